From an optimization exercise on the open Yosys and OpenROAD flow, aimed at small area and a short achievable clock period; shortcuts taken in it are not production practice. RTL that was checked went through simulation tests only; none was proved equivalent to the original. Runs are listed by start time; runs that overlapped did not see each other's results, and the first one shown may already differ from the original design. Some runs may be left out. An edit can pass the tests and still lose a function that they never use. For runs 2 to 14, 17, 18 and 20, only the layout was checked, not whether the RTL still works. The clock cells of runs 8 to 35 come from the design's own scripts or RTL, not from TritonCTS. The clock input has no modelled driver; a real chip could not lean on it and would need a root buffer or a full tree. No activity file was given, so power comes from the tool's default toggle rates.

==> flow/design.v <==
module accumulator_sum #(
    parameter int BIT_WIDTH = 32   
) (
    input  logic        clk,
    input  logic        rst,             
    input  logic        start,           
    input  logic        clear,           
    input  logic [3:0]  data_in_a,       
    input  logic [3:0]  data_in_b,       
    output logic [3:0]  data_out,        
    output logic        data_out_valid,   
    output logic        result_complete,  
    output logic        ready,           
    output logic        response         
);
    localparam int NIBBLES_PER_INPUT = BIT_WIDTH / 4;   
    localparam int OUTPUT_WIDTH = BIT_WIDTH + $clog2(BIT_WIDTH) + 1;   
    localparam int OUTPUT_NIBBLES = OUTPUT_WIDTH / 4;   
    localparam int MAX_NIBBLES = (NIBBLES_PER_INPUT > OUTPUT_NIBBLES) ? NIBBLES_PER_INPUT : OUTPUT_NIBBLES;
    localparam int NIBBLE_COUNTER_WIDTH = $clog2(MAX_NIBBLES);  
    typedef enum logic [2:0] {
        IDLE         = 3'b000,
        RECV_DATA    = 3'b001,
        SEND_RESULT  = 3'b010,
        DONE         = 3'b011
    } state_t;
    state_t current_state;
    state_t next_state;
    logic [OUTPUT_WIDTH-1:0] accumulator;                             
    logic [NIBBLE_COUNTER_WIDTH-1:0] nibble_counter;                   
    always_ff @(posedge clk) begin
        if (rst)
            current_state <= IDLE;
        else
            current_state <= next_state;
    end
    always_comb begin
        next_state = current_state;
        case (current_state)
            IDLE: begin
                if (start) begin
                    if (clear) begin
                        next_state = SEND_RESULT;   
                    end else begin
                        next_state = RECV_DATA;     
                    end
                end
            end
            RECV_DATA: begin
                if (nibble_counter == NIBBLES_PER_INPUT - 1) begin
                    next_state = IDLE;   
                end
            end
            SEND_RESULT: begin
                if (nibble_counter == OUTPUT_NIBBLES - 1) begin   
                    next_state = DONE;
                end
            end
            DONE: begin
                next_state = IDLE;   
            end
        endcase
    end
    always_ff @(posedge clk) begin
        if (rst) begin
            nibble_counter <= '0;
            accumulator <= '0;
        end else
        case (current_state)
            IDLE: begin
                nibble_counter <= '0;
                if (start) begin
                    if (clear) begin
                        nibble_counter <= '0;
                    end else begin
                        accumulator <= accumulator + 
                                     {{(OUTPUT_WIDTH-4){1'b0}}, data_in_a} + 
                                     {{(OUTPUT_WIDTH-4){1'b0}}, data_in_b};
                        nibble_counter <= 1'b1;   
                    end
                end
            end
            RECV_DATA: begin
                accumulator <= accumulator + 
                              ({{(OUTPUT_WIDTH-4){1'b0}}, data_in_a} << (nibble_counter * 4)) +
                              ({{(OUTPUT_WIDTH-4){1'b0}}, data_in_b} << (nibble_counter * 4));
                nibble_counter <= nibble_counter + 1'b1;
                if (nibble_counter == NIBBLES_PER_INPUT - 1) begin
                    nibble_counter <= '0;   
                end
            end
            SEND_RESULT: begin
                nibble_counter <= nibble_counter + 1'b1;
                if (nibble_counter == OUTPUT_NIBBLES - 1) begin
                    nibble_counter <= '0;
                end
            end
            DONE: begin
                nibble_counter <= '0;
                accumulator <= '0;
            end
            default: begin
                nibble_counter <= '0;
            end
        endcase
    end
    always_comb begin
        response = 1'b0;   
        case (current_state)
            RECV_DATA: begin
                if (nibble_counter == NIBBLES_PER_INPUT - 1) begin
                    response = 1'b1;
                end
            end
            SEND_RESULT: begin
                if (nibble_counter == OUTPUT_NIBBLES - 1) begin
                    response = 1'b1;
                end
            end
            default: begin
                response = 1'b0;
            end
        endcase
    end
    always_ff @(posedge clk) begin
        if (rst) begin
            ready <= 1'b1;
            data_out_valid <= 1'b0;
            result_complete <= 1'b0;
            data_out <= 4'h0;
        end else
        case (current_state)
            IDLE: begin
                ready <= 1'b1;
                data_out_valid <= 1'b0;
                result_complete <= 1'b0;
                data_out <= 4'h0;
            end
            RECV_DATA: begin
                ready <= 1'b0;
                data_out_valid <= 1'b0;
                result_complete <= 1'b0;
                data_out <= 4'h0;
            end
            SEND_RESULT: begin
                ready <= 1'b0;
                result_complete <= 1'b0;
                data_out_valid <= 1'b1;
                data_out <= accumulator[nibble_counter * 4 +: 4];
            end
            DONE: begin
                ready <= 1'b1;
                result_complete <= 1'b1;
                data_out_valid <= 1'b0;
                data_out <= 4'h0;
            end
        endcase
    end
endmodule
==> flow/run.sh <==
#!/bin/bash
# synth_recipe.tcl (not shown) runs the flow's synth.tcl, then flattens the netlist and writes it again
# the make line also repeats each setting of config.mk as NAME=value (left out here)
make -C /OpenROAD-flow-scripts/flow DESIGN_CONFIG=/design/flow/config.mk WORK_HOME=/design/flow/orfs CLKGATE_MAP_FILE= SYNTH_SCRIPT=/design/flow/synth_recipe.tcl finish
==> flow/config.mk <==
export PLATFORM = sky130hd
export DESIGN_NAME = accumulator_sum
export DESIGN_NICKNAME = accumulator_sum
export VERILOG_FILES = /design/flow/design.v
export SDC_FILE = /design/flow/constraint.sdc
export NUM_CORES = 4
export LEC_CHECK = 0
export CAP_MARGIN = 20
export CORE_MARGIN = 2
export CORE_UTILIZATION = 40
export SLEW_MARGIN = 20
==> flow/constraint.sdc <==
create_clock -name core_clock -period 10.0 [get_ports {clk}]
set_input_delay 2.0000 -clock core_clock [delete_from_list [all_inputs] [get_ports {clk}]]
set_output_delay 2.0000 -clock core_clock [all_outputs]
set_load 0.01 [all_outputs]
==> results.json, run 1 <==
{
  "maxSlewHeadroom_pct": 26.6,
  "setup_slack_ps": 3900,
  "core_area_um2": 17200,
  "pin_count": 20,
  "antenna_left": 0,
  "final_area_um2": 7470,
  "synth_edf_count": 0,
  "port_buffers": 19,
  "tns_ps": 0,
  "cts_buffers": 5,
  "syn_area_per_cell_um2": 7.68,
  "nets": 993,
  "top_layer": "met4",
  "yosysWarningCount": 1,
  "post_cts_buffers": 0,
  "clk_latency_ps": 310,
  "cp_cell_sequence": "clkdlybuf4s50_1 -> inv_1 -> nor4_1 -> fa_1 -> ha_1 -> inv_1 -> fa_1 -> nand2b_1 -> a21oi_1 -> o21a_1 -> o21ai_1 -> o41ai_1 -> xor2_1 -> a222oi_1 -> nor3_1",
  "area_growth_pct": 6.13,
  "wirelength_mm": 23.5,
  "die_w_um": 137,
  "final_cell_mix": "a21oi_1, nor2_1, nand2_1",
  "fin_cells": 1117,
  "cap_violations": 0,
  "outcome": "timing/DRC/antenna clean",
  "start_util_pct": 40.8,
  "max_freq_mhz": 164,
  "timing.final.hold_violations": 0,
  "worstPathArrival_ps": 6250,
  "drv_slew": 0,
  "clk_pin_slew_ps": 70,
  "cellLeakagePower_nw": 3.16,
  "dp_hpwl_mm": 17.6,
  "die_h_um": 137,
  "final_common_cell": "a21oi_1",
  "grt_max_degree": 50,
  "place_congestion": 0.901,
  "critPathMaxFanout": 6,
  "antenna_found_initial": 0,
  "crit_type": "in2reg",
  "diodes": 0,
  "ys_types": 76,
  "postCtsHoldBufs": 0,
  "grt_pass1_vias": 6672,
  "post_dp_cell_area_um2": 7330,
  "slowest_stage": "clkdlybuf4s50_1",
  "met1Wirelength_mm": 10.7,
  "cts_sinks": 51,
  "synth_nets": 1018,
  "wl_per_cell_um": 21.1,
  "fin_crit_sh_pct": 61.0,
  "drt_iter0_drc": 810,
  "critPathCaptureType": "flop",
  "async_flop_share_pct": 0,
  "post_cts_resized": 0,
  "required_ps": 10150,
  "vias": 7068,
  "powerDensity_nw_per_um2": 138,
  "drive_above_1_share_pct": 4.26,
  "startpoint_type": "primary input",
  "vdd_drop_max_uv": 130,
  "place_inst": 1110,
  "crit_family": "compound AO/OA/AOI/OAI gates",
  "grt_usage_pct": 26.1,
  "wl_met3_mm": 2.05,
  "syn_area_um2": 7040,
  "dr_wl_met2_mm": 10.3,
  "ys_ff_latch": 51,
  "max_slew.worst_pin.slew_ps": 1100,
  "drc_errors": 0,
  "dr.pass1.iters": 5,
  "synth_cells": 917,
  "rsz0062_at_grt": "no",
  "die_area_um2": 18700,
  "crit_path_max_incr_delay_ps": 620,
  "grt_pass1_wl_mm": 37.5,
  "setup_viol": 0,
  "cts_tree": "built",
  "cts_max_level": 2,
  "holdCritPathClass": "reg2reg",
  "rows": 48,
  "fin_worst_skew_ps": 7.96,
  "clockRootBuffer": "clkbuf_16",
  "synth_flop_cell": "dfxtp_1",
  "whs_ps": 493,
  "overflow": 0,
  "clockBufferDepth": 2,
  "critPathBufInv": 3,
  "vias_per_cell": 6.33,
  "pre_cts_ws_ps": 3750,
  "yosysSeqAreaShare_pct": 14.5,
  "layout_min_cycle_time_ps": 6100
}
## power by group
group | switching, mW | internal, mW | total [mW] | leakage, nW
Sequential | 0.0253 | 0.222 | 0.248 | 0.413
Clock | 0.0900 | 0.0985 | 0.188 | 0.0727
Combinational | 0.392 | 0.204 | 0.596 | 2.68
Total | 0.507 | 0.525 | 1.03 | 3.16
## path summary, 6_finish.rpt
kind / startpoint / to / slack, ps / depth (start not counted)
hold reg to reg: current_state[0] / current_state[0] / 490 / 2
setup reg to reg: nibble_counter[1] / accumulator[35] / 5130 / 12
setup / recovery: data_in_b[0] / accumulator[25] / 3900 / 15
hold / removal: current_state[0] / current_state[0] / 490 / 2
## cell families after synthesis
group | after synthesis | share of synthesized area, %
compound gates | 276 | 25.8
xor+xnor | 26 | 3.24
fa+ha+maj | 89 | 20.4
buf+inv | 84 | 4.78
flops | 51 | 14.5
mux | 15 | 3.57
simple gates | 376 | 27.7
## through the flow
step                      utilization, %  total power [mW]
after floorplan                        -             0.691
after global placement              42.5             0.837
after detailed placement            42.5             0.836
after CTS                           43.3              1.02
after global routing                43.3              1.10
final                               43.3              1.03
## tightest hold or removal path, cell delays in order (launching register included)
cell and delay (ps):
dfxtp_1 340, nand2_1 60, a21oi_1 50
## sequential cells by signal, indices dropped and copies added (netlist names)
signal / flops
current_state: 2
data_out_valid: 1
result_complete: 1
accumulator: 38
data_out: 4
ready: 1
nibble_counter: 4
## cell type report
| cell class | instances | area [µm²] |
|---|---|---|
| timing repair buffer | 25 | 230 |
| fill | 1738 | 9770 |
| sequential | 51 | 1020 |
| tap | 225 | 282 |
| clock inverter | 1 | 5.00 |
| inverter | 27 | 101 |
| multi-input combinational | 782 | 5690 |
| clock buffer | 6 | 139 |
## layer usage
metal | vias to the layer above | track usage, %
met2 | 357 | 40.0
met3 | 31 | 3.85
met4 | 0 | 6.89
met1 | 3362 | 38.1
met5 | - | 0
li1 | 3318 | -
## synth_stat cells (4+ instances only)
master | instances | area share, %
a211o_1 | 5 | 0.62
a211oi_1 | 11 | 1.2
a21o_1 | 30 | 3.2
a21oi_1 | 81 | 5.8
a221oi_1 | 4 | 0.50
a22oi_1 | 4 | 0.43
a31oi_1 | 12 | 1.1
a41oi_1 | 6 | 0.75
and2_1 | 43 | 3.8
and3_1 | 37 | 3.3
and4_1 | 7 | 0.87
buf_1 | 5 | 0.27
buf_2 | 5 | 0.36
clkbuf_1 | 45 | 2.4
dfxtp_1 | 51 | 15
fa_1 | 43 | 12
ha_1 | 46 | 8.2
inv_1 | 27 | 1.4
mux2i_1 | 6 | 0.85
mux4_2 | 8 | 2.6
nand2_1 | 74 | 3.9
nand2b_1 | 13 | 1.2
nand3_1 | 30 | 2.1
nand4_1 | 15 | 1.3
nor2_1 | 78 | 4.2
nor2b_1 | 8 | 0.71
nor3_1 | 36 | 2.6
nor3b_1 | 8 | 0.85
nor4_1 | 6 | 0.53
o211ai_1 | 4 | 0.43
o21a_1 | 9 | 0.96
o21ai_0 | 44 | 3.1
o21ai_1 | 14 | 1.0
o21bai_1 | 4 | 0.43
o22ai_1 | 4 | 0.36
o31ai_1 | 5 | 0.53
or2_2 | 5 | 0.44
or3_1 | 5 | 0.44
xnor2_1 | 15 | 1.9
xor2_1 | 11 | 1.4
==> run 2: changes to the inputs <==
==> flow/design.v (replaced) <==
module accumulator_sum (
    input  logic        clk,
    input  logic        rst,
    input  logic        start,
    input  logic        clear,
    input  logic [3:0]  data_in_a,
    input  logic [3:0]  data_in_b,
    output logic [3:0]  data_out,
    output logic        data_out_valid,
    output logic        result_complete,
    output logic        ready,
    output logic        response
);
    logic        s_q;          
    logic        r_q;          
    logic [3:0]  c_q;          
    logic        ready_q, valid_q, complete_q, resp_q;
    logic [31:0] acc_q;        
    logic [3:0]  hi_q;         
    logic [1:0]  cy_q;         
    logic        zq;           
    wire idle    = !s_q && !r_q;
    wire sum_go  = idle && start && !clear;
    wire rd_go   = idle && start && clear;
    wire s_last  = s_q && (c_q == 4'd7);
    wire r_last  = r_q && (c_q == 4'd10);
    wire en_s    = sum_go || s_q;
    wire en      = en_s || (r_q && (c_q != 4'd1));
    wire [3:0] lo  = zq ? 4'd0 : acc_q[3:0];
    wire [5:0] nib = {2'b00, lo} + {2'b00, data_in_a} + {2'b00, data_in_b}
                   + {4'b0000, (s_q ? cy_q : 2'b00)};
    always_ff @(posedge clk) begin
        if (rst) begin
            s_q        <= 1'b0;
            r_q        <= 1'b0;
            c_q        <= 4'd0;
            ready_q    <= 1'b1;
            valid_q    <= 1'b0;
            complete_q <= 1'b0;
            resp_q     <= 1'b0;
        end else begin
            ready_q    <= idle || r_last;
            valid_q    <= r_q && (c_q <= 4'd9);
            complete_q <= r_last;
            resp_q     <= (s_q && c_q == 4'd6) || (r_q && c_q == 4'd8);
            if (sum_go) begin
                s_q <= 1'b1;
                c_q <= 4'd1;
            end else if (rd_go) begin
                r_q <= 1'b1;
                c_q <= 4'd1;
            end else if (s_last || r_last) begin
                s_q <= 1'b0;
                r_q <= 1'b0;
                c_q <= 4'd0;
            end else if (!idle) begin
                c_q <= c_q + 4'd1;
            end
        end
    end
    always_ff @(posedge clk) begin
        if (en)
            acc_q <= {nib[3:0], acc_q[31:4]};
    end
    always_ff @(posedge clk) begin
        if (rst) begin
            cy_q <= 2'b00;
            hi_q <= 4'd0;
            zq   <= 1'b1;
        end else begin
            cy_q <= en_s ? nib[5:4] : 2'b00;
            if (r_last)
                hi_q <= 4'd0;
            else
                hi_q <= hi_q + {2'b00, (s_q ? 2'b00 : cy_q)};
            if (r_last)
                zq <= 1'b1;
            else if (s_last)
                zq <= 1'b0;
        end
    end
    assign data_out        = r_last ? hi_q : (zq ? 4'd0 : acc_q[3:0]);
    assign data_out_valid  = valid_q;
    assign result_complete = complete_q;
    assign ready           = ready_q;
    assign response        = resp_q;
endmodule
==> results.json, run 2 <==
{
  "vias": 1263,
  "largest_register_ff_count": 32,
  "wirelength_mm": 3.52,
  "nets": 226,
  "die_h_um": 78.3,
  "final_cell_mix": "edfxtp_1, inv_1, clkdlybuf4s50_1",
  "holdCritPathClass": "reg2reg",
  "drv_slew": 0,
  "die_area_um2": 6140,
  "cp_cell_sequence": "clkdlybuf4s50_1 -> inv_1 -> fa_1 -> fa_1 -> inv_1 -> ha_1 -> inv_1 -> fa_1 -> nor2b_1 -> o21ai_0 -> a211oi_1",
  "dr.pass1.iters": 4,
  "grt-busiest-layer": "met2",
  "overflow": 0,
  "clk_pin_slew_ps": 90,
  "startpoint_type": "primary input",
  "grt_max_degree": 33,
  "yosysWarningCount": 1,
  "synth_flop_cell": "edfxtp_1",
  "synth_top_area_share_pct": 43.5,
  "cts_tree": "built",
  "diodes": 0,
  "power.share.clock_pct": 28.5,
  "area_growth_pct": 14.4,
  "async_flop_share_pct": 0,
  "clockRootBuffer": "clkbuf_8",
  "start_util_pct": 40.9,
  "tns_ps": 0,
  "ys_types": 43,
  "place_congestion": 0.831,
  "pre_cts_ws_ps": 5330,
  "vdd_drop_max_uv": 93.3,
  "whs_ps": 426,
  "p_switching_mw": 0.0957,
  "cts_sinks": 49,
  "syn_area_um2": 2210,
  "rr_worst_depth": 10,
  "final_common_cell": "edfxtp_1",
  "grtUsageMet1_pct": 17.0,
  "required_ps": 10210,
  "core_area_um2": 5410,
  "p_comb_share_pct": 9.5,
  "syn_area_per_cell_um2": 12.8,
  "worstPathArrival_ps": 4570,
  "grt_use_met2_pct": 20.0,
  "switching_share_pct": 23.7,
  "rsz0062_at_grt": "no",
  "outcome": "timing/DRC/antenna clean",
  "cts_max_level": 2,
  "yosysSeqAreaShare_pct": 58.9,
  "synthTopCellsByArea": "edfxtp_1, dfxtp_1, ha_1",
  "post_cts_buffers": 0,
  "clk_latency_ps": 300,
  "synth_nets": 205,
  "post-route-util_pct": 46.8,
  "power_frac_seq_pct": 61.9,
  "setup_slack_ps": 5640,
  "use_met3_pct": 3.45,
  "timing.final.hold_violations": 0,
  "post_cts_resized": 0,
  "drive_above_1_share_pct": 8.72,
  "critPathCaptureType": "flop",
  "port_buffers": 19,
  "n_fill_cell": 509,
  "crit_type": "in2reg",
  "maxSlewHeadroom_pct": 72.5,
  "power_mw": 0.403,
  "antenna_left": 0,
  "grt_usage_pct": 12.7,
  "p_int_mw": 0.307,
  "grt_pass1_vias": 1292,
  "max_slew.worst_pin.slew_ps": 411,
  "reg_top3": "acc_q: 32 flops, c_q: 4 flops, hi_q: 4 flops",
  "grt_pass1_wl_mm": 6.02,
  "max_freq_mhz": 230,
  "die_w_um": 78.3,
  "setup_viol": 0,
  "powerDensity_nw_per_um2": 159,
  "synth_largest_area_cell": "edfxtp_1",
  "fin_crit_sh_pct": 43.6,
  "synth_edf_count": 32,
  "clockBufferDepth": 2,
  "synth_cells": 173,
  "postCtsHoldBufs": 0,
  "crit_path_max_incr_delay_ps": 500,
  "wl_per_cell_um": 13.2,
  "pin_count": 20,
  "fin_worst_skew_ps": 11.4,
  "ys_ff_latch": 49,
  "slowest_stage": "fa_1",
  "yosysMostFrequentCell": "edfxtp_1",
  "rows": 27,
  "antenna_found_initial": 0,
  "cap_violations": 0,
  "drc_errors": 0,
  "cts_buffers": 5,
  "regMostFlops": "acc_q",
  "layout_min_cycle_time_ps": 4360,
  "cellLeakagePower_nw": 0.995,
  "dp_hpwl_mm": 2.56,
  "vias_per_cell": 4.73,
  "drt_iter0_drc": 39,
  "synth_common_cells": "edfxtp_1, inv_1, dfxtp_1, ha_1, nand2_1",
  "critPathMaxFanout": 2,
  "whs_path_depth": 0
}
## run 2: cell count changes after synthesis, sizes merged, moves of 33 or more
cell	before	now
nand2	74	12
clkbuf	45	0
and3	38	2
dfxtp	51	17
o21ai	58	8
a21oi	81	5
ha	46	13
and2	43	1
nor2	78	8
fa	43	7
## run 2: logic make-up after synthesis
family                   share of synthesized area [%]
buffers and inverters                             7.13
flip-flops                                        58.9
multiplexers                                     0.453
XOR/XNOR                                         0.792
adder cells (fa/ha/maj)                           13.7
AO/OA/AOI/OAI                                     6.85
AND/OR/NAND/NOR                                   12.2
## run 2: worst paths after layout
path	start	end	slack (ps)
setup / recovery	data_in_a[1]	cy_q[1]	5640
setup reg to reg	zq	cy_q[1]	7280
hold / removal	acc_q[24]	acc_q[20]	430
hold reg to reg	acc_q[24]	acc_q[20]	430
## run 2: layer usage
metal / up-vias / part of all wire (%)
met1: 612 / 49
li1: 634 / -
met2: 15 / 48
met3: 2 / 2.7
met4: 0 / 0.71
met5: - / 0
## run 2: power by group through the flow
stage          clock network, mW  logic [mW]  registers [mW]
2_1_floorplan                  0      0.0272           0.251
3_3_place_gp                   0      0.0379           0.253
3_5_place_dp                   0      0.0384           0.254
4_1_cts                    0.120      0.0391           0.250
5_1_grt                    0.128      0.0442           0.252
6_report                   0.115      0.0384           0.250
## run 2: area by class of cell
type | count | area (µm²) | area share (%)
multi-input cells | 92 | 752 | 29.7
repair buffers | 20 | 198 | 7.82
clock buffers | 5 | 68.8 | 2.72
inverters | 26 | 97.6 | 3.86
flip-flops and latches | 49 | 1300 | 51.5
well taps | 72 | 90.1 | 3.56
clock inverters | 3 | 21.3 | 0.841
## run 2: stage by stage
| stage | instances | instance area, µm² |
|---|---|---|
| global route | 267 | 2530 |
| floorplan | 173 | 2210 |
| global placement | 259 | 2440 |
| finish | 267 | 2530 |
| detailed placement | 259 | 2440 |
| CTS | 267 | 2530 |
## run 2: worst max-delay path: cells and delay by family
kind | cells | cell delay, ps
fa+ha+maj | 4 | 1520
compound gates | 2 | 300
simple gates | 1 | 120
buf+inv | 4 | 620
==> run 3: changes to the inputs <==
==> flow/flow/run.sh (new file) <==
#!/bin/bash
# Standard ORFS layout with a few settings changed:
#  - no full/half-adder cells (abc maps the adder as plain gates),
#  - small port buffers (buf_1 instead of the slow clkdlybuf4s50_1),
#  - repair_timing aims for extra setup margin (the clock is much slower than the logic),
#  - no CTS dummy loads.
set -euo pipefail
bash standard.sh \
  ADDER_MAP_FILE= \
  "BUFFER_PORTS_ARGS=-buffer_cell sky130_fd_sc_hd__buf_1" \
  SETUP_SLACK_MARGIN=7.2 \
  "CTS_ARGS=-sink_clustering_enable -repair_clock_nets -dont_use_dummy_load" \
  finish > standard_run.log 2>&1
==> flow/standard.sh (new file) <==
#!/bin/bash
# synth_recipe.tcl (not shown) runs the flow's synth.tcl, then flattens the netlist and writes it again
# the make line also repeats each setting of config.mk as NAME=value (left out here)
make -C /OpenROAD-flow-scripts/flow DESIGN_CONFIG=/design/flow/config.mk WORK_HOME=/design/flow/orfs CLKGATE_MAP_FILE= SYNTH_SCRIPT=/design/flow/synth_recipe.tcl "${@:-finish}"
removed: flow/run.sh
==> results.json, run 3 <==
{
  "outcome": "timing/DRC/antenna clean",
  "overflow": 0,
  "drt_iter0_drc": 75,
  "ys_ff_latch": 49,
  "synth_largest_area_cell": "edfxtp_1",
  "ys_types": 42,
  "dp_hpwl_mm": 2.66,
  "cts_buffers": 5,
  "switching_share_pct": 24.0,
  "r2r_slack_ps": 7830,
  "async_flop_share_pct": 0,
  "wl_per_cell_um": 13.8,
  "reg_top3": "acc_q: 32 flops, c_q: 4 flops, hi_q: 4 flops",
  "setup_viol": 0,
  "regMostFlops": "acc_q",
  "drc_errors": 0,
  "grt_max_degree": 33,
  "syn_area_per_cell_um2": 11.3,
  "syn_area_um2": 2170,
  "area_growth_pct": 26.3,
  "fin_worst_skew_ps": 23.7,
  "yosysMostFrequentCell": "edfxtp_1",
  "fin_crit_sh_pct": 34.5,
  "nets": 237,
  "fin_cells": 293,
  "powerDensity_nw_per_um2": 148,
  "holdCritPathClass": "reg2reg",
  "cts_max_level": 2,
  "grt_pass1_vias": 1394,
  "die_w_um": 77.6,
  "place_congestion": 0.792,
  "largest_register_ff_count": 32,
  "antenna_left": 0,
  "maxSlewHeadroom_pct": 40.9,
  "yosysSeqAreaShare_pct": 60.0,
  "final_common_cell": "edfxtp_1",
  "synthTopCellsByArea": "edfxtp_1, dfxtp_1, xnor2_1",
  "p_switching_mw": 0.0973,
  "start_util_pct": 41.9,
  "min_from": "acc_q[30]",
  "pin_count": 20,
  "max_slew.worst_pin.slew_ps": 876,
  "rr_worst_depth": 6,
  "yosysWarningCount": 1,
  "worst-path-stages": 4,
  "required_ps": 8000,
  "worstPathArrival_ps": 1450,
  "crit_family": "flip-flops",
  "synth_nets": 204,
  "post_dp_cell_area_um2": 2400,
  "vias": 1466,
  "critPathCaptureType": "primary output",
  "grt_usage_pct": 14.3,
  "drv_slew": 0,
  "whs_path_depth": 0,
  "startpoint_type": "flop",
  "tns_ps": 0,
  "diodes": 0,
  "dr.pass1.iters": 4,
  "vias_per_cell": 5.00,
  "rows": 26,
  "core_area_um2": 5170,
  "critPathBufInv": 1,
  "place_inst": 276,
  "clk_latency_ps": 290,
  "cellLeakagePower_nw": 1.00,
  "cts_tree": "built",
  "pre_cts_ws_ps": 6090,
  "rsz0062_at_grt": "yes",
  "die_area_um2": 6020,
  "clk_pin_slew_ps": 90,
  "critPathMaxFanout": 6,
  "power_frac_seq_pct": 61.6,
  "clockBufferDepth": 2,
  "synth_edf_count": 32,
  "clockRootBuffer": "clkbuf_8",
  "port_buffers": 19,
  "final_area_um2": 2740,
  "synth_top_area_share_pct": 44.3,
  "cts_sinks": 49,
  "grt_pass1_wl_mm": 6.75,
  "setup_slack_ps": 6550,
  "wirelength_mm": 4.04,
  "cap_violations": 0,
  "synth_common_cells": "edfxtp_1, nor2_1, nand2_1, dfxtp_1",
  "vdd_drop_max_uv": 104,
  "drive_above_1_share_pct": 30.0,
  "crit_path_max_incr_delay_ps": 370,
  "timing.final.hold_violations": 0,
  "antenna_found_initial": 0,
  "slowest_stage": "dfxtp_4",
  "synth_cells": 192,
  "cp_cell_sequence": "nor3_4 -> nand2_4 -> mux2_4 -> buf_6",
  "synth_flop_cell": "edfxtp_1",
  "p_int_mw": 0.308,
  "layout_min_cycle_time_ps": 3450,
  "power.share.clock_pct": 25.6,
  "timing.rr.end": "cy_q[0]",
  "p_comb_share_pct": 12.8,
  "die_h_um": 77.6,
  "max_freq_mhz": 289,
  "crit_type": "reg2out",
  "holdPathEnd": "acc_q[26]",
  "r2r_start": "s_q",
  "final_cell_mix": "edfxtp_1, nor2_1, nand2_1"
}
## run 3: changes by cell type after synthesis, moves of 4 or more
cell	before	now
ha_1	13	0
o21ai_0	8	12
nor2_1	7	22
inv_1	26	6
xor2_1	1	6
xnor2_1	1	12
fa_1	7	0
nand2_1	12	21
clkbuf_1	0	4
## run 3: layout make-up
| type | instances | area, µm² |
|---|---|---|
| Sequential cell | 49 | 1320 |
| Multi-Input combinational cell | 132 | 1040 |
| Tap cell | 70 | 87.6 |
| Fill cell | 456 | 2430 |
| Inverter | 6 | 22.5 |
| Timing Repair Buffer | 31 | 205 |
| Clock buffer | 5 | 68.8 |
## run 3: cell families after synthesis
group,synth area share (%)
AND/OR/NAND/NOR,15.1
flip-flops,60.0
buffers and inverters,2.25
AO/OA/AOI/OAI,11.3
XOR/XNOR,8.03
adder cells (fa/ha/maj),1.39
multiplexers,1.96
## run 3: metrics by stage
stage | hold WS [ps] | utilization [%] | total power [mW]
finish | 398 | 52.9 | 0.405
global route | 402 | 52.9 | 0.424
CTS | 397 | 50.6 | 0.404
detailed placement | 405 | 46.3 | 0.296
global placement | 402 | 46.3 | 0.295
floorplan | 400 | - | 0.283
## run 3: power groups by stage
stage          logic [mW]  clock network (mW)  registers [mW]
2_1_floorplan      0.0326                   0           0.251
3_3_place_gp       0.0396                   0           0.255
3_5_place_dp       0.0398                   0           0.256
4_1_cts            0.0469               0.107           0.250
5_1_grt            0.0569               0.115           0.252
6_report           0.0517               0.104           0.250
## run 3: repair_timing
action                                  4_1_cts  5_1_grt
endpoints found under the setup margin        9       25
pin swaps                                     6        2
hold buffers                                  0        0
resized for setup                            32       21
setup buffers                                 9        3
cloned                                        0        0
## run 3: worst max-delay path by stage
stage,from,endpoint,slack (ps)
global route,c_q[2],data_out[2],6490
detailed placement,data_in_b[1],cy_q[0],6090
floorplan,data_in_b[0],cy_q[0],6460
CTS,c_q[2],data_out[2],6550
global placement,data_in_b[1],cy_q[0],6150
finish,c_q[2],data_out[2],6550
## run 3: layer usage
metal	vias up	GRT usage, %	part of all wire, %
li1	749	-	-
met1	692	20.5	51
met2	21	21.2	44
met3	4	3.95	3.6
met4	0	4.29	0.82
met5	-	0	0
==> run 4: changes to the inputs <==
--- a/flow/design.v
+++ b/flow/design.v
@@ -15,20 +15,25 @@
     logic        r_q;          
     logic [3:0]  c_q;          
     logic        ready_q, valid_q, complete_q, resp_q;
+    logic        hsel_q;       
     logic [31:0] acc_q;        
     logic [3:0]  hi_q;         
     logic [1:0]  cy_q;         
     logic        zq;           
+    logic [4:0]  ab_q;         
     wire idle    = !s_q && !r_q;
     wire sum_go  = idle && start && !clear;
     wire rd_go   = idle && start && clear;
     wire s_last  = s_q && (c_q == 4'd7);
     wire r_last  = r_q && (c_q == 4'd10);
-    wire en_s    = sum_go || s_q;
-    wire en      = en_s || (r_q && (c_q != 4'd1));
+    wire fold_last = idle && !ready_q;
+    wire fold    = s_q || fold_last;
+    wire en      = fold || (r_q && (c_q != 4'd1));
     wire [3:0] lo  = zq ? 4'd0 : acc_q[3:0];
-    wire [5:0] nib = {2'b00, lo} + {2'b00, data_in_a} + {2'b00, data_in_b}
-                   + {4'b0000, (s_q ? cy_q : 2'b00)};
+    wire [5:0] nib = {2'b00, lo} + {1'b0, ab_q} + {4'b0000, cy_q};
+    always_ff @(posedge clk) begin
+        ab_q <= {1'b0, data_in_a} + {1'b0, data_in_b};
+    end
     always_ff @(posedge clk) begin
         if (rst) begin
             s_q        <= 1'b0;
@@ -38,11 +43,13 @@
             valid_q    <= 1'b0;
             complete_q <= 1'b0;
             resp_q     <= 1'b0;
+            hsel_q     <= 1'b0;
         end else begin
             ready_q    <= idle || r_last;
             valid_q    <= r_q && (c_q <= 4'd9);
             complete_q <= r_last;
             resp_q     <= (s_q && c_q == 4'd6) || (r_q && c_q == 4'd8);
+            hsel_q     <= r_q && (c_q == 4'd9);
             if (sum_go) begin
                 s_q <= 1'b1;
                 c_q <= 4'd1;
@@ -68,18 +75,18 @@
             hi_q <= 4'd0;
             zq   <= 1'b1;
         end else begin
-            cy_q <= en_s ? nib[5:4] : 2'b00;
+            cy_q <= s_q ? nib[5:4] : 2'b00;
             if (r_last)
                 hi_q <= 4'd0;
-            else
-                hi_q <= hi_q + {2'b00, (s_q ? 2'b00 : cy_q)};
+            else if (fold_last)
+                hi_q <= hi_q + {2'b00, nib[5:4]};
             if (r_last)
                 zq <= 1'b1;
-            else if (s_last)
+            else if (fold_last)
                 zq <= 1'b0;
         end
     end
-    assign data_out        = r_last ? hi_q : (zq ? 4'd0 : acc_q[3:0]);
+    assign data_out        = hsel_q ? hi_q : (zq ? 4'd0 : acc_q[3:0]);
     assign data_out_valid  = valid_q;
     assign result_complete = complete_q;
     assign ready           = ready_q;
--- a/flow/flow/run.sh
+++ b/flow/flow/run.sh
@@ -8,6 +8,6 @@
 bash standard.sh \
   ADDER_MAP_FILE= \
   "BUFFER_PORTS_ARGS=-buffer_cell sky130_fd_sc_hd__buf_1" \
-  SETUP_SLACK_MARGIN=7.2 \
+  SETUP_SLACK_MARGIN=7.6 \
   "CTS_ARGS=-sink_clustering_enable -repair_clock_nets -dont_use_dummy_load" \
   finish > standard_run.log 2>&1
==> results.json, run 4 <==
{
  "synth_common_cells": "edfxtp_1, dfxtp_1, nand2_1, nor2_1",
  "synth_nets": 232,
  "synth_cells": 220,
  "drt_iter0_drc": 109,
  "cts_max_level": 2,
  "powerDensity_nw_per_um2": 152,
  "grt_usage_pct": 13.7,
  "clk_latency_ps": 300,
  "max_freq_mhz": 325,
  "startpoint_type": "flop",
  "cap_violations": 0,
  "clockBufferDepth": 2,
  "grt_pass1_vias": 1584,
  "synth_largest_area_cell": "edfxtp_1",
  "pin_count": 20,
  "dp_hpwl_mm": 2.93,
  "port_buffers": 19,
  "antenna_found_initial": 0,
  "crit_family": "flip-flops",
  "clk_pin_slew_ps": 90,
  "critPathMaxFanout": 7,
  "post_dp_cell_area_um2": 2720,
  "die_w_um": 82.8,
  "tns_ps": 0,
  "drv_slew": 0,
  "critPathBufInv": 1,
  "syn_area_um2": 2480,
  "required_ps": 8000,
  "cp_cell_sequence": "nand2b_4 -> o21ai_4 -> buf_2",
  "power_frac_seq_pct": 60.9,
  "ys_ff_latch": 55,
  "yosysWarningCount": 1,
  "core_area_um2": 5960,
  "regMostFlops": "acc_q",
  "die_area_um2": 6860,
  "vias": 1765,
  "fin_worst_skew_ps": 10.9,
  "final_cell_mix": "edfxtp_1, buf_4, dfxtp_1",
  "async_flop_share_pct": 0,
  "dr.pass1.iters": 5,
  "yosysMostFrequentCell": "edfxtp_1",
  "power.share.clock_pct": 22.6,
  "maxSlewHeadroom_pct": 63.5,
  "start_util_pct": 41.7,
  "holdCritPathClass": "reg2reg",
  "post-route-util_pct": 53.4,
  "drive_above_1_share_pct": 33.2,
  "largest_register_ff_count": 32,
  "crit_type": "reg2out",
  "grt_max_degree": 33,
  "syn_area_per_cell_um2": 11.3,
  "grt_pass1_wl_mm": 7.62,
  "reg_top3": "acc_q: 32 flops, ab_q: 5 flops",
  "synth_top_family_by_area": "simple AND/OR/NAND/NOR gates",
  "power_mw": 0.482,
  "yosysSeqAreaShare_pct": 57.2,
  "area_growth_pct": 27.9,
  "fin_crit_sh_pct": 30.8,
  "max_slew.worst_pin.slew_ps": 544,
  "cellLeakagePower_nw": 1.20,
  "wl_per_cell_um": 14.1,
  "postCtsHoldBufs": 0,
  "slowest_stage": "dfxtp_4",
  "vdd_drop_max_uv": 82.1,
  "synthTopCellsByArea": "edfxtp_1, dfxtp_1, xnor2_1",
  "synthXorXnorAreaFrac_pct": 7.05,
  "outcome": "timing/DRC/antenna clean",
  "worstPathArrival_ps": 1080,
  "switching_share_pct": 25.4,
  "drc_errors": 0,
  "diodes": 0,
  "crit_path_max_incr_delay_ps": 380,
  "rsz0062_at_grt": "yes",
  "wirelength_mm": 4.70,
  "timing.final.hold_violations": 0,
  "synth-simple-area-share_pct": 18.0,
  "synth_top_area_share_pct": 38.7,
  "nets": 273,
  "clockRootBuffer": "clkbuf_8",
  "antenna_left": 0,
  "p_switching_mw": 0.122,
  "cts_buffers": 5,
  "cts_tree": "built",
  "final_area_um2": 3180,
  "critPathCaptureType": "primary output",
  "p_int_mw": 0.359,
  "synth_fa_ha_area_share_pct": 1.21,
  "setup_viol": 0,
  "rows": 28,
  "overflow": 0,
  "final_common_cell": "edfxtp_1",
  "place_congestion": 0.800,
  "synth_edf_count": 32,
  "synth_flop_cell": "edfxtp_1",
  "synth_compound_area_share_pct": 12.7,
  "layout_min_cycle_time_ps": 3080,
  "ys_types": 55,
  "die_h_um": 82.8,
  "muxShareOfSynthArea_pct": 1.26,
  "p_comb_share_pct": 16.5,
  "cts_sinks": 55,
  "vias_per_cell": 5.28
}
[run 4: final cells by class]
type	instances	area (µm²)
multi-input cells	151	1170
well taps	75	93.8
repair buffers	45	400
clock buffers	5	68.8
inverters	3	11.3
flip-flops and latches	55	1430
fillers	516	2780
[run 4: kinds of logic after synthesis]
logic type / count (synthesis)
AO/OA/AOI/OAI: 41
XOR/XNOR: 20
adder cells (fa/ha/maj): 3
buffers and inverters: 15
flip-flops: 55
multiplexers: 3
AND/OR/NAND/NOR: 83
[run 4: repair_timing]
action,4_1_cts,5_1_grt
endpoints found under the setup margin,22,18
buffers inserted,20,4
gates resized for setup,43,12
pin swaps,14,8
gates cloned,1,1
[run 4: path summary, 6_finish.rpt]
kind,start,endpoint,slack (ps),depth (start not counted)
min reg2reg,acc_q[28],acc_q[24],420,0
max,zq,data_out[2],6920,3
min,acc_q[28],acc_q[24],420,0
max reg2reg,acc_q[3],hi_q[1],7410,10
[run 4: per-layer routing]
layer / GRT usage [%] / up-vias / wire [µm]
met1: 20.0 / 844 / 2340
met5: 0 / - / 0
met2: 19.6 / 30 / 2120
met3: 3.48 / 7 / 150
li1: - / 884 / -
met4: 4.77 / 0 / 94
[run 4: stage by stage]
step	cells	setup WS, ps	hold WS, ps
after floorplan	220	7160	400
after global placement	303	6930	403
after detailed placement	303	6870	406
after CTS	329	6910	425
after global routing	334	6880	419
final	334	6920	423
[run 4: power groups by stage]
stage / Sequential (mW) / Combinational, mW / Clock, mW
CTS: 0.294 / 0.0747 / 0.112
floorplan: 0.288 / 0.0580 / 0
global route: 0.297 / 0.0867 / 0.121
finish: 0.293 / 0.0797 / 0.109
detailed placement: 0.300 / 0.0590 / 0
global placement: 0.300 / 0.0584 / 0
==> run 5: changes to the inputs <==
--- a/flow/flow/run.sh
+++ b/flow/flow/run.sh
@@ -8,6 +8,6 @@
 bash standard.sh \
   ADDER_MAP_FILE= \
   "BUFFER_PORTS_ARGS=-buffer_cell sky130_fd_sc_hd__buf_1" \
-  SETUP_SLACK_MARGIN=7.6 \
+  SETUP_SLACK_MARGIN=7.2 \
   "CTS_ARGS=-sink_clustering_enable -repair_clock_nets -dont_use_dummy_load" \
   finish > standard_run.log 2>&1
==> results.json, run 5 <==
{
  "synthTopCellsByArea": "edfxtp_1, dfxtp_1, xnor2_1",
  "crit_type": "reg2out",
  "critPathCaptureType": "primary output",
  "whs_ps": 398,
  "layout_min_cycle_time_ps": 3090,
  "die_w_um": 82.8,
  "final_cell_mix": "edfxtp_1, nand2_1, dfxtp_1",
  "r2r_slack_ps": 7390,
  "grt_pass1_vias": 1531,
  "rsz0062_at_grt": "yes",
  "timing.final.hold_violations": 0,
  "start_util_pct": 41.7,
  "reg_top3": "acc_q: 32 flops, ab_q: 5 flops",
  "pin_count": 20,
  "synth_flop_cell": "edfxtp_1",
  "max_slew.worst_pin.slew_ps": 505,
  "cts_sinks": 55,
  "multiInputGateArea_um2": 1080,
  "outcome": "timing/DRC/antenna clean",
  "cts_buffers": 5,
  "n_fill_cell": 550,
  "largest_register_ff_count": 32,
  "vias": 1651,
  "cp_cell_sequence": "nand2b_4 -> o21ai_2 -> buf_2",
  "maxSlewHeadroom_pct": 66.1,
  "async_flop_share_pct": 0,
  "syn_area_per_cell_um2": 11.3,
  "drt_iter0_drc": 98,
  "top_layer": "met4",
  "clk_latency_ps": 310,
  "syn_area_um2": 2480,
  "crit_path_max_incr_delay_ps": 480,
  "grt_usage_pct": 13.0,
  "cap_violations": 0,
  "synth_top_area_share_pct": 38.7,
  "cts_tree": "built",
  "port_buffers": 19,
  "tns_ps": 0,
  "startpoint_type": "flop",
  "area_growth_pct": 14.8,
  "cp-startpoint": "acc_q[2]",
  "overflow": 0,
  "max_freq_mhz": 323,
  "die_area_um2": 6860,
  "core_area_um2": 5960,
  "die_h_um": 82.8,
  "ys_types": 55,
  "yosysMostFrequentCell": "edfxtp_1",
  "post_dp_cell_area_um2": 2650,
  "fin_worst_skew_ps": 28.7,
  "antenna_left": 0,
  "yosysSeqAreaShare_pct": 57.2,
  "register_area_um2": 1430,
  "diodes": 0,
  "final_common_cell": "edfxtp_1",
  "dp_hpwl_mm": 2.83,
  "dr.pass1.iters": 4,
  "clockBufferDepth": 2,
  "vias_per_cell": 5.18,
  "required_ps": 8000,
  "wl_per_cell_um": 13.6,
  "r2r_start": "acc_q[1]",
  "place_congestion": 0.726,
  "met1Wirelength_mm": 2.34,
  "rr_worst_depth": 7,
  "final_area_um2": 2850,
  "setup_viol": 0,
  "dr_wl_met2_mm": 1.85,
  "postCtsHoldBufs": 0,
  "cts_max_level": 2,
  "holdCritPathClass": "reg2reg",
  "clockRootBuffer": "clkbuf_8",
  "synth_largest_area_cell": "edfxtp_1",
  "wirelength_mm": 4.34,
  "rows": 28,
  "drive_above_1_share_pct": 21.7,
  "drv_slew": 0,
  "regMostFlops": "acc_q",
  "cellLeakagePower_nw": 1.04,
  "yosysWarningCount": 1,
  "nets": 258,
  "grt_max_degree": 33,
  "wl_met3_um": 107,
  "vdd_drop_max_uv": 68.5,
  "post-route-util_pct": 47.9,
  "drc_errors": 0,
  "synth_edf_count": 32,
  "ys_ff_latch": 55,
  "timing.rr.end": "hi_q[3]",
  "antenna_found_initial": 0,
  "grt_pass1_wl_mm": 7.33,
  "clk_pin_slew_ps": 110,
  "fin_crit_sh_pct": 30.9,
  "synth_cells": 220,
  "critPathMaxFanout": 2,
  "synth_common_cells": "edfxtp_1, dfxtp_1, nand2_1, nor2_1",
  "worstPathArrival_ps": 1090,
  "slowest_stage": "edfxtp_1",
  "crit_path_end": "data_out[2]",
  "powerDensity_nw_per_um2": 164,
  "synth_nets": 232
}
run 5: repair_timing:
| action | 4_1_cts | 5_1_grt |
|---|---|---|
| endpoints found under the setup margin | 6 | 6 |
| setup buffers | 10 | 1 |
| endpoints found under the hold margin | 0 | 0 |
| gates resized for setup | 15 | 2 |
| pin swaps | 1 | 1 |
run 5: how the worst min path moves through the flow:
| stage | depth (start not counted) | from | end |
|---|---|---|---|
| global route | 0 | acc_q[25] | acc_q[21] |
| finish | 0 | acc_q[18] | acc_q[14] |
| global placement | 0 | acc_q[13] | acc_q[9] |
| floorplan | 0 | acc_q[4] | acc_q[0] |
| CTS | 0 | acc_q[18] | acc_q[14] |
| detailed placement | 0 | acc_q[7] | acc_q[3] |
run 5: cell type report:
| class | instances | area share (%) |
|---|---|---|
| Inverter | 3 | 0.395 |
| Timing Repair Buffer | 31 | 5.97 |
| Tap cell | 75 | 3.29 |
| Clock buffer | 5 | 2.41 |
| Sequential cell | 55 | 50.1 |
| Multi-Input combinational cell | 150 | 37.8 |
run 5: power by group:
group          switching [mW]  leakage, nW  internal (mW)
clock                  0.0637       0.0359         0.0454
combinational          0.0361        0.513         0.0300
sequential             0.0189        0.496          0.274
run 5: through the flow:
step	setup WS, ps	cells	power [mW]
floorplan	7160	220	0.341
global placement	6940	303	0.355
detailed placement	6880	303	0.355
CTS	6870	318	0.472
global route	6820	319	0.496
finish	6910	319	0.468
run 5: routing by layer:
| layer | GRT usage [%] | vias to the layer above |
|---|---|---|
| li1 | - | 860 |
| met1 | 19.5 | 774 |
| met3 | 3.48 | 4 |
| met5 | 0 | - |
| met4 | 2.68 | 0 |
| met2 | 18.8 | 13 |
run 5: cells by family after synthesis:
| kind of cell | Yosys count | share of synthesized area (%) |
|---|---|---|
| compound gates | 41 | 12.7 |
| xor+xnor | 20 | 7.05 |
| fa+ha+maj | 3 | 1.21 |
| buf+inv | 15 | 2.52 |
| flops | 55 | 57.2 |
| mux | 3 | 1.26 |
| simple gates | 83 | 18.0 |
run 5: worst max-delay path: cells and delay by family (launching register included):
family / cells / cell delay, ps
flip-flops: 1 / 480
buffers and inverters: 1 / 140
AND/OR/NAND/NOR: 1 / 110
AO/OA/AOI/OAI: 1 / 50
==> run 6: changes to the inputs <==
--- a/flow/design.v
+++ b/flow/design.v
@@ -15,7 +15,7 @@
     logic        r_q;          
     logic [3:0]  c_q;          
     logic        ready_q, valid_q, complete_q, resp_q;
-    logic        hsel_q;       
+    logic [3:0]  dout_q;       
     logic [31:0] acc_q;        
     logic [3:0]  hi_q;         
     logic [1:0]  cy_q;         
@@ -28,7 +28,7 @@
     wire r_last  = r_q && (c_q == 4'd10);
     wire fold_last = idle && !ready_q;
     wire fold    = s_q || fold_last;
-    wire en      = fold || (r_q && (c_q != 4'd1));
+    wire en      = fold || r_q;
     wire [3:0] lo  = zq ? 4'd0 : acc_q[3:0];
     wire [5:0] nib = {2'b00, lo} + {1'b0, ab_q} + {4'b0000, cy_q};
     always_ff @(posedge clk) begin
@@ -43,13 +43,11 @@
             valid_q    <= 1'b0;
             complete_q <= 1'b0;
             resp_q     <= 1'b0;
-            hsel_q     <= 1'b0;
         end else begin
             ready_q    <= idle || r_last;
             valid_q    <= r_q && (c_q <= 4'd9);
             complete_q <= r_last;
             resp_q     <= (s_q && c_q == 4'd6) || (r_q && c_q == 4'd8);
-            hsel_q     <= r_q && (c_q == 4'd9);
             if (sum_go) begin
                 s_q <= 1'b1;
                 c_q <= 4'd1;
@@ -86,7 +84,10 @@
                 zq <= 1'b0;
         end
     end
-    assign data_out        = hsel_q ? hi_q : (zq ? 4'd0 : acc_q[3:0]);
+    always_ff @(posedge clk) begin
+        dout_q <= (r_q && c_q == 4'd9) ? hi_q : lo;
+    end
+    assign data_out        = dout_q;
     assign data_out_valid  = valid_q;
     assign result_complete = complete_q;
     assign ready           = ready_q;
==> flow/flow/run.sh (replaced) <==
#!/bin/bash
# Standard ORFS layout with a few settings changed:
#  - no full/half-adder cells and abc's area script (abc maps the adders as plain gates),
#  - small port buffers (buf_1 instead of the slow clkdlybuf4s50_1),
#  - repair_timing aims for extra setup margin (the clock is much slower than the logic),
#  - no CTS dummy loads.
set -euo pipefail
bash standard.sh \
  ADDER_MAP_FILE= ABC_AREA=1 \
  "BUFFER_PORTS_ARGS=-buffer_cell sky130_fd_sc_hd__buf_1" \
  SETUP_SLACK_MARGIN=7.2 \
  "CTS_ARGS=-sink_clustering_enable -repair_clock_nets -dont_use_dummy_load" \
  finish > standard_run.log 2>&1
==> results.json, run 6 <==
{
  "die_area_um2": 6420,
  "fin_worst_skew_ps": 12.9,
  "clockRootBuffer": "clkbuf_8",
  "rr_worst_depth": 12,
  "setup_slack_ps": 7220,
  "r2r_start": "zq",
  "startpoint_type": "primary input",
  "vdd_drop_max_uv": 103,
  "dp_hpwl_mm": 2.67,
  "yosysWarningCount": 1,
  "critPathCaptureType": "flop",
  "start_util_pct": 41.8,
  "final_common_cell": "nand2_1",
  "grt_use_met2_pct": 18.8,
  "regMostFlops": "acc_q",
  "cts_sinks": 58,
  "cts_max_level": 3,
  "ys_types": 27,
  "vias_per_cell": 4.59,
  "overflow": 0,
  "cap_violations": 0,
  "core_area_um2": 5540,
  "outcome": "timing/DRC/antenna clean",
  "diodes": 0,
  "wirelength_mm": 3.70,
  "powerDensity_nw_per_um2": 195,
  "n_fill_cell": 547,
  "synthTopCellsByArea": "edfxtp_1, dfxtp_1, nand2_1",
  "worstPathArrival_ps": 3000,
  "synth_cells": 222,
  "cts_tree": "built",
  "yosysMostFrequentCell": "nand2_1",
  "drc_errors": 0,
  "max_slew.worst_pin.slew_ps": 408,
  "cts_buffers": 9,
  "holdPathEnd": "acc_q[0]",
  "clk_pin_slew_ps": 60,
  "multiInputGateArea_um2": 747,
  "post_dp_cell_area_um2": 2520,
  "synth_largest_area_cell": "edfxtp_1",
  "syn_area_um2": 2320,
  "synth_common_cells": "nand2_1, edfxtp_1, inv_1, dfxtp_1, nor2_1",
  "rows": 27,
  "holdCritPathClass": "reg2reg",
  "final_cell_mix": "nand2_1, edfxtp_1, inv_1",
  "max_freq_mhz": 360,
  "pin_count": 20,
  "r2r_slack_ps": 8120,
  "grt_max_degree": 33,
  "min_from": "acc_q[4]",
  "slowest_stage": "maj3_2",
  "whs_ps": 413,
  "clockBufferDepth": 2,
  "final_area_um2": 2660,
  "die_w_um": 80.1,
  "layout_min_cycle_time_ps": 2780,
  "grtUsageMet1_pct": 19.4,
  "largest_register_ff_count": 32,
  "register_area_um2": 1480,
  "crit_type": "in2reg",
  "maxSlewHeadroom_pct": 72.8,
  "setup_viol": 0,
  "clk_latency_ps": 330,
  "timing.rr.end": "hi_q[3]",
  "place_congestion": 0.835,
  "crit_path_max_incr_delay_ps": 320,
  "cp_cell_sequence": "buf_2 -> xnor2_4 -> o21ai_2 -> maj3_2 -> maj3_2",
  "use_met3_pct": 6.74,
  "drive_above_1_share_pct": 21.1,
  "crit_family": "adder cells",
  "async_flop_share_pct": 0,
  "critPathMaxFanout": 2,
  "tns_ps": 0,
  "timing.final.hold_violations": 0,
  "required_ps": 10220,
  "critPathBufInv": 1,
  "area_growth_pct": 15.0,
  "grt_pass1_vias": 1379,
  "postCtsHoldBufs": 0,
  "dr.pass1.iters": 4,
  "post_cts_buffers": 0,
  "grt_usage_pct": 14.1,
  "yosysSeqAreaShare_pct": 63.9,
  "antenna_left": 0,
  "syn_area_per_cell_um2": 10.4,
  "die_h_um": 80.1,
  "pre_cts_ws_ps": 6790,
  "drv_slew": 0,
  "grt-busiest-layer": "met1",
  "antenna_found_initial": 0,
  "cpMostUsedCell": "maj3_2",
  "rsz0062_at_grt": "yes",
  "fin_crit_sh_pct": 27.8,
  "grt_pass1_wl_mm": 6.54,
  "drt_iter0_drc": 111,
  "synth_edf_count": 32,
  "nets": 265,
  "synth_top_area_share_pct": 41.5,
  "whs_path_depth": 0,
  "ys_ff_latch": 58,
  "synth_flop_cell": "edfxtp_1",
  "reg_top3": "acc_q: 32 flops, ab_q: 5 flops",
  "port_buffers": 19,
  "cellLeakagePower_nw": 1.09,
  "vias": 1483,
  "synth_nets": 234,
  "wl_per_cell_um": 11.5
}
-- run 6: per-stage QoR --
stage          instances  power (mW)  util (%)
2_1_floorplan        222       0.351         -
3_3_place_gp         314       0.368      45.4
3_5_place_dp         314       0.370      45.4
4_1_cts              323       0.527      47.7
5_1_grt              323       0.550      48.1
6_report             323       0.519      48.1
-- run 6: cell families (layout without fill, tap and decap cells) --
logic type	count (synthesis)	in the layout	share of synthesized area, %
XOR/XNOR	11	11	4.16
AND/OR/NAND/NOR	92	92	18.6
buffers and inverters	33	62	5.35
flip-flops	58	58	63.9
adder cells (fa/ha/maj)	2	2	0.864
AO/OA/AOI/OAI	26	26	7.13
-- run 6: worst max-delay path by stage --
stage | startpoint | to | slack, ps | depth (start not counted)
after global placement | data_in_a[1] | ab_q[4] | 6820 | 5
after floorplan | data_in_a[1] | ab_q[4] | 7030 | 4
final | data_in_b[1] | ab_q[4] | 7220 | 5
after detailed placement | data_in_a[1] | ab_q[4] | 6790 | 5
after CTS | ready_q | ready | 7200 | 1
after global routing | ready_q | ready | 7190 | 1
-- run 6: timing repair --
action	4_1_cts	5_1_grt
gates resized for setup	4	10
hold endpoints to repair	0	0
pin swaps	0	3
setup endpoints to repair	2	10
-- run 6: area by class of cell --
| type | count | area share [%] |
|---|---|---|
| well taps | 72 | 3.38 |
| inverters | 33 | 4.65 |
| repair buffers | 20 | 3.62 |
| multi-input cells | 131 | 28.0 |
| flip-flops and latches | 58 | 55.7 |
| clock buffers | 9 | 4.65 |
-- run 6: report_power, final --
| group | total (mW) | switching, mW | internal (mW) |
|---|---|---|---|
| logic | 0.0598 | 0.0395 | 0.0203 |
| registers | 0.306 | 0.0124 | 0.293 |
| clock network | 0.154 | 0.0743 | 0.0796 |
| total | 0.519 | 0.126 | 0.393 |
-- run 6: per-layer routing --
metal	routed length, µm	vias up
met5	0	-
met4	53	0
met3	200	5
met2	1510	29
met1	1940	663
li1	-	786
-- run 6: worst register-to-register path: stages (launching register included) --
cell and delay [ps]:
dfxtp_1 320, inv_2 110, nand2_1 160, o21ai_2 190, nand3_2 120, o21ai_2 170, nand2_1 100, nand2_1 120
nor2_2 60, o21bai_2 200, nand2_1 90, nand2_1 80, a21oi_2 50
==> run 7: changes to the inputs <==
--- a/flow/flow/run.sh
+++ b/flow/flow/run.sh
@@ -9,5 +9,5 @@
   ADDER_MAP_FILE= ABC_AREA=1 \
   "BUFFER_PORTS_ARGS=-buffer_cell sky130_fd_sc_hd__buf_1" \
   SETUP_SLACK_MARGIN=7.2 \
-  "CTS_ARGS=-sink_clustering_enable -repair_clock_nets -dont_use_dummy_load" \
+  "CTS_ARGS=-sink_clustering_enable -repair_clock_nets -dont_use_dummy_load -sink_clustering_size 64 -sink_clustering_max_diameter 400 -buf_list sky130_fd_sc_hd__clkbuf_16" \
   finish > standard_run.log 2>&1
==> results.json, run 7 <==
{
  "outcome": "timing/DRC/antenna clean",
  "cap_violations": 0,
  "synth_top_area_share_pct": 41.5,
  "rows": 27,
  "postCtsHoldBufs": 0,
  "power_mw": 0.609,
  "reg_top3": "acc_q: 32 flops, ab_q: 5 flops",
  "synth_flop_cell": "edfxtp_1",
  "layout_min_cycle_time_ps": 2770,
  "port_buffers": 19,
  "grt_pass1_vias": 1372,
  "vdd_drop_max_uv": 124,
  "fin_worst_skew_ps": 11.1,
  "pin_count": 20,
  "worstPathArrival_ps": 2970,
  "timing.final.hold_violations": 0,
  "wl_per_cell_um": 11.7,
  "startpoint_type": "primary input",
  "synth_edf_count": 32,
  "syn_area_um2": 2320,
  "syn_area_per_cell_um2": 10.4,
  "dr.pass1.iters": 4,
  "die_area_um2": 6420,
  "drt_iter0_drc": 88,
  "antenna_left": 0,
  "critPathCaptureType": "flop",
  "cts_tree": "built",
  "max_freq_mhz": 361,
  "synth_common_cells": "nand2_1, edfxtp_1, inv_1, dfxtp_1, nor2_1",
  "ys_types": 27,
  "synth_nets": 234,
  "vias": 1486,
  "required_ps": 10210,
  "cts_buffers": 9,
  "ys_ff_latch": 58,
  "maxSlewHeadroom_pct": 73.2,
  "clk_latency_ps": 320,
  "die_h_um": 80.1,
  "fin_crit_sh_pct": 27.7,
  "max_slew.worst_pin.slew_ps": 402,
  "start_util_pct": 41.8,
  "clockRootBuffer": "clkbuf_16",
  "pre_cts_ws_ps": 6790,
  "yosysMostFrequentCell": "nand2_1",
  "yosysSeqAreaShare_pct": 63.9,
  "yosysWarningCount": 1,
  "grt_pass1_wl_mm": 6.53,
  "final_cell_mix": "nand2_1, edfxtp_1, inv_1",
  "synth_largest_area_cell": "edfxtp_1",
  "core_area_um2": 5540,
  "drv_slew": 0,
  "die_w_um": 80.1,
  "cts_sinks": 58,
  "place_congestion": 0.835,
  "crit_type": "in2reg",
  "post_dp_cell_area_um2": 2520,
  "synth_cells": 222,
  "final_common_cell": "nand2_1",
  "cellLeakagePower_nw": 1.12,
  "critPathMaxFanout": 2,
  "clockBufferDepth": 2,
  "nets": 266,
  "dp_hpwl_mm": 2.67,
  "final_area_um2": 2780,
  "diodes": 0,
  "vias_per_cell": 4.59,
  "area_growth_pct": 19.9,
  "post-route-util_pct": 50.1,
  "wirelength_mm": 3.78,
  "powerDensity_nw_per_um2": 219,
  "clk_pin_slew_ps": 50,
  "overflow": 0,
  "setup_slack_ps": 7230,
  "async_flop_share_pct": 0,
  "drc_errors": 0,
  "grt_max_degree": 33,
  "drive_above_1_share_pct": 19.4,
  "holdCritPathClass": "reg2reg",
  "largest_register_ff_count": 32,
  "cts_max_level": 3,
  "tns_ps": 0,
  "grt_usage_pct": 14.1,
  "synthTopCellsByArea": "edfxtp_1, dfxtp_1, nand2_1",
  "rsz0062_at_grt": "yes",
  "regMostFlops": "acc_q",
  "antenna_found_initial": 0,
  "setup_viol": 0
}
-- run 7: cell counts after synthesis --
Identical to the previous run, type by type.
-- run 7: final timing paths --
| check | to | from | depth (start not counted) | slack, ps |
|---|---|---|---|---|
| worst min register to register | acc_q[0] | acc_q[4] | 0 | 410 |
| worst min-delay path | acc_q[0] | acc_q[4] | 0 | 410 |
| worst max register to register | hi_q[3] | acc_q[3] | 15 | 8110 |
| worst max-delay path | ab_q[4] | data_in_a[1] | 5 | 7230 |
-- run 7: worst max-delay path, stage by stage --
cell and delay, ps:
buf_4 130, xnor2_4 150, o21ai_2 80, maj3_2 310
maj3_2 300
-- run 7: kinds of logic after synthesis --
family / after synthesis / share of synthesized area, %
xor+xnor: 11 / 4.16
flops: 58 / 63.9
fa+ha+maj: 2 / 0.864
simple gates: 92 / 18.6
buf+inv: 33 / 5.35
compound gates: 26 / 7.13
-- run 7: power by group --
group          internal, mW  leakage (nW)  switching, mW
Combinational        0.0210         0.490         0.0396
Sequential            0.294         0.521         0.0125
Clock                 0.156         0.111         0.0857
-- run 7: metrics by stage --
| stage | instances | hold WS, ps |
|---|---|---|
| floorplan | 222 | 400 |
| global placement | 314 | 401 |
| detailed placement | 314 | 405 |
| CTS | 323 | 411 |
| global route | 324 | 417 |
| finish | 324 | 411 |
-- run 7: timing repair --
| item | in CTS | in global routing |
|---|---|---|
| hold endpoints to repair | 0 | 0 |
| pin swaps | 0 | 4 |
| gates resized for setup | 4 | 8 |
| setup buffers | 0 | 1 |
| setup endpoints to repair | 2 | 5 |
-- run 7: routing by layer --
layer	global-route usage [%]	part of all wire (%)
met5	0	0
met4	7.12	1.8
met3	5.73	4.9
met2	18.5	40
met1	19.7	53
-- run 7: final cells by class --
class / count / area (µm²)
sequential: 58 / 1480
fill: 534 / 2760
tap: 72 / 90.1
timing repair buffer: 21 / 106
multi-input combinational: 131 / 747
inverter: 33 / 126
clock buffer: 9 / 225
==> run 8: changes to the inputs <==
--- a/flow/design.v
+++ b/flow/design.v
@@ -20,7 +20,7 @@
     logic [3:0]  hi_q;         
     logic [1:0]  cy_q;         
     logic        zq;           
-    logic [4:0]  ab_q;         
+    logic [3:0]  a_q, b_q;     
     wire idle    = !s_q && !r_q;
     wire sum_go  = idle && start && !clear;
     wire rd_go   = idle && start && clear;
@@ -30,9 +30,10 @@
     wire fold    = s_q || fold_last;
     wire en      = fold || r_q;
     wire [3:0] lo  = zq ? 4'd0 : acc_q[3:0];
-    wire [5:0] nib = {2'b00, lo} + {1'b0, ab_q} + {4'b0000, cy_q};
+    wire [5:0] nib = {2'b00, lo} + {2'b00, a_q} + {2'b00, b_q} + {4'b0000, cy_q};
     always_ff @(posedge clk) begin
-        ab_q <= {1'b0, data_in_a} + {1'b0, data_in_b};
+        a_q <= data_in_a;
+        b_q <= data_in_b;
     end
     always_ff @(posedge clk) begin
         if (rst) begin
==> flow/flow/run.sh (replaced) <==
#!/bin/bash
# Standard ORFS layout with a few settings changed:
#  - no full/half-adder cells and abc's area script (abc maps the adders as plain gates),
#  - small port buffers (buf_1 instead of the slow clkdlybuf4s50_1),
#  - repair_timing aims for extra setup margin (the clock is much slower than the logic),
#  - after CTS, one clock buffer drives all flip-flops (flow/cts_post.tcl).
set -euo pipefail
bash standard.sh \
  ADDER_MAP_FILE= ABC_AREA=1 \
  "BUFFER_PORTS_ARGS=-buffer_cell sky130_fd_sc_hd__buf_1" \
  SETUP_SLACK_MARGIN=7.3 \
  "CTS_ARGS=-repair_clock_nets -dont_use_dummy_load" \
  POST_CTS_TCL=$PWD/flow/cts_post.tcl FLOW_CLKBUF=sky130_fd_sc_hd__clkbuf_8 \
  finish > standard_run.log 2>&1
==> flow/flow/cts_post.tcl (new file) <==
# After CTS: replace the clock tree by one level of 4 clock buffers, each driving
# the flip-flops of one quarter of the design, all driven by the clock port.
# The design is small: this meets the clock-pin slew limit with less latency and
# area than the two-level H-tree CTS builds. All flip-flops get the same kind of path.
set block [ord::get_db_block]
set clk_net [[$block findBTerm clk] getNet]

# (sourced inside a proc: keep the lists in the global namespace)
set ::cts_sinks {}
set ::cts_bufs {}
set ::cts_nets {}
proc walk_clock {net} {
  foreach it [$net getITerms] {
    if {![$it isInputSignal]} { continue }
    set inst [$it getInst]
    set m [[$inst getMaster] getName]
    if {[regexp {__(clkbuf|buf|clkinv|inv)_} $m]} {
      lappend ::cts_bufs $inst
      foreach ot [$inst getITerms] {
        if {[$ot isOutputSignal] && [$ot getNet] ne "NULL"} {
          lappend ::cts_nets [$ot getNet]
          walk_clock [$ot getNet]
        }
      }
    } else {
      lappend ::cts_sinks $it
    }
  }
}
walk_clock $clk_net
set sinks $::cts_sinks
set bufs $::cts_bufs
set nets $::cts_nets
puts "cts_post: [llength $bufs] clock buffers, [llength $sinks] sinks"

# split the sinks into 4 groups by position (halves by x, then halves by y);
# each group gets its own buffer at its centre, all driven by the clock port
proc sink_xy {it} {
  set b [[$it getInst] getBBox]
  return [list [expr {([$b xMin] + [$b xMax]) / 2}] [expr {([$b yMin] + [$b yMax]) / 2}]]
}
proc split_by {items k} {
  set keyed {}
  foreach it $items { lappend keyed [list [lindex [sink_xy $it] $k] $it] }
  set sorted {}
  foreach p [lsort -integer -index 0 $keyed] { lappend sorted [lindex $p 1] }
  set h [expr {[llength $sorted] / 2}]
  return [list [lrange $sorted 0 [expr {$h - 1}]] [lrange $sorted $h end]]
}
set groups {}
foreach half [split_by $sinks 0] {
  foreach q [split_by $half 1] { lappend groups $q }
}

foreach it $sinks { $it disconnect }
foreach inst $bufs { odb::dbInst_destroy $inst }
foreach net $nets { odb::dbNet_destroy $net }

set master [[ord::get_db] findMaster $::env(FLOW_CLKBUF)]
set i 0
foreach g $groups {
  set sx 0; set sy 0
  foreach it $g {
    lassign [sink_xy $it] x y
    set sx [expr {$sx + $x}]; set sy [expr {$sy + $y}]
  }
  set n [llength $g]
  set buf [odb::dbInst_create $block $master clkbuf_leaf_$i]
  set net [odb::dbNet_create $block clknet_leaf_$i]
  $net setSigType CLOCK
  [$buf findITerm A] connect $clk_net
  [$buf findITerm X] connect $net
  foreach it $g { $it connect $net }
  $buf setLocation [expr {$sx / $n}] [expr {$sy / $n}]
  $buf setPlacementStatus PLACED
  incr i
}

detailed_placement
estimate_parasitics -placement
report_clock_latency
repair_timing_helper
detailed_placement
check_placement -verbose
==> results.json, run 8 <==
{
  "synth_top_area_share_pct": 37.4,
  "p_comb_share_pct": 13.0,
  "nets": 296,
  "pre_cts_ws_ps": 7170,
  "drv_slew": 0,
  "core_area_um2": 6280,
  "grt_usage_pct": 13.0,
  "final_cell_mix": "nand2_1, inv_1, edfxtp_1",
  "vdd_drop_max_uv": 105,
  "final_area_um2": 2840,
  "synth_fa_ha_area_share_pct": 0,
  "synthTopCellsByArea": "edfxtp_1, dfxtp_1, nand2_1",
  "yosysWarningCount": 1,
  "die_h_um": 84.1,
  "crit_path_max_incr_delay_ps": 410,
  "ys_types": 34,
  "dp_hpwl_mm": 3.09,
  "clk_pin_slew_ps": 90,
  "tns_ps": 0,
  "synth_flop_cell": "edfxtp_1",
  "worstPathArrival_ps": 2750,
  "vias_per_cell": 4.67,
  "place_inst": 354,
  "switching_share_pct": 23.7,
  "clk_latency_ps": 150,
  "post-route-util_pct": 45.2,
  "fin_worst_skew_ps": 8.64,
  "r2r_slack_ps": 7960,
  "required_ps": 10090,
  "drt_iter0_drc": 76,
  "power.share.clock_pct": 20.8,
  "grt_max_degree": 33,
  "antenna_left": 0,
  "async_flop_share_pct": 0,
  "crit_path_end": "c_q[2]",
  "synth_top_family_by_area": "simple AND/OR/NAND/NOR gates",
  "overflow": 0,
  "grt_pass1_vias": 1578,
  "synth_common_cells": "nand2_1, inv_1, edfxtp_1, dfxtp_1, nor2_1",
  "port_buffers": 19,
  "timing.final.hold_violations": 0,
  "wirelength_mm": 4.20,
  "syn_area_um2": 2570,
  "area_growth_pct": 10.5,
  "power_mw": 0.462,
  "powerDensity_nw_per_um2": 163,
  "drc_errors": 0,
  "synth_nets": 270,
  "critPathCaptureType": "flop",
  "synthXorXnorAreaFrac_pct": 2.05,
  "maxSlewHeadroom_pct": 70.7,
  "p_switching_mw": 0.110,
  "pin_count": 20,
  "rr_worst_depth": 15,
  "die_w_um": 84.1,
  "grt_pass1_wl_mm": 7.21,
  "muxShareOfSynthArea_pct": 0,
  "holdCritPathClass": "reg2reg",
  "vias": 1678,
  "rows": 29,
  "wl_per_cell_um": 11.7,
  "outcome": "timing/DRC/antenna clean",
  "regMostFlops": "acc_q",
  "drive_above_1_share_pct": 23.4,
  "whs_ps": 416,
  "antenna_found_initial": 0,
  "rsz0062_at_grt": "no",
  "startpoint_type": "primary input",
  "synth_largest_area_cell": "edfxtp_1",
  "dr.pass1.iters": 4,
  "post_dp_cell_area_um2": 2750,
  "max_freq_mhz": 376,
  "crit_type": "in2reg",
  "max_slew.worst_pin.slew_ps": 435,
  "syn_area_per_cell_um2": 9.95,
  "yosysSeqAreaShare_pct": 60.0,
  "cp_cell_sequence": "buf_1 -> inv_1 -> nor2_1 -> or3_4 -> nor3b_2",
  "start_util_pct": 40.9,
  "largest_register_ff_count": 32,
  "p_int_mw": 0.352,
  "slowest_stage": "or3_4",
  "cap_violations": 0,
  "setup_slack_ps": 7340,
  "die_area_um2": 7080,
  "synth-simple-area-share_pct": 23.9,
  "cts_sinks": 61,
  "final_common_cell": "nand2_1",
  "setup_viol": 0,
  "layout_min_cycle_time_ps": 2660,
  "critPathMaxFanout": 4,
  "n_fill_cell": 606,
  "cp-startpoint": "start",
  "synth_edf_count": 32,
  "synth_compound_area_share_pct": 7.31,
  "fin_crit_sh_pct": 26.6,
  "diodes": 0,
  "timing.rr.end": "hi_q[3]",
  "yosysMostFrequentCell": "nand2_1",
  "synth_cells": 258,
  "fin_cells": 359,
  "power_frac_seq_pct": 66.1,
  "r2r_start": "cy_q[1]",
  "cellLeakagePower_nw": 1.20,
  "ys_ff_latch": 61,
  "place_congestion": 0.831
}
-- run 8: how the worst min path moves through the flow --
| stage | to | start | depth (start not counted) |
|---|---|---|---|
| 2_1_floorplan | acc_q[0] | acc_q[4] | 0 |
| 3_5_place_dp | acc_q[14] | acc_q[18] | 0 |
| 6_report | acc_q[25] | acc_q[29] | 0 |
| 5_1_grt | acc_q[25] | acc_q[29] | 0 |
| 3_3_place_gp | acc_q[22] | acc_q[26] | 0 |
-- run 8: area by class of cell --
class / count / area [µm²] / share of cell area [%]
plain buffers: 4 / 55.1 / 1.94
inverters: 45 / 169 / 5.95
multi-input cells: 151 / 871 / 30.7
flip-flops and latches: 61 / 1540 / 54.4
well taps: 77 / 96.3 / 3.40
repair buffers: 21 / 104 / 3.66
-- run 8: power groups by stage --
stage / sequential [mW] / combinational [mW] / clock (mW)
5_1_grt: 0.308 / 0.0687 / 0.110
3_3_place_gp: 0.311 / 0.0585 / 0
2_1_floorplan: 0.309 / 0.0457 / 0
6_report: 0.305 / 0.0602 / 0.0963
3_5_place_dp: 0.311 / 0.0597 / 0
-- run 8: logic make-up (layout without fill, tap and decap cells) --
group / Yosys count / in the layout
AO/OA/AOI/OAI: 28 / 28
XOR/XNOR: 6 / 6
buffers and inverters: 46 / 70
flip-flops: 61 / 61
AND/OR/NAND/NOR: 117 / 117
-- run 8: metal layers --
metal,track usage [%],up-vias,wire [µm]
li1,-,878,-
met1,17.2,776,2060
met2,20.7,19,1940
met3,2.77,5,123
met4,5.28,0,81
met5,0,-,0
-- run 8: worst max-delay path, delay by kind of cell --
family / cells / cell delay, ps
buffers and inverters: 2 / 130
AND/OR/NAND/NOR: 3 / 620
==> run 9: changes to the inputs <==
==> flow/flow/run.sh (replaced) <==
#!/bin/bash
# Standard ORFS layout with a few settings changed:
#  - abc maps with an area script (flow/abc_area.script; ORFS's scripts are copied so that
#    only this one file differs), and no full/half-adder cells,
#  - small port buffers (buf_1 instead of the slow clkdlybuf4s50_1),
#  - repair_timing aims for extra setup margin (the clock is much slower than the logic),
#  - after CTS, one level of clock buffers drives all flip-flops (flow/cts_post.tcl).
set -euo pipefail
rm -rf orfs_scripts
cp -r "$FLOW_HOME/scripts" orfs_scripts
cp flow/abc_area.script orfs_scripts/abc_area.script
bash standard.sh \
  SCRIPTS_DIR=$PWD/orfs_scripts \
  ADDER_MAP_FILE= ABC_AREA=1 \
  "BUFFER_PORTS_ARGS=-buffer_cell sky130_fd_sc_hd__buf_1" \
  SETUP_SLACK_MARGIN=7.3 \
  "CTS_ARGS=-repair_clock_nets -dont_use_dummy_load" \
  POST_CTS_TCL=$PWD/flow/cts_post.tcl FLOW_CLKBUF=sky130_fd_sc_hd__clkbuf_8 \
  finish > standard_run.log 2>&1
==> flow/flow/abc_area.script (new file) <==
strash; dc2; dch -f; amap; topo
==> results.json, run 9 <==
{
  "final_cell_mix": "edfxtp_1, dfxtp_1, clkinv_1",
  "cellLeakagePower_nw": 0.914,
  "min_from": "acc_q[14]",
  "async_flop_share_pct": 0,
  "diodes": 0,
  "dr.pass1.iters": 6,
  "ys_ff_latch": 61,
  "max_freq_mhz": 370,
  "area_growth_pct": 20.6,
  "port_buffers": 19,
  "startpoint_type": "flop",
  "clk_pin_slew_ps": 90,
  "max_slew.worst_pin.slew_ps": 404,
  "synth_edf_count": 32,
  "rr_worst_depth": 20,
  "maxSlewHeadroom_pct": 72.9,
  "whs_ps": 423,
  "n_fill_cell": 498,
  "final_common_cell": "edfxtp_1",
  "r2r_slack_ps": 7300,
  "largest_register_ff_count": 32,
  "critPathMaxFanout": 3,
  "antenna_left": 0,
  "final_area_um2": 2600,
  "power_mw": 0.460,
  "worstPathArrival_ps": 2750,
  "whs_path_depth": 0,
  "rsz0062_at_grt": "yes",
  "cts_sinks": 61,
  "drc_errors": 0,
  "wl_per_cell_um": 11.7,
  "cap_violations": 0,
  "synth_top_area_share_pct": 44.5,
  "grt_usage_pct": 10.9,
  "holdCritPathClass": "reg2reg",
  "syn_area_um2": 2160,
  "multiInputGateArea_um2": 664,
  "syn_area_per_cell_um2": 11.3,
  "pin_count": 20,
  "antenna_found_initial": 0,
  "vdd_drop_max_uv": 90.1,
  "outcome": "timing/DRC/antenna clean",
  "yosysWarningCount": 1,
  "r2r_start": "cy_q[1]",
  "fin_crit_sh_pct": 27.0,
  "drive_above_1_share_pct": 24.2,
  "synth_cells": 191,
  "start_util_pct": 42.0,
  "synthTopCellsByArea": "edfxtp_1, dfxtp_1, nor2_1",
  "yosysMostFrequentCell": "edfxtp_1",
  "critPathCaptureType": "flop",
  "synth_nets": 203,
  "timing.final.hold_violations": 0,
  "pre_cts_ws_ps": 6920,
  "grt_max_degree": 33,
  "nets": 237,
  "yosysSeqAreaShare_pct": 71.5,
  "layout_min_cycle_time_ps": 2700,
  "rows": 26,
  "grt_pass1_vias": 1083,
  "die_area_um2": 6000,
  "setup_viol": 0,
  "ys_types": 22,
  "die_h_um": 77.4,
  "holdPathEnd": "acc_q[10]",
  "fin_worst_skew_ps": 8.67,
  "place_congestion": 0.807,
  "synth_largest_area_cell": "edfxtp_1",
  "crit_type": "reg2reg",
  "overflow": 0,
  "synth_flop_cell": "edfxtp_1",
  "dp_hpwl_mm": 2.21,
  "drt_iter0_drc": 105,
  "die_w_um": 77.4,
  "vias_per_cell": 4.75,
  "timing.rr.end": "hi_q[3]",
  "register_area_um2": 1550,
  "wirelength_mm": 3.43,
  "synth_common_cells": "edfxtp_1, dfxtp_1, nor2_1, clkinv_1, nand2_1",
  "drv_slew": 0,
  "setup_slack_ps": 7300,
  "clk_latency_ps": 150,
  "post_dp_cell_area_um2": 2320,
  "core_area_um2": 5140,
  "powerDensity_nw_per_um2": 177,
  "required_ps": 10040,
  "grt_pass1_wl_mm": 4.99,
  "vias": 1392,
  "regMostFlops": "acc_q",
  "tns_ps": 0
}
-- run 9: final cells by class --
| type | count | share of cell area [%] |
|---|---|---|
| repair buffers | 28 | 6.01 |
| inverters | 23 | 3.37 |
| plain buffers | 4 | 2.12 |
| flip-flops and latches | 61 | 59.6 |
| multi-input cells | 107 | 25.5 |
| well taps | 70 | 3.37 |
-- run 9: power by group --
part	switching [mW]	internal [mW]	total, mW
clock network	0.0577	0.0369	0.0947
registers	0.00943	0.301	0.310
logic	0.0347	0.0206	0.0553
total	0.102	0.358	0.460
-- run 9: logic make-up after synthesis --
| kind of cell | Yosys count | synth area share, % |
|---|---|---|
| DFF | 61 | 71.5 |
| and+or+nand+nor | 62 | 12.0 |
| buffers and inverters | 23 | 4.00 |
| AOI/OAI and AO/OA | 45 | 12.5 |
-- run 9: stage by stage --
step,utilization (%),cells
floorplan,-,191
global placement,45.2,281
detailed placement,45.2,281
global route,50.6,293
finish,50.6,293
-- run 9: worst max-delay path, stage by stage, from the launching register on --
cell and delay, ps:
dfxtp_4 370, o21ai_4 170, nor2_2 70, a21oi_2 190
nand2_2 110, o21ai_4 90, o21ai_2 100, nand2_1 130
o21ai_2 100, o21ai_2 130, nand2_1 80, nand2_1 70
nand2_1 60, and2_4 160, nor2_4 140, a21oi_4 40
and2_4 170, o21ai_4 170, nor2_4 70, nor2_2 110
a211oi_2 40
-- run 9: routing by layer --
layer	part of all wire, %	GRT usage [%]	up-vias
li1	-	-	724
met1	51	15.5	641
met2	44	15.8	22
met3	3.5	2.79	5
met4	1.3	4.29	0
met5	0	0	-
-- run 9: worst max path at each step --
stage | startpoint | end | cells past startpoint
after global routing | b_q[2] | hi_q[3] | 20
after global placement | zq | hi_q[3] | 20
after detailed placement | a_q[1] | hi_q[3] | 19
after floorplan | a_q[1] | hi_q[3] | 19
final | cy_q[1] | hi_q[3] | 20
==> run 10: changes to the inputs <==
--- a/flow/flow/run.sh
+++ b/flow/flow/run.sh
@@ -13,7 +13,7 @@
   SCRIPTS_DIR=$PWD/orfs_scripts \
   ADDER_MAP_FILE= ABC_AREA=1 \
   "BUFFER_PORTS_ARGS=-buffer_cell sky130_fd_sc_hd__buf_1" \
-  SETUP_SLACK_MARGIN=7.3 \
+  SETUP_SLACK_MARGIN=7.15 \
   "CTS_ARGS=-repair_clock_nets -dont_use_dummy_load" \
   POST_CTS_TCL=$PWD/flow/cts_post.tcl FLOW_CLKBUF=sky130_fd_sc_hd__clkbuf_8 \
   finish > standard_run.log 2>&1
==> results.json, run 10 <==
{
  "critPathBufInv": 0,
  "crit_family": "simple AND/OR/NAND/NOR gates",
  "wl_met3_um": 107,
  "synthTopCellsByArea": "edfxtp_1, dfxtp_1, nor2_1",
  "drt_iter0_drc": 75,
  "yosysSeqAreaShare_pct": 71.5,
  "critPathMaxFanout": 3,
  "timing.final.hold_violations": 0,
  "synth_cells": 191,
  "max_slew.worst_pin.slew_ps": 396,
  "crit_path_max_incr_delay_ps": 370,
  "yosysWarningCount": 1,
  "worstPathArrival_ps": 2820,
  "maxSlewHeadroom_pct": 73.6,
  "grt_max_degree": 33,
  "nets": 236,
  "dp_hpwl_mm": 2.21,
  "die_area_um2": 6000,
  "pre_cts_ws_ps": 6920,
  "fin_cells": 292,
  "final_common_cell": "edfxtp_1",
  "core_area_um2": 5140,
  "synth_edf_count": 32,
  "die_h_um": 77.4,
  "crit_type": "reg2reg",
  "startpoint_type": "flop",
  "r2r_slack_ps": 7250,
  "syn_area_um2": 2160,
  "clk_latency_ps": 150,
  "clk_pin_slew_ps": 90,
  "regMostFlops": "acc_q",
  "drv_slew": 0,
  "top_layer": "met4",
  "place_inst": 281,
  "die_w_um": 77.4,
  "vdd_drop_max_uv": 96.6,
  "rsz0062_at_grt": "no",
  "outcome": "timing/DRC/antenna clean",
  "fin_worst_skew_ps": 8.58,
  "powerDensity_nw_per_um2": 179,
  "tns_ps": 0,
  "slowest_stage": "dfxtp_4",
  "cap_violations": 0,
  "wirelength_mm": 3.27,
  "synth_nets": 203,
  "final_cell_mix": "edfxtp_1, dfxtp_1, nor2_1",
  "yosysMostFrequentCell": "edfxtp_1",
  "cp_cell_sequence": "o21ai_4 -> nor2_2 -> a21oi_2 -> nand2_2 -> o21ai_4 -> nor2_2 -> a21oi_2 -> nand2_2 -> o21ai_2 -> nand2_1 -> nand2_1 -> nand2_1 -> and2_4 -> nor2_4 -> a21oi_4 -> and2_4 -> o21ai_4 -> nor2_2 -> a211oi_2",
  "vias": 1368,
  "synth_top_area_share_pct": 44.5,
  "wl_per_cell_um": 11.2,
  "ys_types": 22,
  "grt_pass1_vias": 1052,
  "synth_common_cells": "edfxtp_1, dfxtp_1, nor2_1, clkinv_1, nand2_1",
  "setup_viol": 0,
  "async_flop_share_pct": 0,
  "cellLeakagePower_nw": 0.869,
  "post_dp_cell_area_um2": 2320,
  "synth_largest_area_cell": "edfxtp_1",
  "required_ps": 10080,
  "holdCritPathClass": "reg2reg",
  "layout_min_cycle_time_ps": 2750,
  "antenna_found_initial": 0,
  "final_area_um2": 2560,
  "syn_area_per_cell_um2": 11.3,
  "overflow": 0,
  "cts_sinks": 61,
  "drc_errors": 0,
  "area_growth_pct": 18.6,
  "start_util_pct": 42.0,
  "post-route-util_pct": 49.8,
  "met1Wirelength_mm": 1.71,
  "dr_wl_met2_mm": 1.43,
  "ys_ff_latch": 61,
  "place_congestion": 0.807,
  "port_buffers": 19,
  "antenna_left": 0,
  "largest_register_ff_count": 32,
  "drive_above_1_share_pct": 18.9,
  "max_freq_mhz": 364,
  "fin_crit_sh_pct": 27.5,
  "synth_flop_cell": "edfxtp_1",
  "vias_per_cell": 4.68,
  "rows": 26,
  "pin_count": 20,
  "setup_slack_ps": 7250,
  "grt_pass1_wl_mm": 4.80,
  "dr.pass1.iters": 4,
  "grt_usage_pct": 10.5,
  "critPathCaptureType": "flop",
  "diodes": 0
}
-- run 10: cell count changes in the layout (fill, tap and decap cells not counted), moves of 2 or more --
cell    delta
buf_1      +8
nor2_1     +2
buf_2      -6
nor2_4     -2
-- run 10: layout make-up --
type	instances	area, µm²
plain buffers	4	55.1
fillers	502	2580
inverters	23	86.3
multi-input cells	107	648
flip-flops and latches	61	1550
well taps	70	87.6
repair buffers	27	133
-- run 10: worst paths after layout --
check	depth (start not counted)	start	to
worst max register to register	19	cy_q[1]	hi_q[3]
worst min register to register	0	acc_q[14]	acc_q[10]
worst max-delay path	19	cy_q[1]	hi_q[3]
worst min-delay path	0	acc_q[14]	acc_q[10]
-- run 10: cells by family (layout without fill, tap and decap cells) --
logic type      after synthesis  count (layout)  synth area share [%]
buf+inv                      23              54                  4.00
compound gates               45              45                  12.5
simple gates                 62              62                  12.0
flops                        61              61                  71.5
-- run 10: per-stage QoR --
stage | hold slack (ps) | total power, mW
6_report | 420 | 0.458
5_1_grt | 434 | 0.480
3_5_place_dp | 406 | 0.359
3_3_place_gp | 402 | 0.357
2_1_floorplan | 400 | 0.344
-- run 10: report_power, final --
group / internal, mW / switching (mW) / total (mW)
Sequential: 0.301 / 0.00931 / 0.310
Combinational: 0.0195 / 0.0342 / 0.0537
Clock: 0.0369 / 0.0572 / 0.0941
-- run 10: metal layers --
layer / vias up / GRT usage (%)
li1: 727 / -
met1: 616 / 15.1
met2: 20 / 15.0
met3: 5 / 2.79
met4: 0 / 4.29
met5: - / 0
==> run 11: changes to the inputs <==
--- a/flow/flow/run.sh
+++ b/flow/flow/run.sh
@@ -13,7 +13,7 @@
   SCRIPTS_DIR=$PWD/orfs_scripts \
   ADDER_MAP_FILE= ABC_AREA=1 \
   "BUFFER_PORTS_ARGS=-buffer_cell sky130_fd_sc_hd__buf_1" \
-  SETUP_SLACK_MARGIN=7.15 \
+  SETUP_SLACK_MARGIN=6.9 \
   "CTS_ARGS=-repair_clock_nets -dont_use_dummy_load" \
   POST_CTS_TCL=$PWD/flow/cts_post.tcl FLOW_CLKBUF=sky130_fd_sc_hd__clkbuf_8 \
   finish > standard_run.log 2>&1
==> results.json, run 11 <==
{
  "p_int_mw": 0.352,
  "crit_path_end": "hi_q[3]",
  "nets": 229,
  "dr.pass1.iters": 4,
  "synth_flop_cell": "edfxtp_1",
  "post_dp_cell_area_um2": 2320,
  "grt-busiest-layer": "met1",
  "yosysMostFrequentCell": "edfxtp_1",
  "crit_type": "reg2reg",
  "layout_min_cycle_time_ps": 2800,
  "place_congestion": 0.807,
  "yosysSeqAreaShare_pct": 71.5,
  "rr_worst_depth": 20,
  "outcome": "timing/DRC/antenna clean",
  "regMostFlops": "acc_q",
  "p_switching_mw": 0.0961,
  "pre_cts_ws_ps": 6920,
  "power.share.clock_pct": 20.9,
  "die_area_um2": 6000,
  "pin_count": 20,
  "maxSlewHeadroom_pct": 73.7,
  "ys_ff_latch": 61,
  "vdd_drop_max_uv": 90.5,
  "rows": 26,
  "wirelength_mm": 3.05,
  "synth_cells": 191,
  "use_met3_pct": 3.14,
  "startpoint_type": "flop",
  "drt_iter0_drc": 85,
  "syn_area_per_cell_um2": 11.3,
  "cts_sinks": 61,
  "p_comb_share_pct": 9.9,
  "die_h_um": 77.4,
  "cp-startpoint": "zq",
  "vias_per_cell": 4.60,
  "antenna_found_initial": 0,
  "place_inst": 281,
  "wl_per_cell_um": 10.7,
  "largest_register_ff_count": 32,
  "crit_family": "simple AND/OR/NAND/NOR gates",
  "dp_hpwl_mm": 2.21,
  "grt_usage_pct": 10.5,
  "timing.rr.end": "hi_q[3]",
  "synthTopCellsByArea": "edfxtp_1, dfxtp_1, nor2_1",
  "switching_share_pct": 21.4,
  "synth_nets": 203,
  "final_cell_mix": "edfxtp_1, dfxtp_1, nor2_1",
  "fin_crit_sh_pct": 28.0,
  "fin_cells": 285,
  "clk_pin_slew_ps": 90,
  "overflow": 0,
  "cap_violations": 0,
  "start_util_pct": 42.0,
  "grt_pass1_vias": 1047,
  "vias": 1312,
  "timing.final.hold_violations": 0,
  "critPathCaptureType": "flop",
  "cp_cell_sequence": "clkinv_1 -> nand2_2 -> clkinv_1 -> nand2_1 -> o21ai_1 -> nor2_1 -> a21oi_1 -> nand2_1 -> o21ai_1 -> o21ai_2 -> nand2_1 -> nand2_1 -> nand2_1 -> and2_0 -> nor2_2 -> a21oi_1 -> and2_1 -> o21ai_2 -> nor2_2 -> a211oi_1",
  "die_w_um": 77.4,
  "grtUsageMet1_pct": 15.0,
  "cellLeakagePower_nw": 0.812,
  "r2r_slack_ps": 7200,
  "synth_top_area_share_pct": 44.5,
  "grt_use_met2_pct": 14.9,
  "fin_worst_skew_ps": 9.58,
  "slowest_stage": "dfxtp_1",
  "r2r_start": "zq",
  "tns_ps": 0,
  "setup_slack_ps": 7200,
  "grt_max_degree": 33,
  "synth_common_cells": "edfxtp_1, dfxtp_1, nor2_1, clkinv_1, nand2_1",
  "diodes": 0,
  "port_buffers": 19,
  "critPathMaxFanout": 5,
  "antenna_left": 0,
  "clk_latency_ps": 150,
  "drv_slew": 0,
  "max_freq_mhz": 357,
  "core_area_um2": 5140,
  "max_slew.worst_pin.slew_ps": 394,
  "critPathBufInv": 2,
  "rsz0062_at_grt": "no",
  "power_frac_seq_pct": 69.1,
  "async_flop_share_pct": 0,
  "worst-path-stages": 20,
  "yosysWarningCount": 1,
  "holdCritPathClass": "reg2reg",
  "crit_path_max_incr_delay_ps": 320,
  "final_common_cell": "edfxtp_1",
  "syn_area_um2": 2160,
  "setup_viol": 0,
  "cpMostUsedCell": "nand2_1",
  "final_area_um2": 2410,
  "area_growth_pct": 11.8,
  "synth_edf_count": 32,
  "worstPathArrival_ps": 2860,
  "ys_types": 22,
  "drive_above_1_share_pct": 6.98,
  "drc_errors": 0,
  "whs_ps": 420,
  "grt_pass1_wl_mm": 4.77,
  "powerDensity_nw_per_um2": 186,
  "synth_largest_area_cell": "edfxtp_1",
  "required_ps": 10060
}
==> run 11: worst min-delay path by stage <==
stage | start | to | slack (ps) | cells past startpoint
after detailed placement | acc_q[6] | acc_q[2] | 410 | 0
after global routing | acc_q[6] | acc_q[2] | 430 | 0
final | acc_q[14] | acc_q[10] | 420 | 0
after floorplan | acc_q[4] | acc_q[0] | 400 | 0
after global placement | acc_q[16] | acc_q[12] | 400 | 0
==> run 11: logic make-up after synthesis <==
group           after synthesis  share of synthesized area [%]
simple gates                 62                           12.0
compound gates               45                           12.5
flops                        61                           71.5
buf+inv                      23                           4.00
==> run 11: worst reg2reg max path: cells and delay by family, from the launching register on <==
kind / cells / cell delay [ps]
AO/OA/AOI/OAI: 7 / 870
AND/OR/NAND/NOR: 11 / 1290
flip-flops: 1 / 320
buffers and inverters: 2 / 240
==> run 11: power groups by stage <==
stage / Sequential (mW) / Clock, mW / Combinational (mW)
detailed placement: 0.316 / 0 / 0.0426
floorplan: 0.314 / 0 / 0.0301
global placement: 0.315 / 0 / 0.0421
global route: 0.313 / 0.106 / 0.0508
finish: 0.310 / 0.0939 / 0.0444
==> run 11: routing by layer <==
layer	share of wire [%]	vias up
met4	1.4	0
met3	3.5	5
met1	54	570
met5	0	-
met2	41	22
li1	-	715
==> run 11: layout make-up <==
| type | count | area (µm²) |
|---|---|---|
| timing repair buffer | 20 | 78.8 |
| fill | 509 | 2730 |
| inverter | 23 | 86.3 |
| tap | 70 | 87.6 |
| buffer | 4 | 55.1 |
| sequential | 61 | 1540 |
| multi-input combinational | 107 | 562 |
==> run 11: per-stage QoR <==
step | total power, mW | util (%)
2_1_floorplan | 0.344 | -
3_3_place_gp | 0.357 | 45.2
3_5_place_dp | 0.359 | 45.2
5_1_grt | 0.470 | 46.9
6_report | 0.448 | 46.9
==> run 12: changes to the inputs <==
--- a/flow/design.v
+++ b/flow/design.v
@@ -20,7 +20,7 @@
     logic [3:0]  hi_q;         
     logic [1:0]  cy_q;         
     logic        zq;           
-    logic [3:0]  a_q, b_q;     
+    logic [3:0]  p_q, g_q;     
     wire idle    = !s_q && !r_q;
     wire sum_go  = idle && start && !clear;
     wire rd_go   = idle && start && clear;
@@ -29,11 +29,14 @@
     wire fold_last = idle && !ready_q;
     wire fold    = s_q || fold_last;
     wire en      = fold || r_q;
+    wire cy_mid  = (s_q && c_q != 4'd1) || fold_last;
     wire [3:0] lo  = zq ? 4'd0 : acc_q[3:0];
-    wire [5:0] nib = {2'b00, lo} + {2'b00, a_q} + {2'b00, b_q} + {4'b0000, cy_q};
+    wire [3:0] fs  = lo ^ p_q;
+    wire [4:0] fc  = {(g_q | (p_q & lo)), 1'b0};
+    wire [5:0] nib = {2'b00, fs} + {1'b0, fc} + {4'b0000, (cy_mid ? cy_q : 2'b00)};
     always_ff @(posedge clk) begin
-        a_q <= data_in_a;
-        b_q <= data_in_b;
+        p_q <= data_in_a ^ data_in_b;
+        g_q <= data_in_a & data_in_b;
     end
     always_ff @(posedge clk) begin
         if (rst) begin
@@ -74,11 +77,11 @@
             hi_q <= 4'd0;
             zq   <= 1'b1;
         end else begin
-            cy_q <= s_q ? nib[5:4] : 2'b00;
+            cy_q <= fold ? nib[5:4] : 2'b00;
             if (r_last)
                 hi_q <= 4'd0;
-            else if (fold_last)
-                hi_q <= hi_q + {2'b00, nib[5:4]};
+            else
+                hi_q <= hi_q + {2'b00, (cy_mid ? 2'b00 : cy_q)};
             if (r_last)
                 zq <= 1'b1;
             else if (fold_last)
--- a/flow/flow/run.sh
+++ b/flow/flow/run.sh
@@ -13,7 +13,7 @@
   SCRIPTS_DIR=$PWD/orfs_scripts \
   ADDER_MAP_FILE= ABC_AREA=1 \
   "BUFFER_PORTS_ARGS=-buffer_cell sky130_fd_sc_hd__buf_1" \
-  SETUP_SLACK_MARGIN=6.9 \
+  SETUP_SLACK_MARGIN=7.3 \
   "CTS_ARGS=-repair_clock_nets -dont_use_dummy_load" \
   POST_CTS_TCL=$PWD/flow/cts_post.tcl FLOW_CLKBUF=sky130_fd_sc_hd__clkbuf_8 \
   finish > standard_run.log 2>&1
==> results.json, run 12 <==
{
  "outcome": "timing/DRC/antenna clean",
  "powerDensity_nw_per_um2": 174,
  "cap_violations": 0,
  "switching_share_pct": 21.1,
  "fin_cells": 308,
  "antenna_left": 0,
  "place_congestion": 0.780,
  "crit_path_max_incr_delay_ps": 180,
  "pre_cts_ws_ps": 6950,
  "synth_top_area_share_pct": 43.7,
  "timing.final.hold_violations": 0,
  "p_int_mw": 0.348,
  "place_inst": 299,
  "antenna_found_initial": 0,
  "synth_edf_count": 32,
  "ys_ff_latch": 61,
  "drv_slew": 0,
  "yosysWarningCount": 1,
  "syn_area_per_cell_um2": 10.5,
  "rsz0062_at_grt": "yes",
  "fin_crit_sh_pct": 26.9,
  "pin_count": 20,
  "async_flop_share_pct": 0,
  "slowest_stage": "a31oi_4",
  "nets": 252,
  "synth_largest_area_cell": "edfxtp_1",
  "vias": 1444,
  "synth_nets": 221,
  "final_common_cell": "nor2_1",
  "min_from": "acc_q[23]",
  "vdd_drop_max_uv": 84.2,
  "power.share.clock_pct": 21.4,
  "die_h_um": 78.1,
  "drc_errors": 0,
  "whs_ps": 421,
  "wl_per_cell_um": 10.9,
  "cellLeakagePower_nw": 0.901,
  "final_area_um2": 2530,
  "syn_area_um2": 2200,
  "max_freq_mhz": 372,
  "power_mw": 0.441,
  "tns_ps": 0,
  "yosysMostFrequentCell": "nor2_1",
  "largest_register_ff_count": 32,
  "grt_usage_pct": 12.1,
  "wl_met3_um": 129,
  "die_area_um2": 6110,
  "required_ps": 10070,
  "start_util_pct": 42.2,
  "cp_cell_sequence": "buf_8 -> nor2_4 -> clkinv_4 -> a31oi_4 -> clkinv_2 -> a311oi_1",
  "clk_pin_slew_ps": 90,
  "top_layer": "met4",
  "critPathBufInv": 3,
  "cp-startpoint": "rst",
  "setup_viol": 0,
  "critPathCaptureType": "flop",
  "synth_cells": 209,
  "final_cell_mix": "nor2_1, edfxtp_1, dfxtp_1",
  "synth_common_cells": "nor2_1, edfxtp_1, dfxtp_1, clkinv_1, nand2_1",
  "grt_max_degree": 33,
  "regMostFlops": "acc_q",
  "overflow": 0,
  "synth_flop_cell": "edfxtp_1",
  "critPathMaxFanout": 5,
  "holdCritPathClass": "reg2reg",
  "diodes": 0,
  "die_w_um": 78.1,
  "worstPathArrival_ps": 2760,
  "grt_pass1_wl_mm": 5.68,
  "dr_wl_met2_mm": 1.52,
  "post_dp_cell_area_um2": 2400,
  "fin_worst_skew_ps": 7.78,
  "layout_min_cycle_time_ps": 2690,
  "port_buffers": 19,
  "p_switching_mw": 0.0930,
  "rows": 26,
  "met1Wirelength_mm": 1.63,
  "wirelength_mm": 3.35,
  "crit_type": "in2reg",
  "drt_iter0_drc": 58,
  "core_area_um2": 5200,
  "setup_slack_ps": 7310,
  "vias_per_cell": 4.69,
  "ys_types": 18,
  "drive_above_1_share_pct": 11.8,
  "post-route-util_pct": 48.7,
  "area_growth_pct": 15.2,
  "dr.pass1.iters": 4,
  "r2r_start": "c_q[0]",
  "dp_hpwl_mm": 2.44,
  "cts_sinks": 61,
  "startpoint_type": "primary input",
  "max_slew.worst_pin.slew_ps": 610,
  "synthTopCellsByArea": "edfxtp_1, dfxtp_1, nor2_1",
  "p_comb_share_pct": 9.9,
  "n_fill_cell": 488,
  "yosysSeqAreaShare_pct": 70.1,
  "power_frac_seq_pct": 68.7,
  "grt_pass1_vias": 1319,
  "clk_latency_ps": 150,
  "maxSlewHeadroom_pct": 59.0,
  "crit_family": "compound AO/OA/AOI/OAI gates"
}
## run 12: kinds of logic after synthesis
| group | after synthesis | share of synthesized area, % |
|---|---|---|
| flip-flops | 61 | 70.1 |
| buffers and inverters | 28 | 4.78 |
| AND/OR/NAND/NOR | 82 | 15.2 |
| AO/OA/AOI/OAI | 38 | 9.90 |
## run 12: worst register-to-register path, cell delays in order (launching register included)
cell      delay (ps)
dfxtp_1          350
clkinv_1         140
nor2_1           240
nand2_1           90
a21oi_1          250
nor2_1           100
nand2_1           90
nand2_1           70
nand2_1           70
o21a_1           150
nand2_1           90
nand2_1          110
nor2_1            50
nor2_1           100
and2_0           160
nor2_1            50
nor3_1           130
## run 12: worst paths after layout
kind | slack, ps | cells after the start | end
setup / recovery | 7310 | 6 | c_q[0]
hold / removal | 420 | 0 | acc_q[19]
setup reg to reg | 7670 | 16 | cy_q[1]
hold reg to reg | 420 | 0 | acc_q[19]
## run 12: area by class of cell
| cell class | instances | area (µm²) | area share [%] |
|---|---|---|---|
| Buffer | 4 | 55.1 | 2.17 |
| Inverter | 28 | 111 | 4.40 |
| Timing Repair Buffer | 25 | 148 | 5.83 |
| Tap cell | 70 | 87.6 | 3.46 |
| Sequential cell | 61 | 1540 | 60.9 |
| Multi-Input combinational cell | 120 | 588 | 23.2 |
## run 12: power groups by stage
stage	Clock, mW	Sequential, mW	Combinational [mW]
floorplan	0	0.307	0.0292
global placement	0	0.308	0.0402
detailed placement	0	0.309	0.0410
global route	0.110	0.305	0.0501
finish	0.0943	0.303	0.0437
## run 12: metal layers
metal,vias to the layer above,GRT usage (%)
met2,21,18.7
met5,-,0
met4,0,5.26
met3,6,2.76
met1,658,16.3
li1,759,-
==> run 13: changes to the inputs <==
--- a/flow/flow/run.sh
+++ b/flow/flow/run.sh
@@ -13,7 +13,7 @@
   SCRIPTS_DIR=$PWD/orfs_scripts \
   ADDER_MAP_FILE= ABC_AREA=1 \
   "BUFFER_PORTS_ARGS=-buffer_cell sky130_fd_sc_hd__buf_1" \
-  SETUP_SLACK_MARGIN=7.3 \
+  SETUP_SLACK_MARGIN=6.6 \
   "CTS_ARGS=-repair_clock_nets -dont_use_dummy_load" \
   POST_CTS_TCL=$PWD/flow/cts_post.tcl FLOW_CLKBUF=sky130_fd_sc_hd__clkbuf_8 \
   finish > standard_run.log 2>&1
==> results.json, run 13 <==
{
  "outcome": "timing/DRC/antenna clean",
  "dp_hpwl_mm": 2.35,
  "timing.final.hold_violations": 0,
  "ys_ff_latch": 61,
  "antenna_found_initial": 0,
  "synthTopCellsByArea": "edfxtp_1, dfxtp_1, nor2_1",
  "critPathMaxFanout": 6,
  "cpMostUsedCell": "clkinv_1",
  "crit_path_max_incr_delay_ps": 250,
  "drive_above_1_share_pct": 2.15,
  "area_growth_pct": 10.1,
  "wl_per_cell_um": 10.7,
  "setup_viol": 0,
  "port_buffers": 19,
  "min_from": "acc_q[21]",
  "antenna_left": 0,
  "synth_edf_count": 32,
  "max_freq_mhz": 323,
  "grt_pass1_vias": 1229,
  "largest_register_ff_count": 32,
  "synth_nets": 221,
  "core_area_um2": 5200,
  "vdd_drop_max_uv": 85.8,
  "holdCritPathClass": "reg2reg",
  "yosysMostFrequentCell": "nor2_1",
  "crit_type": "in2reg",
  "regMostFlops": "acc_q",
  "synth_cells": 209,
  "r2r_slack_ps": 7660,
  "grt_max_degree": 33,
  "max_slew.worst_pin.slew_ps": 407,
  "fin_crit_sh_pct": 30.9,
  "rows": 26,
  "syn_area_um2": 2200,
  "clk_latency_ps": 150,
  "worstPathArrival_ps": 3160,
  "pre_cts_ws_ps": 6730,
  "powerDensity_nw_per_um2": 180,
  "synth_flop_cell": "edfxtp_1",
  "slowest_stage": "nor2_1",
  "dr.pass1.iters": 4,
  "synth_top_area_share_pct": 43.7,
  "cap_violations": 0,
  "die_h_um": 78.1,
  "critPathCaptureType": "flop",
  "final_cell_mix": "nor2_1, edfxtp_1, dfxtp_1",
  "maxSlewHeadroom_pct": 72.6,
  "diodes": 0,
  "vias_per_cell": 4.61,
  "setup_slack_ps": 6910,
  "cp_cell_sequence": "buf_1 -> nor2_1 -> clkinv_1 -> a31oi_1 -> clkinv_1 -> a311oi_1",
  "die_area_um2": 6110,
  "drt_iter0_drc": 87,
  "drv_slew": 0,
  "start_util_pct": 42.2,
  "whs_path_depth": 0,
  "synth_largest_area_cell": "edfxtp_1",
  "syn_area_per_cell_um2": 10.5,
  "rsz0062_at_grt": "no",
  "clk_pin_slew_ps": 90,
  "r2r_start": "s_q",
  "die_w_um": 78.1,
  "yosysSeqAreaShare_pct": 70.1,
  "vias": 1396,
  "holdPathEnd": "acc_q[17]",
  "startpoint_type": "primary input",
  "overflow": 0,
  "grt_pass1_wl_mm": 5.43,
  "fin_worst_skew_ps": 9.31,
  "final_common_cell": "nor2_1",
  "timing.rr.end": "cy_q[1]",
  "cts_sinks": 61,
  "pin_count": 20,
  "tns_ps": 0,
  "place_congestion": 0.856,
  "cellLeakagePower_nw": 0.827,
  "yosysWarningCount": 1,
  "drc_errors": 0,
  "async_flop_share_pct": 0,
  "synth_common_cells": "nor2_1, edfxtp_1, dfxtp_1, clkinv_1, nand2_1",
  "nets": 247,
  "rr_worst_depth": 16,
  "ys_types": 18,
  "grt_usage_pct": 11.6,
  "required_ps": 10070,
  "layout_min_cycle_time_ps": 3090,
  "wirelength_mm": 3.25
}
## run 13: cell counts after synthesis
Identical to the previous run, type by type.
## run 13: layout make-up
class / count / area [µm²]
plain buffers: 4 / 55.1
fillers: 518 / 2790
well taps: 70 / 87.6
inverters: 28 / 105
repair buffers: 20 / 78.8
multi-input cells: 120 / 552
flip-flops and latches: 61 / 1540
## run 13: critical path, delay by kind of cell
| family | cells | cell delay [ps] |
|---|---|---|
| compound gates | 2 | 430 |
| simple gates | 1 | 250 |
| buf+inv | 3 | 480 |
## run 13: power breakdown
part	internal [mW]	total, mW	switching (mW)
Combinational	0.0122	0.0390	0.0268
Clock	0.0369	0.0940	0.0571
Sequential	0.295	0.303	0.00738
## run 13: how the worst max path moves through the flow
| stage | start | end | slack [ps] | cells past startpoint |
|---|---|---|---|---|
| floorplan | rst | c_q[0] | 7120 | 5 |
| global placement | rst | c_q[0] | 6770 | 6 |
| detailed placement | rst | c_q[0] | 6730 | 6 |
| global route | rst | c_q[0] | 6700 | 6 |
| finish | rst | c_q[0] | 6910 | 6 |
## run 13: cells by family after synthesis
| kind of cell | Yosys count | synth area share [%] |
|---|---|---|
| compound gates | 38 | 9.90 |
| buf+inv | 28 | 4.78 |
| flops | 61 | 70.1 |
| simple gates | 82 | 15.2 |
## run 13: through the flow
stage	utilization, %	hold WS, ps	total power, mW	std cells	cell area [µm²]
finish	46.5	412	0.436	303	2420
global route	46.5	435	0.458	303	2420
detailed placement	45.4	405	0.348	299	2360
global placement	45.4	402	0.347	299	2360
floorplan	-	400	0.335	209	2200
## run 13: metal layers
layer	track usage, %	vias up	part of all wire (%)
met5	0	-	0
li1	-	746	-
met4	5.96	0	1.4
met2	17.0	26	44
met3	2.76	4	3.7
met1	16.2	620	51
==> run 14: changes to the inputs <==
--- a/flow/flow/run.sh
+++ b/flow/flow/run.sh
@@ -13,7 +13,7 @@
   SCRIPTS_DIR=$PWD/orfs_scripts \
   ADDER_MAP_FILE= ABC_AREA=1 \
   "BUFFER_PORTS_ARGS=-buffer_cell sky130_fd_sc_hd__buf_1" \
-  SETUP_SLACK_MARGIN=6.6 \
+  SETUP_SLACK_MARGIN=7.0 \
   "CTS_ARGS=-repair_clock_nets -dont_use_dummy_load" \
   POST_CTS_TCL=$PWD/flow/cts_post.tcl FLOW_CLKBUF=sky130_fd_sc_hd__clkbuf_8 \
   finish > standard_run.log 2>&1
==> results.json, run 14 <==
{
  "outcome": "timing/DRC/antenna clean",
  "overflow": 0,
  "drt_iter0_drc": 94,
  "final_area_um2": 2440,
  "whs_ps": 412,
  "grt_usage_pct": 11.6,
  "crit_path_max_incr_delay_ps": 190,
  "critPathBufInv": 3,
  "critPathCaptureType": "flop",
  "synth-simple-area-share_pct": 15.2,
  "yosysMostFrequentCell": "nor2_1",
  "synth_cells": 209,
  "yosysSeqAreaShare_pct": 70.1,
  "antenna_found_initial": 0,
  "dp_hpwl_mm": 2.35,
  "grt_pass1_wl_mm": 5.43,
  "synth_edf_count": 32,
  "timing.final.hold_violations": 0,
  "final_cell_mix": "nor2_1, edfxtp_1, dfxtp_1",
  "synth_nets": 221,
  "crit_type": "in2reg",
  "ys_types": 18,
  "synth_flop_cell": "edfxtp_1",
  "wl_per_cell_um": 10.9,
  "drive_above_1_share_pct": 3.85,
  "powerDensity_nw_per_um2": 179,
  "nets": 248,
  "dr.pass1.iters": 4,
  "setup_viol": 0,
  "cap_violations": 0,
  "tns_ps": 0,
  "grt_max_degree": 33,
  "vdd_drop_max_uv": 86.0,
  "pre_cts_ws_ps": 6730,
  "rsz0062_at_grt": "no",
  "start_util_pct": 42.2,
  "synth_largest_area_cell": "edfxtp_1",
  "crit_family": "buffers and inverters",
  "synth_top_area_share_pct": 43.7,
  "rows": 26,
  "async_flop_share_pct": 0,
  "synthTopCellsByArea": "edfxtp_1, dfxtp_1, nor2_1",
  "layout_min_cycle_time_ps": 2800,
  "diodes": 0,
  "critPathMaxFanout": 6,
  "port_buffers": 19,
  "regMostFlops": "acc_q",
  "n_fill_cell": 515,
  "fin_worst_skew_ps": 9.16,
  "clk_pin_slew_ps": 90,
  "grt_pass1_vias": 1233,
  "largest_register_ff_count": 32,
  "core_area_um2": 5200,
  "post_dp_cell_area_um2": 2360,
  "die_h_um": 78.1,
  "vias_per_cell": 4.61,
  "drc_errors": 0,
  "die_w_um": 78.1,
  "holdCritPathClass": "reg2reg",
  "syn_area_per_cell_um2": 10.5,
  "wirelength_mm": 3.30,
  "muxShareOfSynthArea_pct": 0,
  "required_ps": 10070,
  "yosysWarningCount": 1,
  "ys_ff_latch": 61,
  "worstPathArrival_ps": 2870,
  "synthXorXnorAreaFrac_pct": 0,
  "max_freq_mhz": 357,
  "cp_cell_sequence": "buf_1 -> nor2_2 -> inv_2 -> a31oi_4 -> clkinv_1 -> a311oi_1",
  "final_common_cell": "nor2_1",
  "synth_fa_ha_area_share_pct": 0,
  "clk_latency_ps": 150,
  "pin_count": 20,
  "synth_top_family_by_area": "simple AND/OR/NAND/NOR gates",
  "maxSlewHeadroom_pct": 67.8,
  "antenna_left": 0,
  "slowest_stage": "a311oi_1",
  "place_congestion": 0.856,
  "cts_sinks": 61,
  "fin_crit_sh_pct": 28.0,
  "max_slew.worst_pin.slew_ps": 479,
  "die_area_um2": 6110,
  "vias": 1402,
  "setup_slack_ps": 7200,
  "drv_slew": 0,
  "cellLeakagePower_nw": 0.837,
  "area_growth_pct": 11.2,
  "startpoint_type": "primary input",
  "synth_compound_area_share_pct": 9.90,
  "syn_area_um2": 2200,
  "synth_common_cells": "nor2_1, edfxtp_1, dfxtp_1, clkinv_1, nand2_1"
}
[run 14: changes by cell type in the layout (fill, tap and decap cells not counted)]
cell      previous run  this run
clkinv_1            28        27
a31oi_4              0         1
buf_4                1         2
a31oi_1              1         0
inv_2                0         1
nor2_1              47        46
nor2_2               0         1
[run 14: final cells by class]
type | instances | area [µm²] | area share [%]
inverters | 28 | 105 | 4.30
multi-input cells | 120 | 569 | 23.3
repair buffers | 21 | 86.3 | 3.53
well taps | 70 | 87.6 | 3.58
flip-flops and latches | 61 | 1540 | 63.1
plain buffers | 4 | 55.1 | 2.25
[run 14: where the power goes]
part | total [mW] | switching (mW) | internal [mW]
Sequential | 0.303 | 0.00746 | 0.295
Combinational | 0.0401 | 0.0274 | 0.0127
Clock | 0.0945 | 0.0576 | 0.0369
[run 14: worst paths after layout]
kind             start   endpoint  slack, ps  cells past startpoint
max reg2reg     c_q[0]    cy_q[1]       7640                     15
min reg2reg  acc_q[21]  acc_q[17]        410                      0
max                rst     c_q[0]       7200                      6
min          acc_q[21]  acc_q[17]        410                      0
[run 14: worst reg2reg max path, stage by stage, from the launching register on]
cell and delay, ps:
dfxtp_1 350, clkinv_1 140, nor2_1 250, nand2_1 90
a21oi_1 260, nor2_1 110, nand2_1 90, o21ai_0 110
nor2_1 180, nand2_1 100, nand2_1 120, nor2_1 60
nor2_1 110, and2_0 160, nor2_1 50, nor3_1 130
[run 14: metrics by stage]
step           total power, mW  util [%]  cells
6_report                 0.437      47.0    304
5_1_grt                  0.459      47.0    304
3_5_place_dp             0.348      45.4    299
3_3_place_gp             0.347      45.4    299
2_1_floorplan            0.335         -    209
[run 14: cells by family (layout without fill, tap and decap cells)]
logic type | count (synthesis) | in the layout
flip-flops | 61 | 61
AND/OR/NAND/NOR | 82 | 82
buffers and inverters | 28 | 53
AO/OA/AOI/OAI | 38 | 38
[run 14: metal layers]
| layer | GRT usage [%] | share of wire (%) | vias up |
|---|---|---|---|
| li1 | - | - | 749 |
| met1 | 16.2 | 50 | 618 |
| met2 | 17.0 | 43 | 29 |
| met3 | 2.76 | 4.3 | 6 |
| met4 | 5.96 | 2.2 | 0 |
| met5 | 0 | 0 | - |
==> run 15: changes to the inputs <==
--- a/flow/design.v
+++ b/flow/design.v
@@ -39,10 +39,12 @@
         g_q <= data_in_a & data_in_b;
     end
     always_ff @(posedge clk) begin
+        c_q <= (sum_go || rd_go) ? 4'd1 : c_q + 4'd1;
+    end
+    always_ff @(posedge clk) begin
         if (rst) begin
             s_q        <= 1'b0;
             r_q        <= 1'b0;
-            c_q        <= 4'd0;
             ready_q    <= 1'b1;
             valid_q    <= 1'b0;
             complete_q <= 1'b0;
@@ -52,19 +54,8 @@
             valid_q    <= r_q && (c_q <= 4'd9);
             complete_q <= r_last;
             resp_q     <= (s_q && c_q == 4'd6) || (r_q && c_q == 4'd8);
-            if (sum_go) begin
-                s_q <= 1'b1;
-                c_q <= 4'd1;
-            end else if (rd_go) begin
-                r_q <= 1'b1;
-                c_q <= 4'd1;
-            end else if (s_last || r_last) begin
-                s_q <= 1'b0;
-                r_q <= 1'b0;
-                c_q <= 4'd0;
-            end else if (!idle) begin
-                c_q <= c_q + 4'd1;
-            end
+            s_q        <= sum_go || (s_q && !s_last);
+            r_q        <= rd_go || (r_q && !r_last);
         end
     end
     always_ff @(posedge clk) begin
--- a/flow/flow/run.sh
+++ b/flow/flow/run.sh
@@ -13,7 +13,7 @@
   SCRIPTS_DIR=$PWD/orfs_scripts \
   ADDER_MAP_FILE= ABC_AREA=1 \
   "BUFFER_PORTS_ARGS=-buffer_cell sky130_fd_sc_hd__buf_1" \
-  SETUP_SLACK_MARGIN=7.0 \
+  SETUP_SLACK_MARGIN=7.3 \
   "CTS_ARGS=-repair_clock_nets -dont_use_dummy_load" \
-  POST_CTS_TCL=$PWD/flow/cts_post.tcl FLOW_CLKBUF=sky130_fd_sc_hd__clkbuf_8 \
+  POST_CTS_TCL=$PWD/flow/cts_post.tcl FLOW_CLKBUF=sky130_fd_sc_hd__clkbuf_8 FLOW_CLKGROUPS=4 \
   finish > standard_run.log 2>&1
--- a/flow/flow/cts_post.tcl
+++ b/flow/flow/cts_post.tcl
@@ -1,5 +1,5 @@
-# After CTS: replace the clock tree by one level of 4 clock buffers, each driving
-# the flip-flops of one quarter of the design, all driven by the clock port.
+# After CTS: replace the clock tree by one level of clock buffers (FLOW_CLKGROUPS of
+# them), each driving the flip-flops of one part of the design, all driven by the clock port.
 # The design is small: this meets the clock-pin slew limit with less latency and
 # area than the two-level H-tree CTS builds. All flip-flops get the same kind of path.
 set block [ord::get_db_block]
@@ -33,7 +33,7 @@
 set nets $::cts_nets
 puts "cts_post: [llength $bufs] clock buffers, [llength $sinks] sinks"
 
-# split the sinks into 4 groups by position (halves by x, then halves by y);
+# split the sinks into 1, 2 or 4 groups by position (halves by x, then halves by y);
 # each group gets its own buffer at its centre, all driven by the clock port
 proc sink_xy {it} {
   set b [[$it getInst] getBBox]
@@ -47,9 +47,14 @@
   set h [expr {[llength $sorted] / 2}]
   return [list [lrange $sorted 0 [expr {$h - 1}]] [lrange $sorted $h end]]
 }
-set groups {}
-foreach half [split_by $sinks 0] {
-  foreach q [split_by $half 1] { lappend groups $q }
+set groups [list $sinks]
+if {$::env(FLOW_CLKGROUPS) >= 2} { set groups [split_by $sinks 0] }
+if {$::env(FLOW_CLKGROUPS) >= 4} {
+  set g4 {}
+  foreach half $groups {
+    foreach q [split_by $half 1] { lappend g4 $q }
+  }
+  set groups $g4
 }
 
 foreach it $sinks { $it disconnect }
==> results.json, run 15 <==
{
  "rows": 26,
  "startpoint_type": "primary input",
  "power_mw": 0.476,
  "drv_slew": 0,
  "worst-path-stages": 4,
  "synth_nets": 212,
  "drt_iter0_drc": 47,
  "whs_path_depth": 0,
  "switching_share_pct": 23.1,
  "max_slew.worst_pin.slew_ps": 449,
  "power.share.clock_pct": 19.7,
  "async_flop_share_pct": 0,
  "synth_top_area_share_pct": 44.2,
  "dr.pass1.iters": 7,
  "port_buffers": 19,
  "layout_min_cycle_time_ps": 2630,
  "synth_largest_area_cell": "edfxtp_1",
  "required_ps": 10090,
  "min_from": "acc_q[27]",
  "drive_above_1_share_pct": 6.25,
  "antenna_found_initial": 0,
  "p_switching_mw": 0.110,
  "holdCritPathClass": "reg2reg",
  "critPathMaxFanout": 6,
  "final_common_cell": "nor2_1",
  "pin_count": 20,
  "yosysSeqAreaShare_pct": 70.9,
  "synth_common_cells": "nor2_1, edfxtp_1, dfxtp_1, clkinv_1, nand2_1",
  "nets": 238,
  "timing.rr.end": "cy_q[1]",
  "vias_per_cell": 4.59,
  "final_cell_mix": "nor2_1, edfxtp_1, dfxtp_1",
  "synthTopCellsByArea": "edfxtp_1, dfxtp_1, nor2_1",
  "crit_type": "in2reg",
  "ys_ff_latch": 61,
  "p_comb_share_pct": 12.0,
  "start_util_pct": 42.0,
  "critPathCaptureType": "flop",
  "cp-startpoint": "rst",
  "grt_pass1_wl_mm": 5.27,
  "setup_viol": 0,
  "rsz0062_at_grt": "no",
  "area_growth_pct": 11.0,
  "grt_pass1_vias": 1196,
  "cp_cell_sequence": "buf_1 -> clkinv_1 -> o21ai_1 -> o21bai_1",
  "core_area_um2": 5170,
  "wirelength_mm": 3.13,
  "timing.final.hold_violations": 0,
  "vias": 1349,
  "fin_crit_sh_pct": 26.3,
  "place_congestion": 0.775,
  "synth_edf_count": 32,
  "regMostFlops": "acc_q",
  "die_area_um2": 6040,
  "vdd_drop_max_uv": 97.1,
  "max_freq_mhz": 381,
  "antenna_left": 0,
  "crit_path_max_incr_delay_ps": 250,
  "crit_family": "compound AO/OA/AOI/OAI gates",
  "clk_latency_ps": 150,
  "worstPathArrival_ps": 2710,
  "cts_sinks": 61,
  "wl_per_cell_um": 10.6,
  "fin_worst_skew_ps": 3.68,
  "slowest_stage": "o21ai_1",
  "diodes": 0,
  "syn_area_um2": 2170,
  "grt_usage_pct": 11.6,
  "r2r_slack_ps": 7680,
  "r2r_start": "zq",
  "power_frac_seq_pct": 68.2,
  "overflow": 0,
  "powerDensity_nw_per_um2": 197,
  "largest_register_ff_count": 32,
  "die_h_um": 77.7,
  "drc_errors": 0,
  "die_w_um": 77.7,
  "syn_area_per_cell_um2": 10.9,
  "maxSlewHeadroom_pct": 70.0,
  "ys_types": 21,
  "tns_ps": 0,
  "synth_cells": 200,
  "dp_hpwl_mm": 2.20,
  "yosysWarningCount": 1,
  "synth_flop_cell": "edfxtp_1",
  "cellLeakagePower_nw": 0.862,
  "holdPathEnd": "acc_q[23]",
  "clk_pin_slew_ps": 90,
  "grt_max_degree": 33,
  "p_int_mw": 0.366,
  "outcome": "timing/DRC/antenna clean",
  "cap_violations": 0,
  "rr_worst_depth": 14,
  "critPathBufInv": 2,
  "yosysMostFrequentCell": "nor2_1"
}
run 15: worst max path at each step:
stage	end
floorplan	ready_q
global placement	ready_q
global route	zq
finish	zq
detailed placement	ready_q
run 15: per-layer routing:
layer	vias up	track usage (%)	part of all wire [%]
met5	-	0	0
met4	0	4.29	1.4
met3	4	4.53	3.8
met2	25	16.8	42
met1	590	15.6	53
li1	730	-	-
run 15: power by group through the flow:
stage	logic (mW)	registers, mW	clock network (mW)
final	0.0573	0.325	0.0938
after global routing	0.0667	0.329	0.107
after detailed placement	0.0572	0.330	0
after global placement	0.0561	0.329	0
after floorplan	0.0414	0.327	0
run 15: cells by family after synthesis:
| group | share of synthesized area, % |
|---|---|
| AND/OR/NAND/NOR | 13.6 |
| flip-flops | 70.9 |
| buffers and inverters | 4.66 |
| AO/OA/AOI/OAI | 10.8 |
run 15: layout make-up:
cell class,count,area [µm²]
Sequential cell,61,1540
Tap cell,70,87.6
Multi-Input combinational cell,112,532
Inverter,27,101
Fill cell,484,2760
Timing Repair Buffer,20,95.1
Buffer,4,55.1
run 15: stage by stage:
step / utilization [%] / std cells / setup slack [ps] / area, µm² / hold WS (ps)
final: 46.7 / 294 / 7370 / 2410 / 425
after global routing: 46.7 / 294 / 7300 / 2410 / 429
after detailed placement: 45.3 / 290 / 7170 / 2340 / 407
after global placement: 45.3 / 290 / 7190 / 2340 / 401
after floorplan: - / 200 / 7440 / 2170 / 388
==> run 16: changes to the inputs <==
--- a/flow/flow/run.sh
+++ b/flow/flow/run.sh
@@ -13,7 +13,7 @@
   SCRIPTS_DIR=$PWD/orfs_scripts \
   ADDER_MAP_FILE= ABC_AREA=1 \
   "BUFFER_PORTS_ARGS=-buffer_cell sky130_fd_sc_hd__buf_1" \
-  SETUP_SLACK_MARGIN=7.3 \
+  SETUP_SLACK_MARGIN=7.0 \
   "CTS_ARGS=-repair_clock_nets -dont_use_dummy_load" \
   POST_CTS_TCL=$PWD/flow/cts_post.tcl FLOW_CLKBUF=sky130_fd_sc_hd__clkbuf_8 FLOW_CLKGROUPS=4 \
   finish > standard_run.log 2>&1
==> results.json, run 16 <==
{
  "outcome": "timing/DRC/antenna clean",
  "critPathMaxFanout": 3,
  "drive_above_1_share_pct": 2.23,
  "syn_area_um2": 2170,
  "fin_crit_sh_pct": 26.8,
  "wirelength_mm": 3.12,
  "wl_per_cell_um": 10.6,
  "die_w_um": 77.7,
  "clk_pin_slew_ps": 90,
  "nets": 238,
  "vdd_drop_max_uv": 97.2,
  "slowest_stage": "dfxtp_1",
  "max_slew.worst_pin.slew_ps": 628,
  "dp_hpwl_mm": 2.20,
  "power_mw": 0.475,
  "cp_cell_sequence": "buf_1",
  "required_ps": 8000,
  "crit_type": "reg2out",
  "synth_cells": 200,
  "max_freq_mhz": 373,
  "setup_viol": 0,
  "vias_per_cell": 4.55,
  "clk_latency_ps": 150,
  "drv_slew": 0,
  "ys_ff_latch": 61,
  "antenna_left": 0,
  "synth_common_cells": "nor2_1, edfxtp_1, dfxtp_1, clkinv_1, nand2_1",
  "maxSlewHeadroom_pct": 57.7,
  "cp-startpoint": "ready_q",
  "yosysSeqAreaShare_pct": 70.9,
  "post_dp_cell_area_um2": 2340,
  "syn_area_per_cell_um2": 10.9,
  "die_h_um": 77.7,
  "critPathCaptureType": "primary output",
  "grt_usage_pct": 11.5,
  "overflow": 0,
  "core_area_um2": 5170,
  "synth_largest_area_cell": "edfxtp_1",
  "pin_count": 20,
  "ys_types": 21,
  "synth_nets": 212,
  "tns_ps": 0,
  "worstPathArrival_ps": 680,
  "largest_register_ff_count": 32,
  "crit_path_max_incr_delay_ps": 370,
  "diodes": 0,
  "whs_ps": 422,
  "place_congestion": 0.775,
  "start_util_pct": 42.0,
  "yosysMostFrequentCell": "nor2_1",
  "regMostFlops": "acc_q",
  "layout_min_cycle_time_ps": 2680,
  "cts_sinks": 61,
  "grt_max_degree": 33,
  "rows": 26,
  "final_area_um2": 2400,
  "grt_pass1_vias": 1196,
  "antenna_found_initial": 0,
  "vias": 1339,
  "timing.final.hold_violations": 0,
  "r2r_start": "zq",
  "async_flop_share_pct": 0,
  "yosysWarningCount": 1,
  "powerDensity_nw_per_um2": 198,
  "drc_errors": 0,
  "synthTopCellsByArea": "edfxtp_1, dfxtp_1, nor2_1",
  "holdCritPathClass": "reg2reg",
  "synth_top_area_share_pct": 44.2,
  "fin_worst_skew_ps": 3.72,
  "dr.pass1.iters": 4,
  "critPathBufInv": 1,
  "startpoint_type": "flop",
  "drt_iter0_drc": 46,
  "crit_family": "flip-flops",
  "port_buffers": 19,
  "grt_pass1_wl_mm": 5.26,
  "cap_violations": 0,
  "area_growth_pct": 10.2,
  "rsz0062_at_grt": "no",
  "final_common_cell": "nor2_1",
  "synth_edf_count": 32,
  "die_area_um2": 6040,
  "synth_flop_cell": "edfxtp_1",
  "final_cell_mix": "nor2_1, edfxtp_1, dfxtp_1",
  "min_from": "acc_q[27]",
  "cellLeakagePower_nw": 0.828
}
## run 16: cell types whose count changed in the layout (fill, tap and decap cells not counted)
cell	delta
buf_1	+8
dfxtp_1	+1
buf_6	-1
dfxtp_2	-1
o21ai_1	-1
buf_2	-7
o21ai_0	+1
## run 16: layout make-up
cell class | count | area (µm²)
timing repair buffer | 20 | 78.8
sequential | 61 | 1540
inverter | 27 | 101
multi-input combinational | 112 | 532
fill | 488 | 2780
buffer | 4 | 55.1
tap | 70 | 87.6
## run 16: final timing paths
kind	endpoint	slack [ps]	cells past startpoint
worst max register to register	cy_q[1]	7680	14
worst min register to register	acc_q[23]	420	0
worst max-delay path	ready	7320	1
worst min-delay path	acc_q[23]	420	0
## run 16: cell families (layout without fill, tap and decap cells)
family / count (synthesis) / in the layout / synth area share, %
and+or+nand+nor: 72 / 72 / 13.6
DFF: 61 / 61 / 70.9
AOI/OAI and AO/OA: 40 / 40 / 10.8
buffers and inverters: 27 / 51 / 4.66
## run 16: per-stage QoR
| stage | utilization, % | cells | setup slack [ps] |
|---|---|---|---|
| after global placement | 45.3 | 290 | 7190 |
| after floorplan | - | 200 | 7440 |
| after detailed placement | 45.3 | 290 | 7170 |
| final | 46.3 | 294 | 7320 |
| after global routing | 46.3 | 294 | 7260 |
## run 16: routing by layer
layer  global-route usage, %  vias to the layer above  share of wire (%)
li1                        -                      728                  -
met1                    15.6                      592                 54
met2                    16.8                       15                 42
met3                    4.53                        4                2.9
met4                    4.29                        0                1.4
met5                       0                        -                  0
## run 16: report_power, final
| part | total (mW) | switching (mW) | internal, mW |
|---|---|---|---|
| clock network | 0.0939 | 0.0570 | 0.0369 |
| registers | 0.324 | 0.0142 | 0.310 |
| logic | 0.0565 | 0.0388 | 0.0177 |
| total | 0.475 | 0.110 | 0.365 |
==> run 17: changes to the inputs <==
--- a/flow/design.v
+++ b/flow/design.v
@@ -15,17 +15,16 @@
     logic        r_q;          
     logic [3:0]  c_q;          
     logic        ready_q, valid_q, complete_q, resp_q;
-    logic [3:0]  dout_q;       
     logic [31:0] acc_q;        
     logic [3:0]  hi_q;         
     logic [1:0]  cy_q;         
     logic        zq;           
-    logic [3:0]  p_q, g_q;     
+    logic [3:0]  p_q, g_q;
     wire idle    = !s_q && !r_q;
     wire sum_go  = idle && start && !clear;
     wire rd_go   = idle && start && clear;
     wire s_last  = s_q && (c_q == 4'd7);
-    wire r_last  = r_q && (c_q == 4'd10);
+    wire r_last  = r_q && (c_q == 4'd15);
     wire fold_last = idle && !ready_q;
     wire fold    = s_q || fold_last;
     wire en      = fold || r_q;
@@ -35,11 +34,14 @@
     wire [4:0] fc  = {(g_q | (p_q & lo)), 1'b0};
     wire [5:0] nib = {2'b00, fs} + {1'b0, fc} + {4'b0000, (cy_mid ? cy_q : 2'b00)};
     always_ff @(posedge clk) begin
-        p_q <= data_in_a ^ data_in_b;
+        if (r_q)
+            p_q <= (c_q == 4'd14) ? hi_q : lo;
+        else
+            p_q <= data_in_a ^ data_in_b;
         g_q <= data_in_a & data_in_b;
     end
     always_ff @(posedge clk) begin
-        c_q <= (sum_go || rd_go) ? 4'd1 : c_q + 4'd1;
+        c_q <= sum_go ? 4'd1 : rd_go ? 4'd6 : c_q + 4'd1;
     end
     always_ff @(posedge clk) begin
         if (rst) begin
@@ -51,9 +53,9 @@
             resp_q     <= 1'b0;
         end else begin
             ready_q    <= idle || r_last;
-            valid_q    <= r_q && (c_q <= 4'd9);
+            valid_q    <= r_q && !r_last;
             complete_q <= r_last;
-            resp_q     <= (s_q && c_q == 4'd6) || (r_q && c_q == 4'd8);
+            resp_q     <= (s_q && c_q == 4'd6) || (r_q && c_q == 4'd13);
             s_q        <= sum_go || (s_q && !s_last);
             r_q        <= rd_go || (r_q && !r_last);
         end
@@ -79,10 +81,7 @@
                 zq <= 1'b0;
         end
     end
-    always_ff @(posedge clk) begin
-        dout_q <= (r_q && c_q == 4'd9) ? hi_q : lo;
-    end
-    assign data_out        = dout_q;
+    assign data_out        = p_q;
     assign data_out_valid  = valid_q;
     assign result_complete = complete_q;
     assign ready           = ready_q;
--- a/flow/flow/run.sh
+++ b/flow/flow/run.sh
@@ -13,7 +13,7 @@
   SCRIPTS_DIR=$PWD/orfs_scripts \
   ADDER_MAP_FILE= ABC_AREA=1 \
   "BUFFER_PORTS_ARGS=-buffer_cell sky130_fd_sc_hd__buf_1" \
-  SETUP_SLACK_MARGIN=7.0 \
+  SETUP_SLACK_MARGIN=7.3 \
   "CTS_ARGS=-repair_clock_nets -dont_use_dummy_load" \
   POST_CTS_TCL=$PWD/flow/cts_post.tcl FLOW_CLKBUF=sky130_fd_sc_hd__clkbuf_8 FLOW_CLKGROUPS=4 \
   finish > standard_run.log 2>&1
==> results.json, run 17 <==
{
  "outcome": "timing/DRC/antenna clean",
  "nets": 237,
  "die_h_um": 76.8,
  "synthTopCellsByArea": "edfxtp_1, dfxtp_1, nor2_1",
  "p_int_mw": 0.364,
  "grtUsageMet1_pct": 18.3,
  "cts_sinks": 57,
  "regMostFlops": "acc_q",
  "vias_per_cell": 4.70,
  "fin_worst_skew_ps": 11.2,
  "fin_crit_sh_pct": 26.7,
  "synth_top_family_by_area": "compound AO/OA/AOI/OAI gates",
  "die_w_um": 76.8,
  "drv_slew": 0,
  "r2r_slack_ps": 7530,
  "grt_max_degree": 33,
  "required_ps": 10050,
  "max_freq_mhz": 375,
  "drt_iter0_drc": 129,
  "wl_per_cell_um": 12.2,
  "drc_errors": 0,
  "die_area_um2": 5890,
  "place_congestion": 0.842,
  "timing.rr.end": "cy_q[1]",
  "powerDensity_nw_per_um2": 199,
  "ys_ff_latch": 57,
  "critPathCaptureType": "flop",
  "grt_use_met2_pct": 18.2,
  "crit_type": "in2reg",
  "use_met3_pct": 2.47,
  "rr_worst_depth": 15,
  "holdCritPathClass": "reg2reg",
  "largest_register_ff_count": 32,
  "synth_compound_area_share_pct": 13.2,
  "timing.final.hold_violations": 0,
  "pin_count": 20,
  "rows": 26,
  "worstPathArrival_ps": 2720,
  "overflow": 0,
  "synthXorXnorAreaFrac_pct": 0,
  "max_slew.worst_pin.slew_ps": 388,
  "post-route-util_pct": 47.8,
  "whs_ps": 421,
  "synth_cells": 195,
  "whs_path_depth": 0,
  "cap_violations": 0,
  "synth_top_area_share_pct": 45.4,
  "grt_pass1_wl_mm": 5.65,
  "port_buffers": 19,
  "power_mw": 0.487,
  "yosysWarningCount": 1,
  "core_area_um2": 5110,
  "synth_fa_ha_area_share_pct": 0,
  "syn_area_per_cell_um2": 10.9,
  "grt_usage_pct": 12.5,
  "p_comb_share_pct": 16.0,
  "power.share.clock_pct": 19.1,
  "r2r_start": "s_q",
  "startpoint_type": "primary input",
  "drive_above_1_share_pct": 13.9,
  "synth_nets": 207,
  "synth_common_cells": "nor2_1, edfxtp_1, clkinv_1, dfxtp_1, nand2_1",
  "wirelength_mm": 3.58,
  "grt-busiest-layer": "met1",
  "clk_pin_slew_ps": 90,
  "synth_edf_count": 32,
  "tns_ps": 0,
  "rsz0062_at_grt": "no",
  "layout_min_cycle_time_ps": 2670,
  "final_cell_mix": "edfxtp_1, nor2_1, clkinv_1",
  "maxSlewHeadroom_pct": 73.9,
  "cellLeakagePower_nw": 0.856,
  "dr.pass1.iters": 4,
  "synth-simple-area-share_pct": 13.0,
  "antenna_left": 0,
  "post_dp_cell_area_um2": 2280,
  "vdd_drop_max_uv": 94.1,
  "yosysMostFrequentCell": "nor2_1",
  "synth_largest_area_cell": "edfxtp_1",
  "synth_flop_cell": "edfxtp_1",
  "critPathMaxFanout": 4,
  "diodes": 0,
  "final_area_um2": 2440,
  "dp_hpwl_mm": 2.53,
  "crit_path_end": "r_q",
  "vias": 1377,
  "antenna_found_initial": 0,
  "cp-startpoint": "rst",
  "power_frac_seq_pct": 65.0,
  "syn_area_um2": 2120,
  "grt_pass1_vias": 1154,
  "setup_viol": 0,
  "final_common_cell": "edfxtp_1",
  "p_switching_mw": 0.123,
  "muxShareOfSynthArea_pct": 0,
  "yosysSeqAreaShare_pct": 69.0,
  "async_flop_share_pct": 0,
  "ys_types": 27,
  "start_util_pct": 41.5,
  "switching_share_pct": 25.2,
  "clk_latency_ps": 150,
  "area_growth_pct": 15.4
}
-- run 17: power groups by stage --
stage | clock network, mW | registers, mW | logic [mW]
global route | 0.105 | 0.322 | 0.0877
global placement | 0 | 0.319 | 0.0673
floorplan | 0 | 0.316 | 0.0479
finish | 0.0928 | 0.316 | 0.0778
detailed placement | 0 | 0.320 | 0.0676
-- run 17: worst min-delay path by stage --
stage / end / slack [ps] / from
after global placement: acc_q[20] / 400 / acc_q[24]
after floorplan: acc_q[0] / 400 / acc_q[4]
after global routing: acc_q[7] / 430 / acc_q[11]
after detailed placement: acc_q[20] / 400 / acc_q[24]
final: acc_q[10] / 420 / acc_q[14]
-- run 17: worst max-delay path, stage by stage --
cell      delay (ps)
buf_1            170
clkinv_1         140
and3_1           220
a31o_1           180
-- run 17: metal layers --
layer	up-vias	wire length [µm]	part of all wire [%]
met3	3	141	3.9
met2	27	1630	46
met4	0	27	0.75
met5	-	0	0
li1	735	-	-
met1	612	1780	50
-- run 17: final cells by class --
cell class | count | area (µm²)
Buffer | 4 | 55.1
Timing Repair Buffer | 24 | 144
Sequential cell | 57 | 1470
Fill cell | 475 | 2660
Tap cell | 70 | 87.6
Multi-Input combinational cell | 111 | 587
Inverter | 27 | 101
-- run 17: stage by stage --
stage | std cells | setup WS (ps)
6_report | 293 | 7330
5_1_grt | 293 | 7270
3_5_place_dp | 285 | 7180
3_3_place_gp | 285 | 7190
2_1_floorplan | 195 | 7450
-- run 17: logic make-up after synthesis --
family                 count (synthesis)
AOI/OAI and AO/OA                     46
DFF                                   57
buffers and inverters                 27
and+or+nand+nor                       65
==> run 18: changes to the inputs <==
--- a/flow/flow/run.sh
+++ b/flow/flow/run.sh
@@ -15,5 +15,5 @@
   "BUFFER_PORTS_ARGS=-buffer_cell sky130_fd_sc_hd__buf_1" \
   SETUP_SLACK_MARGIN=7.3 \
   "CTS_ARGS=-repair_clock_nets -dont_use_dummy_load" \
-  POST_CTS_TCL=$PWD/flow/cts_post.tcl FLOW_CLKBUF=sky130_fd_sc_hd__clkbuf_8 FLOW_CLKGROUPS=4 \
+  POST_CTS_TCL=$PWD/flow/cts_post.tcl FLOW_CLKBUF=sky130_fd_sc_hd__clkbuf_16 FLOW_CLKGROUPS=2 \
   finish > standard_run.log 2>&1
==> results.json, run 18 <==
{
  "critPathCaptureType": "primary output",
  "cap_violations": 0,
  "synth_largest_area_cell": "edfxtp_1",
  "top_layer": "met4",
  "slowest_stage": "dfxtp_2",
  "area_growth_pct": 15.1,
  "yosysSeqAreaShare_pct": 69.0,
  "synth_common_cells": "nor2_1, edfxtp_1, clkinv_1, dfxtp_1, nand2_1",
  "antenna_left": 0,
  "cp-startpoint": "ready_q",
  "vdd_drop_max_uv": 133,
  "drive_above_1_share_pct": 13.1,
  "tns_ps": 0,
  "diodes": 0,
  "wl_per_cell_um": 12.0,
  "drt_iter0_drc": 150,
  "switching_share_pct": 25.2,
  "dp_hpwl_mm": 2.53,
  "crit_family": "flip-flops",
  "worstPathArrival_ps": 670,
  "min_from": "acc_q[14]",
  "required_ps": 8000,
  "regMostFlops": "acc_q",
  "overflow": 0,
  "grt_pass1_wl_mm": 5.63,
  "max_slew.worst_pin.slew_ps": 392,
  "met1Wirelength_mm": 1.76,
  "post_dp_cell_area_um2": 2280,
  "largest_register_ff_count": 32,
  "final_area_um2": 2440,
  "fin_crit_sh_pct": 26.7,
  "vias_per_cell": 4.74,
  "die_h_um": 76.8,
  "cp_cell_sequence": "buf_6",
  "maxSlewHeadroom_pct": 73.7,
  "r2r_start": "s_q",
  "nets": 235,
  "max_freq_mhz": 375,
  "vias": 1378,
  "grt_pass1_vias": 1131,
  "dr_wl_met2_mm": 1.57,
  "startpoint_type": "flop",
  "holdCritPathClass": "reg2reg",
  "yosysWarningCount": 1,
  "cts_sinks": 57,
  "synth_top_area_share_pct": 45.4,
  "wirelength_mm": 3.50,
  "ys_ff_latch": 57,
  "synth_nets": 207,
  "setup_viol": 0,
  "synthTopCellsByArea": "edfxtp_1, dfxtp_1, nor2_1",
  "synth_flop_cell": "edfxtp_1",
  "p_comb_share_pct": 15.9,
  "core_area_um2": 5110,
  "p_switching_mw": 0.123,
  "critPathMaxFanout": 4,
  "rsz0062_at_grt": "yes",
  "ys_types": 27,
  "clk_pin_slew_ps": 110,
  "drv_slew": 0,
  "timing.final.hold_violations": 0,
  "final_cell_mix": "edfxtp_1, nor2_1, clkinv_1",
  "async_flop_share_pct": 0,
  "powerDensity_nw_per_um2": 200,
  "crit_path_max_incr_delay_ps": 390,
  "power_frac_seq_pct": 64.9,
  "rows": 26,
  "pin_count": 20,
  "syn_area_per_cell_um2": 10.9,
  "yosysMostFrequentCell": "nor2_1",
  "fin_cells": 291,
  "power.share.clock_pct": 19.1,
  "pre_cts_ws_ps": 7180,
  "p_int_mw": 0.365,
  "synth_edf_count": 32,
  "setup_slack_ps": 7330,
  "drc_errors": 0,
  "start_util_pct": 41.5,
  "synth_cells": 195,
  "layout_min_cycle_time_ps": 2670,
  "cellLeakagePower_nw": 0.852,
  "critPathBufInv": 1,
  "antenna_found_initial": 0,
  "syn_area_um2": 2120,
  "grt_max_degree": 33,
  "fin_worst_skew_ps": 10.5,
  "port_buffers": 19,
  "outcome": "timing/DRC/antenna clean",
  "place_congestion": 0.842,
  "die_area_um2": 5890,
  "final_common_cell": "edfxtp_1",
  "grt_usage_pct": 12.4,
  "wl_met3_um": 124,
  "crit_type": "reg2out",
  "clk_latency_ps": 170,
  "die_w_um": 76.8,
  "dr.pass1.iters": 4,
  "place_inst": 285
}
-- run 18: cell counts after synthesis --
No cell type changed its count.
-- run 18: layout make-up --
class                           instances  area, µm²
Inverter                               27        101
Sequential cell                        57       1470
Fill cell                             474       2670
Multi-Input combinational cell        111        587
Tap cell                               70       87.6
Timing Repair Buffer                   24        144
Buffer                                  2       50.0
-- run 18: logic make-up (layout without fill, tap and decap cells) --
group                  Yosys count  count (layout)  synth area share [%]
buffers and inverters           27              53                  4.78
flip-flops                      57              57                  69.0
AO/OA/AOI/OAI                   46              46                  13.2
AND/OR/NAND/NOR                 65              65                  13.0
-- run 18: layer usage --
layer / global-route usage (%) / up-vias
li1: - / 737
met5: 0 / -
met2: 18.3 / 25
met1: 18.2 / 613
met3: 2.59 / 3
met4: 4.00 / 0
-- run 18: worst paths after layout --
kind | end | slack, ps | depth (start not counted)
max | ready | 7330 | 1
min | acc_q[10] | 420 | 0
max reg2reg | cy_q[1] | 7520 | 15
min reg2reg | acc_q[10] | 420 | 0
-- run 18: power by group through the flow --
stage	Combinational, mW	Clock [mW]	Sequential (mW)
after global routing	0.0877	0.105	0.322
final	0.0776	0.0933	0.316
after global placement	0.0673	0	0.319
after floorplan	0.0479	0	0.316
after detailed placement	0.0676	0	0.320
-- run 18: through the flow --
step           util, %  power, mW  hold WS [ps]
2_1_floorplan        -      0.364           400
3_5_place_dp      44.7      0.387           405
3_3_place_gp      44.7      0.386           401
6_report          47.7      0.487           421
5_1_grt           47.7      0.514           433
==> run 19: changes to the inputs <==
--- a/flow/design.v
+++ b/flow/design.v
@@ -11,9 +11,8 @@
     output logic        ready,
     output logic        response
 );
-    logic        s_q;          
-    logic        r_q;          
-    logic [3:0]  c_q;          
+    logic        s_q, r_q;
+    logic [2:0]  c_q;
     logic        ready_q, valid_q, complete_q, resp_q;
     logic [31:0] acc_q;        
     logic [3:0]  hi_q;         
@@ -21,27 +20,32 @@
     logic        zq;           
     logic [3:0]  p_q, g_q;
     wire idle    = !s_q && !r_q;
-    wire sum_go  = idle && start && !clear;
-    wire rd_go   = idle && start && clear;
-    wire s_last  = s_q && (c_q == 4'd7);
-    wire r_last  = r_q && (c_q == 4'd15);
+    wire go      = idle && start;
+    wire sum_go  = go && !clear;
+    wire rd_go   = go && clear;
+    wire s_last  = s_q && resp_q;                                    
+    wire r_hi    = r_q && resp_q;                                    
+    wire r_last  = r_q && valid_q && !resp_q && (c_q == 3'd6);       
     wire fold_last = idle && !ready_q;
     wire fold    = s_q || fold_last;
     wire en      = fold || r_q;
-    wire cy_mid  = (s_q && c_q != 4'd1) || fold_last;
+    wire cy_mid  = !r_q && !ready_q;
     wire [3:0] lo  = zq ? 4'd0 : acc_q[3:0];
     wire [3:0] fs  = lo ^ p_q;
     wire [4:0] fc  = {(g_q | (p_q & lo)), 1'b0};
     wire [5:0] nib = {2'b00, fs} + {1'b0, fc} + {4'b0000, (cy_mid ? cy_q : 2'b00)};
     always_ff @(posedge clk) begin
         if (r_q)
-            p_q <= (c_q == 4'd14) ? hi_q : lo;
+            p_q <= r_hi ? hi_q : lo;
         else
             p_q <= data_in_a ^ data_in_b;
         g_q <= data_in_a & data_in_b;
     end
     always_ff @(posedge clk) begin
-        c_q <= sum_go ? 4'd1 : rd_go ? 4'd6 : c_q + 4'd1;
+        if (go)
+            c_q <= clear ? 3'd6 : 3'd0;
+        else if (!resp_q)
+            c_q <= c_q + 3'd1;
     end
     always_ff @(posedge clk) begin
         if (rst) begin
@@ -55,7 +59,7 @@
             ready_q    <= idle || r_last;
             valid_q    <= r_q && !r_last;
             complete_q <= r_last;
-            resp_q     <= (s_q && c_q == 4'd6) || (r_q && c_q == 4'd13);
+            resp_q     <= !idle && (c_q == 3'd5);
             s_q        <= sum_go || (s_q && !s_last);
             r_q        <= rd_go || (r_q && !r_last);
         end
--- a/flow/flow/run.sh
+++ b/flow/flow/run.sh
@@ -15,5 +15,5 @@
   "BUFFER_PORTS_ARGS=-buffer_cell sky130_fd_sc_hd__buf_1" \
   SETUP_SLACK_MARGIN=7.3 \
   "CTS_ARGS=-repair_clock_nets -dont_use_dummy_load" \
-  POST_CTS_TCL=$PWD/flow/cts_post.tcl FLOW_CLKBUF=sky130_fd_sc_hd__clkbuf_16 FLOW_CLKGROUPS=2 \
+  POST_CTS_TCL=$PWD/flow/cts_post.tcl FLOW_CLKBUF=sky130_fd_sc_hd__clkbuf_8 FLOW_CLKGROUPS=4 \
   finish > standard_run.log 2>&1
==> results.json, run 19 <==
{
  "synth_cells": 180,
  "antenna_left": 0,
  "critPathMaxFanout": 2,
  "syn_area_per_cell_um2": 11.5,
  "drc_errors": 0,
  "timing.final.hold_violations": 0,
  "drive_above_1_share_pct": 13.5,
  "place_congestion": 0.796,
  "synth-simple-area-share_pct": 11.3,
  "largest_register_ff_count": 32,
  "synth_compound_area_share_pct": 13.2,
  "die_w_um": 75.8,
  "pre_cts_ws_ps": 7150,
  "grt_pass1_vias": 1099,
  "synth_flop_cell": "edfxtp_1",
  "layout_min_cycle_time_ps": 2620,
  "muxShareOfSynthArea_pct": 0,
  "vias_per_cell": 4.59,
  "max_freq_mhz": 382,
  "holdCritPathClass": "reg2reg",
  "crit_path_max_incr_delay_ps": 360,
  "yosysMostFrequentCell": "edfxtp_1",
  "fin_worst_skew_ps": 5.14,
  "synth_nets": 192,
  "required_ps": 8000,
  "max_slew.worst_pin.slew_ps": 391,
  "grt_pass1_wl_mm": 5.29,
  "drv_slew": 0,
  "whs_ps": 419,
  "register_area_um2": 1480,
  "clk_latency_ps": 150,
  "maxSlewHeadroom_pct": 73.9,
  "yosysSeqAreaShare_pct": 71.3,
  "wl_per_cell_um": 12.3,
  "worst-path-stages": 1,
  "synthTopCellsByArea": "edfxtp_1, dfxtp_1, nand2_1",
  "fin_cells": 278,
  "dr.pass1.iters": 4,
  "ys_types": 20,
  "grt_usage_pct": 13.0,
  "rows": 26,
  "drt_iter0_drc": 96,
  "n_fill_cell": 463,
  "outcome": "timing/DRC/antenna clean",
  "overflow": 0,
  "clk_pin_slew_ps": 90,
  "crit_type": "reg2out",
  "dp_hpwl_mm": 2.35,
  "vdd_drop_max_uv": 83.7,
  "nets": 222,
  "critPathCaptureType": "primary output",
  "start_util_pct": 40.9,
  "crit_path_end": "ready",
  "r2r_start": "ready_q",
  "grt_max_degree": 33,
  "synth_top_area_share_pct": 50.9,
  "tns_ps": 0,
  "area_growth_pct": 15.8,
  "yosysWarningCount": 1,
  "post-route-util_pct": 47.4,
  "critPathBufInv": 1,
  "worstPathArrival_ps": 620,
  "synth_top_family_by_area": "compound AO/OA/AOI/OAI gates",
  "fin_crit_sh_pct": 26.2,
  "die_area_um2": 5750,
  "synthXorXnorAreaFrac_pct": 0,
  "die_h_um": 75.8,
  "final_common_cell": "edfxtp_1",
  "setup_viol": 0,
  "synth_largest_area_cell": "edfxtp_1",
  "powerDensity_nw_per_um2": 187,
  "regMostFlops": "acc_q",
  "slowest_stage": "dfxtp_2",
  "syn_area_um2": 2060,
  "rsz0062_at_grt": "yes",
  "core_area_um2": 5040,
  "cellLeakagePower_nw": 0.798,
  "ys_ff_latch": 56,
  "cp-startpoint": "ready_q",
  "synth_edf_count": 35,
  "async_flop_share_pct": 0,
  "r2r_slack_ps": 7740,
  "port_buffers": 19,
  "antenna_found_initial": 0,
  "timing.rr.end": "cy_q[1]",
  "vias": 1275,
  "cts_sinks": 56,
  "synth_fa_ha_area_share_pct": 0,
  "synth_common_cells": "edfxtp_1, nand2_1, clkinv_1, nor2_1, dfxtp_1",
  "cap_violations": 0,
  "cp_cell_sequence": "buf_6",
  "place_inst": 270,
  "setup_slack_ps": 7380,
  "crit_family": "flip-flops",
  "startpoint_type": "flop",
  "rr_worst_depth": 13,
  "wirelength_mm": 3.41,
  "diodes": 0,
  "multiInputGateArea_um2": 517,
  "pin_count": 20,
  "final_cell_mix": "edfxtp_1, nand2_1, clkinv_1, nor2_1"
}
run 19: cell count changes in the layout (fill, tap and decap cells not counted), sizes merged, moves of 3 or more:
cell	delta
o221ai	+4
o22a	-3
o211ai	+4
o22ai	-5
edfxtp	+3
nand2	+7
dfxtp	-4
nor2	-10
clkinv	-3
run 19: worst min path at each step:
stage / from / slack [ps] / cells past startpoint / to
final: acc_q[27] / 420 / 0 / acc_q[23]
after global routing: acc_q[27] / 420 / 0 / acc_q[23]
after floorplan: acc_q[4] / 400 / 0 / acc_q[0]
after global placement: acc_q[19] / 400 / 0 / acc_q[15]
after detailed placement: acc_q[27] / 410 / 0 / acc_q[23]
run 19: metrics by stage:
| step | total power [mW] | area [µm²] |
|---|---|---|
| after floorplan | 0.336 | 2060 |
| after global placement | 0.353 | 2230 |
| after detailed placement | 0.354 | 2230 |
| after global routing | 0.470 | 2390 |
| final | 0.446 | 2390 |
run 19: report_power, final:
group	switching, mW	internal (mW)
combinational	0.0354	0.0225
clock	0.0529	0.0368
sequential	0.0118	0.287
run 19: area by class of cell:
class / instances / area share, %
timing repair buffer: 24 / 6.81
sequential: 56 / 62.0
multi-input combinational: 101 / 21.6
inverter: 23 / 3.61
tap: 70 / 3.67
buffer: 4 / 2.30
run 19: routing by layer:
metal	share of wire (%)	track usage (%)	up-vias
li1	-	-	684
met1	52	18.6	564
met2	42	17.9	23
met3	5.6	5.56	4
met4	1.1	3.51	0
met5	0	0	-
run 19: kinds of logic (layout without fill, tap and decap cells):
family / after synthesis / count (layout)
AND/OR/NAND/NOR: 57 / 57
buffers and inverters: 23 / 51
AO/OA/AOI/OAI: 44 / 44
flip-flops: 56 / 56
==> run 20: changes to the inputs <==
--- a/flow/design.v
+++ b/flow/design.v
@@ -36,7 +36,7 @@
     wire [5:0] nib = {2'b00, fs} + {1'b0, fc} + {4'b0000, (cy_mid ? cy_q : 2'b00)};
     always_ff @(posedge clk) begin
         if (r_q)
-            p_q <= r_hi ? hi_q : lo;
+            p_q <= zq ? 4'd0 : (r_hi ? hi_q : acc_q[3:0]);
         else
             p_q <= data_in_a ^ data_in_b;
         g_q <= data_in_a & data_in_b;
@@ -69,21 +69,17 @@
             acc_q <= {nib[3:0], acc_q[31:4]};
     end
     always_ff @(posedge clk) begin
-        if (rst) begin
-            cy_q <= 2'b00;
+        cy_q <= fold ? nib[5:4] : 2'b00;
+        if (fold_last && zq)
             hi_q <= 4'd0;
-            zq   <= 1'b1;
-        end else begin
-            cy_q <= fold ? nib[5:4] : 2'b00;
-            if (r_last)
-                hi_q <= 4'd0;
-            else
-                hi_q <= hi_q + {2'b00, (cy_mid ? 2'b00 : cy_q)};
-            if (r_last)
-                zq <= 1'b1;
-            else if (fold_last)
-                zq <= 1'b0;
-        end
+        else
+            hi_q <= hi_q + {2'b00, (cy_mid ? 2'b00 : cy_q)};
+    end
+    always_ff @(posedge clk) begin
+        if (rst || r_last)
+            zq <= 1'b1;
+        else if (fold_last)
+            zq <= 1'b0;
     end
     assign data_out        = p_q;
     assign data_out_valid  = valid_q;
==> results.json, run 20 <==
{
  "outcome": "timing/DRC/antenna clean",
  "grt_pass1_wl_mm": 5.93,
  "synth_top_area_share_pct": 50.5,
  "regMostFlops": "acc_q",
  "die_w_um": 76.1,
  "power_mw": 0.470,
  "yosysWarningCount": 1,
  "power.share.clock_pct": 19.2,
  "post-route-util_pct": 47.4,
  "tns_ps": 0,
  "fin_cells": 284,
  "die_area_um2": 5800,
  "layout_min_cycle_time_ps": 2620,
  "synth_edf_count": 35,
  "die_h_um": 76.1,
  "timing.final.hold_violations": 0,
  "crit_family": "compound AO/OA/AOI/OAI gates",
  "ys_types": 21,
  "yosysSeqAreaShare_pct": 70.7,
  "rsz0062_at_grt": "no",
  "synth_fa_ha_area_share_pct": 0,
  "worstPathArrival_ps": 2660,
  "synth_cells": 185,
  "synth_common_cells": "edfxtp_1, nor2_1, nand2_1, dfxtp_1, clkinv_1",
  "critPathCaptureType": "flop",
  "largest_register_ff_count": 32,
  "p_int_mw": 0.358,
  "slowest_stage": "a31o_1",
  "grt_usage_pct": 13.0,
  "powerDensity_nw_per_um2": 196,
  "yosysMostFrequentCell": "edfxtp_1",
  "core_area_um2": 5070,
  "clk_latency_ps": 150,
  "fin_worst_skew_ps": 6.06,
  "required_ps": 10040,
  "cp_cell_sequence": "buf_1 -> clkinv_1 -> o31ai_1 -> nor2_1 -> a31o_1",
  "muxShareOfSynthArea_pct": 0,
  "critPathBufInv": 2,
  "maxSlewHeadroom_pct": 68.6,
  "grt_pass1_vias": 1222,
  "power_frac_seq_pct": 66.1,
  "synth-simple-area-share_pct": 14.9,
  "ys_ff_latch": 56,
  "synthXorXnorAreaFrac_pct": 0,
  "drt_iter0_drc": 101,
  "switching_share_pct": 23.8,
  "drc_errors": 0,
  "max_slew.worst_pin.slew_ps": 468,
  "vias_per_cell": 4.58,
  "rr_worst_depth": 15,
  "synth_nets": 197,
  "startpoint_type": "primary input",
  "dr.pass1.iters": 4,
  "rows": 26,
  "vias": 1300,
  "overflow": 0,
  "place_inst": 275,
  "p_comb_share_pct": 14.7,
  "synth_compound_area_share_pct": 11.4,
  "crit_path_max_incr_delay_ps": 190,
  "cellLeakagePower_nw": 0.848,
  "synth_top_family_by_area": "simple AND/OR/NAND/NOR gates",
  "antenna_left": 0,
  "critPathMaxFanout": 3,
  "whs_path_depth": 0,
  "dp_hpwl_mm": 2.36,
  "start_util_pct": 41.0,
  "antenna_found_initial": 0,
  "synth_flop_cell": "edfxtp_1",
  "worst-path-stages": 5,
  "p_switching_mw": 0.112,
  "final_common_cell": "edfxtp_1",
  "r2r_slack_ps": 7790,
  "wl_per_cell_um": 12.1,
  "syn_area_um2": 2080,
  "cap_violations": 0,
  "drv_slew": 0,
  "final_cell_mix": "edfxtp_1, nor2_1, nand2_1",
  "synthTopCellsByArea": "edfxtp_1, dfxtp_1, nor2_1",
  "pin_count": 20,
  "area_growth_pct": 15.6,
  "cts_sinks": 56,
  "holdCritPathClass": "reg2reg",
  "clk_pin_slew_ps": 80,
  "nets": 228,
  "crit_type": "in2reg",
  "synth_largest_area_cell": "edfxtp_1",
  "port_buffers": 19,
  "async_flop_share_pct": 0,
  "diodes": 0,
  "fin_crit_sh_pct": 26.2,
  "vdd_drop_max_uv": 87.2,
  "place_congestion": 0.788,
  "setup_viol": 0,
  "syn_area_per_cell_um2": 11.2,
  "max_freq_mhz": 382,
  "grt_max_degree": 33,
  "drive_above_1_share_pct": 11.7,
  "wirelength_mm": 3.43
}
==> run 20: worst register-to-register path, cell delays in order (launching register included) <==
cell and delay (ps):
dfxtp_1 350, clkinv_1 190, nand2_1 130, nor2_1 50, or2_0 210, nand2_1 80, o21a_1 130, nand2_1 60
nand2_1 90, nand2_1 60, o21a_1 110, nand2_1 80, nand2_1 70, and2_0 170, o21a_1 190, nor3_1 180
==> run 20: through the flow <==
stage / instance area, µm² / hold WS, ps / setup WS, ps
floorplan: 2080 / 400 / 7450
detailed placement: 2250 / 405 / 7230
finish: 2400 / 424 / 7380
global placement: 2250 / 402 / 7270
global route: 2400 / 431 / 7330
==> run 20: cell type report <==
type	instances	area [µm²]
buffer	4	55.1
tap	70	87.6
multi-input combinational	112	546
fill	486	2670
inverter	17	63.8
sequential	56	1480
timing repair buffer	25	170
==> run 20: cell families after synthesis <==
logic type	after synthesis
and+or+nand+nor	72
buffers and inverters	17
DFF	56
AOI/OAI and AO/OA	40
==> run 20: worst paths after layout <==
| kind | from | endpoint |
|---|---|---|
| worst max-delay path | rst | r_q |
| worst min-delay path | acc_q[26] | acc_q[22] |
| worst max register to register | zq | cy_q[0] |
| worst min register to register | acc_q[26] | acc_q[22] |
==> run 20: routing by layer <==
metal | up-vias | part of all wire, % | routed length (µm) | GRT usage, %
li1 | 705 | - | - | -
met1 | 550 | 53 | 1820 | 20.3
met2 | 39 | 39 | 1340 | 17.4
met3 | 6 | 5.8 | 198 | 2.73
met4 | 0 | 2.0 | 67 | 5.45
met5 | - | 0 | 0 | 0
==> run 20: power by group through the flow <==
stage / sequential (mW) / clock [mW] / combinational, mW
floorplan: 0.312 / 0 / 0.0455
global route: 0.315 / 0.103 / 0.0802
detailed placement: 0.316 / 0 / 0.0622
global placement: 0.315 / 0 / 0.0619
finish: 0.311 / 0.0903 / 0.0693
==> run 21: changes to the inputs <==
--- a/flow/design.v
+++ b/flow/design.v
@@ -36,7 +36,7 @@
     wire [5:0] nib = {2'b00, fs} + {1'b0, fc} + {4'b0000, (cy_mid ? cy_q : 2'b00)};
     always_ff @(posedge clk) begin
         if (r_q)
-            p_q <= zq ? 4'd0 : (r_hi ? hi_q : acc_q[3:0]);
+            p_q <= r_hi ? hi_q : lo;
         else
             p_q <= data_in_a ^ data_in_b;
         g_q <= data_in_a & data_in_b;
@@ -69,17 +69,21 @@
             acc_q <= {nib[3:0], acc_q[31:4]};
     end
     always_ff @(posedge clk) begin
-        cy_q <= fold ? nib[5:4] : 2'b00;
-        if (fold_last && zq)
+        if (rst) begin
+            cy_q <= 2'b00;
             hi_q <= 4'd0;
-        else
-            hi_q <= hi_q + {2'b00, (cy_mid ? 2'b00 : cy_q)};
-    end
-    always_ff @(posedge clk) begin
-        if (rst || r_last)
-            zq <= 1'b1;
-        else if (fold_last)
-            zq <= 1'b0;
+            zq   <= 1'b1;
+        end else begin
+            cy_q <= fold ? nib[5:4] : 2'b00;
+            if (r_last)
+                hi_q <= 4'd0;
+            else
+                hi_q <= hi_q + {2'b00, (cy_mid ? 2'b00 : cy_q)};
+            if (r_last)
+                zq <= 1'b1;
+            else if (fold_last)
+                zq <= 1'b0;
+        end
     end
     assign data_out        = p_q;
     assign data_out_valid  = valid_q;
--- a/flow/flow/run.sh
+++ b/flow/flow/run.sh
@@ -15,5 +15,5 @@
   "BUFFER_PORTS_ARGS=-buffer_cell sky130_fd_sc_hd__buf_1" \
   SETUP_SLACK_MARGIN=7.3 \
   "CTS_ARGS=-repair_clock_nets -dont_use_dummy_load" \
-  POST_CTS_TCL=$PWD/flow/cts_post.tcl FLOW_CLKBUF=sky130_fd_sc_hd__clkbuf_8 FLOW_CLKGROUPS=4 \
+  POST_CTS_TCL=$PWD/flow/cts_post.tcl FLOW_CLKBUF=sky130_fd_sc_hd__clkbuf_16 FLOW_CLKGROUPS=4 \
   finish > standard_run.log 2>&1
==> results.json, run 21 <==
{
  "grt_usage_pct": 13.0,
  "port_buffers": 19,
  "regMostFlops": "acc_q",
  "maxSlewHeadroom_pct": 73.4,
  "synth_common_cells": "edfxtp_1, nand2_1, clkinv_1, nor2_1, dfxtp_1",
  "rsz0062_at_grt": "no",
  "yosysSeqAreaShare_pct": 71.3,
  "holdCritPathClass": "reg2reg",
  "async_flop_share_pct": 0,
  "min_from": "acc_q[27]",
  "synth_flop_cell": "edfxtp_1",
  "drc_errors": 0,
  "startpoint_type": "primary input",
  "drt_iter0_drc": 104,
  "tns_ps": 0,
  "core_area_um2": 5040,
  "required_ps": 10030,
  "rows": 26,
  "timing.final.hold_violations": 0,
  "critPathMaxFanout": 7,
  "crit_type": "in2reg",
  "cts_sinks": 56,
  "setup_viol": 0,
  "cap_violations": 0,
  "grt_pass1_vias": 1077,
  "grt_max_degree": 33,
  "start_util_pct": 40.9,
  "synth_top_area_share_pct": 50.9,
  "fin_crit_sh_pct": 26.2,
  "whs_ps": 415,
  "holdPathEnd": "acc_q[23]",
  "timing.rr.end": "cy_q[1]",
  "critPathCaptureType": "flop",
  "diodes": 0,
  "final_cell_mix": "edfxtp_1, nand2_1, clkinv_1, nor2_1, dfxtp_1",
  "wirelength_mm": 3.41,
  "vias": 1273,
  "crit_path_max_incr_delay_ps": 180,
  "rr_worst_depth": 13,
  "die_h_um": 75.8,
  "vias_per_cell": 4.58,
  "layout_min_cycle_time_ps": 2620,
  "outcome": "timing/DRC/antenna clean",
  "yosysMostFrequentCell": "edfxtp_1",
  "largest_register_ff_count": 32,
  "cp_cell_sequence": "buf_1 -> clkinv_1 -> nand2_4 -> nor2_1 -> a31o_1",
  "max_slew.worst_pin.slew_ps": 399,
  "whs_path_depth": 0,
  "power_mw": 0.482,
  "final_common_cell": "edfxtp_1",
  "pre_cts_ws_ps": 7150,
  "clk_pin_slew_ps": 60,
  "place_congestion": 0.796,
  "yosysWarningCount": 1,
  "wl_per_cell_um": 12.3,
  "ys_types": 20,
  "antenna_left": 0,
  "grt_pass1_wl_mm": 5.29,
  "worstPathArrival_ps": 2650,
  "max_freq_mhz": 381,
  "synthTopCellsByArea": "edfxtp_1, dfxtp_1, nand2_1",
  "dp_hpwl_mm": 2.35,
  "area_growth_pct": 18.4,
  "drive_above_1_share_pct": 13.9,
  "clk_latency_ps": 130,
  "cellLeakagePower_nw": 0.820,
  "nets": 222,
  "synth_cells": 180,
  "overflow": 0,
  "ys_ff_latch": 56,
  "synth_nets": 192,
  "pin_count": 20,
  "syn_area_per_cell_um2": 11.5,
  "die_area_um2": 5750,
  "synth_edf_count": 35,
  "syn_area_um2": 2060,
  "r2r_start": "ready_q",
  "antenna_found_initial": 0,
  "slowest_stage": "a31o_1",
  "synth_largest_area_cell": "edfxtp_1",
  "die_w_um": 75.8,
  "r2r_slack_ps": 7780,
  "vdd_drop_max_uv": 97.8,
  "dr.pass1.iters": 4,
  "drv_slew": 0,
  "post-route-util_pct": 48.4,
  "powerDensity_nw_per_um2": 197,
  "setup_slack_ps": 7380,
  "fin_worst_skew_ps": 3.07
}
==> run 21: cell types whose count changed in the layout (fill, tap and decap cells not counted), sizes merged, moves of 4 or more <==
| cell | previous run | this run |
|---|---|---|
| a21oi | 11 | 15 |
| o221ai | 0 | 4 |
| o211ai | 0 | 4 |
| clkinv | 17 | 23 |
| nor3 | 6 | 1 |
| nor2 | 31 | 23 |
| and2 | 5 | 0 |
==> run 21: logic make-up (layout without fill, tap and decap cells) <==
group / count (synthesis) / count (layout) / synth area share (%)
simple gates: 57 / 57 / 11.3
buf+inv: 23 / 51 / 4.18
flops: 56 / 56 / 71.3
compound gates: 44 / 44 / 13.2
==> run 21: where the power goes <==
| part | leakage [nW] | switching [mW] | internal, mW |
|---|---|---|---|
| clock network | 0.0493 | 0.0534 | 0.0715 |
| registers | 0.512 | 0.0118 | 0.287 |
| logic | 0.259 | 0.0358 | 0.0226 |
==> run 21: worst max-delay path by stage <==
stage / from / end / slack, ps / depth (start not counted)
2_1_floorplan: rst / r_q / 7430 / 4
3_3_place_gp: rst / r_q / 7210 / 5
3_5_place_dp: rst / r_q / 7150 / 5
5_1_grt: rst / r_q / 7300 / 5
6_report: rst / r_q / 7380 / 5
==> run 21: per-layer routing <==
metal	routed length, µm	share of wire, %	track usage, %
met4	23	0.67	4.09
met3	194	5.7	5.56
met1	1790	52	18.9
met5	0	0	0
met2	1410	41	17.3
==> run 21: layout make-up <==
cell class	count	area (µm²)
Fill cell	458	2600
Timing Repair Buffer	24	163
Multi-Input combinational cell	101	526
Sequential cell	56	1480
Tap cell	70	87.6
Inverter	23	86.3
Buffer	4	100
==> run 21: worst max-delay path, delay by kind of cell <==
family                 cells  cell delay (ps)
buffers and inverters      2              280
AOI/OAI and AO/OA          1              180
and+or+nand+nor            2              180
==> run 21: metrics by stage <==
step	instance area, µm²	std cells
6_report	2440	278
5_1_grt	2440	278
3_5_place_dp	2230	270
3_3_place_gp	2230	270
2_1_floorplan	2060	180
==> run 22: changes to the inputs <==
--- a/flow/flow/run.sh
+++ b/flow/flow/run.sh
@@ -13,7 +13,7 @@
   SCRIPTS_DIR=$PWD/orfs_scripts \
   ADDER_MAP_FILE= ABC_AREA=1 \
   "BUFFER_PORTS_ARGS=-buffer_cell sky130_fd_sc_hd__buf_1" \
-  SETUP_SLACK_MARGIN=7.3 \
+  SETUP_SLACK_MARGIN=7.45 \
   "CTS_ARGS=-repair_clock_nets -dont_use_dummy_load" \
-  POST_CTS_TCL=$PWD/flow/cts_post.tcl FLOW_CLKBUF=sky130_fd_sc_hd__clkbuf_16 FLOW_CLKGROUPS=4 \
+  POST_CTS_TCL=$PWD/flow/cts_post.tcl FLOW_CLKBUF=sky130_fd_sc_hd__clkbuf_8 FLOW_CLKGROUPS=4 \
   finish > standard_run.log 2>&1
==> results.json, run 22 <==
{
  "crit_type": "reg2out",
  "rows": 26,
  "critPathMaxFanout": 2,
  "die_h_um": 75.8,
  "drive_above_1_share_pct": 17.1,
  "max_slew.worst_pin.slew_ps": 390,
  "synth_largest_area_cell": "edfxtp_1",
  "critPathCaptureType": "primary output",
  "max_freq_mhz": 383,
  "die_w_um": 75.8,
  "crit_family": "flip-flops",
  "muxShareOfSynthArea_pct": 0,
  "maxSlewHeadroom_pct": 74.0,
  "cellLeakagePower_nw": 0.815,
  "final_cell_mix": "edfxtp_1, nand2_1, clkinv_1, nor2_1, a21oi_1",
  "synth_top_family_by_area": "compound AO/OA/AOI/OAI gates",
  "fin_worst_skew_ps": 6.05,
  "yosysMostFrequentCell": "edfxtp_1",
  "synth_edf_count": 35,
  "cts_sinks": 56,
  "start_util_pct": 40.9,
  "vdd_drop_max_uv": 84.7,
  "dr.pass1.iters": 4,
  "setup_slack_ps": 7390,
  "syn_area_per_cell_um2": 11.5,
  "synthXorXnorAreaFrac_pct": 0,
  "clk_latency_ps": 150,
  "syn_area_um2": 2060,
  "drc_errors": 0,
  "synth_cells": 180,
  "grt_usage_pct": 13.9,
  "layout_min_cycle_time_ps": 2610,
  "slowest_stage": "dfxtp_2",
  "multiInputGateArea_um2": 532,
  "vias": 1291,
  "yosysSeqAreaShare_pct": 71.3,
  "synth_fa_ha_area_share_pct": 0,
  "post_dp_cell_area_um2": 2230,
  "pin_count": 20,
  "rsz0062_at_grt": "yes",
  "cap_violations": 0,
  "critPathBufInv": 1,
  "place_inst": 270,
  "drt_iter0_drc": 54,
  "wl_per_cell_um": 12.7,
  "ys_types": 20,
  "vias_per_cell": 4.61,
  "synth-simple-area-share_pct": 11.3,
  "synthTopCellsByArea": "edfxtp_1, dfxtp_1, nand2_1",
  "grt_pass1_vias": 1208,
  "place_congestion": 0.775,
  "register_area_um2": 1480,
  "nets": 224,
  "wirelength_mm": 3.56,
  "drv_slew": 0,
  "timing.final.hold_violations": 0,
  "setup_viol": 0,
  "holdCritPathClass": "reg2reg",
  "clk_pin_slew_ps": 90,
  "synth_common_cells": "edfxtp_1, nand2_1, clkinv_1, nor2_1, dfxtp_1",
  "core_area_um2": 5040,
  "ys_ff_latch": 56,
  "pre_cts_ws_ps": 7210,
  "worstPathArrival_ps": 610,
  "cp_cell_sequence": "buf_6",
  "n_fill_cell": 472,
  "grt_pass1_wl_mm": 5.73,
  "async_flop_share_pct": 0,
  "synth_top_area_share_pct": 50.9,
  "final_area_um2": 2430,
  "whs_ps": 419,
  "yosysWarningCount": 1,
  "post-route-util_pct": 48.2,
  "largest_register_ff_count": 32,
  "powerDensity_nw_per_um2": 184,
  "synth_compound_area_share_pct": 13.2,
  "synth_nets": 192,
  "overflow": 0,
  "fin_crit_sh_pct": 26.1,
  "antenna_found_initial": 0,
  "outcome": "timing/DRC/antenna clean",
  "port_buffers": 19,
  "required_ps": 8000,
  "final_common_cell": "edfxtp_1",
  "power_mw": 0.448,
  "crit_path_max_incr_delay_ps": 360,
  "regMostFlops": "acc_q",
  "antenna_left": 0,
  "tns_ps": 0,
  "grt_max_degree": 33,
  "synth_flop_cell": "edfxtp_1",
  "die_area_um2": 5750,
  "dp_hpwl_mm": 2.40,
  "diodes": 0,
  "fin_cells": 280,
  "area_growth_pct": 17.8,
  "startpoint_type": "flop"
}
run 22: report_power, final:
group,switching [mW],internal [mW],leakage (nW)
Sequential,0.0119,0.287,0.512
Clock,0.0525,0.0368,0.0288
Combinational,0.0365,0.0241,0.275
run 22: final cells by class:
type,count,area share [%]
tap,70,3.60
timing repair buffer,26,7.62
buffer,4,2.27
inverter,23,3.60
multi-input combinational,101,21.9
sequential,56,61.0
run 22: cell families (layout without fill, tap and decap cells):
kind of cell	after synthesis	in the layout
flops	56	56
compound gates	44	44
buf+inv	23	53
simple gates	57	57
run 22: worst paths after layout:
kind	cells after the start	to	slack, ps	startpoint
setup / recovery	1	ready	7390	ready_q
hold / removal	0	acc_q[5]	420	acc_q[9]
setup reg to reg	13	cy_q[1]	7740	ready_q
hold reg to reg	0	acc_q[5]	420	acc_q[9]
run 22: routing by layer:
layer  GRT usage [%]  routed length (µm)  up-vias
met3            5.69                 163        3
met1            20.2                1900      578
li1                -                   -      690
met4            4.09                  36        0
met5               0                   0        -
met2            19.1                1460       20
==> run 23: changes to the inputs <==
--- a/flow/flow/run.sh
+++ b/flow/flow/run.sh
@@ -6,14 +6,17 @@
 #  - repair_timing aims for extra setup margin (the clock is much slower than the logic),
 #  - after CTS, one level of clock buffers drives all flip-flops (flow/cts_post.tcl).
 set -euo pipefail
+PLATFORM_DONT_USE=$(sed -n '/^export DONT_USE_CELLS/,/^$/p' "$FLOW_HOME/platforms/sky130hd/config.mk" | grep -o 'sky130_fd_sc_hd__[A-Za-z0-9_]*' | tr '\n' ' ')
+BIG="sky130_fd_sc_hd__buf_6 sky130_fd_sc_hd__buf_8 sky130_fd_sc_hd__buf_12 sky130_fd_sc_hd__buf_16 sky130_fd_sc_hd__dfxtp_4 sky130_fd_sc_hd__inv_6 sky130_fd_sc_hd__inv_8 sky130_fd_sc_hd__inv_12 sky130_fd_sc_hd__inv_16"
 rm -rf orfs_scripts
 cp -r "$FLOW_HOME/scripts" orfs_scripts
 cp flow/abc_area.script orfs_scripts/abc_area.script
 bash standard.sh \
   SCRIPTS_DIR=$PWD/orfs_scripts \
   ADDER_MAP_FILE= ABC_AREA=1 \
+  "DONT_USE_CELLS=$PLATFORM_DONT_USE $BIG" \
   "BUFFER_PORTS_ARGS=-buffer_cell sky130_fd_sc_hd__buf_1" \
-  SETUP_SLACK_MARGIN=7.45 \
+  SETUP_SLACK_MARGIN=7.3 \
   "CTS_ARGS=-repair_clock_nets -dont_use_dummy_load" \
   POST_CTS_TCL=$PWD/flow/cts_post.tcl FLOW_CLKBUF=sky130_fd_sc_hd__clkbuf_8 FLOW_CLKGROUPS=4 \
   finish > standard_run.log 2>&1
==> results.json, run 23 <==
{
  "cap_violations": 0,
  "syn_area_um2": 2060,
  "core_area_um2": 5040,
  "fin_cells": 280,
  "crit_type": "reg2out",
  "min_from": "acc_q[5]",
  "final_common_cell": "edfxtp_1",
  "tns_ps": 0,
  "maxSlewHeadroom_pct": 53.9,
  "diodes": 0,
  "cellLeakagePower_nw": 0.802,
  "fin_worst_skew_ps": 6.80,
  "ys_types": 20,
  "holdPathEnd": "acc_q[1]",
  "required_ps": 8000,
  "wl_per_cell_um": 12.7,
  "whs_path_depth": 0,
  "yosysSeqAreaShare_pct": 71.3,
  "start_util_pct": 40.9,
  "clk_latency_ps": 150,
  "place_inst": 270,
  "max_slew.worst_pin.slew_ps": 690,
  "whs_ps": 420,
  "timing.rr.end": "cy_q[1]",
  "dr.pass1.iters": 4,
  "layout_min_cycle_time_ps": 2630,
  "grt_pass1_vias": 1159,
  "grt_usage_pct": 13.5,
  "pre_cts_ws_ps": 7170,
  "post_dp_cell_area_um2": 2230,
  "grt_max_degree": 18,
  "setup_viol": 0,
  "holdCritPathClass": "reg2reg",
  "yosysWarningCount": 1,
  "slowest_stage": "dfxtp_2",
  "synth_edf_count": 35,
  "port_buffers": 19,
  "cp_cell_sequence": "buf_2",
  "rsz0062_at_grt": "no",
  "async_flop_share_pct": 0,
  "synth_largest_area_cell": "edfxtp_1",
  "wirelength_mm": 3.55,
  "drt_iter0_drc": 46,
  "final_area_um2": 2360,
  "syn_area_per_cell_um2": 11.5,
  "synth_common_cells": "edfxtp_1, nand2_1, clkinv_1, nor2_1, dfxtp_1",
  "worstPathArrival_ps": 630,
  "r2r_slack_ps": 7620,
  "overflow": 0,
  "crit_path_max_incr_delay_ps": 340,
  "rr_worst_depth": 13,
  "area_growth_pct": 14.6,
  "vias": 1276,
  "vdd_drop_max_uv": 87.6,
  "outcome": "timing/DRC/antenna clean",
  "max_freq_mhz": 381,
  "die_w_um": 75.8,
  "antenna_found_initial": 0,
  "drive_above_1_share_pct": 10.5,
  "grt_pass1_wl_mm": 5.51,
  "crit_family": "flip-flops",
  "regMostFlops": "acc_q",
  "antenna_left": 0,
  "rows": 26,
  "ys_ff_latch": 56,
  "critPathBufInv": 1,
  "synth_nets": 192,
  "power_mw": 0.445,
  "critPathCaptureType": "primary output",
  "yosysMostFrequentCell": "edfxtp_1",
  "dp_hpwl_mm": 2.50,
  "critPathMaxFanout": 2,
  "cts_sinks": 56,
  "die_h_um": 75.8,
  "timing.final.hold_violations": 0,
  "cp-startpoint": "ready_q",
  "synth_flop_cell": "edfxtp_1",
  "synthTopCellsByArea": "edfxtp_1, dfxtp_1, nand2_1",
  "final_cell_mix": "edfxtp_1, nand2_1, clkinv_1, nor2_1, a21oi_1",
  "die_area_um2": 5750,
  "drc_errors": 0,
  "fin_crit_sh_pct": 26.3,
  "clk_pin_slew_ps": 90,
  "powerDensity_nw_per_um2": 188,
  "r2r_start": "ready_q",
  "post-route-util_pct": 46.9,
  "vias_per_cell": 4.56,
  "synth_top_area_share_pct": 50.9,
  "setup_slack_ps": 7370,
  "pin_count": 20,
  "synth_cells": 180,
  "place_congestion": 0.799,
  "n_fill_cell": 486,
  "nets": 224,
  "startpoint_type": "flop",
  "largest_register_ff_count": 32,
  "drv_slew": 0
}
## run 23: worst max-delay path by stage
| stage | slack, ps | cells after the start | endpoint |
|---|---|---|---|
| floorplan | 7430 | 4 | r_q |
| global placement | 7210 | 5 | r_q |
| detailed placement | 7170 | 5 | r_q |
| global route | 7310 | 5 | r_q |
| finish | 7370 | 1 | ready |
## run 23: logic make-up after synthesis
kind of cell	after synthesis	share of synthesized area (%)
DFF	56	71.3
and+or+nand+nor	57	11.3
AOI/OAI and AO/OA	44	13.2
buffers and inverters	23	4.18
## run 23: routing by layer
layer | track usage, % | up-vias | wire (µm)
met5 | 0 | - | 0
met4 | 4.09 | 0 | 9
met3 | 5.69 | 2 | 190
met2 | 18.7 | 27 | 1470
met1 | 19.3 | 553 | 1880
li1 | - | 694 | -
## run 23: final cells by class
type,instances,area (µm²),area share (%)
timing repair buffer,26,143,6.03
buffer,4,55.1,2.33
sequential,56,1480,62.7
inverter,23,86.3,3.65
multi-input combinational,101,510,21.6
tap,70,87.6,3.71
## run 23: power breakdown
group	internal, mW	total, mW	switching (mW)
sequential	0.287	0.298	0.0114
clock	0.0368	0.0917	0.0548
combinational	0.0194	0.0550	0.0356
total	0.343	0.445	0.102
==> run 24: changes to the inputs <==
--- a/flow/flow/run.sh
+++ b/flow/flow/run.sh
@@ -16,7 +16,7 @@
   ADDER_MAP_FILE= ABC_AREA=1 \
   "DONT_USE_CELLS=$PLATFORM_DONT_USE $BIG" \
   "BUFFER_PORTS_ARGS=-buffer_cell sky130_fd_sc_hd__buf_1" \
-  SETUP_SLACK_MARGIN=7.3 \
+  SETUP_SLACK_MARGIN=7.15 \
   "CTS_ARGS=-repair_clock_nets -dont_use_dummy_load" \
   POST_CTS_TCL=$PWD/flow/cts_post.tcl FLOW_CLKBUF=sky130_fd_sc_hd__clkbuf_8 FLOW_CLKGROUPS=4 \
   finish > standard_run.log 2>&1
==> results.json, run 24 <==
{
  "outcome": "timing/DRC/antenna clean",
  "start_util_pct": 40.9,
  "wirelength_mm": 3.44,
  "setup_slack_ps": 7290,
  "regMostFlops": "acc_q",
  "synth_top_area_share_pct": 50.9,
  "crit_path_max_incr_delay_ps": 400,
  "powerDensity_nw_per_um2": 192,
  "synth_largest_area_cell": "edfxtp_1",
  "setup_viol": 0,
  "power_frac_seq_pct": 67.9,
  "post-route-util_pct": 45.5,
  "max_freq_mhz": 369,
  "crit_type": "reg2out",
  "antenna_left": 0,
  "critPathCaptureType": "primary output",
  "drc_errors": 0,
  "layout_min_cycle_time_ps": 2710,
  "required_ps": 8000,
  "p_int_mw": 0.340,
  "crit_family": "flip-flops",
  "vias": 1250,
  "dr.pass1.iters": 4,
  "drv_slew": 0,
  "pin_count": 20,
  "cp_cell_sequence": "buf_2",
  "slowest_stage": "dfxtp_1",
  "timing.final.hold_violations": 0,
  "die_h_um": 75.8,
  "synth_edf_count": 35,
  "grt_pass1_vias": 1112,
  "rsz0062_at_grt": "no",
  "vias_per_cell": 4.56,
  "drive_above_1_share_pct": 4.90,
  "final_cell_mix": "edfxtp_1, nand2_1, clkinv_1, nor2_1, dfxtp_1",
  "worstPathArrival_ps": 710,
  "synth_flop_cell": "edfxtp_1",
  "synthTopCellsByArea": "edfxtp_1, dfxtp_1, nand2_1",
  "maxSlewHeadroom_pct": 53.9,
  "final_common_cell": "edfxtp_1",
  "vdd_drop_max_uv": 87.0,
  "pre_cts_ws_ps": 7170,
  "clk_pin_slew_ps": 90,
  "p_switching_mw": 0.100,
  "cts_sinks": 56,
  "nets": 218,
  "clk_latency_ps": 150,
  "antenna_found_initial": 0,
  "fin_worst_skew_ps": 6.83,
  "power.share.clock_pct": 20.7,
  "syn_area_per_cell_um2": 11.5,
  "cap_violations": 0,
  "yosysWarningCount": 1,
  "ys_types": 20,
  "overflow": 0,
  "fin_crit_sh_pct": 27.1,
  "area_growth_pct": 11.2,
  "critPathMaxFanout": 4,
  "holdCritPathClass": "reg2reg",
  "place_congestion": 0.799,
  "grt_max_degree": 18,
  "async_flop_share_pct": 0,
  "yosysMostFrequentCell": "edfxtp_1",
  "ys_ff_latch": 56,
  "startpoint_type": "flop",
  "dp_hpwl_mm": 2.50,
  "max_slew.worst_pin.slew_ps": 690,
  "tns_ps": 0,
  "core_area_um2": 5040,
  "die_w_um": 75.8,
  "syn_area_um2": 2060,
  "critPathBufInv": 1,
  "grt_usage_pct": 13.0,
  "synth_cells": 180,
  "grt_pass1_wl_mm": 5.31,
  "largest_register_ff_count": 32,
  "drt_iter0_drc": 45,
  "wl_per_cell_um": 12.6,
  "synth_common_cells": "edfxtp_1, nand2_1, clkinv_1, nor2_1, dfxtp_1",
  "cellLeakagePower_nw": 0.749,
  "rows": 26,
  "switching_share_pct": 22.8,
  "p_comb_share_pct": 11.4,
  "die_area_um2": 5750,
  "port_buffers": 19,
  "diodes": 0,
  "yosysSeqAreaShare_pct": 71.3,
  "synth_nets": 192
}
-- run 24: per-layer routing --
metal	part of all wire (%)	global-route usage (%)
met4	0.26	4.09
met2	41	17.6
met3	5.2	5.69
met5	0	0
met1	54	18.7
-- run 24: final timing paths --
kind              slack [ps]  cells past startpoint      from  endpoint
setup / recovery        7290                      1   ready_q     ready
hold / removal           420                      0  acc_q[5]  acc_q[1]
setup reg to reg        7620                     13        zq   cy_q[1]
hold reg to reg          420                      0  acc_q[5]  acc_q[1]
-- run 24: cell families after synthesis --
family                 after synthesis  synth area share, %
buffers and inverters               23                 4.18
AO/OA/AOI/OAI                       44                 13.2
AND/OR/NAND/NOR                     57                 11.3
flip-flops                          56                 71.3
-- run 24: stage by stage --
stage	total power, mW	hold WS [ps]	cell area [µm²]	instances
floorplan	0.336	400	2060	180
global placement	0.354	400	2230	270
detailed placement	0.355	405	2230	270
global route	0.462	427	2290	274
finish	0.440	420	2290	274
-- run 24: final cells by class --
type	count	area, µm²
inverters	23	86.3
repair buffers	20	85.1
fillers	486	2750
flip-flops and latches	56	1470
plain buffers	4	55.1
well taps	70	87.6
multi-input cells	101	505
-- run 24: power groups by stage --
stage	sequential, mW	clock, mW	combinational, mW
6_report	0.299	0.0914	0.0502
2_1_floorplan	0.301	0	0.0344
5_1_grt	0.303	0.101	0.0580
3_3_place_gp	0.303	0	0.0502
3_5_place_dp	0.305	0	0.0501
==> run 25: changes to the inputs <==
==> flow/flow/run.sh (replaced) <==
#!/bin/bash
# Standard ORFS layout with a few settings changed:
#  - abc maps with an area script (flow/abc_area.script; ORFS's scripts are copied so that
#    only this one file differs), and no full/half-adder cells,
#  - small port buffers (buf_1 instead of the slow clkdlybuf4s50_1),
#  - repair_timing aims for extra setup margin (the clock is much slower than the logic),
#  - after CTS, one level of clock buffers drives all flip-flops (flow/cts_post.tcl).
set -euo pipefail
rm -rf orfs_scripts
cp -r "$FLOW_HOME/scripts" orfs_scripts
cp flow/abc_area.script orfs_scripts/abc_area.script
bash standard.sh \
  SCRIPTS_DIR=$PWD/orfs_scripts \
  ADDER_MAP_FILE= ABC_AREA=1 \
  "BUFFER_PORTS_ARGS=-buffer_cell sky130_fd_sc_hd__buf_1" \
  SETUP_SLACK_MARGIN=7.0 \
  "CTS_ARGS=-repair_clock_nets -dont_use_dummy_load" \
  POST_CTS_TCL=$PWD/flow/cts_post.tcl FLOW_CLKBUF=sky130_fd_sc_hd__clkbuf_8 FLOW_CLKGROUPS=4 \
  finish > standard_run.log 2>&1
==> results.json, run 25 <==
{
  "die_w_um": 75.8,
  "synth_common_cells": "edfxtp_1, nand2_1, clkinv_1, nor2_1, dfxtp_1",
  "synth_flop_cell": "edfxtp_1",
  "cap_violations": 0,
  "pin_count": 20,
  "worstPathArrival_ps": 750,
  "die_area_um2": 5750,
  "grt_pass1_wl_mm": 5.13,
  "synth_largest_area_cell": "edfxtp_1",
  "wl_per_cell_um": 12.1,
  "ys_types": 20,
  "dp_hpwl_mm": 2.35,
  "start_util_pct": 40.9,
  "drive_above_1_share_pct": 2.45,
  "drv_slew": 0,
  "cp_cell_sequence": "buf_1",
  "port_buffers": 19,
  "regMostFlops": "acc_q",
  "outcome": "timing/DRC/antenna clean",
  "syn_area_um2": 2060,
  "fin_worst_skew_ps": 5.14,
  "vdd_drop_max_uv": 81.3,
  "clk_latency_ps": 150,
  "setup_slack_ps": 7250,
  "synth_top_family_by_area": "compound AO/OA/AOI/OAI gates",
  "tns_ps": 0,
  "grt_usage_pct": 12.5,
  "wirelength_mm": 3.30,
  "pre_cts_ws_ps": 7150,
  "synth_fa_ha_area_share_pct": 0,
  "drt_iter0_drc": 89,
  "timing.final.hold_violations": 0,
  "rsz0062_at_grt": "no",
  "powerDensity_nw_per_um2": 192,
  "yosysSeqAreaShare_pct": 71.3,
  "yosysMostFrequentCell": "edfxtp_1",
  "place_congestion": 0.796,
  "die_h_um": 75.8,
  "ys_ff_latch": 56,
  "critPathBufInv": 1,
  "antenna_found_initial": 0,
  "crit_path_max_incr_delay_ps": 410,
  "cts_sinks": 56,
  "holdCritPathClass": "reg2reg",
  "drc_errors": 0,
  "grt_pass1_vias": 1075,
  "slowest_stage": "dfxtp_1",
  "diodes": 0,
  "synth-simple-area-share_pct": 11.3,
  "final_common_cell": "edfxtp_1",
  "async_flop_share_pct": 0,
  "critPathCaptureType": "primary output",
  "muxShareOfSynthArea_pct": 0,
  "synthXorXnorAreaFrac_pct": 0,
  "max_freq_mhz": 364,
  "synth_nets": 192,
  "cellLeakagePower_nw": 0.737,
  "area_growth_pct": 10.7,
  "nets": 218,
  "grt_max_degree": 33,
  "n_fill_cell": 483,
  "fin_crit_sh_pct": 27.5,
  "vias": 1257,
  "synth_compound_area_share_pct": 13.2,
  "max_slew.worst_pin.slew_ps": 392,
  "startpoint_type": "flop",
  "crit_type": "reg2out",
  "antenna_left": 0,
  "final_area_um2": 2280,
  "required_ps": 8000,
  "critPathMaxFanout": 4,
  "crit_family": "flip-flops",
  "synth_cells": 180,
  "setup_viol": 0,
  "yosysWarningCount": 1,
  "maxSlewHeadroom_pct": 73.9,
  "final_cell_mix": "edfxtp_1, nand2_1, clkinv_1, nor2_1, dfxtp_1",
  "core_area_um2": 5040,
  "rows": 26,
  "overflow": 0,
  "syn_area_per_cell_um2": 11.5,
  "vias_per_cell": 4.59,
  "synth_edf_count": 35,
  "synthTopCellsByArea": "edfxtp_1, dfxtp_1, nand2_1",
  "largest_register_ff_count": 32,
  "synth_top_area_share_pct": 50.9,
  "layout_min_cycle_time_ps": 2750,
  "power_mw": 0.438,
  "clk_pin_slew_ps": 90,
  "post-route-util_pct": 45.3,
  "post_dp_cell_area_um2": 2230,
  "dr.pass1.iters": 5
}
## run 25: cell counts after synthesis
Identical to the previous run, type by type.
## run 25: power breakdown
part | internal [mW] | switching (mW)
logic | 0.0166 | 0.0337
registers | 0.286 | 0.0117
clock network | 0.0368 | 0.0530
## run 25: metrics by stage
stage	hold slack (ps)	cells
after floorplan	400	180
after global placement	401	270
after detailed placement	405	270
after global routing	425	274
final	418	274
## run 25: logic make-up after synthesis
group,Yosys count
AO/OA/AOI/OAI,44
flip-flops,56
AND/OR/NAND/NOR,57
buffers and inverters,23
## run 25: final cells by class
cell class / instances / area [µm²] / area share, %
Inverter: 23 / 86.3 / 3.78
Buffer: 4 / 55.1 / 2.41
Timing Repair Buffer: 20 / 78.8 / 3.45
Tap cell: 70 / 87.6 / 3.83
Sequential cell: 56 / 1470 / 64.4
Multi-Input combinational cell: 101 / 505 / 22.1
## run 25: final timing paths
kind | startpoint | endpoint | slack [ps] | cells past startpoint
hold reg to reg | acc_q[27] | acc_q[23] | 420 | 0
setup / recovery | ready_q | ready | 7250 | 1
hold / removal | acc_q[27] | acc_q[23] | 420 | 0
setup reg to reg | zq | cy_q[1] | 7630 | 13
## run 25: layer usage
| layer | global-route usage, % | up-vias | part of all wire (%) |
|---|---|---|---|
| met1 | 18.2 | 553 | 52 |
| met5 | 0 | - | 0 |
| met3 | 5.56 | 4 | 6.0 |
| met4 | 3.51 | 0 | 1.2 |
| li1 | - | 677 | - |
| met2 | 16.9 | 23 | 40 |
==> run 26: changes to the inputs <==
--- a/flow/flow/run.sh
+++ b/flow/flow/run.sh
@@ -13,7 +13,7 @@
   SCRIPTS_DIR=$PWD/orfs_scripts \
   ADDER_MAP_FILE= ABC_AREA=1 \
   "BUFFER_PORTS_ARGS=-buffer_cell sky130_fd_sc_hd__buf_1" \
-  SETUP_SLACK_MARGIN=7.0 \
+  SETUP_SLACK_MARGIN=7.15 \
   "CTS_ARGS=-repair_clock_nets -dont_use_dummy_load" \
   POST_CTS_TCL=$PWD/flow/cts_post.tcl FLOW_CLKBUF=sky130_fd_sc_hd__clkbuf_8 FLOW_CLKGROUPS=4 \
   finish > standard_run.log 2>&1
==> results.json, run 26 <==
{
  "whs_path_depth": 0,
  "yosysWarningCount": 1,
  "clk_latency_ps": 150,
  "register_area_um2": 1470,
  "vias_per_cell": 4.55,
  "rsz0062_at_grt": "no",
  "crit_type": "reg2out",
  "place_congestion": 0.796,
  "area_growth_pct": 11.2,
  "wl_per_cell_um": 12.1,
  "syn_area_per_cell_um2": 11.5,
  "cellLeakagePower_nw": 0.748,
  "yosysMostFrequentCell": "edfxtp_1",
  "p_switching_mw": 0.0982,
  "max_slew.worst_pin.slew_ps": 399,
  "drt_iter0_drc": 91,
  "setup_viol": 0,
  "crit_path_max_incr_delay_ps": 390,
  "vdd_drop_max_uv": 78.1,
  "fin_cells": 274,
  "timing.final.hold_violations": 0,
  "fin_worst_skew_ps": 5.56,
  "final_area_um2": 2290,
  "outcome": "timing/DRC/antenna clean",
  "slowest_stage": "dfxtp_1",
  "r2r_start": "zq",
  "n_fill_cell": 479,
  "p_int_mw": 0.340,
  "cap_violations": 0,
  "grt_pass1_wl_mm": 5.13,
  "p_comb_share_pct": 11.7,
  "clk_pin_slew_ps": 80,
  "timing.rr.end": "cy_q[1]",
  "worstPathArrival_ps": 680,
  "synth_common_cells": "edfxtp_1, nand2_1, clkinv_1, nor2_1, dfxtp_1",
  "final_cell_mix": "edfxtp_1, nand2_1, clkinv_1, nor2_1, dfxtp_1",
  "layout_min_cycle_time_ps": 2680,
  "fin_crit_sh_pct": 26.8,
  "min_from": "acc_q[27]",
  "worst-path-stages": 1,
  "final_common_cell": "edfxtp_1",
  "synth_flop_cell": "edfxtp_1",
  "synth_top_area_share_pct": 50.9,
  "multiInputGateArea_um2": 508,
  "startpoint_type": "flop",
  "power_frac_seq_pct": 67.9,
  "async_flop_share_pct": 0,
  "r2r_slack_ps": 7690,
  "synth_edf_count": 35,
  "powerDensity_nw_per_um2": 191,
  "dr.pass1.iters": 4,
  "dp_hpwl_mm": 2.35,
  "die_h_um": 75.8,
  "start_util_pct": 40.9,
  "overflow": 0,
  "yosysSeqAreaShare_pct": 71.3,
  "critPathCaptureType": "primary output",
  "pre_cts_ws_ps": 7150,
  "rr_worst_depth": 13,
  "drive_above_1_share_pct": 5.88,
  "setup_slack_ps": 7320,
  "holdCritPathClass": "reg2reg",
  "cp_cell_sequence": "buf_2",
  "syn_area_um2": 2060,
  "drv_slew": 0,
  "drc_errors": 0,
  "synth_nets": 192,
  "core_area_um2": 5040,
  "wirelength_mm": 3.31,
  "grt_usage_pct": 12.5,
  "holdPathEnd": "acc_q[23]",
  "nets": 218,
  "place_inst": 270,
  "crit_family": "flip-flops",
  "cts_sinks": 56,
  "rows": 26,
  "antenna_left": 0,
  "grt_pass1_vias": 1075,
  "synth_largest_area_cell": "edfxtp_1",
  "vias": 1247,
  "die_area_um2": 5750,
  "regMostFlops": "acc_q",
  "ys_ff_latch": 56,
  "required_ps": 8000,
  "switching_share_pct": 22.4,
  "maxSlewHeadroom_pct": 73.4,
  "post_dp_cell_area_um2": 2230,
  "ys_types": 20,
  "power.share.clock_pct": 20.4,
  "critPathMaxFanout": 4,
  "port_buffers": 19,
  "tns_ps": 0,
  "largest_register_ff_count": 32,
  "whs_ps": 421,
  "post-route-util_pct": 45.5,
  "die_w_um": 75.8,
  "power_mw": 0.438,
  "grt_max_degree": 33,
  "synthTopCellsByArea": "edfxtp_1, dfxtp_1, nand2_1",
  "max_freq_mhz": 373,
  "antenna_found_initial": 0,
  "critPathBufInv": 1,
  "diodes": 0,
  "synth_cells": 180,
  "pin_count": 20
}
## run 26: changes by cell type in the layout (fill, tap and decap cells not counted)
cell     before  now
buf_1        19   15
buf_2         0    4
dfxtp_1      21   19
dfxtp_2       0    2
nor2b_1       4    3
nor2b_2       0    1
o21ai_0      11   10
o21ai_1       0    1
## run 26: cell type report
cell class              count  area share [%]
multi-input cells         101            22.1
repair buffers             20            3.65
inverters                  23            3.76
well taps                  70            3.82
flip-flops and latches     56            64.2
plain buffers               4            2.40
## run 26: power by group through the flow
| stage | Clock, mW | Sequential [mW] | Combinational, mW |
|---|---|---|---|
| floorplan | 0 | 0.301 | 0.0344 |
| global placement | 0 | 0.303 | 0.0504 |
| detailed placement | 0 | 0.304 | 0.0503 |
| global route | 0.102 | 0.301 | 0.0587 |
| finish | 0.0894 | 0.298 | 0.0511 |
## run 26: logic make-up after synthesis
family / count (synthesis) / synth area share, %
AND/OR/NAND/NOR: 57 / 11.3
flip-flops: 56 / 71.3
AO/OA/AOI/OAI: 44 / 13.2
buffers and inverters: 23 / 4.18
## run 26: how the worst max path moves through the flow
stage               slack (ps)   start          end
finish                    7320  p_q[1]  data_out[1]
global route              7180      zq      cy_q[1]
detailed placement        7150     rst          r_q
global placement          7210     rst          r_q
floorplan                 7430     rst          r_q
## run 26: layer usage
| metal | track usage, % | wire (µm) |
|---|---|---|
| met3 | 5.56 | 188 |
| met1 | 18.2 | 1760 |
| met2 | 16.9 | 1330 |
| met5 | 0 | 0 |
| met4 | 3.51 | 38 |
==> run 27: changes to the inputs <==
--- a/flow/flow/run.sh
+++ b/flow/flow/run.sh
@@ -6,14 +6,17 @@
 #  - repair_timing aims for extra setup margin (the clock is much slower than the logic),
 #  - after CTS, one level of clock buffers drives all flip-flops (flow/cts_post.tcl).
 set -euo pipefail
+PLATFORM_DONT_USE=$(sed -n '/^export DONT_USE_CELLS/,/^$/p' "$FLOW_HOME/platforms/sky130hd/config.mk" | grep -o 'sky130_fd_sc_hd__[A-Za-z0-9_]*' | tr '\n' ' ')
+BIG="sky130_fd_sc_hd__dlygate4sd1_1 sky130_fd_sc_hd__dlygate4sd2_1 sky130_fd_sc_hd__dlygate4sd3_1 sky130_fd_sc_hd__dlymetal6s2s_1 sky130_fd_sc_hd__dlymetal6s4s_1 sky130_fd_sc_hd__dlymetal6s6s_1 sky130_fd_sc_hd__clkdlybuf4s15_1 sky130_fd_sc_hd__clkdlybuf4s18_1 sky130_fd_sc_hd__clkdlybuf4s25_1 sky130_fd_sc_hd__clkdlybuf4s50_1 sky130_fd_sc_hd__clkdlybuf4s15_2 sky130_fd_sc_hd__clkdlybuf4s18_2 sky130_fd_sc_hd__clkdlybuf4s25_2 sky130_fd_sc_hd__clkdlybuf4s50_2 sky130_fd_sc_hd__buf_6 sky130_fd_sc_hd__buf_8 sky130_fd_sc_hd__buf_12 sky130_fd_sc_hd__buf_16 sky130_fd_sc_hd__dfxtp_4 sky130_fd_sc_hd__inv_6 sky130_fd_sc_hd__inv_8 sky130_fd_sc_hd__inv_12 sky130_fd_sc_hd__inv_16"
 rm -rf orfs_scripts
 cp -r "$FLOW_HOME/scripts" orfs_scripts
 cp flow/abc_area.script orfs_scripts/abc_area.script
 bash standard.sh \
   SCRIPTS_DIR=$PWD/orfs_scripts \
   ADDER_MAP_FILE= ABC_AREA=1 \
+  "DONT_USE_CELLS=$PLATFORM_DONT_USE $BIG" \
   "BUFFER_PORTS_ARGS=-buffer_cell sky130_fd_sc_hd__buf_1" \
-  SETUP_SLACK_MARGIN=7.15 \
+  SETUP_SLACK_MARGIN=7.3 \
   "CTS_ARGS=-repair_clock_nets -dont_use_dummy_load" \
   POST_CTS_TCL=$PWD/flow/cts_post.tcl FLOW_CLKBUF=sky130_fd_sc_hd__clkbuf_8 FLOW_CLKGROUPS=4 \
   finish > standard_run.log 2>&1
==> results.json, run 27 <==
{
  "outcome": "timing/DRC/antenna clean",
  "r2r_slack_ps": 7710,
  "die_area_um2": 5750,
  "ys_types": 20,
  "largest_register_ff_count": 32,
  "pin_count": 20,
  "synth_edf_count": 35,
  "crit_type": "reg2out",
  "synth_largest_area_cell": "edfxtp_1",
  "setup_viol": 0,
  "place_inst": 270,
  "die_h_um": 75.8,
  "r2r_start": "zq",
  "fin_crit_sh_pct": 26.2,
  "whs_ps": 420,
  "vias_per_cell": 4.72,
  "rr_worst_depth": 14,
  "final_common_cell": "edfxtp_1",
  "port_buffers": 19,
  "synth_cells": 180,
  "yosysMostFrequentCell": "edfxtp_1",
  "grt_max_degree": 18,
  "cp_cell_sequence": "buf_4",
  "grt_usage_pct": 13.2,
  "synth_flop_cell": "edfxtp_1",
  "overflow": 0,
  "drv_slew": 0,
  "antenna_found_initial": 0,
  "core_area_um2": 5040,
  "diodes": 0,
  "critPathMaxFanout": 2,
  "fin_worst_skew_ps": 5.70,
  "regMostFlops": "acc_q",
  "dp_hpwl_mm": 2.45,
  "cts_sinks": 56,
  "final_area_um2": 2330,
  "cap_violations": 0,
  "critPathBufInv": 1,
  "async_flop_share_pct": 0,
  "whs_path_depth": 0,
  "worstPathArrival_ps": 620,
  "tns_ps": 0,
  "antenna_left": 0,
  "synth_common_cells": "edfxtp_1, nand2_1, clkinv_1, nor2_1, dfxtp_1",
  "timing.final.hold_violations": 0,
  "area_growth_pct": 13.0,
  "syn_area_per_cell_um2": 11.5,
  "crit_family": "flip-flops",
  "drive_above_1_share_pct": 10.5,
  "ys_ff_latch": 56,
  "power_mw": 0.444,
  "synth_top_area_share_pct": 50.9,
  "place_congestion": 0.800,
  "final_cell_mix": "edfxtp_1, nand2_1, clkinv_1, nor2_1, buf_1",
  "slowest_stage": "dfxtp_2",
  "holdPathEnd": "acc_q[5]",
  "holdCritPathClass": "reg2reg",
  "critPathCaptureType": "primary output",
  "yosysSeqAreaShare_pct": 71.3,
  "yosysWarningCount": 1,
  "dr.pass1.iters": 4,
  "drt_iter0_drc": 83,
  "layout_min_cycle_time_ps": 2620,
  "fin_cells": 280,
  "rows": 26,
  "drc_errors": 0,
  "wl_per_cell_um": 12.5,
  "grt_pass1_wl_mm": 5.35,
  "nets": 224,
  "maxSlewHeadroom_pct": 46.0,
  "min_from": "acc_q[9]",
  "clk_latency_ps": 150,
  "wirelength_mm": 3.51,
  "vias": 1321,
  "timing.rr.end": "cy_q[1]",
  "clk_pin_slew_ps": 90,
  "rsz0062_at_grt": "no",
  "crit_path_max_incr_delay_ps": 330,
  "powerDensity_nw_per_um2": 190,
  "post_dp_cell_area_um2": 2230,
  "synth_nets": 192,
  "cellLeakagePower_nw": 0.769,
  "worst-path-stages": 1,
  "required_ps": 8000,
  "max_freq_mhz": 381,
  "start_util_pct": 40.9,
  "synthTopCellsByArea": "edfxtp_1, dfxtp_1, nand2_1",
  "max_slew.worst_pin.slew_ps": 809,
  "grt_pass1_vias": 1128,
  "die_w_um": 75.8,
  "startpoint_type": "flop",
  "vdd_drop_max_uv": 89.1,
  "syn_area_um2": 2060
}
-- run 27: cell counts after synthesis --
Identical to the previous run, type by type.
-- run 27: worst max-delay path by stage --
stage | slack, ps | startpoint | end
2_1_floorplan | 7430 | rst | r_q
3_3_place_gp | 7210 | rst | r_q
3_5_place_dp | 7170 | rst | r_q
5_1_grt | 7310 | rst | r_q
6_report | 7380 | ready_q | ready
-- run 27: kinds of logic after synthesis --
family	synth area share, %
buffers and inverters	4.18
and+or+nand+nor	11.3
AOI/OAI and AO/OA	13.2
DFF	71.3
-- run 27: report_power, final --
part / internal (mW) / leakage, nW / total [mW] / switching (mW)
clock: 0.0368 / 0.0288 / 0.0915 / 0.0546
sequential: 0.287 / 0.512 / 0.298 / 0.0115
combinational: 0.0180 / 0.229 / 0.0538 / 0.0358
-- run 27: area by class of cell --
type                            count  area [µm²]
Fill cell                         480        2710
Sequential cell                    56        1480
Multi-Input combinational cell    101         510
Timing Repair Buffer               26         110
Tap cell                           70        87.6
Inverter                           23        86.3
Buffer                              4        55.1
-- run 27: through the flow --
stage          setup slack, ps  utilization, %
3_3_place_gp              7210            44.1
3_5_place_dp              7170            44.1
6_report                  7380            46.2
2_1_floorplan             7430               -
5_1_grt                   7310            46.2
-- run 27: metal layers --
layer | global-route usage (%) | wire length (µm)
met4 | 3.51 | 0
met2 | 17.6 | 1460
met3 | 6.35 | 235
met1 | 19.0 | 1810
met5 | 0 | 0
==> run 28: changes to the inputs <==
--- a/flow/design.v
+++ b/flow/design.v
@@ -44,8 +44,8 @@
     always_ff @(posedge clk) begin
         if (go)
             c_q <= clear ? 3'd6 : 3'd0;
-        else if (!resp_q)
-            c_q <= c_q + 3'd1;
+        else
+            c_q <= c_q + {2'b00, !resp_q};
     end
     always_ff @(posedge clk) begin
         if (rst) begin
==> results.json, run 28 <==
{
  "async_flop_share_pct": 0,
  "n_fill_cell": 449,
  "grt_max_degree": 18,
  "overflow": 0,
  "diodes": 0,
  "slowest_stage": "dfxtp_2",
  "synth_flop_cell": "edfxtp_1",
  "yosysWarningCount": 1,
  "port_buffers": 19,
  "synth_nets": 187,
  "required_ps": 8000,
  "yosysMostFrequentCell": "edfxtp_1",
  "cap_violations": 0,
  "synth-simple-area-share_pct": 11.9,
  "holdCritPathClass": "reg2reg",
  "synth_cells": 175,
  "critPathCaptureType": "primary output",
  "crit_family": "flip-flops",
  "ys_ff_latch": 56,
  "final_cell_mix": "edfxtp_1, nor2_1, nand2_1",
  "powerDensity_nw_per_um2": 194,
  "vdd_drop_max_uv": 121,
  "synth_common_cells": "edfxtp_1, nor2_1, dfxtp_1, nand2_1, a21oi_1",
  "drv_slew": 0,
  "grt_pass1_wl_mm": 5.71,
  "syn_area_per_cell_um2": 11.5,
  "yosysSeqAreaShare_pct": 71.4,
  "wl_per_cell_um": 12.6,
  "vias": 1295,
  "final_common_cell": "edfxtp_1",
  "synth_edf_count": 32,
  "tns_ps": 0,
  "synth_compound_area_share_pct": 13.6,
  "critPathMaxFanout": 2,
  "fin_worst_skew_ps": 7.80,
  "clk_pin_slew_ps": 90,
  "synthXorXnorAreaFrac_pct": 0.434,
  "nets": 219,
  "regMostFlops": "acc_q",
  "max_freq_mhz": 381,
  "synthTopCellsByArea": "edfxtp_1, dfxtp_1, nor2_1",
  "drt_iter0_drc": 90,
  "largest_register_ff_count": 32,
  "dr.pass1.iters": 4,
  "power_mw": 0.441,
  "drc_errors": 0,
  "synth_largest_area_cell": "edfxtp_1",
  "place_congestion": 0.765,
  "synth_fa_ha_area_share_pct": 0,
  "cts_sinks": 56,
  "critPathBufInv": 1,
  "startpoint_type": "flop",
  "die_h_um": 75.0,
  "outcome": "timing/DRC/antenna clean",
  "rows": 25,
  "setup_viol": 0,
  "area_growth_pct": 12.6,
  "synth_top_area_share_pct": 47.6,
  "synth_top_family_by_area": "compound AO/OA/AOI/OAI gates",
  "cellLeakagePower_nw": 0.771,
  "antenna_left": 0,
  "core_area_um2": 4790,
  "rsz0062_at_grt": "no",
  "antenna_found_initial": 0,
  "syn_area_um2": 2020,
  "crit_type": "reg2out",
  "drive_above_1_share_pct": 9.27,
  "grt_pass1_vias": 1227,
  "layout_min_cycle_time_ps": 2620,
  "ys_types": 22,
  "timing.final.hold_violations": 0,
  "muxShareOfSynthArea_pct": 0,
  "die_area_um2": 5630,
  "vias_per_cell": 4.76,
  "wirelength_mm": 3.42,
  "clk_latency_ps": 150,
  "crit_path_max_incr_delay_ps": 350,
  "pin_count": 20,
  "max_slew.worst_pin.slew_ps": 839,
  "die_w_um": 75.0,
  "start_util_pct": 42.2,
  "grt_usage_pct": 14.0,
  "fin_crit_sh_pct": 26.2,
  "dp_hpwl_mm": 2.40,
  "maxSlewHeadroom_pct": 44.0,
  "cp_cell_sequence": "buf_2",
  "worstPathArrival_ps": 620
}
==> run 28: through the flow <==
| step | hold slack (ps) | worst slack (ps) | util, % | cells | area, µm² |
|---|---|---|---|---|---|
| after floorplan | 400 | 7510 | - | 175 | 2020 |
| after global placement | 403 | 7310 | 45.5 | 262 | 2180 |
| after detailed placement | 405 | 7260 | 45.5 | 262 | 2180 |
| after global routing | 435 | 7340 | 47.5 | 272 | 2270 |
| final | 424 | 7380 | 47.5 | 272 | 2270 |
==> run 28: layer usage <==
layer  share of wire, %  global-route usage, %  routed length, µm
met4                1.9                   4.37                 65
met1                 49                   20.9               1690
met5                  0                      0                  0
met3                5.1                   4.82                174
met2                 44                   19.3               1500
==> run 28: where the power goes <==
group / internal (mW) / total [mW] / leakage (nW) / switching [mW]
sequential: 0.284 / 0.296 / 0.505 / 0.0125
clock: 0.0368 / 0.0901 / 0.0288 / 0.0533
combinational: 0.0182 / 0.0544 / 0.237 / 0.0362
total: 0.339 / 0.441 / 0.771 / 0.102
==> run 28: layout make-up <==
class	instances	area (µm²)	share of cell area, %
Multi-Input combinational cell	105	524	23.1
Sequential cell	56	1450	63.8
Inverter	14	52.6	2.31
Buffer	4	55.1	2.42
Tap cell	67	83.8	3.69
Timing Repair Buffer	26	108	4.73
==> run 28: worst register-to-register path: stages (launching register included) <==
cell	delay [ps]
dfxtp_1	460
nor2b_1	130
o21ai_0	300
nor2_1	70
a21oi_1	150
nand2_1	80
o21ai_0	100
nand2_1	100
o21a_1	120
nand2_1	80
nand2_1	90
a22oi_1	200
nor2_1	90
a211oi_1	200
==> run 28: cell families (layout without fill, tap and decap cells) <==
logic type      after synthesis  in the layout
simple gates                 57             57
flops                        56             56
compound gates               47             47
buf+inv                      14             44
xor+xnor                      1              1
==> run 28: final timing paths <==
| path | from | endpoint | slack, ps | depth (start not counted) |
|---|---|---|---|---|
| setup / recovery | resp_q | response | 7380 | 1 |
| hold / removal | acc_q[5] | acc_q[1] | 420 | 0 |
| setup reg to reg | zq | cy_q[0] | 7750 | 13 |
| hold reg to reg | acc_q[5] | acc_q[1] | 420 | 0 |
==> run 29: changes to the inputs <==
--- a/flow/flow/run.sh
+++ b/flow/flow/run.sh
@@ -16,7 +16,7 @@
   ADDER_MAP_FILE= ABC_AREA=1 \
   "DONT_USE_CELLS=$PLATFORM_DONT_USE $BIG" \
   "BUFFER_PORTS_ARGS=-buffer_cell sky130_fd_sc_hd__buf_1" \
-  SETUP_SLACK_MARGIN=7.3 \
+  SETUP_SLACK_MARGIN=7.4 CORE_UTILIZATION=65 \
   "CTS_ARGS=-repair_clock_nets -dont_use_dummy_load" \
   POST_CTS_TCL=$PWD/flow/cts_post.tcl FLOW_CLKBUF=sky130_fd_sc_hd__clkbuf_8 FLOW_CLKGROUPS=4 \
   finish > standard_run.log 2>&1
==> results.json, run 29 <==
{
  "antenna_left": 0,
  "vdd_drop_max_uv": 119,
  "syn_area_per_cell_um2": 11.5,
  "synth_common_cells": "edfxtp_1, nor2_1, dfxtp_1, nand2_1, a21oi_1",
  "area_growth_pct": 11.5,
  "rows": 20,
  "holdCritPathClass": "reg2reg",
  "vias_per_cell": 5.46,
  "yosysSeqAreaShare_pct": 71.4,
  "powerDensity_nw_per_um2": 195,
  "wirelength_mm": 3.23,
  "synth-simple-area-share_pct": 11.9,
  "synth_top_family_by_area": "compound AO/OA/AOI/OAI gates",
  "final_cell_mix": "edfxtp_1, nor2_1, buf_1",
  "synth_top_area_share_pct": 47.6,
  "synth_nets": 187,
  "slowest_stage": "dfxtp_2",
  "pre_cts_ws_ps": 7270,
  "timing.final.hold_violations": 0,
  "rsz0062_at_grt": "yes",
  "cts_sinks": 56,
  "outcome": "timing/DRC/antenna clean",
  "yosysMostFrequentCell": "edfxtp_1",
  "startpoint_type": "flop",
  "critPathCaptureType": "primary output",
  "dr.pass1.iters": 6,
  "setup_viol": 0,
  "synth_edf_count": 32,
  "syn_area_um2": 2020,
  "grt_pass1_wl_mm": 4.92,
  "overflow": 0,
  "wl_per_cell_um": 13.4,
  "fin_worst_skew_ps": 11.5,
  "ys_types": 22,
  "max_slew.worst_pin.slew_ps": 949,
  "cellLeakagePower_nw": 0.777,
  "setup_slack_ps": 7390,
  "clk_pin_slew_ps": 90,
  "place_congestion": 0.835,
  "tns_ps": 0,
  "drc_errors": 0,
  "cap_violations": 0,
  "diodes": 0,
  "worstPathArrival_ps": 610,
  "final_common_cell": "edfxtp_1",
  "grt_use_met2_pct": 29.5,
  "place_inst": 228,
  "synth_cells": 175,
  "grt_usage_pct": 19.2,
  "start_util_pct": 67.2,
  "dp_hpwl_mm": 2.24,
  "muxShareOfSynthArea_pct": 0,
  "final_area_um2": 2250,
  "crit_family": "flip-flops",
  "antenna_found_initial": 0,
  "pin_count": 20,
  "synth_flop_cell": "edfxtp_1",
  "drv_slew": 0,
  "nets": 222,
  "max_freq_mhz": 383,
  "use_met3_pct": 6.71,
  "die_area_um2": 3570,
  "synth_fa_ha_area_share_pct": 0,
  "synthXorXnorAreaFrac_pct": 0.434,
  "async_flop_share_pct": 0,
  "crit_path_max_incr_delay_ps": 340,
  "regMostFlops": "acc_q",
  "vias": 1316,
  "grt-busiest-layer": "met2",
  "layout_min_cycle_time_ps": 2610,
  "yosysWarningCount": 1,
  "grt_pass1_vias": 1117,
  "port_buffers": 19,
  "ys_ff_latch": 56,
  "drt_iter0_drc": 37,
  "power_mw": 0.440,
  "critPathBufInv": 1,
  "post_dp_cell_area_um2": 2130,
  "maxSlewHeadroom_pct": 36.7,
  "core_area_um2": 3000,
  "critPathMaxFanout": 2,
  "cp_cell_sequence": "buf_2",
  "synth_compound_area_share_pct": 13.6,
  "synth_largest_area_cell": "edfxtp_1",
  "grt_max_degree": 20,
  "crit_type": "reg2out",
  "fin_crit_sh_pct": 26.1,
  "die_w_um": 59.7,
  "largest_register_ff_count": 32,
  "grtUsageMet1_pct": 26.4,
  "synthTopCellsByArea": "edfxtp_1, dfxtp_1, nor2_1",
  "drive_above_1_share_pct": 10.1,
  "clk_latency_ps": 150,
  "die_h_um": 59.7,
  "required_ps": 8000,
  "fin_cells": 241
}
run 29: kinds of logic after synthesis:
group                     Yosys count
buffers and inverters              14
DFF                                56
AOI/OAI and AO/OA                  47
and+or+nand+nor                    57
xor gates and xnor gates            1
run 29: routing by layer:
metal / routed length [µm] / up-vias / part of all wire, %
met3: 160 / 2 / 4.9
li1: - / 685 / -
met4: 27 / 0 / 0.83
met2: 1510 / 27 / 47
met1: 1530 / 602 / 47
met5: 0 / - / 0
run 29: path summary, 6_finish.rpt:
check | from | endpoint | slack (ps) | cells past startpoint
min reg2reg | acc_q[8] | acc_q[4] | 420 | 0
max | resp_q | response | 7390 | 1
min | acc_q[8] | acc_q[4] | 420 | 0
max reg2reg | zq | cy_q[0] | 7710 | 13
run 29: cell type report:
type | count | area, µm²
Fill cell | 212 | 753
Timing Repair Buffer | 29 | 121
Buffer | 4 | 55.1
Sequential cell | 56 | 1450
Tap cell | 33 | 41.3
Inverter | 14 | 52.6
Multi-Input combinational cell | 105 | 529
run 29: through the flow:
step	util (%)	hold slack, ps
finish	74.9	422
floorplan	-	400
global placement	71.1	402
detailed placement	71.1	405
global route	74.9	425
run 29: report_power, final:
part	switching [mW]	internal (mW)	total, mW
sequential	0.0123	0.284	0.296
clock	0.0518	0.0368	0.0885
combinational	0.0359	0.0191	0.0550
total	0.100	0.340	0.440
run 29: worst register-to-register path, cell delays in order (launching register included):
cell and delay [ps]:
dfxtp_1 480, nor2b_1 150, a21oi_1 250, nor2_1 70, a21oi_1 150, nand2_1 80, o21ai_0 100, nand2_1 100
o21a_1 120, nand2_1 80, nand2_1 80, a22oi_1 190, nor2_1 90, a211oi_1 240
==> run 30: changes to the inputs <==
--- a/flow/flow/run.sh
+++ b/flow/flow/run.sh
@@ -16,7 +16,7 @@
   ADDER_MAP_FILE= ABC_AREA=1 \
   "DONT_USE_CELLS=$PLATFORM_DONT_USE $BIG" \
   "BUFFER_PORTS_ARGS=-buffer_cell sky130_fd_sc_hd__buf_1" \
-  SETUP_SLACK_MARGIN=7.4 CORE_UTILIZATION=65 \
+  SETUP_SLACK_MARGIN=7.2 CORE_UTILIZATION=65 \
   "CTS_ARGS=-repair_clock_nets -dont_use_dummy_load" \
   POST_CTS_TCL=$PWD/flow/cts_post.tcl FLOW_CLKBUF=sky130_fd_sc_hd__clkbuf_8 FLOW_CLKGROUPS=4 \
   finish > standard_run.log 2>&1
==> results.json, run 30 <==
{
  "outcome": "timing/DRC/antenna clean",
  "die_area_um2": 3570,
  "diodes": 0,
  "synth_top_family_by_area": "compound AO/OA/AOI/OAI gates",
  "cp-startpoint": "resp_q",
  "clk_latency_ps": 150,
  "die_w_um": 59.7,
  "powerDensity_nw_per_um2": 196,
  "critPathMaxFanout": 2,
  "rr_worst_depth": 13,
  "largest_register_ff_count": 32,
  "syn_area_per_cell_um2": 11.5,
  "synth_fa_ha_area_share_pct": 0,
  "final_cell_mix": "edfxtp_1, nor2_1, nand2_1",
  "ys_ff_latch": 56,
  "start_util_pct": 67.2,
  "synth_edf_count": 32,
  "vias": 1300,
  "final_common_cell": "edfxtp_1",
  "crit_type": "reg2out",
  "regMostFlops": "acc_q",
  "cp_cell_sequence": "buf_2",
  "async_flop_share_pct": 0,
  "yosysMostFrequentCell": "edfxtp_1",
  "dr.pass1.iters": 4,
  "critPathBufInv": 1,
  "drv_slew": 0,
  "drc_errors": 0,
  "max_freq_mhz": 382,
  "muxShareOfSynthArea_pct": 0,
  "n_fill_cell": 212,
  "overflow": 0,
  "rsz0062_at_grt": "no",
  "timing.rr.end": "cy_q[0]",
  "maxSlewHeadroom_pct": 36.7,
  "layout_min_cycle_time_ps": 2620,
  "synth_top_area_share_pct": 47.6,
  "vdd_drop_max_uv": 119,
  "slowest_stage": "dfxtp_2",
  "synth-simple-area-share_pct": 11.9,
  "core_area_um2": 3000,
  "grt_max_degree": 20,
  "fin_crit_sh_pct": 26.2,
  "synth_cells": 175,
  "holdCritPathClass": "reg2reg",
  "crit_path_end": "response",
  "worstPathArrival_ps": 620,
  "synth_common_cells": "edfxtp_1, nor2_1, dfxtp_1, nand2_1, a21oi_1",
  "rows": 20,
  "crit_family": "flip-flops",
  "synth_flop_cell": "edfxtp_1",
  "cts_sinks": 56,
  "grt_usage_pct": 19.2,
  "grt_pass1_vias": 1113,
  "port_buffers": 19,
  "yosysWarningCount": 1,
  "tns_ps": 0,
  "pin_count": 20,
  "setup_viol": 0,
  "critPathCaptureType": "primary output",
  "fin_cells": 239,
  "drt_iter0_drc": 38,
  "r2r_slack_ps": 7650,
  "startpoint_type": "flop",
  "area_growth_pct": 10.7,
  "ys_types": 22,
  "antenna_left": 0,
  "place_inst": 228,
  "synth_largest_area_cell": "edfxtp_1",
  "synth_compound_area_share_pct": 13.6,
  "timing.final.hold_violations": 0,
  "nets": 220,
  "wl_per_cell_um": 13.3,
  "max_slew.worst_pin.slew_ps": 949,
  "crit_path_max_incr_delay_ps": 340,
  "grt_pass1_wl_mm": 4.92,
  "vias_per_cell": 5.44,
  "r2r_start": "zq",
  "drive_above_1_share_pct": 9.22,
  "cap_violations": 0,
  "fin_worst_skew_ps": 12.2,
  "worst-path-stages": 1,
  "syn_area_um2": 2020,
  "synth_nets": 187,
  "wirelength_mm": 3.17,
  "whs_path_depth": 0,
  "antenna_found_initial": 0,
  "synthXorXnorAreaFrac_pct": 0.434,
  "place_congestion": 0.835,
  "dp_hpwl_mm": 2.24,
  "synthTopCellsByArea": "edfxtp_1, dfxtp_1, nor2_1",
  "yosysSeqAreaShare_pct": 71.4,
  "clk_pin_slew_ps": 90,
  "cellLeakagePower_nw": 0.773,
  "required_ps": 8000,
  "die_h_um": 59.7
}
==> run 30: cell families (layout without fill, tap and decap cells) <==
group	Yosys count	after routing
AND/OR/NAND/NOR	57	57
flip-flops	56	56
buffers and inverters	14	45
AO/OA/AOI/OAI	47	47
XOR/XNOR	1	1
==> run 30: cell type report <==
cell class	instances	area (µm²)	area share (%)
inverter	14	52.6	2.35
multi-input combinational	105	524	23.5
sequential	56	1450	64.9
timing repair buffer	27	111	4.98
tap	33	41.3	1.85
buffer	4	55.1	2.46
==> run 30: worst min-delay path by stage <==
stage / startpoint / to
2_1_floorplan: acc_q[4] / acc_q[0]
3_3_place_gp: acc_q[26] / acc_q[22]
3_5_place_dp: acc_q[21] / acc_q[17]
5_1_grt: acc_q[26] / acc_q[22]
6_report: acc_q[6] / acc_q[2]
==> run 30: stage by stage <==
| stage | utilization, % | power [mW] | instance area, µm² | hold WS [ps] | worst slack (ps) |
|---|---|---|---|---|---|
| after floorplan | - | 0.334 | 2020 | 400 | 7510 |
| after global placement | 71.1 | 0.349 | 2130 | 402 | 7300 |
| after detailed placement | 71.1 | 0.352 | 2130 | 405 | 7270 |
| after global routing | 74.4 | 0.458 | 2230 | 425 | 7260 |
| final | 74.4 | 0.438 | 2230 | 420 | 7380 |
==> run 30: per-layer routing <==
layer / vias up / GRT usage [%] / part of all wire, %
li1: 682 / - / -
met1: 592 / 26.4 / 48
met2: 24 / 29.5 / 46
met3: 2 / 6.71 / 4.9
met4: 0 / 5.08 / 0.85
met5: - / 0 / 0
==> run 30: report_power, final <==
| group | switching (mW) | internal [mW] | total [mW] |
|---|---|---|---|
| sequential | 0.0121 | 0.284 | 0.296 |
| clock | 0.0519 | 0.0368 | 0.0886 |
| combinational | 0.0353 | 0.0183 | 0.0536 |
==> run 31: changes to the inputs <==
--- a/flow/flow/run.sh
+++ b/flow/flow/run.sh
@@ -16,7 +16,7 @@
   ADDER_MAP_FILE= ABC_AREA=1 \
   "DONT_USE_CELLS=$PLATFORM_DONT_USE $BIG" \
   "BUFFER_PORTS_ARGS=-buffer_cell sky130_fd_sc_hd__buf_1" \
-  SETUP_SLACK_MARGIN=7.2 CORE_UTILIZATION=65 \
+  SETUP_SLACK_MARGIN=7.3 CORE_UTILIZATION=65 GPL_TIMING_DRIVEN=1 \
   "CTS_ARGS=-repair_clock_nets -dont_use_dummy_load" \
   POST_CTS_TCL=$PWD/flow/cts_post.tcl FLOW_CLKBUF=sky130_fd_sc_hd__clkbuf_8 FLOW_CLKGROUPS=4 \
   finish > standard_run.log 2>&1
==> results.json, run 31 <==
{
  "async_flop_share_pct": 0,
  "overflow": 0,
  "drc_errors": 0,
  "diodes": 0,
  "cp_cell_sequence": "buf_2",
  "rows": 20,
  "pin_count": 20,
  "crit_path_max_incr_delay_ps": 340,
  "maxSlewHeadroom_pct": 36.7,
  "final_common_cell": "edfxtp_1",
  "powerDensity_nw_per_um2": 196,
  "core_area_um2": 3000,
  "register_area_um2": 1450,
  "grt_usage_pct": 19.2,
  "nets": 220,
  "final_cell_mix": "edfxtp_1, nor2_1, nand2_1",
  "vias": 1301,
  "largest_register_ff_count": 32,
  "grt_pass1_vias": 1113,
  "holdCritPathClass": "reg2reg",
  "synth_edf_count": 32,
  "critPathCaptureType": "primary output",
  "yosysSeqAreaShare_pct": 71.4,
  "start_util_pct": 67.2,
  "max_slew.worst_pin.slew_ps": 949,
  "outcome": "timing/DRC/antenna clean",
  "max_freq_mhz": 382,
  "vias_per_cell": 5.44,
  "port_buffers": 19,
  "grt-busiest-layer": "met2",
  "drive_above_1_share_pct": 9.22,
  "regMostFlops": "acc_q",
  "multiInputGateArea_um2": 524,
  "wl_per_cell_um": 13.3,
  "critPathBufInv": 1,
  "cts_sinks": 56,
  "cap_violations": 0,
  "die_h_um": 59.7,
  "critPathMaxFanout": 2,
  "die_area_um2": 3570,
  "use_met3_pct": 6.71,
  "rsz0062_at_grt": "no",
  "setup_viol": 0,
  "crit_type": "reg2out",
  "dr.pass1.iters": 4,
  "syn_area_per_cell_um2": 11.5,
  "synthTopCellsByArea": "edfxtp_1, dfxtp_1, nor2_1",
  "synth_flop_cell": "edfxtp_1",
  "grt_pass1_wl_mm": 4.92,
  "power_mw": 0.438,
  "antenna_found_initial": 0,
  "drv_slew": 0,
  "ys_types": 22,
  "syn_area_um2": 2020,
  "worstPathArrival_ps": 620,
  "dp_hpwl_mm": 2.24,
  "yosysMostFrequentCell": "edfxtp_1",
  "fin_crit_sh_pct": 26.2,
  "slowest_stage": "dfxtp_2",
  "clk_latency_ps": 150,
  "synth_top_area_share_pct": 47.6,
  "clk_pin_slew_ps": 90,
  "cellLeakagePower_nw": 0.773,
  "wirelength_mm": 3.17,
  "grt_use_met2_pct": 29.5,
  "place_congestion": 0.835,
  "grt_max_degree": 20,
  "synth_common_cells": "edfxtp_1, nor2_1, dfxtp_1, nand2_1, a21oi_1",
  "area_growth_pct": 10.7,
  "antenna_left": 0,
  "required_ps": 8000,
  "tns_ps": 0,
  "synth_cells": 175,
  "fin_worst_skew_ps": 11.8,
  "n_fill_cell": 212,
  "crit_family": "flip-flops",
  "layout_min_cycle_time_ps": 2620,
  "grtUsageMet1_pct": 26.4,
  "die_w_um": 59.7,
  "yosysWarningCount": 1,
  "startpoint_type": "flop",
  "drt_iter0_drc": 38,
  "synth_nets": 187,
  "timing.final.hold_violations": 0,
  "synth_largest_area_cell": "edfxtp_1",
  "vdd_drop_max_uv": 119,
  "ys_ff_latch": 56
}
==> run 31: cell counts after synthesis <==
Identical to the previous run, type by type.
==> run 31: worst paths after layout <==
path / start / to / slack, ps / depth (start not counted)
setup reg to reg: zq / cy_q[0] / 7700 / 14
hold / removal: acc_q[6] / acc_q[2] / 420 / 0
hold reg to reg: acc_q[6] / acc_q[2] / 420 / 0
setup / recovery: resp_q / response / 7380 / 1
==> run 31: stage by stage <==
stage	instance area [µm²]	hold WS, ps	setup slack, ps	cells	utilization [%]
after detailed placement	2130	405	7270	228	71.1
after global routing	2230	425	7330	239	74.4
after floorplan	2020	400	7510	175	-
final	2230	420	7380	239	74.4
after global placement	2130	402	7300	228	71.1
==> run 31: where the power goes <==
part           internal [mW]  total (mW)  switching, mW  leakage [nW]
Sequential             0.284       0.296         0.0121         0.505
Combinational         0.0184      0.0538         0.0354         0.239
Clock                 0.0368      0.0885         0.0517        0.0288
Total                  0.339       0.438         0.0992         0.773
==> run 31: logic make-up after synthesis <==
logic type	synth area share, %
compound gates	13.6
xor+xnor	0.434
buf+inv	2.60
flops	71.4
simple gates	11.9
==> run 31: area by class of cell <==
cell class,count,share of cell area [%]
Buffer,4,2.46
Inverter,14,2.35
Multi-Input combinational cell,105,23.5
Sequential cell,56,64.9
Tap cell,33,1.85
Timing Repair Buffer,27,4.98
==> run 31: metal layers <==
layer	vias to the layer above	wire length, µm
met5	-	0
met4	0	27
met3	2	149
met2	22	1460
met1	595	1530
li1	682	-
==> run 32: changes to the inputs <==
--- a/flow/flow/run.sh
+++ b/flow/flow/run.sh
@@ -16,7 +16,7 @@
   ADDER_MAP_FILE= ABC_AREA=1 \
   "DONT_USE_CELLS=$PLATFORM_DONT_USE $BIG" \
   "BUFFER_PORTS_ARGS=-buffer_cell sky130_fd_sc_hd__buf_1" \
-  SETUP_SLACK_MARGIN=7.3 CORE_UTILIZATION=65 GPL_TIMING_DRIVEN=1 \
+  SETUP_SLACK_MARGIN=7.3 CORE_UTILIZATION=80 PLACE_DENSITY=0.85 \
   "CTS_ARGS=-repair_clock_nets -dont_use_dummy_load" \
   POST_CTS_TCL=$PWD/flow/cts_post.tcl FLOW_CLKBUF=sky130_fd_sc_hd__clkbuf_8 FLOW_CLKGROUPS=4 \
   finish > standard_run.log 2>&1
==> results.json, run 32 <==
{
  "outcome": "timing/DRC/antenna clean",
  "critPathCaptureType": "flop",
  "powerDensity_nw_per_um2": 205,
  "die_h_um": 54.2,
  "syn_area_um2": 2020,
  "maxSlewHeadroom_pct": 41.9,
  "final_common_cell": "edfxtp_1",
  "area_growth_pct": 12.7,
  "r2r_start": "zq",
  "power_frac_seq_pct": 64.8,
  "clk_latency_ps": 150,
  "vdd_drop_max_uv": 195,
  "ys_types": 22,
  "syn_area_per_cell_um2": 11.5,
  "nets": 220,
  "ys_ff_latch": 56,
  "required_ps": 10030,
  "drv_slew": 0,
  "synth_top_area_share_pct": 47.6,
  "vias_per_cell": 7.42,
  "power_mw": 0.467,
  "startpoint_type": "primary input",
  "die_w_um": 54.2,
  "grt_pass1_wl_mm": 9.10,
  "yosysMostFrequentCell": "edfxtp_1",
  "fin_crit_sh_pct": 26.7,
  "fin_worst_skew_ps": 12.8,
  "switching_share_pct": 26.9,
  "yosysSeqAreaShare_pct": 71.4,
  "synth_edf_count": 32,
  "power.share.clock_pct": 20.2,
  "antenna_left": 0,
  "core_area_um2": 2430,
  "die_area_um2": 2940,
  "p_int_mw": 0.342,
  "diodes": 0,
  "start_util_pct": 83.0,
  "max_freq_mhz": 374,
  "yosysWarningCount": 1,
  "synth_largest_area_cell": "edfxtp_1",
  "final_cell_mix": "edfxtp_1, nor2_1, nand2_1",
  "cp-startpoint": "data_in_a[2]",
  "synth_nets": 187,
  "dp_hpwl_mm": 3.17,
  "vias": 1752,
  "drc_errors": 0,
  "dr.pass1.iters": 8,
  "timing.final.hold_violations": 0,
  "cap_violations": 0,
  "critPathMaxFanout": 2,
  "pin_count": 20,
  "drt_iter0_drc": 180,
  "min_from": "acc_q[22]",
  "place_congestion": 0.842,
  "grt_usage_pct": 48.1,
  "post-route-util_pct": 93.5,
  "cellLeakagePower_nw": 0.786,
  "rows": 18,
  "rsz0062_at_grt": "yes",
  "grt_pass1_vias": 1663,
  "largest_register_ff_count": 32,
  "clk_pin_slew_ps": 100,
  "drive_above_1_share_pct": 15.5,
  "tns_ps": 0,
  "p_switching_mw": 0.126,
  "holdCritPathClass": "reg2reg",
  "synth_common_cells": "edfxtp_1, nor2_1, dfxtp_1, nand2_1, a21oi_1",
  "setup_viol": 0,
  "layout_min_cycle_time_ps": 2670,
  "overflow": 0,
  "synthTopCellsByArea": "edfxtp_1, dfxtp_1, nor2_1",
  "port_buffers": 19,
  "worstPathArrival_ps": 2700,
  "antenna_found_initial": 0,
  "grt_max_degree": 19,
  "max_slew.worst_pin.slew_ps": 872,
  "crit_type": "in2reg",
  "regMostFlops": "acc_q",
  "wl_per_cell_um": 26.6,
  "cts_sinks": 56,
  "wirelength_mm": 6.28,
  "p_comb_share_pct": 15.0,
  "synth_cells": 175,
  "synth_flop_cell": "edfxtp_1",
  "async_flop_share_pct": 0
}
## run 32: cell types whose count changed in the layout (fill, tap and decap cells not counted), sizes merged
| cell | previous run | this run |
|---|---|---|
| clkinv | 14 | 13 |
| inv | 0 | 1 |
## run 32: per-layer routing
metal  up-vias  wire length [µm]  part of all wire [%]  track usage [%]
met1       763              1810                    29             46.2
met4         0               709                    11             41.3
met2       216              2940                    47             68.7
li1        684                 -                     -                -
met3        89               818                    13             33.6
met5         -                 0                     0                0
## run 32: layout make-up
class	instances	area, µm²
plain buffers	4	55.1
fillers	75	158
repair buffers	27	113
flip-flops and latches	56	1450
multi-input cells	105	566
inverters	14	52.6
well taps	30	37.5
## run 32: cell families (layout without fill, tap and decap cells)
logic type / after synthesis / count (layout) / share of synthesized area, %
buf+inv: 14 / 45 / 2.60
simple gates: 57 / 57 / 11.9
compound gates: 47 / 47 / 13.6
flops: 56 / 56 / 71.4
xor+xnor: 1 / 1 / 0.434
## run 32: worst max-delay path, stage by stage
cell and delay [ps]:
buf_1 110, and2_0 200, o32ai_1 390
## run 32: through the flow
step	cell area, µm²	instances	worst slack (ps)	hold WS, ps
3_5_place_dp	2130	225	7220	405
2_1_floorplan	2020	175	7510	400
6_report	2270	236	7330	426
5_1_grt	2270	236	7320	436
3_3_place_gp	2130	225	7310	403
## run 32: path summary, 6_finish.rpt
check | cells after the start | endpoint | slack (ps)
max | 3 | p_q[2] | 7330
min | 0 | acc_q[18] | 430
max reg2reg | 12 | cy_q[1] | 7330
min reg2reg | 0 | acc_q[18] | 430
## run 32: power groups by stage
stage	combinational (mW)	sequential (mW)	clock (mW)
after floorplan	0.0351	0.299	0
after global placement	0.0473	0.301	0
after detailed placement	0.0521	0.305	0
after global routing	0.0735	0.305	0.0965
final	0.0702	0.303	0.0943
==> run 33: changes to the inputs <==
--- a/flow/flow/run.sh
+++ b/flow/flow/run.sh
@@ -16,7 +16,7 @@
   ADDER_MAP_FILE= ABC_AREA=1 \
   "DONT_USE_CELLS=$PLATFORM_DONT_USE $BIG" \
   "BUFFER_PORTS_ARGS=-buffer_cell sky130_fd_sc_hd__buf_1" \
-  SETUP_SLACK_MARGIN=7.3 CORE_UTILIZATION=80 PLACE_DENSITY=0.85 \
+  SETUP_SLACK_MARGIN=7.3 CORE_UTILIZATION=65 \
   "CTS_ARGS=-repair_clock_nets -dont_use_dummy_load" \
   POST_CTS_TCL=$PWD/flow/cts_post.tcl FLOW_CLKBUF=sky130_fd_sc_hd__clkbuf_8 FLOW_CLKGROUPS=4 \
   finish > standard_run.log 2>&1
==> results.json, run 33 <==
{
  "outcome": "timing/DRC/antenna clean",
  "yosysWarningCount": 1,
  "drt_iter0_drc": 38,
  "overflow": 0,
  "wl_per_cell_um": 13.3,
  "rsz0062_at_grt": "no",
  "dr.pass1.iters": 4,
  "timing.final.hold_violations": 0,
  "clk_latency_ps": 150,
  "syn_area_um2": 2020,
  "async_flop_share_pct": 0,
  "core_area_um2": 3000,
  "critPathBufInv": 1,
  "place_congestion": 0.835,
  "synth_nets": 187,
  "synth_fa_ha_area_share_pct": 0,
  "synthTopCellsByArea": "edfxtp_1, dfxtp_1, nor2_1",
  "grt_pass1_vias": 1113,
  "grt_usage_pct": 19.2,
  "area_growth_pct": 10.7,
  "critPathCaptureType": "primary output",
  "vdd_drop_max_uv": 119,
  "crit_path_max_incr_delay_ps": 340,
  "synth_edf_count": 32,
  "syn_area_per_cell_um2": 11.5,
  "synth_top_area_share_pct": 47.6,
  "clk_pin_slew_ps": 90,
  "ys_ff_latch": 56,
  "fin_worst_skew_ps": 11.8,
  "crit_family": "flip-flops",
  "synth-simple-area-share_pct": 11.9,
  "holdCritPathClass": "reg2reg",
  "largest_register_ff_count": 32,
  "die_w_um": 59.7,
  "cellLeakagePower_nw": 0.773,
  "synthXorXnorAreaFrac_pct": 0.434,
  "synth_common_cells": "edfxtp_1, nor2_1, dfxtp_1, nand2_1, a21oi_1",
  "crit_type": "reg2out",
  "synth_cells": 175,
  "die_area_um2": 3570,
  "rows": 20,
  "layout_min_cycle_time_ps": 2620,
  "final_cell_mix": "edfxtp_1, nor2_1, nand2_1",
  "synth_flop_cell": "edfxtp_1",
  "diodes": 0,
  "yosysMostFrequentCell": "edfxtp_1",
  "slowest_stage": "dfxtp_2",
  "pin_count": 20,
  "worstPathArrival_ps": 620,
  "vias": 1301,
  "antenna_found_initial": 0,
  "drive_above_1_share_pct": 9.22,
  "grt_max_degree": 20,
  "antenna_left": 0,
  "maxSlewHeadroom_pct": 36.7,
  "ys_types": 22,
  "max_slew.worst_pin.slew_ps": 949,
  "cap_violations": 0,
  "muxShareOfSynthArea_pct": 0,
  "synth_compound_area_share_pct": 13.6,
  "wirelength_mm": 3.17,
  "grt_pass1_wl_mm": 4.92,
  "drc_errors": 0,
  "max_freq_mhz": 382,
  "start_util_pct": 67.2,
  "cts_sinks": 56,
  "startpoint_type": "flop",
  "required_ps": 8000,
  "vias_per_cell": 5.44,
  "regMostFlops": "acc_q",
  "tns_ps": 0,
  "final_common_cell": "edfxtp_1",
  "fin_crit_sh_pct": 26.2,
  "synth_top_family_by_area": "compound AO/OA/AOI/OAI gates",
  "n_fill_cell": 212,
  "dp_hpwl_mm": 2.24,
  "critPathMaxFanout": 2,
  "cp_cell_sequence": "buf_2",
  "whs_ps": 420,
  "setup_viol": 0,
  "post-route-util_pct": 74.4,
  "yosysSeqAreaShare_pct": 71.4,
  "die_h_um": 59.7,
  "port_buffers": 19,
  "drv_slew": 0,
  "powerDensity_nw_per_um2": 196,
  "synth_largest_area_cell": "edfxtp_1",
  "nets": 220
}
-- run 33: cell counts after synthesis --
Identical to the previous run, type by type.
-- run 33: kinds of logic after synthesis --
kind of cell	count (synthesis)
compound gates	47
xor+xnor	1
buf+inv	14
flops	56
simple gates	57
-- run 33: metal layers --
layer / global-route usage, % / wire, µm / vias up
met3: 6.71 / 149 / 2
met2: 29.5 / 1460 / 22
met5: 0 / 0 / -
met1: 26.4 / 1530 / 595
met4: 5.08 / 27 / 0
li1: - / - / 682
-- run 33: path summary, 6_finish.rpt --
| kind | cells past startpoint | slack, ps | start | to |
|---|---|---|---|---|
| min reg2reg | 0 | 420 | acc_q[6] | acc_q[2] |
| min | 0 | 420 | acc_q[6] | acc_q[2] |
| max reg2reg | 14 | 7700 | zq | cy_q[0] |
| max | 1 | 7380 | resp_q | response |
-- run 33: final cells by class --
class / instances / area [µm²] / share of cell area (%)
Sequential cell: 56 / 1450 / 64.9
Multi-Input combinational cell: 105 / 524 / 23.5
Timing Repair Buffer: 27 / 111 / 4.98
Buffer: 4 / 55.1 / 2.46
Inverter: 14 / 52.6 / 2.35
Tap cell: 33 / 41.3 / 1.85
-- run 33: report_power, final --
part           total (mW)  switching [mW]  internal, mW
logic              0.0538          0.0354        0.0184
registers           0.296          0.0121         0.284
clock network      0.0885          0.0517        0.0368
total               0.438          0.0992         0.339
-- run 33: through the flow --
stage               setup slack [ps]  cell area, µm²  cells  power (mW)
floorplan                       7510            2020    175       0.334
global placement                7300            2130    228       0.349
detailed placement              7270            2130    228       0.352
global route                    7330            2230    239       0.458
finish                          7380            2230    239       0.438
==> run 34: changes to the inputs <==
==> flow/flow/run.sh (replaced) <==
#!/bin/bash
# The standard ORFS layout (standard.sh, at the design's clock period and SDC),
# with these settings changed:
#  - synthesis: abc maps with an area script (flow/abc_area.script; ORFS's scripts are
#    copied to orfs_scripts/ so that only this one file differs) and no full/half-adder
#    cells. The registers are the same as in the standard synthesis.
#  - ports get buf_1 buffers instead of the slow clkdlybuf4s50_1.
#  - repair_timing aims for 7.3 ns of setup margin: the 10 ns clock is much slower
#    than the logic, and the achieved period is what counts.
#  - core utilisation 65 % (a smaller die, shorter wires).
#  - after CTS, one level of 4 clock buffers drives all flip-flops (flow/cts_post.tcl).
# Each tool's output goes to standard_run.log and to ORFS's logs under orfs/logs/.
set -euo pipefail
PLATFORM_DONT_USE=$(sed -n '/^export DONT_USE_CELLS/,/^$/p' "$FLOW_HOME/platforms/sky130hd/config.mk" | grep -o 'sky130_fd_sc_hd__[A-Za-z0-9_]*' | tr '\n' ' ')
NO_REPAIR="sky130_fd_sc_hd__dlygate4sd1_1 sky130_fd_sc_hd__dlygate4sd2_1 sky130_fd_sc_hd__dlygate4sd3_1 sky130_fd_sc_hd__dlymetal6s2s_1 sky130_fd_sc_hd__dlymetal6s4s_1 sky130_fd_sc_hd__dlymetal6s6s_1 sky130_fd_sc_hd__clkdlybuf4s15_1 sky130_fd_sc_hd__clkdlybuf4s18_1 sky130_fd_sc_hd__clkdlybuf4s25_1 sky130_fd_sc_hd__clkdlybuf4s50_1 sky130_fd_sc_hd__clkdlybuf4s15_2 sky130_fd_sc_hd__clkdlybuf4s18_2 sky130_fd_sc_hd__clkdlybuf4s25_2 sky130_fd_sc_hd__clkdlybuf4s50_2 sky130_fd_sc_hd__buf_6 sky130_fd_sc_hd__buf_8 sky130_fd_sc_hd__buf_12 sky130_fd_sc_hd__buf_16 sky130_fd_sc_hd__dfxtp_4 sky130_fd_sc_hd__inv_6 sky130_fd_sc_hd__inv_8 sky130_fd_sc_hd__inv_12 sky130_fd_sc_hd__inv_16"
rm -rf orfs_scripts
cp -r "$FLOW_HOME/scripts" orfs_scripts
cp flow/abc_area.script orfs_scripts/abc_area.script
bash standard.sh \
  SCRIPTS_DIR=$PWD/orfs_scripts \
  ADDER_MAP_FILE= ABC_AREA=1 \
  "DONT_USE_CELLS=$PLATFORM_DONT_USE $NO_REPAIR" \
  "BUFFER_PORTS_ARGS=-buffer_cell sky130_fd_sc_hd__buf_1" \
  SETUP_SLACK_MARGIN=7.3 CORE_UTILIZATION=65 \
  "CTS_ARGS=-repair_clock_nets -dont_use_dummy_load" \
  POST_CTS_TCL=$PWD/flow/cts_post.tcl FLOW_CLKBUF=sky130_fd_sc_hd__clkbuf_16 FLOW_CLKGROUPS=2 \
  finish > standard_run.log 2>&1
==> results.json, run 34 <==
{
  "worst-path-stages": 1,
  "overflow": 0,
  "final_area_um2": 2230,
  "rows": 20,
  "final_common_cell": "edfxtp_1",
  "post_dp_cell_area_um2": 2130,
  "grt_pass1_wl_mm": 4.93,
  "wirelength_mm": 3.20,
  "outcome": "timing/DRC/antenna clean",
  "vdd_drop_max_uv": 173,
  "powerDensity_nw_per_um2": 196,
  "cellLeakagePower_nw": 0.768,
  "grt_pass1_vias": 1117,
  "crit_family": "flip-flops",
  "critPathBufInv": 1,
  "timing.rr.end": "cy_q[0]",
  "max_slew.worst_pin.slew_ps": 945,
  "largest_register_ff_count": 32,
  "start_util_pct": 67.2,
  "async_flop_share_pct": 0,
  "die_area_um2": 3570,
  "synth_edf_count": 32,
  "rr_worst_depth": 13,
  "synth_top_area_share_pct": 47.6,
  "fin_worst_skew_ps": 3.37,
  "cts_sinks": 56,
  "ys_ff_latch": 56,
  "pin_count": 20,
  "ys_types": 22,
  "layout_min_cycle_time_ps": 2630,
  "crit_path_end": "response",
  "synth_nets": 187,
  "maxSlewHeadroom_pct": 37.0,
  "holdCritPathClass": "reg2reg",
  "tns_ps": 0,
  "r2r_start": "zq",
  "critPathMaxFanout": 2,
  "grt_usage_pct": 18.7,
  "drt_iter0_drc": 44,
  "setup_viol": 0,
  "clk_pin_slew_ps": 100,
  "nets": 218,
  "crit_type": "reg2out",
  "vias_per_cell": 5.45,
  "timing.final.hold_violations": 0,
  "synth_flop_cell": "edfxtp_1",
  "max_freq_mhz": 381,
  "whs_path_depth": 0,
  "required_ps": 8000,
  "syn_area_per_cell_um2": 11.5,
  "area_growth_pct": 10.5,
  "drv_slew": 0,
  "antenna_left": 0,
  "dp_hpwl_mm": 2.24,
  "vias": 1291,
  "cp-startpoint": "resp_q",
  "die_w_um": 59.7,
  "slowest_stage": "dfxtp_2",
  "synth_common_cells": "edfxtp_1, nor2_1, dfxtp_1, nand2_1, a21oi_1",
  "wl_per_cell_um": 13.5,
  "port_buffers": 19,
  "yosysMostFrequentCell": "edfxtp_1",
  "clk_latency_ps": 160,
  "core_area_um2": 3000,
  "startpoint_type": "flop",
  "drive_above_1_share_pct": 8.33,
  "yosysSeqAreaShare_pct": 71.4,
  "synthTopCellsByArea": "edfxtp_1, dfxtp_1, nor2_1",
  "regMostFlops": "acc_q",
  "grt_max_degree": 29,
  "cap_violations": 0,
  "antenna_found_initial": 0,
  "die_h_um": 59.7,
  "place_inst": 228,
  "yosysWarningCount": 1,
  "diodes": 0,
  "cp_cell_sequence": "buf_2",
  "r2r_slack_ps": 7610,
  "syn_area_um2": 2020,
  "drc_errors": 0,
  "fin_cells": 237,
  "fin_crit_sh_pct": 26.3,
  "critPathCaptureType": "primary output",
  "synth_largest_area_cell": "edfxtp_1",
  "dr.pass1.iters": 4,
  "place_congestion": 0.835,
  "worstPathArrival_ps": 630,
  "final_cell_mix": "edfxtp_1, nor2_1, nand2_1",
  "rsz0062_at_grt": "no",
  "crit_path_max_incr_delay_ps": 340,
  "synth_cells": 175
}
==> run 34: changes by cell type in the layout (fill, tap and decap cells not counted), sizes merged <==
cell / change
clkbuf: -2
==> run 34: cells by family (layout without fill, tap and decap cells) <==
group / Yosys count / count (layout) / share of synthesized area, %
buffers and inverters: 14 / 43 / 2.60
DFF: 56 / 56 / 71.4
AOI/OAI and AO/OA: 47 / 47 / 13.6
and+or+nand+nor: 57 / 57 / 11.9
xor gates and xnor gates: 1 / 1 / 0.434
==> run 34: power breakdown <==
group	leakage (nW)	total, mW	internal, mW	switching (mW)
clock	0.0246	0.0877	0.0368	0.0509
sequential	0.505	0.296	0.284	0.0121
combinational	0.238	0.0538	0.0183	0.0355
total	0.768	0.437	0.339	0.0985
==> run 34: metrics by stage <==
stage | power (mW) | utilization [%] | setup slack [ps] | hold slack [ps]
after floorplan | 0.334 | - | 7510 | 400
after global placement | 0.349 | 71.1 | 7300 | 402
after detailed placement | 0.352 | 71.1 | 7270 | 405
after global routing | 0.456 | 74.3 | 7300 | 435
final | 0.437 | 74.3 | 7370 | 424
==> run 34: final cells by class <==
| cell class | instances | area (µm²) |
|---|---|---|
| Inverter | 14 | 52.6 |
| Timing Repair Buffer | 27 | 111 |
| Multi-Input combinational cell | 105 | 524 |
| Tap cell | 33 | 41.3 |
| Buffer | 2 | 50.0 |
| Sequential cell | 56 | 1450 |
| Fill cell | 209 | 773 |
==> run 34: how the worst min path moves through the flow <==
stage | end | start
detailed placement | acc_q[17] | acc_q[21]
finish | acc_q[17] | acc_q[21]
global route | acc_q[26] | acc_q[30]
global placement | acc_q[22] | acc_q[26]
floorplan | acc_q[0] | acc_q[4]
==> run 34: metal layers <==
| layer | vias up | GRT usage (%) | routed length (µm) | part of all wire [%] |
|---|---|---|---|---|
| li1 | 680 | - | - | - |
| met1 | 587 | 25.6 | 1530 | 48 |
| met2 | 22 | 31.4 | 1520 | 48 |
| met3 | 2 | 3.90 | 128 | 4.0 |
| met4 | 0 | 3.17 | 21 | 0.66 |
| met5 | - | 0 | 0 | 0 |
==> run 35: changes to the inputs <==
--- a/flow/flow/run.sh
+++ b/flow/flow/run.sh
@@ -23,5 +23,5 @@
   "BUFFER_PORTS_ARGS=-buffer_cell sky130_fd_sc_hd__buf_1" \
   SETUP_SLACK_MARGIN=7.3 CORE_UTILIZATION=65 \
   "CTS_ARGS=-repair_clock_nets -dont_use_dummy_load" \
-  POST_CTS_TCL=$PWD/flow/cts_post.tcl FLOW_CLKBUF=sky130_fd_sc_hd__clkbuf_16 FLOW_CLKGROUPS=2 \
+  POST_CTS_TCL=$PWD/flow/cts_post.tcl FLOW_CLKBUF=sky130_fd_sc_hd__clkbuf_8 FLOW_CLKGROUPS=4 \
   finish > standard_run.log 2>&1
==> results.json, run 35 <==
{
  "power_mw": 0.438,
  "p_int_mw": 0.339,
  "yosysMostFrequentCell": "edfxtp_1",
  "slowest_stage": "dfxtp_2",
  "p_comb_share_pct": 12.3,
  "final_cell_mix": "edfxtp_1, nor2_1, nand2_1",
  "crit_family": "flip-flops",
  "grt_pass1_vias": 1113,
  "setup_viol": 0,
  "critPathCaptureType": "primary output",
  "area_growth_pct": 10.7,
  "power_frac_seq_pct": 67.5,
  "outcome": "timing/DRC/antenna clean",
  "grt_usage_pct": 19.2,
  "pre_cts_ws_ps": 7270,
  "die_h_um": 59.7,
  "min_from": "acc_q[6]",
  "fin_crit_sh_pct": 26.2,
  "rsz0062_at_grt": "no",
  "syn_area_per_cell_um2": 11.5,
  "holdCritPathClass": "reg2reg",
  "nets": 220,
  "switching_share_pct": 22.6,
  "powerDensity_nw_per_um2": 196,
  "antenna_found_initial": 0,
  "grt_pass1_wl_mm": 4.92,
  "place_inst": 228,
  "synth_nets": 187,
  "drc_errors": 0,
  "cap_violations": 0,
  "synth_flop_cell": "edfxtp_1",
  "largest_register_ff_count": 32,
  "yosysWarningCount": 1,
  "n_fill_cell": 212,
  "yosysSeqAreaShare_pct": 71.4,
  "maxSlewHeadroom_pct": 36.7,
  "max_freq_mhz": 382,
  "drive_above_1_share_pct": 9.22,
  "cp-startpoint": "resp_q",
  "core_area_um2": 3000,
  "drv_slew": 0,
  "synth_edf_count": 32,
  "async_flop_share_pct": 0,
  "crit_type": "reg2out",
  "diodes": 0,
  "synth_common_cells": "edfxtp_1, nor2_1, dfxtp_1, nand2_1, a21oi_1",
  "drt_iter0_drc": 38,
  "fin_cells": 239,
  "power.share.clock_pct": 20.2,
  "die_w_um": 59.7,
  "required_ps": 8000,
  "vias": 1301,
  "place_congestion": 0.835,
  "syn_area_um2": 2020,
  "critPathBufInv": 1,
  "dr.pass1.iters": 4,
  "overflow": 0,
  "synth_cells": 175,
  "cellLeakagePower_nw": 0.773,
  "crit_path_max_incr_delay_ps": 340,
  "vdd_drop_max_uv": 119,
  "die_area_um2": 3570,
  "antenna_left": 0,
  "cp_cell_sequence": "buf_2",
  "final_common_cell": "edfxtp_1",
  "fin_worst_skew_ps": 11.8,
  "synth_largest_area_cell": "edfxtp_1",
  "synth_top_area_share_pct": 47.6,
  "critPathMaxFanout": 2,
  "synthTopCellsByArea": "edfxtp_1, dfxtp_1, nor2_1",
  "vias_per_cell": 5.44,
  "grt_max_degree": 20,
  "ys_types": 22,
  "clk_pin_slew_ps": 90,
  "pin_count": 20,
  "layout_min_cycle_time_ps": 2620,
  "startpoint_type": "flop",
  "p_switching_mw": 0.0992,
  "start_util_pct": 67.2,
  "rows": 20,
  "wl_per_cell_um": 13.3,
  "tns_ps": 0,
  "regMostFlops": "acc_q",
  "setup_slack_ps": 7380,
  "r2r_start": "zq",
  "wirelength_mm": 3.17,
  "ys_ff_latch": 56,
  "clk_latency_ps": 150,
  "dp_hpwl_mm": 2.24,
  "worstPathArrival_ps": 620,
  "post-route-util_pct": 74.4,
  "port_buffers": 19,
  "max_slew.worst_pin.slew_ps": 949,
  "timing.final.hold_violations": 0,
  "cts_sinks": 56
}
## run 35: cell counts after synthesis
Identical to the previous run, type by type.
## run 35: kinds of logic after synthesis
kind of cell	after synthesis	synth area share, %
buffers and inverters	14	2.60
and+or+nand+nor	57	11.9
DFF	56	71.4
AOI/OAI and AO/OA	47	13.6
xor gates and xnor gates	1	0.434
## run 35: worst paths after layout
check	end	slack [ps]	cells past startpoint
max	response	7380	1
min	acc_q[2]	420	0
max reg2reg	cy_q[0]	7700	14
min reg2reg	acc_q[2]	420	0
## run 35: power by group through the flow
stage | Combinational [mW] | Sequential, mW | Clock [mW]
after global routing | 0.0621 | 0.299 | 0.0966
final | 0.0538 | 0.296 | 0.0885
after detailed placement | 0.0496 | 0.302 | 0
after global placement | 0.0479 | 0.301 | 0
after floorplan | 0.0351 | 0.299 | 0
## run 35: metal layers
layer,global-route usage (%),part of all wire [%]
met1,26.4,48
met2,29.5,46
met3,6.71,4.7
met4,5.08,0.85
met5,0,0
## run 35: cell type report
| cell class | instances | area [µm²] | area share, % |
|---|---|---|---|
| sequential | 56 | 1450 | 64.9 |
| multi-input combinational | 105 | 524 | 23.5 |
| inverter | 14 | 52.6 | 2.35 |
| tap | 33 | 41.3 | 1.85 |
| timing repair buffer | 27 | 111 | 4.98 |
| buffer | 4 | 55.1 | 2.46 |
## run 35: stage by stage
stage | hold slack, ps | instance area [µm²]
3_5_place_dp | 405 | 2130
2_1_floorplan | 400 | 2020
3_3_place_gp | 402 | 2130
6_report | 420 | 2230
5_1_grt | 425 | 2230

-- what the ideal ports hide --
No port has a modelled driver above. Below, the same layouts with a new extraction and two added sets of constraints.
Step 1 assumes that a clkbuf_16 drives the clock port and a buf_2 every other input.
Step 2 adds t to the input delays and takes it off the output delays; t is the mean of the earliest and latest rising clock arrival at the registers after step 1. Input paths then give back, and output paths get back, about the clock's delay inside the block.
a / b / c = no drivers / after step 1 / after step 2; a / b = the first two.
run | t (ns) | setup slack, ns | worst register clock-pin slew, ns
run 1 | 0.343 | 3.898 / 3.915 / 3.572 | 0.08 / 0.08
run 2 | 0.316 | 5.644 / 5.636 / 5.320 | 0.09 / 0.09
run 3 | 0.311 | 6.545 / 6.517 / 6.249 | 0.09 / 0.09
run 4 | 0.327 | 6.923 / 6.891 / 7.011 | 0.09 / 0.09
run 5 | 0.322 | 6.905 / 6.878 / 6.970 | 0.11 / 0.11
run 6 | 0.350 | 7.219 / 7.200 / 6.881 | 0.06 / 0.06
run 7 | 0.347 | 7.231 / 7.207 / 6.893 | 0.05 / 0.05
run 8 | 0.205 | 7.340 / 7.348 / 7.172 | 0.09 / 0.09
run 9 | 0.201 | 7.296 / 7.296 / 7.235 | 0.09 / 0.09
run 10 | 0.199 | 7.251 / 7.251 / 7.092 | 0.09 / 0.09
run 11 | 0.200 | 7.201 / 7.201 / 7.080 | 0.09 / 0.09
run 12 | 0.201 | 7.313 / 7.322 / 7.121 | 0.09 / 0.09
run 13 | 0.199 | 6.907 / 6.940 / 6.741 | 0.09 / 0.09
run 14 | 0.201 | 7.201 / 7.236 / 7.035 | 0.09 / 0.09
run 15 | 0.202 | 7.374 / 7.334 / 7.204 | 0.09 / 0.09
run 16 | 0.202 | 7.319 / 7.264 / 7.169 | 0.09 / 0.09
run 17 | 0.198 | 7.334 / 7.301 / 7.167 | 0.09 / 0.09
run 18 | 0.211 | 7.330 / 7.282 / 7.168 | 0.11 / 0.11
run 19 | 0.196 | 7.384 / 7.331 / 7.225 | 0.09 / 0.09
run 20 | 0.198 | 7.385 / 7.337 / 7.219 | 0.09 / 0.09
run 21 | 0.201 | 7.378 / 7.336 / 7.228 | 0.06 / 0.06
run 22 | 0.199 | 7.386 / 7.331 / 7.329 | 0.09 / 0.09
run 23 | 0.201 | 7.372 / 7.318 / 7.234 | 0.09 / 0.09
run 24 | 0.201 | 7.288 / 7.233 / 7.182 | 0.09 / 0.09
run 25 | 0.197 | 7.254 / 7.200 / 7.164 | 0.09 / 0.09
run 26 | 0.197 | 7.318 / 7.265 / 7.161 | 0.09 / 0.09
run 27 | 0.198 | 7.375 / 7.323 / 7.224 | 0.09 / 0.09
run 28 | 0.197 | 7.376 / 7.324 / 7.254 | 0.09 / 0.09
run 29 | 0.194 | 7.387 / 7.336 / 7.312 | 0.09 / 0.09
run 30 | 0.195 | 7.385 / 7.334 / 7.261 | 0.09 / 0.09
run 31 | 0.194 | 7.385 / 7.334 / 7.261 | 0.09 / 0.09
run 32 | 0.199 | 7.329 / 7.325 / 7.157 | 0.10 / 0.10
run 33 | 0.194 | 7.385 / 7.334 / 7.261 | 0.09 / 0.09
run 34 | 0.199 | 7.375 / 7.331 / 7.267 | 0.10 / 0.10
run 35 | 0.194 | 7.385 / 7.334 / 7.261 | 0.09 / 0.09
After both steps every run listed still meets setup and hold.
